This is an optimization exercise on Yosys and OpenROAD, whose aim is small area, not a production implementation. RTL that was checked went through simulation tests only; none was proved equivalent to the original. Order is by start time. A run may have started before the one above it ended, and the first run may already hold edits. Some runs may be left out. An edit can pass the tests and still lose a function that they never use. Only the layout flow was run in runs 3 and 4; the RTL was not checked for function there. The clock cells of runs 11 to 15 come from the design's own scripts or RTL, not from TritonCTS. No driver is modelled on the clock port, so clock power and skew are understated where the tree is cut down; a real chip needs a root buffer or a tree. Power is estimated from default activity; no workload was simulated.

File: flow/design.v
`timescale 1ns / 1ps
module ball_write(X,Y,Sx,Sy,on);
    input [2:0] X;
    input [2:0] Y;
    input on;
    output reg [7:0] Sx;
    output reg [7:0] Sy;
    always @(X, Y, on)
    begin
    Sx = 8'b00000000;
    Sy = 8'b00000000;
    if (on == 0)
    begin
        Sx = 8'b00000000;
        Sy = 8'b00000000;
    end
    else
    begin
        if (X == 3'b000)
        begin
            Sx = 8'b00000001;
            if (Y == 3'b000)
            begin
                Sy = 8'b11111110;
            end
            else if (Y == 3'b001)
            begin
                Sy = 8'b11111101;
            end
            else if (Y == 3'b010)
            begin
                Sy = 8'b11111011;
            end
            else if (Y == 3'b011)
            begin
                Sy = 8'b11110111;
            end
            else if (Y == 3'b100)
            begin
                Sy = 8'b11101111;
            end
            else if (Y == 3'b101)
            begin
                Sy = 8'b11011111;
            end
            else if (Y == 3'b110)
            begin
                Sy = 8'b10111111;
            end
            else if (Y == 3'b111)
            begin
                Sy = 8'b01111111;
            end
        end
        if (X == 3'b001)
            Sx = 8'b00000010;
            if (Y == 3'b000)
            begin
                Sy = 8'b11111110;
            end
            else if (Y == 3'b001)
            begin
                Sy = 8'b11111101;
            end
            else if (Y == 3'b010)
            begin
                Sy = 8'b11111011;
            end
            else if (Y == 3'b011)
            begin
                Sy = 8'b11110111;
            end
            else if (Y == 3'b100)
            begin
                Sy = 8'b11101111;
            end
            else if (Y == 3'b101)
            begin
                Sy = 8'b11011111;
            end
            else if (Y == 3'b110)
            begin
                Sy = 8'b10111111;
            end
            else if (Y == 3'b111)
            begin
                Sy = 8'b01111111;
            end
        if (X == 3'b010)
        begin
            Sx = 8'b00000100;
            if (Y == 3'b000)
            begin
                Sy = 8'b11111110;
            end
            else if (Y == 3'b001)
            begin
                Sy = 8'b11111101;
            end
            else if (Y == 3'b010)
            begin
                Sy = 8'b11111011;
            end
            else if (Y == 3'b011)
            begin
                Sy = 8'b11110111;
            end
            else if (Y == 3'b100)
            begin
                Sy = 8'b11101111;
            end
            else if (Y == 3'b101)
            begin
                Sy = 8'b11011111;
            end
            else if (Y == 3'b110)
            begin
                Sy = 8'b10111111;
            end
            else if (Y == 3'b111)
            begin
                Sy = 8'b01111111;
            end
        end
        if (X == 3'b011)
        begin
            Sx = 8'b00001000;
            if (Y == 3'b000)
            begin
                Sy = 8'b11111110;
            end
            else if (Y == 3'b001)
            begin
                Sy = 8'b11111101;
            end
            else if (Y == 3'b010)
            begin
                Sy = 8'b11111011;
            end
            else if (Y == 3'b011)
            begin
                Sy = 8'b11110111;
            end
            else if (Y == 3'b100)
            begin
                Sy = 8'b11101111;
            end
            else if (Y == 3'b101)
            begin
                Sy = 8'b11011111;
            end
            else if (Y == 3'b110)
            begin
                Sy = 8'b10111111;
            end
            else if (Y == 3'b111)
            begin
                Sy = 8'b01111111;
            end
        end
        if (X == 3'b100)
        begin
            Sx = 8'b00010000;
            if (Y == 3'b000)
            begin
                Sy = 8'b11111110;
            end
            else if (Y == 3'b001)
            begin
                Sy = 8'b11111101;
            end
            else if (Y == 3'b010)
            begin
                Sy = 8'b11111011;
            end
            else if (Y == 3'b011)
            begin
                Sy = 8'b11110111;
            end
            else if (Y == 3'b100)
            begin
                Sy = 8'b11101111;
            end
            else if (Y == 3'b101)
            begin
                Sy = 8'b11011111;
            end
            else if (Y == 3'b110)
            begin
                Sy = 8'b10111111;
            end
            else if (Y == 3'b111)
            begin
                Sy = 8'b01111111;
            end
        end
        if (X == 3'b101)
        begin
            Sx = 8'b00100000;
            if (Y == 3'b000)
            begin
                Sy = 8'b11111110;
            end
            else if (Y == 3'b001)
            begin
                Sy = 8'b11111101;
            end
            else if (Y == 3'b010)
            begin
                Sy = 8'b11111011;
            end
            else if (Y == 3'b011)
            begin
                Sy = 8'b11110111;
            end
            else if (Y == 3'b100)
            begin
                Sy = 8'b11101111;
            end
            else if (Y == 3'b101)
            begin
                Sy = 8'b11011111;
            end
            else if (Y == 3'b110)
            begin
                Sy = 8'b10111111;
            end
            else if (Y == 3'b111)
            begin
                Sy = 8'b01111111;
            end
        end
        if (X == 3'b110)
        begin
            Sx = 8'b01000000;
            if (Y == 3'b000)
            begin
                Sy = 8'b11111110;
            end
            else if (Y == 3'b001)
            begin
                Sy = 8'b11111101;
            end
            else if (Y == 3'b010)
            begin
                Sy = 8'b11111011;
            end
            else if (Y == 3'b011)
            begin
                Sy = 8'b11110111;
            end
            else if (Y == 3'b100)
            begin
                Sy = 8'b11101111;
            end
            else if (Y == 3'b101)
            begin
                Sy = 8'b11011111;
            end
            else if (Y == 3'b110)
            begin
                Sy = 8'b10111111;
            end
            else if (Y == 3'b111)
            begin
                Sy = 8'b01111111;
            end
        end
        if (X == 3'b111)
        begin
            Sx = 8'b10000000;
            if (Y == 3'b000)
            begin
                Sy = 8'b11111110;
            end
            else if (Y == 3'b001)
            begin
                Sy = 8'b11111101;
            end
            else if (Y == 3'b010)
            begin
                Sy = 8'b11111011;
            end
            else if (Y == 3'b011)
            begin
                Sy = 8'b11110111;
            end
            else if (Y == 3'b100)
            begin
                Sy = 8'b11101111;
            end
            else if (Y == 3'b101)
            begin
                Sy = 8'b11011111;
            end
            else if (Y == 3'b110)
            begin
                Sy = 8'b10111111;
            end
            else if (Y == 3'b111)
            begin
                Sy = 8'b01111111;
            end
        end
    end
end
endmodule
`timescale 1ns / 1ps
module paddle_write1(pos,Sx,Sy,on);
       input [2:0] pos; 
       input on;
       output reg [7:0] Sx;
       output reg [7:0] Sy;
       always @(pos, on)
       begin
            if (on == 0)
            begin
                Sx = 8'b00000000;
                Sy = 8'b00000000;
            end
            else
            begin
                Sx = 8'b00000000;
                Sx[pos] = 1'b1;
                Sx[pos + 1] = 1'b1;
                Sx[pos + 2] = 1'b1;
                Sy = 8'b01111111;
            end
       end
endmodule
module paddle_write2(pos,Sx,Sy,on);
       input [2:0] pos; 
       input on;
       output reg [7:0] Sx;
       output reg [7:0] Sy;
       always @(pos, on)
       begin
            if (on == 0)
            begin
                Sx = 8'b00000000;
                Sy = 8'b00000000;
            end
            else
            begin
                Sx = 8'b00000000;
                Sx[pos] = 1'b1;
                Sx[pos + 1] = 1'b1;
                Sx[pos + 2] = 1'b1;
                Sy = 8'b11111110;
            end
       end
endmodule
`timescale 1ns / 1ps
module ping_pong(Ox,Oy,sysclk,rst,p1b1,p1b2,p2b1,p2b2,divclk,divclk2,divclk3,DA,D1,D2,Dt1,Dt2
);
    input sysclk;
    input rst;
    input p1b1;
    input p1b2;
    input p2b1;
    input p2b2;
    output [7:0] Ox;
    output [7:0] Oy;
    output [6:0] DA;
    output Dt1, Dt2;
    assign Dt1 = 1'b1;
    assign Dt2 = 1'b1;
    wire [6:0] DA1;
    wire [6:0] DA2;
    output reg D1;
    output reg D2;
    assign DA = DA1 | DA2;
    wire [7:0] Sx;
    wire [7:0] Sy;
    wire [7:0] Px1;
    wire [7:0] Py1;
    wire [7:0] Px2;
    wire [7:0] Py2;
    wire [7:0] Px;
    wire [7:0] Py;
    wire [2:0] Wx;
    wire [2:0] Wy;
    output divclk;
    output divclk2;
    output divclk3;
    reg ball_on;
    reg paddle_on1;
    reg paddle_on2;
    ball_write l1(Wx, Wy, Sx, Sy, ball_on);
    reg [2:0] dir;
    reg [2:0] X;
    reg [2:0] Y;
    reg [2:0] P1;
    reg [2:0] P2;
    integer ctr;
    integer disp;
    reg [3:0] sc1;
    reg [3:0] sc2;
    paddle_write1 d1(P1, Px1, Py1, paddle_on1);
    paddle_write2 d2(P2, Px2, Py2, paddle_on2);
    assign Wx = X;
    assign Wy = Y;
    assign Ox = Sx | Px1 | Px2;
    assign Oy = Sy | Py1 | Py2;
    wire rise1, rise2, rise3;
    freq_div  #(.DIVISOR(28'd700))  f1(sysclk, rst, divclk,  rise1);
    freq_div2 #(.DIVISOR(28'd1000)) f2(sysclk, rst, divclk2, rise2);
    freq_div3 #(.DIVISOR(28'd200))  f3(sysclk, rst, divclk3, rise3);
    bcd_display bd1(sc1, D1, DA1);
    bcd_display bd2(sc2, D2, DA2);
    always @(posedge sysclk)
    begin
        if (rst)
        begin
            D1 <= 1'b1;
            D2 <= 1'b1;
            disp <= 0;
        end
        else if (rise3)
        begin
            if (disp % 2 == 0)
            begin
                D1 <= 1'b1;
                D2 <= 1'b0;
            end
            if (disp % 2 == 1)
            begin
                D1 <= 1'b0;
                D2 <= 1'b1;
            end
            disp <= disp + 1;
        end
    end
    reg [2:0] nP1, nP2;
    always @(*)
    begin
        nP1 = P1;
        nP2 = P2;
        if (p1b1 == 1)
        begin
            if (nP1 != 3'b000)
                nP1 = nP1 - 1;
        end
        if (p1b2 == 1)
        begin
            if (nP1 != 3'b101)
                nP1 = nP1 + 1;
        end
        if (p2b1 == 1)
        begin
            if (nP2 != 3'b000)
                nP2 = nP2 - 1;
        end
        if (p2b2 == 1)
        begin
            if (nP2 != 3'b101)
                nP2 = nP2 + 1;
        end
    end
    always @(posedge sysclk)
    begin
        if (rst)
        begin
            P1 <= 3'b000;
            P2 <= 3'b000;
        end
        else if (rise2)
        begin
            P1 <= nP1;
            P2 <= nP2;
        end
    end
    always @(posedge sysclk)
    begin
        if (rst)
        begin
            ball_on <= 1;
            paddle_on1 <= 0;
            paddle_on2 <= 0;
            ctr <= 0;
        end
        else if (rise3)
        begin
            if (ctr % 3 == 0)
            begin
                ball_on <= 1;
                paddle_on1 <= 0;
                paddle_on2 <= 0;
            end
            if (ctr % 3 == 1)
            begin
                ball_on <= 0;
                paddle_on1 <= 1;
                paddle_on2 <= 0;
            end
            if (ctr % 3 == 2)
            begin
                ball_on <= 0;
                paddle_on1 <= 0;
                paddle_on2 <= 1;
            end
            ctr <= ctr + 1;
        end
    end
    reg [2:0] nX, nY, ndir;
    reg [3:0] nsc1, nsc2;
    always @(*)
    begin
        nX = X;
        nY = Y;
        ndir = dir;
        nsc1 = sc1;
        nsc2 = sc2;
        if (nX == 3'b000)
        begin
            if (ndir == 3'b011)
                ndir = 3'b001;
            if (ndir == 3'b100)
                ndir = 3'b000;
            if (ndir == 3'b101)
               ndir = 3'b111;
        end
        if (nX == 3'b111)
        begin
            if (ndir == 3'b000)
                ndir = 3'b100;
            if (ndir == 3'b001)
                ndir = 3'b011;
            if (ndir == 3'b111)
               ndir = 3'b101;
        end
        if (nY == 3'b000 )
        begin
            if (P2 == nX)
            begin
                ndir = 3'b011;
            end
            else if (P2 + 1 == nX)
            begin
                ndir = 3'b010;
            end
            else if (P2 + 2 == nX)
            begin
                ndir = 3'b001;
            end
            else
            begin
                nX = 3'b100;
                nY = 3'b100;
                ndir = 3'b010;
                nsc1 = nsc1 + 1;
            end
        end
        if (nY == 3'b111)
        begin
            if (P1 == nX)
            begin
                ndir = 3'b101;
            end
            else if (P1 + 1 == nX)
            begin
                ndir = 3'b110;
            end
            else if (P1 + 2 == nX)
            begin
                ndir = 3'b111;
            end
            else
            begin
                nX = 3'b100;
                nY = 3'b100;
                ndir = 3'b110;
                nsc2 = nsc2 + 1;
            end
        end
        if (ndir == 3'b000)
        begin
            nX = nX + 1;
        end
        if (ndir == 3'b001)
        begin
            nX = nX + 1;
            nY = nY + 1;
        end
        if (ndir == 3'b010)
        begin
            nY = nY + 1;
        end
        if (ndir == 3'b011)
        begin
            nX = nX - 1;
            nY = nY + 1;
        end
        if (ndir == 3'b100)
        begin
            nX = nX - 1;
        end
        if (ndir == 3'b101)
        begin
            nX = nX - 1;
            nY = nY - 1;
        end
        if (ndir == 3'b110)
         begin
            nY = nY - 1;
        end
        if (ndir == 3'b111)
        begin
            nX = nX + 1;
            nY = nY - 1;
        end
    end
    always @(posedge sysclk)
    begin
        if (rst)
        begin
            dir <= 3'b001;
            X <= 3'b100;
            Y <= 3'b100;
            sc1 <= 4'b0000;
            sc2 <= 4'b0000;
        end
        else if (rise1 && ctr % 3 == 0)
        begin
            dir <= ndir;
            X <= nX;
            Y <= nY;
            sc1 <= nsc1;
            sc2 <= nsc2;
        end
    end
endmodule
module freq_div(clk, rst, out_clk, rise);
    input clk;
    input rst;
    output reg out_clk;
    output rise;
    reg[27:0] counter;
    parameter DIVISOR = 28'd7000000;
    assign rise = !out_clk && (counter < DIVISOR/2);
    always @(posedge clk)
    begin
        if (rst)
        begin
            counter <= 28'd0;
            out_clk <= 1'b0;
        end
        else
        begin
        counter <= counter + 1;
        if (counter >= (DIVISOR-1))
            counter <= 28'd0;
        out_clk <= (counter < DIVISOR/2) ? 1'b1 : 1'b0;
        end
    end
endmodule
module freq_div2(clk, rst, out_clk, rise);
    input clk;
    input rst;
    output reg out_clk;
    output rise;
    reg[27:0] counter;
    parameter DIVISOR = 28'd10000000;
    assign rise = !out_clk && (counter < DIVISOR/2);
    always @(posedge clk)
    begin
        if (rst)
        begin
            counter <= 28'd0;
            out_clk <= 1'b0;
        end
        else
        begin
        counter <= counter + 1;
        if (counter >= (DIVISOR-1))
            counter <= 28'd0;
        out_clk <= (counter < DIVISOR/2) ? 1'b1 : 1'b0;
        end
    end
endmodule
module freq_div3(clk, rst, out_clk, rise);
    input clk;
    input rst;
    output reg out_clk;
    output rise;
    reg[27:0] counter;
    parameter DIVISOR = 28'd2000000;
    assign rise = !out_clk && (counter < DIVISOR/2);
    always @(posedge clk)
    begin
        if (rst)
        begin
            counter <= 28'd0;
            out_clk <= 1'b0;
        end
        else
        begin
        counter <= counter + 1;
        if (counter >= (DIVISOR-1))
            counter <= 28'd0;
        out_clk <= (counter < DIVISOR/2) ? 1'b1 : 1'b0;
        end
    end
endmodule
module bcd_display(
    input [3:0] sc1,
    input D1,
    output reg [6:0] DA1
);
    always @(*)
    begin
        if (D1 == 1'b0)
            DA1 = 7'b0000000;
        else
        begin
            case (sc1)
                4'b0000: DA1 = 7'b1000000;  
                4'b0001: DA1 = 7'b1111001;  
                4'b0010: DA1 = 7'b0100100;  
                4'b0011: DA1 = 7'b0110000;  
                4'b0100: DA1 = 7'b0011001;  
                4'b0101: DA1 = 7'b0010010;  
                4'b0110: DA1 = 7'b0000010;  
                4'b0111: DA1 = 7'b1111000;  
                4'b1000: DA1 = 7'b0000000;  
                4'b1001: DA1 = 7'b0010000;  
                default : DA1 = 7'b0000000;
           endcase
        end
    end
endmodule
File: flow/run.sh
#!/bin/bash
# synth_recipe.tcl (not shown) runs the flow's synth.tcl, then flattens the netlist and writes it again
# the make line also repeats each setting of config.mk as NAME=value (left out here)
make -C /OpenROAD-flow-scripts/flow DESIGN_CONFIG=/design/flow/config.mk WORK_HOME=/design/flow/orfs CLKGATE_MAP_FILE= SYNTH_SCRIPT=/design/flow/synth_recipe.tcl finish
File: flow/config.mk
export PLATFORM = sky130hd
export DESIGN_NAME = ping_pong
export DESIGN_NICKNAME = ping_pong
export VERILOG_FILES = /design/flow/design.v
export SDC_FILE = /design/flow/constraint.sdc
export NUM_CORES = 4
export LEC_CHECK = 0
export CAP_MARGIN = 20
export CORE_MARGIN = 2
export CORE_UTILIZATION = 40
export SLEW_MARGIN = 20
File: flow/constraint.sdc
create_clock -name core_clock -period 14.0 [get_ports {sysclk}]
set_input_delay 2.8000 -clock core_clock [delete_from_list [all_inputs] [get_ports {sysclk}]]
set_output_delay 2.8000 -clock core_clock [all_outputs]
set_load 0.01 [all_outputs]
==> results.yml, run 1 <==
clock_tree:
  clk_latency_ns: 0.43
  path_clk_slew_ns: 0.08
  cts_buffers: 17
  cts_setup_buffers: 0
  hold_buffers: 0
  cts_resized: 0
  htreeDepth: 4
  cts-root-buf: "clkbuf_16"
  clkSinkCount: 193
  cts_buffer_depth: 2
  cts_tree: "built"
status:
  status: "timing/DRC/antenna clean"
final_layout:
  diodes: 0
  area_growth_pct: 10.6
  fin_util: 0.447
  layout-drive-gt1-share: 0.0632
  layout.nets: 1722
  fin_cells: 2104
floorplanning:
  rows: 66
  start_util: 0.404
  io_pins: 36
  die_y_um: 185
  core-area_um2: 32400
  dieArea_um2: 34200
  die_w_um: 185
timing:
  setup_viol: 0
  finalSetupTns_ns: 0
  finalMaxSlewViolations: 0
  max_freq_ghz: 0.0789
  relSlewSlack: 0.329
  min_period_ns: 12.67
  clock_skew_ns: 0.00887
  finalHoldViolations: 0
  fin_crit_sh: 0.905
  tightest_slew_ns: 1.00
  layout_setup_ws_ns: 1.33
placed_design:
  port_buffers: 33
  dpl.cell_count: 2072
  dp_hpwl_mm: 21.6
  pre_cts_ws_ns: 1.28
  globalplace.congestion: 0.846
flow_run:
  cap_violations: 0
synth:
  synth.top_cell.area_share: 0.295
  synthCells: 1616
  ys_seq_area_frac: 0.295
  synth_edf_count: 0
  async_reset_ff_frac: 0
  synth_area_um2: 13100
  ys_warn_count: 8
  postSynthAreaPerCell_um2: 8.10
  yosys.area.top_type: "dfxtp_1"
  synthTopCellsByArea: "dfxtp_1, ha_1, xor2_1"
  synthFlopType: "dfxtp_1"
  synth_cell_types: 99
  ys_ff_latch: 193
worst_setup_path:
  crit_arrival_ns: 12.98
  worst-setup-path-type: "reg2reg"
  crit_required_ns: 14.31
  start_kind: "flop"
  cp_max_fo: 18
  crit_slowest_cell: "and3_1"
  worst_setup_path_end_kind: "flop"
  cpPeakStageDelay_ns: 0.57
routing:
  ant_nets: 0
  drt-pass1-iter-count: 9
  finalWirelength_mm: 29.5
  via_count: 11527
  vias_per_cell: 5.48
  drt_iter0_drc: 898
  drc: 0
  drt-wirelength-per-cell_um: 14.0
global_routing:
  track_usage: 0.175
  grt-ovfl-total: 0
  antenna_found_initial: 0
  grt_pass1_wl_mm: 50.5
  grt_pass1_vias: 10557
  grt_max_degree: 80
hold_path:
  hold_path_class: "reg2reg"
[worst max-delay path: cells and delay by family (launching register included)]
kind / cells / cell delay [ns]
xor gates and xnor gates: 3 / 0.66
and+or+nand+nor: 19 / 4.54
DFF: 1 / 0.48
buffers and inverters: 6 / 0.70
AOI/OAI and AO/OA: 16 / 4.68
muxes: 1 / 0.28
adders and majority gates: 5 / 1.20
[area by class of cell]
| type | instances | area [µm²] |
|---|---|---|
| Clock inverter | 15 | 204 |
| Fill cell | 3231 | 17900 |
| Tap cell | 442 | 553 |
| Multi-Input combinational cell | 1335 | 8810 |
| Sequential cell | 193 | 3860 |
| Inverter | 61 | 229 |
| Timing Repair Buffer | 41 | 388 |
| Clock buffer | 17 | 425 |
[sequential cells by signal, summed over array words and instances (netlist names), named ones only]
| name | cells |
|---|---|
| f1.counter | 28 |
| P1 | 3 |
| paddle_on2 | 1 |
| D1 | 1 |
| f1.out_clk | 1 |
| Y | 3 |
| P2 | 3 |
| D2 | 1 |
| f2.counter | 28 |
| sc2 | 4 |
| f3.counter | 28 |
| f3.out_clk | 1 |
| sc1 | 4 |
| ctr | 32 |
| ball_on | 1 |
| paddle_on1 | 1 |
| f2.out_clk | 1 |
| X | 3 |
| dir | 3 |
| disp | 32 |
[synthesized netlist by cell type (all sizes together) (11+ instances only)]
cell type,count
or2,11
ha,67
a21oi,67
clkbuf,43
mux2i,19
nand2,144
dfxtp,193
buf,40
inv,60
nand4,32
nor4,35
o211ai,14
xor2,92
xnor2,71
o22ai,13
o21ai,71
and3,35
a31oi,20
o31ai,14
nor2b,11
o41ai,14
and4,14
nor2,183
nand2b,16
and2,18
nand3,65
or3,22
nor3,52
a211oi,13
[kinds of logic after synthesis]
logic type | synth area share
AND/OR/NAND/NOR | 0.260
flip-flops | 0.295
other | 0.000574
multiplexers | 0.0226
adder cells (fa/ha/maj) | 0.0641
buffers and inverters | 0.0491
AO/OA/AOI/OAI | 0.198
XOR/XNOR | 0.111
[per-layer routing]
metal  up-vias  routed length, µm  global-route usage
met4         0                466              0.0470
met3        30               1160              0.0254
met5         -                  0                   0
met1      5350              14700               0.246
li1       5891                  -                   -
met2       256              13100               0.281
[metrics by stage]
step / hold slack (ns) / instance area [µm²]
2_1_floorplan: 0.418 / 13300
3_3_place_gp: 0.430 / 13800
3_5_place_dp: 0.436 / 13800
4_1_cts: 0.451 / 14500
5_1_grt: 0.476 / 14500
6_report: 0.454 / 14500
[cells in the final DEF, fill, tap and decap left out, types with 16 or more instances in the layout]
| master | n |
|---|---|
| clkdlybuf4s50_1 | 32 |
| nor2_1 | 183 |
| dfxtp_1 | 193 |
| nand2b_1 | 16 |
| nand2_1 | 143 |
| clkbuf_16 | 17 |
| a21oi_1 | 66 |
| conb_1 | 58 |
| nand4_1 | 31 |
| nand3_1 | 62 |
| xnor2_1 | 69 |
| or3_1 | 22 |
| inv_1 | 58 |
| a31oi_1 | 20 |
| nor4_1 | 27 |
| ha_1 | 67 |
| nor3_1 | 51 |
| and3_1 | 35 |
| and2_1 | 16 |
| xor2_1 | 89 |
| o21ai_0 | 65 |
| mux2i_1 | 19 |
[path summary, 6_finish.rpt]
path | start | end | slack (ns) | cells after the start
worst min register to register | f2.counter[0] | f2.counter[0] | 0.45 | 1
worst min-delay path | f2.counter[0] | f2.counter[0] | 0.45 | 1
worst max-delay path | ctr[0] | flop | 1.33 | 50
worst max register to register | ctr[0] | flop | 1.33 | 50
Power of run 1 is not shown: the default activity estimate is doubtful for this run.
==> inputs of run 2 (changes only) <==
==> flow/design.v (replaced) <==
module ping_pong(Ox,Oy,sysclk,rst,p1b1,p1b2,p2b1,p2b2,divclk,divclk2,divclk3,DA,D1,D2,Dt1,Dt2);
    input sysclk;
    input rst;
    input p1b1;
    input p1b2;
    input p2b1;
    input p2b2;
    output [7:0] Ox;
    output [7:0] Oy;
    output [6:0] DA;
    output D1, D2;
    output Dt1, Dt2;
    output divclk, divclk2, divclk3;
    assign Dt1 = 1'b1;
    assign Dt2 = 1'b1;
    reg [6:0] b;
    reg [3:0] k10;
    reg [2:0] k7;
    wire bz = (b == 7'd0);
    wire bw = (b == 7'd99);
    always @(posedge sysclk) begin
        if (rst) begin
            b <= 7'd0;
            k10 <= 4'd0;
            k7 <= 3'd0;
        end else begin
            b <= bw ? 7'd0 : b + 7'd1;
            if (bw) begin
                k10 <= (k10 == 4'd9) ? 4'd0 : k10 + 4'd1;
                k7 <= (k7 == 3'd6) ? 3'd0 : k7 + 3'd1;
            end
        end
    end
    assign divclk  = (k7 == 3'd0) ? !bz : (k7 == 3'd1 || k7 == 3'd2) ? 1'b1 :
                     (k7 == 3'd3) ? (b <= 7'd50) : 1'b0;
    assign divclk2 = (k10 == 4'd0) ? !bz : (k10 <= 4'd4) ? 1'b1 :
                     (k10 == 4'd5) ? bz : 1'b0;
    assign divclk3 = k10[0] ? bz : !bz;
    wire rise1 = bz && (k7 == 3'd0);
    wire rise2 = bz && (k10 == 4'd0);
    wire rise3 = bz && !k10[0];
    reg u, v, p;
    wire R = u & v;
    wire ball_on = (u == v);
    wire paddle_on1 = !u & v;
    wire paddle_on2 = u & !v;
    always @(posedge sysclk) begin
        if (rst) begin
            u <= 1'b1;
            v <= 1'b1;
            p <= 1'b0;
        end else if (rise3) begin
            u <= !u & v;
            v <= !u & !v;
            p <= !p;
        end
    end
    assign D1 = R | p;
    assign D2 = R | !p;
    reg [2:0] P1, P2;
    function [2:0] pnext;
        input [2:0] P;
        input bdn, bup;
        begin
            pnext = P;
            if (bdn && P != 3'd0) pnext = pnext - 3'd1;
            if (bup && pnext != 3'd5) pnext = pnext + 3'd1;
        end
    endfunction
    always @(posedge sysclk) begin
        if (rst) begin
            P1 <= 3'd0;
            P2 <= 3'd0;
        end else if (rise2) begin
            P1 <= pnext(P1, p1b1, p1b2);
            P2 <= pnext(P2, p2b1, p2b2);
        end
    end
    reg [2:0] X, Y;
    reg dl, dr, dy;
    reg [3:0] sc1, sc2;
    wire [2:0] d2 = X - P2;
    wire [2:0] d1 = X - P1;
    reg [2:0] nX, nY;
    reg ndl, ndr, ndy, inc1, inc2;
    always @(*) begin
        nX = X;
        nY = Y;
        ndl = dl;
        ndr = dr;
        ndy = dy;
        inc1 = 1'b0;
        inc2 = 1'b0;
        if (X == 3'd0 && dl) begin ndl = 1'b0; ndr = 1'b1; end
        if (X == 3'd7 && dr) begin ndl = 1'b1; ndr = 1'b0; end
        if (Y == 3'd0) begin
            ndy = 1'b1;
            if (d2 == 3'd0) begin ndl = 1'b1; ndr = 1'b0; end
            else if (d2 == 3'd1) begin ndl = 1'b0; ndr = 1'b0; end
            else if (d2 == 3'd2) begin ndl = 1'b0; ndr = 1'b1; end
            else begin nX = 3'd4; nY = 3'd4; ndl = 1'b0; ndr = 1'b0; inc1 = 1'b1; end
        end
        if (Y == 3'd7) begin
            ndy = 1'b0;
            if (d1 == 3'd0) begin ndl = 1'b1; ndr = 1'b0; end
            else if (d1 == 3'd1) begin ndl = 1'b0; ndr = 1'b0; end
            else if (d1 == 3'd2) begin ndl = 1'b0; ndr = 1'b1; end
            else begin nX = 3'd4; nY = 3'd4; ndl = 1'b0; ndr = 1'b0; inc2 = 1'b1; end
        end
        if (ndl) nX = nX - 3'd1;
        if (ndr) nX = nX + 3'd1;
        if (ndy) nY = nY + 3'd1; else nY = nY - 3'd1;
    end
    always @(posedge sysclk) begin
        if (rst) begin
            X <= 3'd4;
            Y <= 3'd4;
            dl <= 1'b0;
            dr <= 1'b1;
            dy <= 1'b1;
            sc1 <= 4'd0;
            sc2 <= 4'd0;
        end else if (rise1 && u) begin
            X <= nX;
            Y <= nY;
            dl <= ndl;
            dr <= ndr;
            dy <= ndy;
            if (inc1) sc1 <= sc1 + 4'd1;
            if (inc2) sc2 <= sc2 + 4'd1;
        end
    end
    wire [2:0] Pm = paddle_on1 ? P1 : P2;
    wire [2:0] Xm = ball_on ? X : Pm;
    reg [7:0] ox;
    integer i;
    always @(*) begin
        for (i = 0; i < 8; i = i + 1)
            ox[i] = ball_on ? (Xm == i) : ((i - Xm) >= 0 && (i - Xm) <= 2);
    end
    assign Ox = ox;
    assign Oy = ball_on ? ~(8'd1 << Y) : paddle_on1 ? 8'b01111111 : 8'b11111110;
    wire [3:0] sc = p ? sc1 : sc2;
    reg [6:0] seg;
    always @(*) begin
        case (sc)
            4'd0: seg = 7'b1000000;
            4'd1: seg = 7'b1111001;
            4'd2: seg = 7'b0100100;
            4'd3: seg = 7'b0110000;
            4'd4: seg = 7'b0011001;
            4'd5: seg = 7'b0010010;
            4'd6: seg = 7'b0000010;
            4'd7: seg = 7'b1111000;
            4'd9: seg = 7'b0010000;
            default: seg = 7'b0000000;
        endcase
    end
    assign DA = seg;
endmodule
==> run 2 against run 1 <==
Effect of this change: via count down 77%; worst setup slack better by 6.2 ns; critical path type is now reg2out; highest routed layer unchanged; synthesized cell count fell by 75%; clock skew grew 0.00063 ns; critical path depth down 40; non-clock buffer count is 7 lower; sequential cell count shrank 153.
==> results.yml, run 2 <==
global_routing:
  grt_pass1_vias: 2345
  grt_use_met1: 0.204
  grt.busiest_layer: "met2"
  antenna_found_initial: 0
  grt_pass1_wl_mm: 10.8
  use_met2: 0.263
  grt-ovfl-total: 0
  met3_usage: 0.0244
  grt_max_degree: 32
  track_usage: 0.153
timing:
  layout_setup_ws_ns: 7.56
  fin_crit_sh: 0.460
  clock_skew_ns: 0.00951
  finalSetupTns_ns: 0
  finalHoldViolations: 0
  tightest_slew_ns: 0.622
  min_period_ns: 6.44
  max_freq_ghz: 0.155
  setup_viol: 0
  relSlewSlack: 0.585
  rsz0062_at_grt: "false"
  finalMaxSlewViolations: 0
synth:
  synth.top_cell.area_share: 0.255
  synthCells: 396
  ys_warn_count: 1
  ys_seq_area_frac: 0.255
  synth_edf_count: 0
  synth_cell_types: 54
  synthTopCellsByArea: "dfxtp_1, ha_1, nor2_1"
  synth_area_um2: 3140
  yosys.area.top_type: "dfxtp_1"
  yosysMostFrequentCell: "nor2_1"
  async_reset_ff_frac: 0
  synthFlopType: "dfxtp_1"
  synth_common_cells: "nor2_1, dfxtp_1, nand2_1"
  postSynthAreaPerCell_um2: 7.93
  ys_ff_latch: 40
clock_tree:
  htreeDepth: 2
  cts_buffer_depth: 2
  clkSinkCount: 40
  clk_latency_ns: 0.29
  path_clk_slew_ns: 0.08
  cts_setup_buffers: 0
  cts-root-buf: "clkbuf_8"
  cts_tree: "built"
  hold_buffers: 0
  cts_buffers: 5
  cts_resized: 0
final_layout:
  final_common_cell: "nor2_1"
  area_growth_pct: 15.1
  top_register: "b"
  layout-drive-gt1-share: 0.0545
  multiInputGateArea_um2: 2150
  layout.nets: 464
  final_cell_mix: "nor2_1, dfxtp_1, nand2_1, ha_1, clkdlybuf4s50_1"
  diodes: 0
  fillers: 751
  largest_reg_flops: 7
  seq_area_um2: 801
routing:
  drc: 0
  vias_per_cell: 5.06
  finalWirelength_mm: 6.48
  via_count: 2650
  drt_iter0_drc: 75
  drt-wirelength-per-cell_um: 12.4
  ant_nets: 0
  drt-pass1-iter-count: 4
power_and_ir_drop:
  pwr-share-clk: 0.154
  seq_power_share: 0.313
  internal_power_uw: 280
  p_per_area_nw_per_um2: 131
  p_leak_nw: 1.50
  p_comb_frac: 0.533
  switching_share: 0.406
  vdd_drop_max_mv: 0.0573
  power_switching_uw: 192
floorplanning:
  dieArea_um2: 8580
  core-area_um2: 7650
  die_y_um: 92.6
  die_w_um: 92.6
  io_pins: 36
  rows: 32
  start_util: 0.411
hold_path:
  min_path_cells: 1
  holdPathEnd: "b[0]"
  hold_start: "b[0]"
  hold_path_class: "reg2reg"
placed_design:
  pre_cts_ws_ns: 7.91
  globalplace.congestion: 0.795
  dp_hpwl_mm: 4.92
  port_buffers: 33
worst_setup_path:
  r2r-end: "X[1]"
  setup.worst_path.start: "u"
  start_kind: "flop"
  crit_required_ns: 11.20
  worst_setup_path_end_kind: "primary output"
  rrSetupSlack_ns: 10.68
  r2r_cells: 12
  r2r_start: "X[0]"
  crit_arrival_ns: 3.64
  worst-setup-path-type: "reg2out"
  cp_max_fo: 19
status:
  status: "timing/DRC/antenna clean"
flow_run:
  cap_violations: 0
[run 2: cell count changes after synthesis, sizes merged, moves of 50 or more]
cell and change:
nor2 -131, xnor2 -61, o21ai -50, dfxtp -153, nand3 -54, xor2 -82, nand2 -105
[run 2: how the worst max path moves through the flow]
stage / to / slack (ns) / depth (start not counted)
after floorplan: Ox[0] / 8.65 / 10
after global placement: Ox[0] / 7.97 / 10
after detailed placement: Ox[0] / 7.91 / 10
after CTS: Ox[0] / 7.55 / 10
after global routing: Ox[0] / 7.27 / 10
final: Ox[0] / 7.56 / 10
[run 2: metrics by stage]
step	hold WS, ns	util	power, mW	instance area [µm²]	instances
2_1_floorplan	0.430	-	0.328	3140	397
3_3_place_gp	0.443	0.462	0.397	3540	517
3_5_place_dp	0.462	0.462	0.402	3540	517
4_1_cts	0.473	0.473	0.476	3610	524
5_1_grt	0.503	0.473	0.512	3610	524
6_report	0.467	0.473	0.472	3610	524
[run 2: layout make-up]
type | count | share of cell area
multi-input combinational | 310 | 0.596
sequential | 40 | 0.222
timing repair buffer | 34 | 0.0935
tap | 102 | 0.0353
inverter | 31 | 0.0322
clock buffer | 6 | 0.0201
clock inverter | 1 | 0.00139
[run 2: worst max-delay path: stages (launching register included)]
cell and delay [ns]:
dfxtp_1 0.37, inv_1 0.09, ha_1 0.69, nor2_1 0.09, a21oi_1 0.40, inv_1 0.18, ha_1 0.24, ha_1 0.30
inv_1 0.04, o41ai_1 0.34, clkdlybuf4s50_1 0.59
[run 2: kinds of logic (layout without fill, tap and decap cells)]
group | Yosys count | count (layout) | synth area share
xor gates and xnor gates | 23 | 23 | 0.0781
DFF | 40 | 40 | 0.255
muxes | 18 | 18 | 0.0594
AOI/OAI and AO/OA | 76 | 76 | 0.160
and+or+nand+nor | 155 | 155 | 0.235
buffers and inverters | 47 | 72 | 0.0606
other | 1 | 2 | 0.00119
adders and majority gates | 36 | 36 | 0.151
[run 2: layer usage]
| metal | vias to the layer above | wire length [µm] |
|---|---|---|
| li1 | 1401 | - |
| met1 | 1217 | 3350 |
| met2 | 30 | 2960 |
| met3 | 2 | 153 |
| met4 | 0 | 23 |
| met5 | - | 0 |
[run 2: power by group through the flow]
stage	sequential [mW]	combinational, mW	clock [mW]
after floorplan	0.137	0.191	0
after global placement	0.151	0.247	0
after detailed placement	0.151	0.251	0
after CTS	0.148	0.253	0.0753
after global routing	0.151	0.283	0.0791
final	0.148	0.252	0.0726
==> inputs of run 3 (changes only) <==
--- a/flow/design.v
+++ b/flow/design.v
@@ -1,16 +1,3 @@
-module ping_pong(Ox,Oy,sysclk,rst,p1b1,p1b2,p2b1,p2b2,divclk,divclk2,divclk3,DA,D1,D2,Dt1,Dt2);
-    input sysclk;
-    input rst;
-    input p1b1;
-    input p1b2;
-    input p2b1;
-    input p2b2;
-    output [7:0] Ox;
-    output [7:0] Oy;
-    output [6:0] DA;
-    output D1, D2;
-    output Dt1, Dt2;
-    output divclk, divclk2, divclk3;
-    assign Dt1 = 1'b1;
-    assign Dt2 = 1'b1;
+module timebase(input clk, input rst, output divclk, output divclk2, output divclk3,
+                output rise1, output rise2, output rise3);
     reg [6:0] b;
@@ -20,3 +7,3 @@
     wire bw = (b == 7'd99);
-    always @(posedge sysclk) begin
+    always @(posedge clk) begin
         if (rst) begin
@@ -38,11 +25,14 @@
     assign divclk3 = k10[0] ? bz : !bz;
-    wire rise1 = bz && (k7 == 3'd0);
-    wire rise2 = bz && (k10 == 4'd0);
-    wire rise3 = bz && !k10[0];
+    assign rise1 = bz && (k7 == 3'd0);
+    assign rise2 = bz && (k10 == 4'd0);
+    assign rise3 = bz && !k10[0];
+endmodule
+module phase(input clk, input rst, input rise3, output u, output ball_on, output paddle_on1,
+             output paddle_on2, output p, output D1, output D2);
     reg u, v, p;
     wire R = u & v;
-    wire ball_on = (u == v);
-    wire paddle_on1 = !u & v;
-    wire paddle_on2 = u & !v;
-    always @(posedge sysclk) begin
+    assign ball_on = (u == v);
+    assign paddle_on1 = !u & v;
+    assign paddle_on2 = u & !v;
+    always @(posedge clk) begin
         if (rst) begin
@@ -59,3 +49,5 @@
     assign D2 = R | !p;
-    reg [2:0] P1, P2;
+endmodule
+module paddles(input clk, input rst, input rise2, input p1b1, input p1b2, input p2b1, input p2b2,
+               output reg [2:0] P1, output reg [2:0] P2);
     function [2:0] pnext;
@@ -69,3 +61,3 @@
     endfunction
-    always @(posedge sysclk) begin
+    always @(posedge clk) begin
         if (rst) begin
@@ -78,5 +70,6 @@
     end
-    reg [2:0] X, Y;
+endmodule
+module ballst(input clk, input rst, input en, input [2:0] P1, input [2:0] P2,
+              output reg [2:0] X, output reg [2:0] Y, output reg [3:0] sc1, output reg [3:0] sc2);
     reg dl, dr, dy;
-    reg [3:0] sc1, sc2;
     wire [2:0] d2 = X - P2;
@@ -113,3 +106,3 @@
     end
-    always @(posedge sysclk) begin
+    always @(posedge clk) begin
         if (rst) begin
@@ -122,3 +115,3 @@
             sc2 <= 4'd0;
-        end else if (rise1 && u) begin
+        end else if (en) begin
             X <= nX;
@@ -132,2 +125,5 @@
     end
+endmodule
+module matrix(input ball_on, input paddle_on1, input [2:0] X, input [2:0] Y, input [2:0] P1,
+              input [2:0] P2, output [7:0] Ox, output [7:0] Oy);
     wire [2:0] Pm = paddle_on1 ? P1 : P2;
@@ -138,3 +134,3 @@
         for (i = 0; i < 8; i = i + 1)
-            ox[i] = ball_on ? (Xm == i) : ((i - Xm) >= 0 && (i - Xm) <= 2);
+            ox[i] = ball_on ? (Xm == i) : ((i - Xm) <= 2);
     end
@@ -142,4 +138,5 @@
     assign Oy = ball_on ? ~(8'd1 << Y) : paddle_on1 ? 8'b01111111 : 8'b11111110;
+endmodule
+module segs(input p, input [3:0] sc1, input [3:0] sc2, output reg [6:0] seg);
     wire [3:0] sc = p ? sc1 : sc2;
-    reg [6:0] seg;
     always @(*) begin
@@ -158,3 +155,27 @@
     end
-    assign DA = seg;
 endmodule
+module ping_pong(Ox,Oy,sysclk,rst,p1b1,p1b2,p2b1,p2b2,divclk,divclk2,divclk3,DA,D1,D2,Dt1,Dt2);
+    input sysclk;
+    input rst;
+    input p1b1;
+    input p1b2;
+    input p2b1;
+    input p2b2;
+    output [7:0] Ox;
+    output [7:0] Oy;
+    output [6:0] DA;
+    output D1, D2;
+    output Dt1, Dt2;
+    output divclk, divclk2, divclk3;
+    assign Dt1 = 1'b1;
+    assign Dt2 = 1'b1;
+    wire rise1, rise2, rise3, u, ball_on, paddle_on1, paddle_on2, p;
+    wire [2:0] P1, P2, X, Y;
+    wire [3:0] sc1, sc2;
+    timebase tb(sysclk, rst, divclk, divclk2, divclk3, rise1, rise2, rise3);
+    phase ph(sysclk, rst, rise3, u, ball_on, paddle_on1, paddle_on2, p, D1, D2);
+    paddles pd(sysclk, rst, rise2, p1b1, p1b2, p2b1, p2b2, P1, P2);
+    ballst bl(sysclk, rst, rise1 & u, P1, P2, X, Y, sc1, sc2);
+    matrix mx(ball_on, paddle_on1, X, Y, P1, P2, Ox, Oy);
+    segs sg(p, sc1, sc2, DA);
+endmodule
==> flow/flow/run.sh (new file) <==
#!/bin/bash
# Own layout flow: the standard ORFS flow, with two synthesis changes and one
# placement change:
#  - ABC maps the logic with an area-oriented script (flow/abc_area.script)
#    instead of ORFS's speed script; the clock period is long, so timing is not at risk;
#  - no extraction of half/full adder cells, so ABC can optimise the adder logic
#    together with the rest;
#  - ports are buffered with buf_1 rather than the default buffer choice.
# Everything else (register inference, flattening, renaming, floorplan, PDN,
# placement, CTS, routing) is the standard flow, run through standard.sh.
set -euo pipefail
W=$(pwd)
S=$W/mysynth
mkdir -p $S
# synth.tcl as ORFS has it, with the ABC script replaced right after the preamble
awk -v abc="$W/flow/abc_area.script" '{print} /^source .*synth_preamble.tcl/ {print "set abc_args [list -script " abc " {*}$lib_args {*}$lib_dont_use_args -constr $::env(OBJECTS_DIR)/abc.constr]"}' \
    "$FLOW_HOME/scripts/synth.tcl" > $S/synth.tcl
grep -q "flow/abc_area.script" $S/synth.tcl
# synth_recipe.tcl, sourcing the patched synth.tcl
sed "s#\$::env(SCRIPTS_DIR)/synth.tcl#$S/synth.tcl#" $W/synth_recipe.tcl > $S/synth_recipe.tcl
grep -q "$S/synth.tcl" $S/synth_recipe.tcl
bash $W/standard.sh SYNTH_SCRIPT=$S/synth_recipe.tcl ADDER_MAP_FILE= \
    "BUFFER_PORTS_ARGS=-buffer_cell sky130_fd_sc_hd__buf_1" finish > $W/flow_make.log 2>&1
==> flow/flow/abc_area.script (new file) <==
strash
dc2
dch -f
amap
topo
==> flow/standard.sh (new file) <==
#!/bin/bash
# synth_recipe.tcl (not shown) runs the flow's synth.tcl, then flattens the netlist and writes it again
# the make line also repeats each setting of config.mk as NAME=value (left out here)
make -C /OpenROAD-flow-scripts/flow DESIGN_CONFIG=/design/flow/config.mk WORK_HOME=/design/flow/orfs CLKGATE_MAP_FILE= SYNTH_SCRIPT=/design/flow/synth_recipe.tcl "${@:-finish}"
removed: flow/run.sh
==> run 3 against run 2 <==
Effect of this change: still clean; final area is 27% lower; combinational power fell by 58%; core utilization grew 0.31 points; sequential share of layout area up 8.2 points; clock skew barely moved; maximum frequency rose by 22%; cell count fell by 13%.
==> results.yml, run 3 <==
status:
  status: "timing/DRC/antenna clean"
synth:
  synth_edf_count: 0
  synthTopCellsByArea: "dfxtp_1, nor2_1, clkinv_1"
  ys_warn_count: 6
  async_reset_ff_frac: 0
  postSynthAreaPerCell_um2: 6.75
  synth_common_cells: "nor2_1, clkinv_1, dfxtp_1"
  synthCells: 342
  synth.top_cell.area_share: 0.347
  ys_ff_latch: 40
  yosys.area.top_type: "dfxtp_1"
  ys_seq_area_frac: 0.347
  synth_cell_types: 32
  synth_area_um2: 2310
  yosysMostFrequentCell: "nor2_1"
  synthFlopType: "dfxtp_1"
floorplanning:
  io_pins: 36
  rows: 27
  dieArea_um2: 6390
  die_w_um: 79.9
  core-area_um2: 5540
  die_y_um: 79.9
  start_util: 0.416
clock_tree:
  cts_tree: "built"
  path_clk_slew_ns: 0.08
  hold_buffers: 0
  cts_setup_buffers: 0
  cts_resized: 0
  clkSinkCount: 40
  cts_buffers: 5
  htreeDepth: 2
  cts_buffer_depth: 2
  clk_latency_ns: 0.30
  cts-root-buf: "clkbuf_8"
final_layout:
  final_common_cell: "nor2_1"
  layout.nets: 388
  layout-drive-gt1-share: 0.0261
  final_cell_mix: "nor2_1, clkinv_1, dfxtp_1, buf_1, nand2_1"
  fin_util: 0.476
  post-route-cell-area_um2: 2640
  fillers: 587
  area_growth_pct: 14.2
  top_register: "tb.b"
  diodes: 0
  largest_reg_flops: 7
power_and_ir_drop:
  p_comb_frac: 0.319
  p_per_area_nw_per_um2: 125
  p_total_uw: 331
  internal_power_uw: 209
  switching_share: 0.367
  pwr-share-clk: 0.287
  seq_power_share: 0.394
  p_leak_nw: 0.857
  power_switching_uw: 121
  vdd_drop_max_mv: 0.0608
global_routing:
  grt_max_degree: 18
  grt.busiest_layer: "met2"
  use_met2: 0.301
  grt_pass1_wl_mm: 9.56
  met3_usage: 0.0305
  grt_pass1_vias: 2220
  grt-ovfl-total: 0
  grt_use_met1: 0.245
  track_usage: 0.185
  antenna_found_initial: 0
routing:
  via_count: 2393
  finalWirelength_mm: 5.54
  vias_per_cell: 5.26
  drt_iter0_drc: 136
  ant_nets: 0
  drt-pass1-iter-count: 4
  drt-wirelength-per-cell_um: 12.2
  drc: 0
worst_setup_path:
  r2r_cells: 16
  worst-setup-path-type: "reg2out"
  cp_max_fo: 11
  worst_setup_path_end_kind: "primary output"
  setup.worst_path.start: "ph.v"
  rrSetupSlack_ns: 10.93
  crit_path_end: "Ox[2]"
  crit_required_ns: 11.20
  r2r-end: "bl.X[2]"
  crit_arrival_ns: 2.47
  start_kind: "flop"
  r2r_start: "bl.X[1]"
timing:
  finalMaxSlewViolations: 0
  tightest_slew_ns: 0.913
  finalHoldViolations: 0
  setup_viol: 0
  relSlewSlack: 0.392
  min_period_ns: 5.27
  rsz0062_at_grt: "false"
  clock_skew_ns: 0.0100
  finalSetupTns_ns: 0
  max_freq_ghz: 0.190
  fin_crit_sh: 0.376
hold_path:
  hold_path_class: "reg2reg"
  hold_start: "tb.b[0]"
placed_design:
  place_area_um2: 2520
  globalplace.congestion: 0.883
  dp_hpwl_mm: 4.29
  port_buffers: 33
flow_run:
  cap_violations: 0
==> run 3: power groups by stage <==
stage	clock network, mW	logic [mW]	registers, mW
final	0.0948	0.106	0.130
after global routing	0.103	0.121	0.132
after CTS	0.0978	0.105	0.130
after detailed placement	0	0.105	0.133
after global placement	0	0.105	0.133
after floorplan	0	0.0800	0.131
==> run 3: worst max-delay path, cell delays in order, from the launching register on <==
cell	delay [ns]
dfxtp_1	0.42
nor2_1	0.08
a21oi_1	0.28
clkinv_1	0.32
a21oi_1	0.42
clkinv_1	0.18
nor2_1	0.16
nand2_1	0.07
o21ai_0	0.06
buf_1	0.17
==> run 3: metal layers <==
metal	part of all wire	wire, µm	vias up
li1	-	-	1300
met1	0.51	2820	1056
met2	0.45	2510	29
met3	0.026	144	8
met4	0.013	72	0
met5	0	0	-
==> run 3: final cells by class <==
class	count	area [µm²]	share of cell area
multi-input cells	252	1320	0.500
flip-flops and latches	40	801	0.304
inverters	49	184	0.0698
repair buffers	34	131	0.0499
well taps	72	90.1	0.0342
clock buffers	5	68.8	0.0261
clock inverters	3	42.5	0.0161
==> run 3: metrics by stage <==
step / setup slack [ns] / std cells / hold slack [ns]
after floorplan: 9.35 / 343 / 0.413
after global placement: 8.92 / 447 / 0.429
after detailed placement: 8.85 / 447 / 0.434
after CTS: 8.51 / 455 / 0.453
after global routing: 8.49 / 455 / 0.488
final: 8.73 / 455 / 0.450
==> run 3: worst min-delay path by stage <==
| stage | to | slack [ns] | depth (start not counted) |
|---|---|---|---|
| after floorplan | tb.b[0] | 0.41 | 1 |
| after global placement | tb.b[0] | 0.43 | 1 |
| after detailed placement | tb.b[0] | 0.43 | 1 |
| after CTS | tb.b[0] | 0.45 | 1 |
| after global routing | tb.b[0] | 0.49 | 1 |
| final | tb.b[0] | 0.45 | 1 |
==> run 3: logic make-up (layout without fill, tap and decap cells) <==
group,after synthesis,count (layout),share of synthesized area
AND/OR/NAND/NOR,139,139,0.260
AO/OA/AOI/OAI,111,111,0.305
buffers and inverters,51,91,0.0862
flip-flops,40,40,0.347
other,1,2,0.00163
==> inputs of run 4 (changes only) <==
==> flow/design.v (replaced) <==
module timebase(input clk, input rst, output divclk, output divclk2, output divclk3,
                output rise1, output rise2, output rise3);
    reg [5:0] c;
    reg [1:0] m4;
    reg [2:0] m7;
    reg [2:0] m5;
    wire e = (c[4:0] == 5'b10001);
    wire fb = ~(c[5] ^ c[4]) ^ e;
    always @(posedge clk) begin
        if (rst) begin
            c <= 6'b110001;
            m4 <= 2'd0;
            m7 <= 3'd0;
            m5 <= 3'd0;
        end else begin
            c <= {c[4:0], fb};
            if (e) begin
                m4 <= m4 + 2'd1;
                m7 <= (m7 == 3'd6) ? 3'd0 : m7 + 3'd1;
                if (m4 == 2'd3) m5 <= (m5 == 3'd4) ? 3'd0 : m5 + 3'd1;
            end
        end
    end
    assign divclk3 = (m4 == 2'd1) || (m4 == 2'd2);
    assign rise3 = e && (m4 == 2'd0);
    assign divclk = (m7 == 3'd0) ? m4[0] : (m4[0] == m7[0]);
    assign rise1 = e && (m7 == 3'd0) && !m4[0];
    assign divclk2 = (m5 == 3'd0) ? (m4 != 2'd0) : (m5 == 3'd1) ? 1'b1 :
                     (m5 == 3'd2) ? (m4 != 2'd3) : 1'b0;
    assign rise2 = e && (m5 == 3'd0) && (m4 == 2'd0);
endmodule
module phase(input clk, input rst, input rise3, output u, output ball_on, output paddle_on1,
             output paddle_on2, output p, output D1, output D2);
    reg u, v, p;
    wire R = u & v;
    assign ball_on = (u == v);
    assign paddle_on1 = !u & v;
    assign paddle_on2 = u & !v;
    always @(posedge clk) begin
        if (rst) begin
            u <= 1'b1;
            v <= 1'b1;
            p <= 1'b0;
        end else if (rise3) begin
            u <= !u & v;
            v <= !u & !v;
            p <= !p;
        end
    end
    assign D1 = R | p;
    assign D2 = R | !p;
endmodule
module paddles(input clk, input rst, input rise2, input p1b1, input p1b2, input p2b1, input p2b2,
               output reg [2:0] P1, output reg [2:0] P2);
    function [2:0] pnext;
        input [2:0] q;
        input bdn, bup;
        reg z, f, up, dn;
        begin
            z = !q[2] & !q[0];
            f = q[2] & !q[1];
            up = bup & (bdn ? z : !f);
            dn = bdn & !bup & !z;
            pnext = up ? {q[1], q[0], !q[2]} : dn ? {!q[0], q[2], q[1]} : q;
        end
    endfunction
    always @(posedge clk) begin
        if (rst) begin
            P1 <= 3'd0;
            P2 <= 3'd0;
        end else if (rise2) begin
            P1 <= pnext(P1, p1b1, p1b2);
            P2 <= pnext(P2, p2b1, p2b2);
        end
    end
endmodule
module pbin(input [2:0] q, output [2:0] b);
    assign b = {q[2] & !q[0], q[1] & q[0], q[2] ^ q[1] ^ q[0]};
endmodule
module ballst(input clk, input rst, input en, input [2:0] P1, input [2:0] P2,
              output reg [2:0] X, output reg [2:0] Y, output reg [3:0] sc1, output reg [3:0] sc2);
    reg dl, dr, dy;
    wire yb = (Y == 3'd0);
    wire yt = (Y == 3'd7);
    wire edg = yb | yt;
    wire [2:0] Pj = yt ? P1 : P2;
    wire [2:0] Pm;
    pbin pb(Pj, Pm);
    wire [2:0] d = X - Pm;
    wire h0 = (d == 3'd0), h1 = (d == 3'd1), h2 = (d == 3'd2);
    wire miss = edg & !(h0 | h1 | h2);
    wire ndl = edg ? h0 : ((dl & (X != 3'd0)) | (dr & (X == 3'd7)));
    wire ndr = edg ? h2 : ((dr & (X != 3'd7)) | (dl & (X == 3'd0)));
    wire ndy = yb | (dy & !yt);
    wire [2:0] nX = miss ? 3'd4 : ndr ? X + 3'd1 : ndl ? X - 3'd1 : X;
    wire [2:0] nY = miss ? (yb ? 3'd5 : 3'd3) : ndy ? Y + 3'd1 : Y - 3'd1;
    always @(posedge clk) begin
        if (rst) begin
            X <= 3'd4; Y <= 3'd4; dl <= 1'b0; dr <= 1'b1; dy <= 1'b1;
            sc1 <= 4'd0; sc2 <= 4'd0;
        end else if (en) begin
            X <= nX; Y <= nY; dl <= ndl; dr <= ndr; dy <= ndy;
            if (miss & yb) sc1 <= sc1 + 4'd1;
            if (miss & yt) sc2 <= sc2 + 4'd1;
        end
    end
endmodule
module pmask(input [2:0] q, output [7:0] m);
    assign m = {q[2] & !q[1], q[2] & !q[0], q[2], q[1], q[0], !q[2], !q[2] & !q[1], !q[2] & !q[0]};
endmodule
module matrix(input ball_on, input paddle_on1, input [2:0] X, input [2:0] Y, input [2:0] P1,
              input [2:0] P2, output [7:0] Ox, output [7:0] Oy);
    wire [2:0] Pm = paddle_on1 ? P1 : P2;
    wire [7:0] pm;
    pmask mk(Pm, pm);
    assign Ox = ball_on ? (8'd1 << X) : pm;
    assign Oy = ball_on ? ~(8'd1 << Y) : paddle_on1 ? 8'b01111111 : 8'b11111110;
endmodule
module segs(input p, input [3:0] sc1, input [3:0] sc2, output reg [6:0] seg);
    wire [3:0] sc = p ? sc1 : sc2;
    always @(*) begin
        case (sc)
            4'd0: seg = 7'b1000000;
            4'd1: seg = 7'b1111001;
            4'd2: seg = 7'b0100100;
            4'd3: seg = 7'b0110000;
            4'd4: seg = 7'b0011001;
            4'd5: seg = 7'b0010010;
            4'd6: seg = 7'b0000010;
            4'd7: seg = 7'b1111000;
            4'd9: seg = 7'b0010000;
            default: seg = 7'b0000000;
        endcase
    end
endmodule
module ping_pong(Ox,Oy,sysclk,rst,p1b1,p1b2,p2b1,p2b2,divclk,divclk2,divclk3,DA,D1,D2,Dt1,Dt2);
    input sysclk;
    input rst;
    input p1b1;
    input p1b2;
    input p2b1;
    input p2b2;
    output [7:0] Ox;
    output [7:0] Oy;
    output [6:0] DA;
    output D1, D2;
    output Dt1, Dt2;
    output divclk, divclk2, divclk3;
    assign Dt1 = 1'b1;
    assign Dt2 = 1'b1;
    wire rise1, rise2, rise3, u, ball_on, paddle_on1, paddle_on2, p;
    wire [2:0] P1, P2, X, Y;
    wire [3:0] sc1, sc2;
    timebase tb(sysclk, rst, divclk, divclk2, divclk3, rise1, rise2, rise3);
    phase ph(sysclk, rst, rise3, u, ball_on, paddle_on1, paddle_on2, p, D1, D2);
    paddles pd(sysclk, rst, rise2, p1b1, p1b2, p2b1, p2b2, P1, P2);
    ballst bl(sysclk, rst, rise1 & u, P1, P2, X, Y, sc1, sc2);
    matrix mx(ball_on, paddle_on1, X, Y, P1, P2, Ox, Oy);
    segs sg(p, sc1, sc2, DA);
endmodule
--- a/flow/flow/run.sh
+++ b/flow/flow/run.sh
@@ -22,2 +22,3 @@
 bash $W/standard.sh SYNTH_SCRIPT=$S/synth_recipe.tcl ADDER_MAP_FILE= \
-    "BUFFER_PORTS_ARGS=-buffer_cell sky130_fd_sc_hd__buf_1" finish > $W/flow_make.log 2>&1
+    "BUFFER_PORTS_ARGS=-buffer_cell sky130_fd_sc_hd__buf_1" \
+    "CTS_ARGS=-sink_clustering_enable -repair_clock_nets -dont_use_dummy_load -sink_clustering_size 40 -sink_clustering_max_diameter 300 -buf_list sky130_fd_sc_hd__clkbuf_8 -root_buf sky130_fd_sc_hd__clkbuf_8" finish > $W/flow_make.log 2>&1
==> flow/flow/abc_area.script (replaced) <==
strash
fraig
dc2
balance
rewrite -z
refactor -z
rewrite -z
dch -f
amap
topo
==> run 4 against run 3 <==
Effect of this change: still clean on timing, DRC and antenna; register-to-register slack got worse by 1.4 ns; maximum frequency rose by 5.8%; routed wire length fell by 9.5%; die area shrank 5.8%; critical path depth stayed put; power fell by 17%; highest routed layer is now met3.
==> results.yml, run 4 <==
floorplanning:
  die_y_um: 77.6
  die_w_um: 77.6
  rows: 26
  start_util: 0.419
  io_pins: 36
  core-area_um2: 5170
  dieArea_um2: 6020
routing:
  drt_iter0_drc: 178
  drt-wirelength-per-cell_um: 11.8
  vias_per_cell: 5.21
  drc: 0
  via_count: 2207
  wirelength_met1_mm: 2.56
  finalWirelength_mm: 5.01
  route.met3.wl_um: 216
  ant_nets: 0
  drt-pass1-iter-count: 4
  wl_met2_mm: 2.24
  top_layer: "met3"
clock_tree:
  cts_tree: "built"
  cts-root-buf: "clkbuf_8"
  clkSinkCount: 40
  cts_buffer_depth: 2
  cts_resized: 0
  cts_setup_buffers: 0
  path_clk_slew_ns: 0.07
  cts_buffers: 5
  hold_buffers: 0
  htreeDepth: 2
  clk_latency_ns: 0.28
synth:
  synthTopCellsByArea: "dfxtp_1, nor2_1, clkinv_1"
  synth_cell_types: 32
  yosys.area.top_type: "dfxtp_1"
  async_reset_ff_frac: 0
  postSynthAreaPerCell_um2: 6.88
  synth_area_um2: 2170
  ys_ff_latch: 40
  ys_warn_count: 5
  synth_edf_count: 0
  ys_seq_area_frac: 0.370
  synth.top_cell.area_share: 0.370
  yosysMostFrequentCell: "nor2_1"
  synthFlopType: "dfxtp_1"
  synthCells: 315
  synth_common_cells: "nor2_1, clkinv_1, dfxtp_1"
timing:
  tightest_slew_ns: 0.583
  finalHoldViolations: 0
  min_period_ns: 4.98
  worst_hold_slack_ns: 0.424
  max_freq_ghz: 0.201
  fin_crit_sh: 0.355
  rsz0062_at_grt: "false"
  clock_skew_ns: 0.00620
  finalMaxSlewViolations: 0
  finalSetupTns_ns: 0
  relSlewSlack: 0.607
  setup_viol: 0
final_layout:
  seq_area_um2: 801
  largest_reg_flops: 6
  fillers: 532
  post-route-cell-area_um2: 2450
  layout-drive-gt1-share: 0.0198
  fin_util: 0.474
  layout.nets: 362
  top_register: "tb.c"
  top_regs: "tb.c: 6 flops, bl.sc1: 4 flops, bl.sc2: 4 flops"
  area_growth_pct: 13.1
  multiInputGateArea_um2: 1170
  final_common_cell: "nor2_1"
  final_cell_mix: "nor2_1, clkinv_1, dfxtp_1, buf_1, o21ai_0"
  diodes: 0
worst_setup_path:
  crit_arrival_ns: 2.18
  worst_setup_path_end_kind: "primary output"
  r2r_cells: 19
  rrSetupSlack_ns: 9.56
  start_kind: "flop"
  cp_max_fo: 5
  crit_required_ns: 11.20
  worst-setup-path-type: "reg2out"
global_routing:
  grt-ovfl-total: 0
  track_usage: 0.181
  grt_max_degree: 33
  grt_pass1_wl_mm: 9.00
  grt_pass1_vias: 1960
  antenna_found_initial: 0
placed_design:
  dp_hpwl_mm: 3.85
  place_area_um2: 2380
  port_buffers: 33
  globalplace.congestion: 0.890
power_and_ir_drop:
  vdd_drop_max_mv: 0.0548
  p_per_area_nw_per_um2: 111
  p_leak_nw: 0.862
flow_run:
  cap_violations: 0
hold_path:
  hold_path_class: "reg2reg"
  min_path_cells: 2
status:
  status: "timing/DRC/antenna clean"
## run 4: critical path, cell delays in order, from the launching register on
cell and delay, ns:
dfxtp_1 0.37, clkinv_1 0.11, nor2_1 0.27, clkinv_1 0.22
o22ai_1 0.23, clkinv_1 0.13, nor2_1 0.15, clkinv_1 0.11
o32ai_1 0.13, buf_1 0.18
## run 4: routing by layer
metal,up-vias,global-route usage
li1,1192,-
met1,967,0.253
met2,48,0.275
met3,0,0.0395
met4,0,0.0607
met5,-,0
## run 4: kinds of logic after synthesis
kind of cell,Yosys count,share of synthesized area
and+or+nand+nor,125,0.255
AOI/OAI and AO/OA,98,0.282
buffers and inverters,51,0.0919
DFF,40,0.370
other,1,0.00173
## run 4: path summary, 6_finish.rpt
check,start,end
worst max-delay path,ph.v,Ox[1]
worst min-delay path,tb.c[0],tb.c[1]
worst max register to register,bl.Y[2],bl.sc1[3]
worst min register to register,tb.c[0],tb.c[1]
## run 4: layout make-up
type,count,area share
Sequential cell,40,0.327
Timing Repair Buffer,35,0.0567
Inverter,49,0.0751
Tap cell,70,0.0358
Clock buffer,5,0.0281
Multi-Input combinational cell,225,0.478
## run 4: power breakdown
group / switching [mW] / leakage, nW / internal (mW) / total, mW
Sequential: 0.00772 / 0.326 / 0.120 / 0.128
Clock: 0.0356 / 0.0359 / 0.0321 / 0.0678
Combinational: 0.0511 / 0.499 / 0.0261 / 0.0772
Total: 0.0945 / 0.862 / 0.178 / 0.273
## run 4: stage by stage
step           total power, mW  setup slack [ns]  std cells
6_report                 0.273              9.02        424
5_1_grt                  0.294              8.71        424
4_1_cts                  0.276              9.01        424
3_5_place_dp             0.207              9.33        419
3_3_place_gp             0.207              9.45        419
2_1_floorplan            0.185              9.68        316
==> inputs of run 5 (changes only) <==
--- a/flow/design.v
+++ b/flow/design.v
@@ -31,5 +31,5 @@
 endmodule
-module phase(input clk, input rst, input rise3, output u, output ball_on, output paddle_on1,
-             output paddle_on2, output p, output D1, output D2);
-    reg u, v, p;
+module phase(input clk, input rst, input rise3, output reg u, output ball_on, output paddle_on1,
+             output paddle_on2, output reg p, output D1, output D2);
+    reg v;
     wire R = u & v;
--- a/flow/flow/run.sh
+++ b/flow/flow/run.sh
@@ -22,3 +22,2 @@
 bash $W/standard.sh SYNTH_SCRIPT=$S/synth_recipe.tcl ADDER_MAP_FILE= \
-    "BUFFER_PORTS_ARGS=-buffer_cell sky130_fd_sc_hd__buf_1" \
-    "CTS_ARGS=-sink_clustering_enable -repair_clock_nets -dont_use_dummy_load -sink_clustering_size 40 -sink_clustering_max_diameter 300 -buf_list sky130_fd_sc_hd__clkbuf_8 -root_buf sky130_fd_sc_hd__clkbuf_8" finish > $W/flow_make.log 2>&1
+    "BUFFER_PORTS_ARGS=-buffer_cell sky130_fd_sc_hd__buf_1" finish > $W/flow_make.log 2>&1
==> run 5 against run 4 <==
Effect of this change: power grew 3.8%; cell count grew 0.71%; first-iteration DRC count rose by 19%; hold slack hardly changed; still clean; largest cell class unchanged; sequential cell count did not move; clock power is 15% higher; non-clock buffer count did not move; global-route usage unchanged; register-to-register slack hardly changed; routed wire length rose by 0.34%.
==> results.yml, run 5 <==
timing:
  finalHoldViolations: 0
  max_freq_ghz: 0.201
  finalMaxSlewViolations: 0
  tightest_slew_ns: 0.581
  fin_crit_sh: 0.356
  finalSetupTns_ns: 0
  relSlewSlack: 0.608
  rsz0062_at_grt: "false"
  min_period_ns: 4.98
  clock_skew_ns: 0.00702
  setup_viol: 0
routing:
  route.met3.wl_um: 255
  wirelength_met1_mm: 2.57
  drt-wirelength-per-cell_um: 11.8
  drt_iter0_drc: 211
  drc: 0
  finalWirelength_mm: 5.03
  wl_met2_mm: 2.20
  vias_per_cell: 5.18
  drt-pass1-iter-count: 4
  ant_nets: 0
  via_count: 2213
  top_layer: "met3"
global_routing:
  grt_pass1_wl_mm: 9.01
  grt-ovfl-total: 0
  track_usage: 0.181
  antenna_found_initial: 0
  grt_pass1_vias: 1958
  grt_max_degree: 33
final_layout:
  layout.nets: 362
  post-route-cell-area_um2: 2470
  top_register: "tb.c"
  fin_util: 0.478
  layout-drive-gt1-share: 0.0224
  fillers: 531
  largest_reg_flops: 6
  final_common_cell: "nor2_1"
  fin_cells: 427
  area_growth_pct: 14.1
  top_regs: "tb.c: 6 flops, bl.sc1: 4 flops, bl.sc2: 4 flops"
  final_cell_mix: "nor2_1, clkinv_1, dfxtp_1, buf_1, o21ai_0"
  diodes: 0
synth:
  synthCells: 315
  synth_area_um2: 2170
  async_reset_ff_frac: 0
  synth_cell_types: 32
  synth.top_cell.area_share: 0.370
  synth_common_cells: "nor2_1, clkinv_1, dfxtp_1"
  postSynthAreaPerCell_um2: 6.88
  synth_edf_count: 0
  synthFlopType: "dfxtp_1"
  ys_warn_count: 5
  yosysMostFrequentCell: "nor2_1"
  ys_seq_area_frac: 0.370
  yosys.area.top_type: "dfxtp_1"
  synthTopCellsByArea: "dfxtp_1, nor2_1, clkinv_1"
  ys_ff_latch: 40
worst_setup_path:
  crit_required_ns: 11.20
  cp_max_fo: 5
  crit_arrival_ns: 2.18
  worst-setup-path-type: "reg2out"
  start_kind: "flop"
  worst_setup_path_end_kind: "primary output"
  r2r_cells: 19
placed_design:
  dpl.cell_count: 419
  globalplace.congestion: 0.890
  place_area_um2: 2380
  dp_hpwl_mm: 3.85
  port_buffers: 33
hold_path:
  hold_path_class: "reg2reg"
  min_path_cells: 2
clock_tree:
  cts-root-buf: "clkbuf_8"
  htreeDepth: 2
  cts_setup_buffers: 0
  cts_buffers: 5
  clkSinkCount: 40
  cts_buffer_depth: 2
  hold_buffers: 0
  cts_resized: 0
  cts_tree: "built"
  path_clk_slew_ns: 0.07
  clk_latency_ns: 0.29
power_and_ir_drop:
  vdd_drop_max_mv: 0.0607
  p_per_area_nw_per_um2: 115
  p_leak_nw: 0.871
floorplanning:
  io_pins: 36
  dieArea_um2: 6020
  die_y_um: 77.6
  core-area_um2: 5170
  start_util: 0.419
  die_w_um: 77.6
  rows: 26
status:
  status: "timing/DRC/antenna clean"
flow_run:
  cap_violations: 0
==> run 5: cell counts after synthesis <==
No cell type changed its count.
==> run 5: path summary, 6_finish.rpt <==
check,endpoint,from,slack [ns]
worst max-delay path,Ox[1],ph.v,9.02
worst min-delay path,tb.c[1],tb.c[0],0.42
worst max register to register,bl.sc1[3],bl.Y[2],9.56
worst min register to register,tb.c[1],tb.c[0],0.42
==> run 5: logic make-up after synthesis <==
group,count (synthesis),synth area share
buf+inv,51,0.0919
other cells,1,0.00173
compound gates,98,0.282
flops,40,0.370
simple gates,125,0.255
==> run 5: worst max-delay path, cell delays in order, from the launching register on <==
cell      delay (ns)
dfxtp_1         0.37
clkinv_1        0.11
nor2_1          0.27
clkinv_1        0.22
o22ai_1         0.23
clkinv_1        0.13
nor2_1          0.15
clkinv_1        0.11
o32ai_1         0.13
buf_1           0.18
==> run 5: report_power, final <==
part	total (mW)	internal (mW)	switching, mW
clock	0.0780	0.0402	0.0378
combinational	0.0773	0.0261	0.0513
sequential	0.128	0.120	0.00767
total	0.283	0.186	0.0968
==> run 5: layout make-up <==
type	count	area (µm²)	area share
Tap cell	70	87.6	0.0354
Sequential cell	40	801	0.324
Inverter	49	184	0.0744
Timing Repair Buffer	35	139	0.0562
Clock buffer	8	90.1	0.0365
Multi-Input combinational cell	225	1170	0.473
==> run 5: stage by stage <==
| step | power, mW | hold slack [ns] | setup WS, ns |
|---|---|---|---|
| after floorplan | 0.185 | 0.402 | 9.68 |
| final | 0.283 | 0.424 | 9.02 |
| after detailed placement | 0.207 | 0.418 | 9.33 |
| after global routing | 0.304 | 0.461 | 8.70 |
| after global placement | 0.207 | 0.416 | 9.45 |
| after CTS | 0.286 | 0.429 | 9.00 |
==> run 5: per-layer routing <==
| metal | GRT usage | vias to the layer above |
|---|---|---|
| met5 | 0 | - |
| met4 | 0.0607 | 0 |
| met3 | 0.0395 | 0 |
| met2 | 0.274 | 46 |
| met1 | 0.254 | 971 |
| li1 | - | 1196 |
==> inputs of run 6 (changes only) <==
--- a/flow/design.v
+++ b/flow/design.v
@@ -12,4 +12,4 @@
             m4 <= 2'd0;
-            m7 <= 3'd0;
-            m5 <= 3'd0;
+            m7 <= 3'b111;
+            m5 <= 3'b000;
         end else begin
@@ -18,4 +18,4 @@
                 m4 <= m4 + 2'd1;
-                m7 <= (m7 == 3'd6) ? 3'd0 : m7 + 3'd1;
-                if (m4 == 2'd3) m5 <= (m5 == 3'd4) ? 3'd0 : m5 + 3'd1;
+                m7 <= {m7[1:0], m7[2] ^ m7[1]};
+                if (m4 == 2'd3) m5 <= {m5[1:0], !(m5[2] | m5[1])};
             end
@@ -23,25 +23,30 @@
     end
-    assign divclk3 = (m4 == 2'd1) || (m4 == 2'd2);
+    wire m7z = m7[2] & m7[1] & m7[0];                
+    wire m7h = (m7[0] & !m7[1]) | (m7[1] & m7[2]);   
+    wire m5z = !m5[2] & !m5[0];                       
+    wire m5o = m5[0] & !m5[1];                        
+    wire m5t = m5[1] & m5[0];                         
+    assign divclk3 = m4[1] ^ m4[0];
     assign rise3 = e && (m4 == 2'd0);
-    assign divclk = (m7 == 3'd0) ? m4[0] : (m4[0] == m7[0]);
-    assign rise1 = e && (m7 == 3'd0) && !m4[0];
-    assign divclk2 = (m5 == 3'd0) ? (m4 != 2'd0) : (m5 == 3'd1) ? 1'b1 :
-                     (m5 == 3'd2) ? (m4 != 2'd3) : 1'b0;
-    assign rise2 = e && (m5 == 3'd0) && (m4 == 2'd0);
+    assign divclk = !(m4[0] ^ m7h);
+    assign rise1 = e && m7z && !m4[0];
+    assign divclk2 = m5z ? (m4 != 2'd0) : m5o ? 1'b1 : m5t ? (m4 != 2'd3) : 1'b0;
+    assign rise2 = e && m5z && (m4 == 2'd0);
 endmodule
-module phase(input clk, input rst, input rise3, output reg u, output ball_on, output paddle_on1,
+module phase(input clk, input rst, input rise3, output u, output ball_on, output paddle_on1,
              output paddle_on2, output reg p, output D1, output D2);
-    reg v;
-    wire R = u & v;
-    assign ball_on = (u == v);
-    assign paddle_on1 = !u & v;
-    assign paddle_on2 = u & !v;
+    reg s1, s0;
+    wire R = !s1 & s0;
+    assign u = s0;
+    assign ball_on = !s1;
+    assign paddle_on1 = s1 & !s0;
+    assign paddle_on2 = s1 & s0;
     always @(posedge clk) begin
         if (rst) begin
-            u <= 1'b1;
-            v <= 1'b1;
+            s1 <= 1'b0;
+            s0 <= 1'b1;
             p <= 1'b0;
         end else if (rise3) begin
-            u <= !u & v;
-            v <= !u & !v;
+            s1 <= !s0;
+            s0 <= s1 & !s0;
             p <= !p;
--- a/flow/flow/run.sh
+++ b/flow/flow/run.sh
@@ -22,2 +22,3 @@
 bash $W/standard.sh SYNTH_SCRIPT=$S/synth_recipe.tcl ADDER_MAP_FILE= \
-    "BUFFER_PORTS_ARGS=-buffer_cell sky130_fd_sc_hd__buf_1" finish > $W/flow_make.log 2>&1
+    "BUFFER_PORTS_ARGS=-buffer_cell sky130_fd_sc_hd__buf_1" \
+    "CTS_ARGS=-sink_clustering_enable -repair_clock_nets -dont_use_dummy_load -sink_clustering_size 40 -sink_clustering_max_diameter 300 -buf_list sky130_fd_sc_hd__clkbuf_8 -root_buf sky130_fd_sc_hd__clkbuf_8" finish > $W/flow_make.log 2>&1
==> run 6 against run 5 <==
Effect of this change: power fell by 8.9%; die area decreased by 3.2%; sequential cell count stayed put; critical path depth shrank 2; clock skew up 0.0086 ns; sequential share of layout area increased by 1.4 points; synthesized cell count down 3.8%; final area shrank 4.1%; clock power down 9.6%; sequential power about the same; critical endpoint is now Ox[0]; largest cell class unchanged.
==> results.yml, run 6 <==
floorplanning:
  rows: 26
  core-area_um2: 5070
  die_w_um: 76.3
  die_y_um: 76.3
  dieArea_um2: 5830
  start_util: 0.412
  io_pins: 36
timing:
  max_freq_ghz: 0.190
  worst_hold_slack_ns: 0.438
  rsz0062_at_grt: "false"
  finalHoldViolations: 0
  clock_skew_ns: 0.0156
  finalMaxSlewViolations: 0
  fin_crit_sh: 0.375
  layout_setup_ws_ns: 8.75
  setup_viol: 0
  min_period_ns: 5.25
  finalSetupTns_ns: 0
global_routing:
  grt_pass1_vias: 1948
  grt-ovfl-total: 0
  grt_pass1_wl_mm: 8.81
  track_usage: 0.183
  grt_max_degree: 31
  antenna_found_initial: 0
synth:
  synthCells: 303
  synth.top_cell.area_share: 0.383
  synth_cell_types: 28
  synthTopCellsByArea: "dfxtp_1, nor2_1, clkinv_1"
  postSynthAreaPerCell_um2: 6.91
  ys_seq_area_frac: 0.383
  async_reset_ff_frac: 0
  yosys.area.top_type: "dfxtp_1"
  synth_edf_count: 0
  synth_area_um2: 2090
  yosysMostFrequentCell: "nor2_1"
  synthFlopType: "dfxtp_1"
  synth_common_cells: "nor2_1, clkinv_1, dfxtp_1"
  ys_warn_count: 5
  ys_ff_latch: 40
worst_setup_path:
  crit_required_ns: 11.20
  worst-setup-path-type: "reg2out"
  cpPeakStageDelay_ns: 0.43
  path_cells: "clkinv_1 -> nor2_1 -> clkinv_1 -> o22ai_1 -> clkinv_1 -> o22ai_1 -> buf_1"
  cp_max_fo: 14
  cpMostUsedCell: "clkinv_1"
  crit_slowest_cell: "dfxtp_1"
  start_kind: "flop"
  worst_setup_path_end_kind: "primary output"
  crit_arrival_ns: 2.45
final_layout:
  area_growth_pct: 13.2
  diodes: 0
  layout.nets: 349
  layout-drive-gt1-share: 0.0176
  top_register: "tb.c"
  largest_reg_flops: 6
  final_common_cell: "nor2_1"
  fillers: 538
  final_cell_mix: "nor2_1, clkinv_1, dfxtp_1, buf_1, nand2_1"
  top_regs: "tb.c: 6 flops, bl.sc1: 4 flops, bl.sc2: 4 flops"
flow_run:
  cap_violations: 0
routing:
  via_count: 2134
  drt-wirelength-per-cell_um: 12.2
  finalWirelength_mm: 5.03
  drt_iter0_drc: 100
  drc: 0
  ant_nets: 0
  drt-pass1-iter-count: 4
  vias_per_cell: 5.19
power_and_ir_drop:
  p_comb_frac: 0.234
  p_leak_nw: 0.823
  power_switching_uw: 85.1
  seq_power_share: 0.492
  internal_power_uw: 173
  p_per_area_nw_per_um2: 109
  pwr-share-clk: 0.273
  switching_share: 0.330
  vdd_drop_max_mv: 0.0587
clock_tree:
  htreeDepth: 2
  cts_setup_buffers: 0
  cts_buffer_depth: 2
  clk_latency_ns: 0.30
  clkSinkCount: 40
  path_clk_slew_ns: 0.08
  cts_resized: 0
  cts_buffers: 5
  cts-root-buf: "clkbuf_8"
  hold_buffers: 0
  cts_tree: "built"
status:
  status: "timing/DRC/antenna clean"
placed_design:
  pre_cts_ws_ns: 9.09
  port_buffers: 33
  globalplace.congestion: 0.864
  dp_hpwl_mm: 3.83
hold_path:
  hold_path_class: "reg2reg"
## run 6: worst paths after layout
check | cells after the start | startpoint | slack (ns) | endpoint
max | 7 | ph.s1 | 8.75 | Ox[0]
min | 2 | tb.c[0] | 0.44 | tb.c[1]
max reg2reg | 22 | bl.Y[0] | 9.83 | bl.sc1[3]
min reg2reg | 2 | tb.c[0] | 0.44 | tb.c[1]
## run 6: logic make-up after synthesis
kind of cell	after synthesis	share of synthesized area
DFF	40	0.383
other	1	0.00179
AOI/OAI and AO/OA	89	0.262
and+or+nand+nor	127	0.267
buffers and inverters	46	0.0861
## run 6: cell type report
type / instances / area [µm²] / area share
clock buffers: 5 / 68.8 / 0.0290
well taps: 70 / 87.6 / 0.0370
multi-input cells: 218 / 1120 / 0.471
repair buffers: 34 / 131 / 0.0554
inverters: 44 / 165 / 0.0697
flip-flops and latches: 40 / 801 / 0.338
## run 6: worst max-delay path, delay by kind of cell, from the launching register on
| kind | cells | cell delay (ns) |
|---|---|---|
| buf+inv | 4 | 0.88 |
| compound gates | 2 | 0.46 |
| flops | 1 | 0.43 |
| simple gates | 1 | 0.38 |
## run 6: power by group through the flow
stage | clock, mW | combinational (mW) | sequential [mW]
6_report | 0.0705 | 0.0605 | 0.127
5_1_grt | 0.0760 | 0.0693 | 0.128
4_1_cts | 0.0725 | 0.0608 | 0.127
3_5_place_dp | 0 | 0.0605 | 0.130
3_3_place_gp | 0 | 0.0608 | 0.130
2_1_floorplan | 0 | 0.0447 | 0.128
## run 6: routing by layer
| layer | vias up | track usage | part of all wire |
|---|---|---|---|
| li1 | 1140 | - | - |
| met1 | 944 | 0.238 | 0.49 |
| met2 | 41 | 0.304 | 0.46 |
| met3 | 9 | 0.0308 | 0.031 |
| met4 | 0 | 0.0691 | 0.016 |
| met5 | - | 0 | 0 |
## run 6: stage by stage
step / power [mW] / std cells / cell area [µm²] / utilization
after floorplan: 0.172 / 304 / 2100 / -
after global placement: 0.190 / 406 / 2300 / 0.453
after detailed placement: 0.190 / 406 / 2300 / 0.453
after CTS: 0.260 / 411 / 2370 / 0.467
after global routing: 0.273 / 411 / 2370 / 0.467
final: 0.258 / 411 / 2370 / 0.467
==> inputs of run 7 (changes only) <==
--- a/flow/flow/run.sh
+++ b/flow/flow/run.sh
@@ -23,2 +23,2 @@
     "BUFFER_PORTS_ARGS=-buffer_cell sky130_fd_sc_hd__buf_1" \
-    "CTS_ARGS=-sink_clustering_enable -repair_clock_nets -dont_use_dummy_load -sink_clustering_size 40 -sink_clustering_max_diameter 300 -buf_list sky130_fd_sc_hd__clkbuf_8 -root_buf sky130_fd_sc_hd__clkbuf_8" finish > $W/flow_make.log 2>&1
+    "CTS_ARGS=-sink_clustering_enable -repair_clock_nets -dont_use_dummy_load -sink_clustering_size 40 -sink_clustering_max_diameter 300 -buf_list sky130_fd_sc_hd__clkbuf_4 -root_buf sky130_fd_sc_hd__clkbuf_4" finish > $W/flow_make.log 2>&1
--- a/flow/config.mk
+++ b/flow/config.mk
@@ -9,3 +9,3 @@
 export CORE_MARGIN = 2
-export CORE_UTILIZATION = 40
+export CORE_UTILIZATION = 55
 export SLEW_MARGIN = 20
==> run 7 against run 6 <==
Effect of this change: final area shrank 2.5%; critical path depth unchanged; non-clock buffer count unchanged; hold slack worse by 0.0020 ns; first-iteration DRC count increased by 18%; die area fell by 26%; sequential power hardly changed; register-to-register slack got worse by 0.02 ns; sequential cell count unchanged; sequential share of layout area up 0.86 points; global-route usage grew 5.1 points; power down 7.7%; critical endpoint is now Ox[7]; largest cell class unchanged; highest routed layer unchanged.
==> results.yml, run 7 <==
status:
  status: "timing/DRC/antenna clean"
worst_setup_path:
  critPathTopFamily: "buffers and inverters"
  start_kind: "flop"
  cpPeakStageDelay_ns: 0.44
  path_cells: "clkinv_1 -> nor2_1 -> clkinv_1 -> o22ai_1 -> clkinv_1 -> o22ai_1 -> buf_1"
  cpMostUsedCell: "clkinv_1"
  worst_setup_path_end_kind: "primary output"
  crit_buf_inv: 4
  rrSetupSlack_ns: 9.81
  crit_required_ns: 11.20
  crit_slowest_cell: "dfxtp_1"
  cp_max_fo: 14
  crit_arrival_ns: 2.45
  worst-setup-path-type: "reg2out"
global_routing:
  grt_pass1_vias: 1871
  antenna_found_initial: 0
  grt_pass1_wl_mm: 7.90
  grt_max_degree: 31
  track_usage: 0.235
  grt-ovfl-total: 0
synth:
  synth.top_cell.area_share: 0.383
  synth_cell_types: 28
  postSynthAreaPerCell_um2: 6.91
  synthTopCellsByArea: "dfxtp_1, nor2_1, clkinv_1"
  yosysMostFrequentCell: "nor2_1"
  synthFlopType: "dfxtp_1"
  synth_common_cells: "nor2_1, clkinv_1, dfxtp_1"
  ys_warn_count: 5
  yosys.area.top_type: "dfxtp_1"
  synth_area_um2: 2090
  async_reset_ff_frac: 0
  ys_seq_area_frac: 0.383
  ys_ff_latch: 40
  synth_edf_count: 0
  synthCells: 303
routing:
  vias_per_cell: 5.65
  drt-pass1-iter-count: 4
  via_count: 2196
  drt_iter0_drc: 118
  drc: 0
  finalWirelength_mm: 4.76
  ant_nets: 0
  drt-wirelength-per-cell_um: 12.2
timing:
  max_freq_ghz: 0.190
  finalHoldViolations: 0
  layout_setup_ws_ns: 8.75
  clock_skew_ns: 0.0204
  finalMaxSlewViolations: 0
  min_period_ns: 5.25
  fin_crit_sh: 0.375
  rsz0062_at_grt: "false"
  finalSetupTns_ns: 0
  setup_viol: 0
floorplanning:
  die_y_um: 65.7
  io_pins: 36
  dieArea_um2: 4320
  start_util: 0.572
  die_w_um: 65.7
  rows: 22
  core-area_um2: 3660
clock_tree:
  cts_setup_buffers: 0
  clk_latency_ns: 0.35
  cts_buffer_depth: 2
  clkSinkCount: 40
  cts_tree: "built"
  path_clk_slew_ns: 0.10
  htreeDepth: 2
  cts_buffers: 5
  cts-root-buf: "clkbuf_4"
  cts_resized: 0
  hold_buffers: 0
power_and_ir_drop:
  p_comb_frac: 0.255
  power_switching_uw: 80.7
  internal_power_uw: 158
  vdd_drop_max_mv: 0.0724
  pwr-share-clk: 0.212
  p_leak_nw: 0.811
  p_per_area_nw_per_um2: 103
  seq_power_share: 0.533
  switching_share: 0.339
hold_path:
  hold_path_class: "reg2reg"
placed_design:
  place_area_um2: 2270
  globalplace.congestion: 0.915
  pre_cts_ws_ns: 9.16
  port_buffers: 33
  dp_hpwl_mm: 3.69
final_layout:
  layout.nets: 349
  post-route-cell-area_um2: 2310
  fillers: 363
  top_register: "tb.c"
  top_regs: "tb.c: 6 flops, bl.sc1: 4 flops, bl.sc2: 4 flops"
  largest_reg_flops: 6
  area_growth_pct: 10.4
  seq_area_um2: 801
  diodes: 0
  layout-drive-gt1-share: 0.0176
  final_common_cell: "nor2_1"
  final_cell_mix: "nor2_1, clkinv_1, dfxtp_1, buf_1, nand2_1"
  multiInputGateArea_um2: 1120
flow_run:
  cap_violations: 0
[run 7: tightest hold or removal path, cell delays in order (launching register included)]
cell and delay [ns]:
dfxtp_1 0.32, clkinv_1 0.05, nor2_1 0.04
[run 7: path summary, 6_finish.rpt]
path	depth (start not counted)	start	end
min	2	tb.c[0]	tb.c[1]
max	7	ph.s1	Ox[7]
min reg2reg	2	tb.c[0]	tb.c[1]
max reg2reg	22	bl.Y[0]	bl.sc1[3]
[run 7: final cells by class]
cell class	instances	area share
Clock buffer	5	0.0162
Sequential cell	40	0.347
Inverter	44	0.0715
Tap cell	48	0.0260
Multi-Input combinational cell	218	0.483
Timing Repair Buffer	34	0.0568
[run 7: per-layer routing]
layer | up-vias | wire length (µm) | GRT usage
li1 | 1145 | - | -
met1 | 976 | 2230 | 0.300
met2 | 67 | 2160 | 0.389
met3 | 8 | 307 | 0.0582
met4 | 0 | 68 | 0.0703
met5 | - | 0 | 0
[run 7: power by group through the flow]
stage	sequential (mW)	clock [mW]	combinational, mW
6_report	0.127	0.0505	0.0608
5_1_grt	0.128	0.0571	0.0689
4_1_cts	0.127	0.0520	0.0609
3_5_place_dp	0.129	0	0.0607
3_3_place_gp	0.129	0	0.0598
2_1_floorplan	0.128	0	0.0447
[run 7: per-stage QoR]
step	instances	hold slack [ns]	power [mW]	utilization
after floorplan	304	0.402	0.172	-
after global placement	384	0.428	0.189	0.621
after detailed placement	384	0.416	0.190	0.621
after CTS	389	0.441	0.240	0.631
after global routing	389	0.465	0.254	0.631
final	389	0.436	0.238	0.631
[run 7: kinds of logic after synthesis]
family,share of synthesized area
simple gates,0.267
compound gates,0.262
buf+inv,0.0861
flops,0.383
other cells,0.00179
==> inputs of run 8 (changes only) <==
--- a/flow/design.v
+++ b/flow/design.v
@@ -86,3 +86,3 @@
               output reg [2:0] X, output reg [2:0] Y, output reg [3:0] sc1, output reg [3:0] sc2);
-    reg dl, dr, dy;
+    reg mv, rt, dy;
     wire yb = (Y == 3'd0);
@@ -90,3 +90,3 @@
     wire edg = yb | yt;
-    wire [2:0] Pj = yt ? P1 : P2;
+    wire [2:0] Pj = dy ? P1 : P2;
     wire [2:0] Pm;
@@ -96,13 +96,13 @@
     wire miss = edg & !(h0 | h1 | h2);
-    wire ndl = edg ? h0 : ((dl & (X != 3'd0)) | (dr & (X == 3'd7)));
-    wire ndr = edg ? h2 : ((dr & (X != 3'd7)) | (dl & (X == 3'd0)));
-    wire ndy = yb | (dy & !yt);
-    wire [2:0] nX = miss ? 3'd4 : ndr ? X + 3'd1 : ndl ? X - 3'd1 : X;
-    wire [2:0] nY = miss ? (yb ? 3'd5 : 3'd3) : ndy ? Y + 3'd1 : Y - 3'd1;
+    wire nmv = edg ? (h0 | h2) : mv;
+    wire nrt = edg ? h2 : ((X == 3'd0) | (rt & (X != 3'd7)));
+    wire ndy = dy ^ edg;
+    wire [2:0] nX = miss ? 3'd4 : !nmv ? X : nrt ? X + 3'd1 : X - 3'd1;
+    wire [2:0] nY = miss ? (dy ? 3'd3 : 3'd5) : ndy ? Y + 3'd1 : Y - 3'd1;
     always @(posedge clk) begin
         if (rst) begin
-            X <= 3'd4; Y <= 3'd4; dl <= 1'b0; dr <= 1'b1; dy <= 1'b1;
+            X <= 3'd4; Y <= 3'd4; mv <= 1'b1; rt <= 1'b1; dy <= 1'b1;
             sc1 <= 4'd0; sc2 <= 4'd0;
         end else if (en) begin
-            X <= nX; Y <= nY; dl <= ndl; dr <= ndr; dy <= ndy;
+            X <= nX; Y <= nY; mv <= nmv; rt <= nrt; dy <= ndy;
             if (miss & yb) sc1 <= sc1 + 4'd1;
--- a/flow/flow/run.sh
+++ b/flow/flow/run.sh
@@ -23,2 +23,2 @@
     "BUFFER_PORTS_ARGS=-buffer_cell sky130_fd_sc_hd__buf_1" \
-    "CTS_ARGS=-sink_clustering_enable -repair_clock_nets -dont_use_dummy_load -sink_clustering_size 40 -sink_clustering_max_diameter 300 -buf_list sky130_fd_sc_hd__clkbuf_4 -root_buf sky130_fd_sc_hd__clkbuf_4" finish > $W/flow_make.log 2>&1
+    "CTS_ARGS=-sink_clustering_enable -repair_clock_nets -dont_use_dummy_load -sink_clustering_size 40 -sink_clustering_max_diameter 300 -buf_list sky130_fd_sc_hd__clkbuf_8 -root_buf sky130_fd_sc_hd__clkbuf_8" finish > $W/flow_make.log 2>&1
--- a/flow/config.mk
+++ b/flow/config.mk
@@ -9,3 +9,3 @@
 export CORE_MARGIN = 2
-export CORE_UTILIZATION = 55
+export CORE_UTILIZATION = 40
 export SLEW_MARGIN = 20
==> run 8 against run 7 <==
Effect of this change: still clean on timing, DRC and antenna; synthesized cell count down 4.6%; count of clock-buffer cells in the layout unchanged; cell count is 2.1% higher; final area grew 0.87%; largest cell class unchanged; highest routed layer unchanged.
==> results.yml, run 8 <==
timing:
  max_freq_ghz: 0.193
  finalSetupTns_ns: 0
  layout_setup_ws_ns: 8.82
  setup_viol: 0
  relSlewSlack: 0.625
  fin_crit_sh: 0.370
  rsz0062_at_grt: "false"
  finalHoldViolations: 0
  min_period_ns: 5.18
  tightest_slew_ns: 0.559
  finalMaxSlewViolations: 0
  clock_skew_ns: 0.0170
synth:
  synthFlopType: "dfxtp_1"
  postSynthAreaPerCell_um2: 7.11
  yosys.area.top_type: "dfxtp_1"
  synth_common_cells: "nor2_1, clkinv_1, dfxtp_1"
  synth_cell_types: 32
  ys_warn_count: 5
  synth_edf_count: 0
  ys_seq_area_frac: 0.390
  synth_area_um2: 2050
  async_reset_ff_frac: 0
  synthTopCellsByArea: "dfxtp_1, nor2_1, clkinv_1"
  yosysMostFrequentCell: "nor2_1"
  synth.top_cell.area_share: 0.390
  ys_ff_latch: 40
  synthCells: 289
worst_setup_path:
  crit_buf_inv: 4
  crit_required_ns: 11.20
  critPathTopFamily: "buffers and inverters"
  r2r_cells: 19
  start_kind: "flop"
  setup.worst_path.start: "ph.s1"
  crit_slowest_cell: "dfxtp_1"
  cp_max_fo: 14
  worst_setup_path_end_kind: "primary output"
  cpMostUsedCell: "clkinv_1"
  crit_arrival_ns: 2.38
  r2r-end: "bl.sc2[3]"
  r2r_start: "bl.dy"
  path_cells: "clkinv_1 -> nor2_1 -> clkinv_1 -> o22ai_1 -> clkinv_1 -> o32ai_1 -> buf_1"
  rrSetupSlack_ns: 10.09
  cpPeakStageDelay_ns: 0.44
  worst-setup-path-type: "reg2out"
hold_path:
  min_path_cells: 2
  holdPathEnd: "tb.c[1]"
  hold_path_class: "reg2reg"
  hold_start: "tb.c[0]"
global_routing:
  grt-ovfl-total: 0
  antenna_found_initial: 0
  grt_pass1_wl_mm: 7.78
  grt_max_degree: 35
  grt_pass1_vias: 1745
  track_usage: 0.177
floorplanning:
  dieArea_um2: 5730
  rows: 26
  io_pins: 36
  core-area_um2: 5040
  start_util: 0.407
  die_w_um: 75.7
  die_y_um: 75.7
final_layout:
  final_cell_mix: "nor2_1, clkinv_1, dfxtp_1, buf_1"
  largest_reg_flops: 6
  top_regs: "tb.c: 6 flops, bl.sc1: 4 flops, bl.sc2: 4 flops"
  top_register: "tb.c"
  diodes: 0
  layout-drive-gt1-share: 0.0183
  area_growth_pct: 13.5
  fin_util: 0.462
  final_common_cell: "nor2_1"
  layout.nets: 335
  fin_cells: 397
clock_tree:
  hold_buffers: 0
  htreeDepth: 2
  cts_setup_buffers: 0
  cts_resized: 0
  cts_buffers: 5
  cts-root-buf: "clkbuf_8"
  cts_buffer_depth: 2
  cts_tree: "built"
  path_clk_slew_ns: 0.07
  clk_latency_ns: 0.29
  clkSinkCount: 40
routing:
  ant_nets: 0
  drt_iter0_drc: 99
  drc: 0
  drt-pass1-iter-count: 5
  drt-wirelength-per-cell_um: 11.6
  via_count: 2060
  finalWirelength_mm: 4.61
  vias_per_cell: 5.19
flow_run:
  cap_violations: 0
status:
  status: "timing/DRC/antenna clean"
placed_design:
  dp_hpwl_mm: 3.55
  globalplace.congestion: 0.812
  pre_cts_ws_ns: 9.14
  port_buffers: 33
  dpl.cell_count: 392
power_and_ir_drop:
  p_per_area_nw_per_um2: 110
  p_leak_nw: 0.797
  vdd_drop_max_mv: 0.0549
  p_total_uw: 257
## run 8: cell types whose count changed in the layout (fill, tap and decap cells not counted), sizes merged, moves of 2 or more
cell,before,now
nand2,28,23
nor2,55,52
nor3,16,14
o21ai,25,23
and3,4,2
clkinv,44,41
a21oi,22,19
nand4,4,2
a211oi,4,6
## run 8: where the power goes
group / switching, mW / total [mW] / internal (mW)
registers: 0.00692 / 0.127 / 0.120
logic: 0.0409 / 0.0619 / 0.0210
clock network: 0.0359 / 0.0680 / 0.0321
## run 8: area by class of cell
class / instances / area [µm²]
flip-flops and latches: 40 / 801
fillers: 524 / 2710
inverters: 41 / 154
clock buffers: 5 / 68.8
well taps: 70 / 87.6
repair buffers: 34 / 131
multi-input cells: 207 / 1090
## run 8: worst max-delay path by stage
| stage | depth (start not counted) | endpoint |
|---|---|---|
| finish | 7 | Ox[7] |
| global route | 7 | Ox[7] |
| CTS | 7 | Ox[7] |
| detailed placement | 7 | Ox[7] |
| global placement | 7 | Ox[7] |
| floorplan | 6 | Ox[0] |
## run 8: cells by family (layout without fill, tap and decap cells)
logic type             Yosys count  after routing  synth area share
AO/OA/AOI/OAI                   90             90             0.280
buffers and inverters           43             80            0.0822
flip-flops                      40             40             0.390
other                            1              2           0.00183
AND/OR/NAND/NOR                115            115             0.246
## run 8: metal layers
layer  track usage  up-vias  share of wire
li1              -     1118              -
met1         0.236      888           0.49
met2         0.295       49           0.45
met3        0.0397        5          0.053
met4        0.0409        0         0.0091
met5             0        -              0
## run 8: worst reg2reg max path, cell delays in order, from the launching register on
cell and delay [ns]:
dfxtp_1 0.49, clkinv_1 0.24, o22a_1 0.23, nand2_1 0.11, o21ai_0 0.11, nor2_1 0.11
a21oi_1 0.07, nor2_1 0.19, clkinv_1 0.11, a21oi_1 0.17, nor2_1 0.07, a21oi_1 0.16
a211oi_1 0.09, a21oi_1 0.19, o21ai_0 0.23, nor2_1 0.40, and3_1 0.27, and2_0 0.20
nand2_1 0.09, a221oi_1 0.29
## run 8: per-stage QoR
step / cell area, µm² / hold slack (ns)
6_report: 2330 / 0.431
5_1_grt: 2330 / 0.469
2_1_floorplan: 2060 / 0.402
3_5_place_dp: 2260 / 0.416
4_1_cts: 2330 / 0.434
3_3_place_gp: 2260 / 0.419
==> inputs of run 9 (changes only) <==
--- a/flow/flow/run.sh
+++ b/flow/flow/run.sh
@@ -23,2 +23,2 @@
     "BUFFER_PORTS_ARGS=-buffer_cell sky130_fd_sc_hd__buf_1" \
-    "CTS_ARGS=-sink_clustering_enable -repair_clock_nets -dont_use_dummy_load -sink_clustering_size 40 -sink_clustering_max_diameter 300 -buf_list sky130_fd_sc_hd__clkbuf_8 -root_buf sky130_fd_sc_hd__clkbuf_8" finish > $W/flow_make.log 2>&1
+    "CTS_ARGS=-sink_clustering_enable -repair_clock_nets -dont_use_dummy_load -sink_clustering_size 40 -sink_clustering_max_diameter 300 -buf_list sky130_fd_sc_hd__clkbuf_4 -root_buf sky130_fd_sc_hd__clkbuf_4" finish > $W/flow_make.log 2>&1
--- a/flow/config.mk
+++ b/flow/config.mk
@@ -9,3 +9,3 @@
 export CORE_MARGIN = 2
-export CORE_UTILIZATION = 40
+export CORE_UTILIZATION = 55
 export SLEW_MARGIN = 20
==> run 9 against run 8 <==
Effect of this change: core utilization increased by 16 points; power down 7.3%; sequential cell count unchanged; maximum frequency grew 0.31%; count of clock-buffer cells in the layout stayed put; combinational power decreased by 0.8%; largest cell class unchanged.
==> results.yml, run 9 <==
status:
  status: "timing/DRC/antenna clean"
worst_setup_path:
  r2r_start: "bl.dy"
  worst_setup_path_end_kind: "primary output"
  crit_buf_inv: 4
  path_cells: "clkinv_1 -> nor2_1 -> clkinv_1 -> o22ai_1 -> clkinv_1 -> o32ai_1 -> buf_1"
  crit_path_end: "Ox[7]"
  crit_required_ns: 11.20
  setup.worst_path.start: "ph.s1"
  rrSetupSlack_ns: 9.99
  path_depth: 7
  start_kind: "flop"
  crit_arrival_ns: 2.37
  critPathTopFamily: "buffers and inverters"
  worst-setup-path-type: "reg2out"
  crit_slowest_cell: "dfxtp_1"
  cp_max_fo: 14
  cpPeakStageDelay_ns: 0.44
  r2r-end: "bl.sc2[3]"
  cpMostUsedCell: "clkinv_1"
  r2r_cells: 19
floorplanning:
  dieArea_um2: 4240
  io_pins: 36
  core-area_um2: 3630
  start_util: 0.565
  die_y_um: 65.1
  rows: 22
  die_w_um: 65.1
global_routing:
  grt_pass1_wl_mm: 7.85
  use_met2: 0.379
  grt_max_degree: 35
  grt-ovfl-total: 0
  grt.busiest_layer: "met2"
  met3_usage: 0.0599
  grt_pass1_vias: 1799
  antenna_found_initial: 0
  track_usage: 0.237
  grt_use_met1: 0.312
synth:
  ys_ff_latch: 40
  synth_cell_types: 32
  postSynthAreaPerCell_um2: 7.11
  synth.top_cell.area_share: 0.390
  ys_warn_count: 5
  synth_common_cells: "nor2_1, clkinv_1, dfxtp_1"
  synthFlopType: "dfxtp_1"
  synthTopCellsByArea: "dfxtp_1, nor2_1, clkinv_1"
  ys_seq_area_frac: 0.390
  synthCells: 289
  synth_area_um2: 2050
  synth_edf_count: 0
  async_reset_ff_frac: 0
  yosysMostFrequentCell: "nor2_1"
  yosys.area.top_type: "dfxtp_1"
routing:
  ant_nets: 0
  drt-wirelength-per-cell_um: 12.0
  drt_iter0_drc: 122
  via_count: 2068
  drc: 0
  finalWirelength_mm: 4.49
  vias_per_cell: 5.51
  drt-pass1-iter-count: 4
clock_tree:
  cts_buffers: 5
  path_clk_slew_ns: 0.12
  hold_buffers: 0
  clk_latency_ns: 0.34
  cts_tree: "built"
  cts_resized: 0
  cts_buffer_depth: 2
  cts_setup_buffers: 0
  cts-root-buf: "clkbuf_4"
  htreeDepth: 2
  clkSinkCount: 40
placed_design:
  dp_hpwl_mm: 3.36
  dpl.cell_count: 370
  pre_cts_ws_ns: 9.18
  port_buffers: 33
  globalplace.congestion: 0.833
timing:
  finalSetupTns_ns: 0
  relSlewSlack: 0.619
  tightest_slew_ns: 0.568
  min_period_ns: 5.17
  clock_skew_ns: 0.0283
  layout_setup_ws_ns: 8.83
  finalMaxSlewViolations: 0
  finalHoldViolations: 0
  rsz0062_at_grt: "false"
  worst_hold_slack_ns: 0.445
  fin_crit_sh: 0.369
  setup_viol: 0
  max_freq_ghz: 0.194
final_layout:
  layout.nets: 335
  diodes: 0
  final_cell_mix: "nor2_1, clkinv_1, dfxtp_1, buf_1"
  layout-drive-gt1-share: 0.0183
  fillers: 365
  final_common_cell: "nor2_1"
  area_growth_pct: 10.6
  largest_reg_flops: 6
  top_register: "tb.c"
  fin_cells: 375
  top_regs: "tb.c: 6 flops, bl.sc1: 4 flops, bl.sc2: 4 flops"
power_and_ir_drop:
  p_leak_nw: 0.784
  p_total_uw: 238
  vdd_drop_max_mv: 0.0661
  p_per_area_nw_per_um2: 105
flow_run:
  cap_violations: 0
hold_path:
  hold_path_class: "reg2reg"
  min_path_cells: 2
run 9: cell counts after synthesis:
No cell type changed its count.
run 9: worst reg2reg max path, stage by stage (launching register included):
cell      delay (ns)
dfxtp_1         0.51
clkinv_1        0.24
o22a_1          0.24
nand2_1         0.10
o21ai_0         0.11
nor2_1          0.11
a21oi_1         0.06
nor2_1          0.19
clkinv_1        0.11
a21oi_1         0.17
nor2_1          0.07
a21oi_1         0.15
a211oi_1        0.08
a21oi_1         0.19
o21ai_0         0.22
nor2_1          0.42
and3_1          0.27
and2_0          0.21
nand2_1         0.10
a221oi_1        0.32
run 9: stage by stage:
stage,util,area [µm²]
after CTS,0.625,2270
after detailed placement,0.615,2230
after global placement,0.615,2230
after floorplan,-,2060
after global routing,0.625,2270
final,0.625,2270
run 9: layout make-up:
type,instances,area [µm²],share of cell area
Clock buffer,5,37.5,0.0165
Inverter,41,154,0.0677
Multi-Input combinational cell,207,1090,0.479
Sequential cell,40,801,0.352
Tap cell,48,60.1,0.0264
Timing Repair Buffer,34,131,0.0578
run 9: how the worst min path moves through the flow:
stage                  from      end
finish              tb.c[0]  tb.c[1]
global route        tb.c[0]  tb.c[1]
CTS                 tb.c[0]  tb.c[1]
detailed placement  tb.c[0]  tb.c[1]
global placement    tb.c[0]  tb.c[1]
floorplan           tb.c[0]  tb.c[1]
run 9: where the power goes:
part / internal [mW] / switching (mW)
combinational: 0.0210 / 0.0403
clock: 0.0168 / 0.0331
sequential: 0.120 / 0.00689
total: 0.158 / 0.0803
run 9: routing by layer:
layer,up-vias,routed length (µm)
li1,1102,-
met1,910,2180
met2,50,1990
met3,6,246
met4,0,74
met5,-,0
run 9: logic make-up after synthesis:
logic type      after synthesis  synth area share
buf+inv                      43            0.0822
compound gates               90             0.280
simple gates                115             0.246
flops                        40             0.390
other cells                   1           0.00183
==> inputs of run 10 (changes only) <==
==> flow/flow/abc_area.script (replaced) <==
strash
drf
fraig
drw
resub
dc2
resub -K 8 -z
dc2 -b
dch -f
amap -F 50 -A 50
topo
--- a/flow/config.mk
+++ b/flow/config.mk
@@ -9,3 +9,3 @@
 export CORE_MARGIN = 2
-export CORE_UTILIZATION = 55
+export CORE_UTILIZATION = 60
 export SLEW_MARGIN = 20
==> run 10 against run 9 <==
Effect of this change: maximum frequency about the same; power increased by 3.8%; sequential cell count unchanged; first-iteration DRC count increased by 14%; final area decreased by 1.3%; core utilization rose by 5.8 points; synthesized cell count is 3.8% lower; critical path depth unchanged; hold slack got worse by 0.013 ns.
==> results.yml, run 10 <==
final_layout:
  fin_util: 0.683
  post-route-cell-area_um2: 2240
  fin_cells: 362
  area_growth_pct: 10.6
  final_cell_mix: "clkinv_1, dfxtp_1, o21ai_0, buf_1, nor2_1"
  layout-drive-gt1-share: 0.0190
  top_regs: "tb.c: 6 flops, bl.sc1: 4 flops, bl.sc2: 4 flops"
  largest_reg_flops: 6
  final_common_cell: "clkinv_1"
  seq_area_um2: 801
  multiInputGateArea_um2: 1060
  diodes: 0
  fillers: 292
  top_register: "tb.c"
  layout.nets: 324
worst_setup_path:
  cpPeakStageDelay_ns: 0.47
  crit_required_ns: 11.20
  start_kind: "flop"
  worst_setup_path_end_kind: "primary output"
  path_cells: "clkinv_1 -> nor2_1 -> clkinv_1 -> o22ai_1 -> clkinv_1 -> o32ai_1 -> buf_1"
  cp_max_fo: 13
  cpMostUsedCell: "clkinv_1"
  worst-setup-path-type: "reg2out"
  crit_arrival_ns: 2.36
  crit_slowest_cell: "dfxtp_1"
clock_tree:
  htreeDepth: 2
  cts_buffers: 5
  clkSinkCount: 40
  clk_latency_ns: 0.34
  cts_buffer_depth: 2
  cts_setup_buffers: 0
  cts_resized: 0
  hold_buffers: 0
  cts-root-buf: "clkbuf_4"
  path_clk_slew_ns: 0.11
  cts_tree: "built"
routing:
  ant_nets: 0
  drc: 0
  wirelength_met1_mm: 2.23
  wl_met2_mm: 1.98
  route.met3.wl_um: 257
  top_layer: "met4"
  finalWirelength_mm: 4.51
  vias_per_cell: 5.82
  drt-wirelength-per-cell_um: 12.4
  drt-pass1-iter-count: 5
  via_count: 2107
  drt_iter0_drc: 139
synth:
  synthTopCellsByArea: "dfxtp_1, o21ai_0, clkinv_1"
  yosysMostFrequentCell: "clkinv_1"
  synthCells: 278
  synth_common_cells: "clkinv_1, dfxtp_1, o21ai_0"
  async_reset_ff_frac: 0
  synthFlopType: "dfxtp_1"
  synth.top_cell.area_share: 0.395
  synth_cell_types: 31
  ys_warn_count: 5
  postSynthAreaPerCell_um2: 7.30
  synth_area_um2: 2030
  synth_edf_count: 0
  ys_seq_area_frac: 0.395
  ys_ff_latch: 40
  yosys.area.top_type: "dfxtp_1"
timing:
  tightest_slew_ns: 0.578
  min_period_ns: 5.16
  worst_hold_slack_ns: 0.431
  finalMaxSlewViolations: 0
  finalSetupTns_ns: 0
  clock_skew_ns: 0.0287
  rsz0062_at_grt: "false"
  relSlewSlack: 0.610
  max_freq_ghz: 0.194
  fin_crit_sh: 0.369
  setup_viol: 0
  layout_setup_ws_ns: 8.84
  finalHoldViolations: 0
power_and_ir_drop:
  p_total_uw: 248
  vdd_drop_max_mv: 0.0640
  pwr-share-clk: 0.202
  p_per_area_nw_per_um2: 110
  switching_share: 0.350
  internal_power_uw: 161
  p_comb_frac: 0.280
  seq_power_share: 0.518
  power_switching_uw: 86.7
  p_leak_nw: 0.793
floorplanning:
  dieArea_um2: 3860
  core-area_um2: 3280
  io_pins: 36
  die_y_um: 62.1
  rows: 21
  die_w_um: 62.1
  start_util: 0.618
placed_design:
  pre_cts_ws_ns: 9.21
  dp_hpwl_mm: 3.36
  globalplace.congestion: 0.907
  place_area_um2: 2210
  dpl.cell_count: 357
  port_buffers: 33
hold_path:
  hold_path_class: "reg2reg"
status:
  status: "timing/DRC/antenna clean"
global_routing:
  grt_pass1_vias: 1787
  track_usage: 0.244
  grt_pass1_wl_mm: 7.75
  grt-ovfl-total: 0
  antenna_found_initial: 0
  grt_max_degree: 24
flow_run:
  cap_violations: 0
==> run 10: cell count changes in the layout (fill, tap and decap cells not counted), sizes merged, moves of 3 or more <==
cell,previous run,this run
a21oi,19,16
nor2,52,32
a211oi,6,9
nand4,2,7
o21ai,23,37
o22ai,16,19
nor3,14,8
==> run 10: per-layer routing <==
metal,global-route usage,vias up
met4,0.0778,0
li1,-,1101
met5,0,-
met2,0.397,71
met1,0.321,933
met3,0.0616,2
==> run 10: area by class of cell <==
| type | instances | share of cell area |
|---|---|---|
| tap | 46 | 0.0257 |
| inverter | 41 | 0.0686 |
| timing repair buffer | 34 | 0.0586 |
| multi-input combinational | 196 | 0.474 |
| sequential | 40 | 0.357 |
| clock buffer | 5 | 0.0167 |
==> run 10: power by group through the flow <==
stage	registers, mW	clock network [mW]	logic, mW
floorplan	0.129	0	0.0514
global placement	0.131	0	0.0674
detailed placement	0.131	0	0.0680
CTS	0.128	0.0508	0.0683
global route	0.130	0.0550	0.0780
finish	0.128	0.0500	0.0692
==> run 10: worst max-delay path: cells and delay by family (launching register included) <==
| family | cells | cell delay (ns) |
|---|---|---|
| compound gates | 2 | 0.35 |
| flops | 1 | 0.47 |
| simple gates | 1 | 0.37 |
| buf+inv | 4 | 0.87 |
==> run 10: kinds of logic after synthesis <==
kind of cell,count (synthesis),synth area share
and+or+nand+nor,86,0.187
buffers and inverters,43,0.0833
other,1,0.00185
AOI/OAI and AO/OA,108,0.333
DFF,40,0.395
==> run 10: path summary, 6_finish.rpt <==
path	startpoint	to	slack, ns	cells past startpoint
setup / recovery	ph.s1	Ox[7]	8.84	7
hold / removal	tb.c[0]	tb.c[1]	0.43	2
setup reg to reg	bl.dy	bl.sc1[3]	10.05	20
hold reg to reg	tb.c[0]	tb.c[1]	0.43	2
==> inputs of run 11 (changes only) <==
--- a/flow/design.v
+++ b/flow/design.v
@@ -47,3 +47,3 @@
             s0 <= 1'b1;
-            p <= 1'b0;
+            p <= 1'b1;
         end else if (rise3) begin
@@ -51,6 +51,6 @@
             s0 <= s1 & !s0;
-            p <= !p;
+            p <= !p | R;
         end
     end
-    assign D1 = R | p;
+    assign D1 = p;
     assign D2 = R | !p;
==> flow/flow/run.sh (replaced) <==
#!/bin/bash
# Own layout flow: the standard ORFS flow (standard.sh, on a copy of the
# ORFS scripts) with these changes:
#  - synthesis: ABC maps the logic with an area-oriented script
#    (flow/abc_area.script) instead of ORFS's speed script, and no half/full
#    adder cells are extracted, so ABC optimises adder logic with the rest.
#    Register inference, flattening and renaming are the standard synthesis's.
#  - placement: ports are buffered with buf_1.
#  - CTS: flow/manual_cts.tcl replaces clock_tree_synthesis: the clock port
#    drives one root clkbuf_4, which drives 6 leaf clkbuf_4s, each at the centre
#    of an equal-size cluster of registers. Every register gets its clock
#    through the same two buffer levels. The rest of the CTS step (placement
#    legalisation, timing repair) and everything after it is unchanged.
# The make output goes to flow_make.log and each ORFS step's log to orfs/logs/.
set -euo pipefail
W=$(pwd)
SD=$W/scripts
rm -rf $SD
cp -r "$FLOW_HOME/scripts" $SD
# synth.tcl with the ABC script replaced right after the preamble
awk -v abc="$W/flow/abc_area.script" '{print} /^source .*synth_preamble.tcl/ {print "set abc_args [list -script " abc " {*}$lib_args {*}$lib_dont_use_args -constr $::env(OBJECTS_DIR)/abc.constr]"}' \
    "$FLOW_HOME/scripts/synth.tcl" > $SD/synth.tcl
grep -q "flow/abc_area.script" $SD/synth.tcl
# cts.tcl with the hand-built clock tree in place of clock_tree_synthesis
awk -v m="$W/flow/manual_cts.tcl" '/^log_cmd clock_tree_synthesis/ {print "source " m; print "manual_cts sysclk sky130_fd_sc_hd__clkbuf_4 sky130_fd_sc_hd__clkbuf_4 6"; print "set_propagated_clock [all_clocks]"; next} {print}' \
    "$FLOW_HOME/scripts/cts.tcl" > $SD/cts.tcl
grep -q "^manual_cts " $SD/cts.tcl
bash $W/standard.sh SCRIPTS_DIR=$SD ADDER_MAP_FILE= \
    "BUFFER_PORTS_ARGS=-buffer_cell sky130_fd_sc_hd__buf_1" finish > $W/flow_make.log 2>&1
==> flow/flow/abc_area.script (replaced) <==
strash
drf
fraig
dch -f
fraig
drw
resub
dc2
resub -K 8 -z
dc2 -b
dch -f
amap -F 50 -A 50
topo
==> flow/flow/manual_cts.tcl (new file) <==
# Clock tree built by hand in place of clock_tree_synthesis: the clock port
# drives one root buffer, which drives $nleaf leaf buffers, each placed at the
# centre of a cluster of registers (k-means on register positions) and
# driving that cluster's clock pins. Every register sees the same two buffer
# levels.
proc manual_cts { port root_cell leaf_cell nleaf } {
  set db [ord::get_db]
  set block [ord::get_db_block]
  set clknet [$block findNet $port]
  set pts {}
  set sinks {}
  foreach it [$clknet getITerms] {
    set box [[$it getInst] getBBox]
    lappend sinks $it
    lappend pts [list [expr {([$box xMin] + [$box xMax]) / 2.0}] [expr {([$box yMin] + [$box yMax]) / 2.0}]]
  }
  set n [llength $pts]
  # k-means, seeded with points spread along the sorted x+y order
  set order [lsort -real -indices [lmap p $pts {expr {[lindex $p 0] + [lindex $p 1]}}]]
  set cent {}
  for {set k 0} {$k < $nleaf} {incr k} {
    lappend cent [lindex $pts [lindex $order [expr {int(($k + 0.5) * $n / $nleaf)}]]]
  }
  for {set iter 0} {$iter < 50} {incr iter} {
    # assignment with a capacity of ceil(n/nleaf) registers per leaf:
    # registers in order of their best-to-second-best distance gap
    set cap [expr {($n + $nleaf - 1) / $nleaf}]
    set cnt {}
    for {set k 0} {$k < $nleaf} {incr k} { lappend cnt 0 }
    set keyed {}
    set i 0
    foreach p $pts {
      set ds {}
      for {set k 0} {$k < $nleaf} {incr k} {
        set c [lindex $cent $k]
        lappend ds [expr {abs([lindex $p 0] - [lindex $c 0]) + abs([lindex $p 1] - [lindex $c 1])}]
      }
      set sd [lsort -real $ds]
      lappend keyed [list $i [expr {[lindex $sd 1] - [lindex $sd 0]}] $ds]
      incr i
    }
    set asg [lrepeat $n 0]
    foreach item [lsort -real -decreasing -index 1 $keyed] {
      lassign $item i gap ds
      set best -1; set bd 1e30
      for {set k 0} {$k < $nleaf} {incr k} {
        if {[lindex $cnt $k] < $cap && [lindex $ds $k] < $bd} { set bd [lindex $ds $k]; set best $k }
      }
      lset asg $i $best
      lset cnt $best [expr {[lindex $cnt $best] + 1}]
    }
    set newc {}
    for {set k 0} {$k < $nleaf} {incr k} {
      set sx 0; set sy 0; set m 0
      foreach p $pts a $asg {
        if {$a == $k} { set sx [expr {$sx + [lindex $p 0]}]; set sy [expr {$sy + [lindex $p 1]}]; incr m }
      }
      if {$m > 0} { lappend newc [list [expr {$sx / $m}] [expr {$sy / $m}]] } else { lappend newc [lindex $cent $k] }
    }
    set cent $newc
  }
  set rmaster [$db findMaster $root_cell]
  set lmaster [$db findMaster $leaf_cell]
  set root [odb::dbInst_create $block $rmaster clkbuf_0_$port]
  set rnet [odb::dbNet_create $block clknet_0_$port]
  $rnet setSigType CLOCK
  foreach it $sinks { $it disconnect }
  [$root findITerm A] connect $clknet
  [$root findITerm X] connect $rnet
  set rx 0; set ry 0
  for {set k 0} {$k < $nleaf} {incr k} {
    set leaf [odb::dbInst_create $block $lmaster clkbuf_1_${k}_$port]
    set lnet [odb::dbNet_create $block clknet_1_${k}_$port]
    $lnet setSigType CLOCK
    [$leaf findITerm A] connect $rnet
    [$leaf findITerm X] connect $lnet
    set c [lindex $cent $k]
    $leaf setLocation [expr {int([lindex $c 0])}] [expr {int([lindex $c 1])}]
    $leaf setPlacementStatus PLACED
    set rx [expr {$rx + [lindex $c 0]}]; set ry [expr {$ry + [lindex $c 1]}]
    set m 0
    foreach it $sinks a $asg { if {$a == $k} { $it connect $lnet; incr m } }
    puts "manual_cts: leaf $k at [lindex $c 0] [lindex $c 1] drives $m clock pins"
  }
  $root setLocation [expr {int($rx / $nleaf)}] [expr {int($ry / $nleaf)}]
  $root setPlacementStatus PLACED
}
==> run 11 against run 10 <==
Effect of this change: critical path depth did not move; sequential share of layout area down 0.26 points; routed wire length up 2.6%; sequential power about the same; core utilization increased by 0.50 points; synthesized area about the same; synthesized cell count increased by 0.72%; combinational power up 1%; die area hardly changed; sequential cell count did not move; largest cell class unchanged.
==> results.yml, run 11 <==
final_layout:
  final_common_cell: "clkinv_1"
  fillers: 304
  top_regs: "tb.c: 6 flops, bl.sc1: 4 flops, bl.sc2: 4 flops"
  fin_util: 0.688
  layout-drive-gt1-share: 0.0250
  layout.nets: 328
  diodes: 0
  fin_cells: 366
  post-route-cell-area_um2: 2260
  largest_reg_flops: 6
  final_cell_mix: "clkinv_1, dfxtp_1, nor2_1, o21ai_0, buf_1"
  top_register: "tb.c"
  area_growth_pct: 11.3
global_routing:
  track_usage: 0.243
  met3_usage: 0.0308
  grt_pass1_wl_mm: 8.12
  antenna_found_initial: 0
  grt_pass1_vias: 1869
  grt_use_met1: 0.330
  grt_max_degree: 25
  grt-ovfl-total: 0
  grt.busiest_layer: "met2"
  use_met2: 0.428
clock_tree:
  path_clk_slew_ns: 0.07
  cts_resized: 0
  cts_setup_buffers: 0
  hold_buffers: 0
  clk_latency_ns: 0.37
synth:
  synth.top_cell.area_share: 0.395
  yosys.area.top_type: "dfxtp_1"
  postSynthAreaPerCell_um2: 7.25
  synth_area_um2: 2030
  yosysMostFrequentCell: "clkinv_1"
  synthFlopType: "dfxtp_1"
  ys_seq_area_frac: 0.395
  synth_common_cells: "clkinv_1, dfxtp_1, nor2_1"
  synth_cell_types: 29
  synthTopCellsByArea: "dfxtp_1, o21ai_0, clkinv_1"
  ys_warn_count: 5
  synth_edf_count: 0
  synthCells: 280
  async_reset_ff_frac: 0
  ys_ff_latch: 40
worst_setup_path:
  rrSetupSlack_ns: 10.22
  cp_max_fo: 14
  start_kind: "flop"
  worst_setup_path_end_kind: "primary output"
  worst-setup-path-type: "reg2out"
  crit_required_ns: 11.20
  crit_arrival_ns: 2.42
timing:
  rsz0062_at_grt: "false"
  finalHoldViolations: 0
  relSlewSlack: 0.607
  layout_setup_ws_ns: 8.78
  finalSetupTns_ns: 0
  tightest_slew_ns: 0.583
  min_period_ns: 5.22
  clock_skew_ns: 0.0228
  setup_viol: 0
  max_freq_ghz: 0.192
  finalMaxSlewViolations: 0
  worst_hold_slack_ns: 0.430
  fin_crit_sh: 0.373
floorplanning:
  rows: 21
  start_util: 0.618
  core-area_um2: 3280
  die_y_um: 62.2
  io_pins: 36
  dieArea_um2: 3860
  die_w_um: 62.2
routing:
  finalWirelength_mm: 4.62
  drt_iter0_drc: 116
  via_count: 2110
  ant_nets: 0
  drt-wirelength-per-cell_um: 12.6
  drc: 0
  drt-pass1-iter-count: 4
  vias_per_cell: 5.77
hold_path:
  hold_path_class: "reg2reg"
placed_design:
  globalplace.congestion: 0.870
  dp_hpwl_mm: 3.40
  pre_cts_ws_ns: 9.18
  port_buffers: 33
  place_area_um2: 2210
  dpl.cell_count: 359
flow_run:
  cap_violations: 0
power_and_ir_drop:
  p_total_uw: 257
  p_per_area_nw_per_um2: 114
  vdd_drop_max_mv: 0.0677
  p_leak_nw: 0.818
status:
  status: "timing/DRC/antenna clean"
[run 11: worst paths after layout]
| kind | end | cells after the start | from |
|---|---|---|---|
| setup / recovery | Ox[7] | 7 | ph.s1 |
| hold / removal | tb.c[1] | 2 | tb.c[0] |
| setup reg to reg | bl.sc1[3] | 20 | bl.dy |
| hold reg to reg | tb.c[1] | 2 | tb.c[0] |
[run 11: final cells by class]
type	count	area, µm²	share of cell area
plain buffers	7	52.6	0.0233
well taps	46	57.6	0.0255
multi-input cells	198	1060	0.471
repair buffers	34	131	0.0581
flip-flops and latches	40	801	0.354
inverters	41	154	0.0681
[run 11: critical path: stages, from the launching register on]
cell	delay (ns)
dfxtp_1	0.41
clkinv_1	0.34
nor2_1	0.38
clkinv_1	0.21
o22ai_1	0.22
clkinv_1	0.11
o21ai_0	0.21
buf_1	0.17
[run 11: cell families after synthesis]
logic type	synth area share
buffers and inverters	0.0832
flip-flops	0.395
other	0.00185
AO/OA/AOI/OAI	0.329
AND/OR/NAND/NOR	0.192
[run 11: report_power, final]
group	leakage, nW	internal (mW)	switching, mW	total (mW)
registers	0.327	0.121	0.00741	0.128
logic	0.460	0.0238	0.0462	0.0699
clock network	0.0322	0.0232	0.0359	0.0591
total	0.818	0.168	0.0895	0.257
[run 11: routing by layer]
layer,part of all wire,vias to the layer above,wire [µm]
met1,0.48,933,2220
met4,0.011,0,50
li1,-,1111,-
met5,0,-,0
met2,0.44,60,2050
met3,0.064,6,298
==> inputs of run 12 (changes only) <==
--- a/flow/flow/run.sh
+++ b/flow/flow/run.sh
@@ -9,6 +9,8 @@
 #  - CTS: flow/manual_cts.tcl replaces clock_tree_synthesis: the clock port
-#    drives one root clkbuf_4, which drives 6 leaf clkbuf_4s, each at the centre
-#    of an equal-size cluster of registers. Every register gets its clock
-#    through the same two buffer levels. The rest of the CTS step (placement
-#    legalisation, timing repair) and everything after it is unchanged.
+#    drives one root clkbuf_2, which drives N leaf clkbuf_4s, each at the centre
+#    of an equal-size cluster of registers; N is the smallest from 4 to 8 whose
+#    estimated register clock-pin slew is at most 100 ps. Every register gets
+#    its clock through the same two buffer levels. The rest of the CTS step
+#    (placement legalisation, timing repair) and everything after it is
+#    unchanged.
 # The make output goes to flow_make.log and each ORFS step's log to orfs/logs/.
@@ -24,3 +26,3 @@
 # cts.tcl with the hand-built clock tree in place of clock_tree_synthesis
-awk -v m="$W/flow/manual_cts.tcl" '/^log_cmd clock_tree_synthesis/ {print "source " m; print "manual_cts sysclk sky130_fd_sc_hd__clkbuf_4 sky130_fd_sc_hd__clkbuf_4 6"; print "set_propagated_clock [all_clocks]"; next} {print}' \
+awk -v m="$W/flow/manual_cts.tcl" '/^log_cmd clock_tree_synthesis/ {print "source " m; print "manual_cts sysclk sky130_fd_sc_hd__clkbuf_2 sky130_fd_sc_hd__clkbuf_4 4 8 0.100"; print "set_propagated_clock [all_clocks]"; next} {print}' \
     "$FLOW_HOME/scripts/cts.tcl" > $SD/cts.tcl
--- a/flow/flow/manual_cts.tcl
+++ b/flow/flow/manual_cts.tcl
@@ -5,3 +5,3 @@
 # levels.
-proc manual_cts { port root_cell leaf_cell nleaf } {
+proc manual_cts_build { port root_cell leaf_cell nleaf } {
   set db [ord::get_db]
@@ -87 +87,38 @@
 }
+
+# Undo manual_cts_build: the clock port drives the register clock pins again.
+proc manual_cts_undo { port nleaf } {
+  set block [ord::get_db_block]
+  set clknet [$block findNet $port]
+  for {set k 0} {$k < $nleaf} {incr k} {
+    set lnet [$block findNet clknet_1_${k}_$port]
+    foreach it [$lnet getITerms] {
+      if {[[$it getInst] getName] eq "clkbuf_1_${k}_$port"} { continue }
+      $it disconnect
+      $it connect $clknet
+    }
+    odb::dbInst_destroy [$block findInst clkbuf_1_${k}_$port]
+    odb::dbNet_destroy $lnet
+  }
+  odb::dbInst_destroy [$block findInst clkbuf_0_$port]
+  odb::dbNet_destroy [$block findNet clknet_0_$port]
+}
+
+# The smallest number of leaves, from nmin to nmax, whose estimated register
+# clock-pin slew after placement is at most max_slew (in the library's time
+# unit); nmax if none is.
+proc manual_cts { port root_cell leaf_cell nmin nmax max_slew } {
+  set_propagated_clock [all_clocks]
+  for {set n $nmin} {$n <= $nmax} {incr n} {
+    manual_cts_build $port $root_cell $leaf_cell $n
+    estimate_parasitics -placement
+    set worst 0
+    foreach pin [get_pins */CLK] {
+      set s [get_property $pin slew_max]
+      if {$s > $worst} { set worst $s }
+    }
+    puts "manual_cts: $n leaves, estimated worst clock-pin slew $worst"
+    if {$worst <= $max_slew || $n == $nmax} { return }
+    manual_cts_undo $port $n
+  }
+}
==> run 12 against run 11 <==
Effect of this change: sequential cell count stayed put; final area is 0.44% lower; maximum frequency is 0.99% lower; core utilization is 0.30 points lower; global-route usage hardly changed; worst setup slack worse by 0.052 ns; first-iteration DRC count is 17% higher; critical path depth stayed put; largest power group unchanged.
==> results.yml, run 12 <==
flow_run:
  cap_violations: 0
routing:
  drc: 0
  drt-wirelength-per-cell_um: 12.7
  vias_per_cell: 5.76
  finalWirelength_mm: 4.62
  via_count: 2101
  drt-pass1-iter-count: 4
  drt_iter0_drc: 136
  ant_nets: 0
hold_path:
  hold_path_class: "reg2reg"
timing:
  finalHoldViolations: 0
  min_period_ns: 5.27
  rsz0062_at_grt: "false"
  relSlewSlack: 0.607
  worst_hold_slack_ns: 0.431
  max_freq_ghz: 0.190
  setup_viol: 0
  finalSetupTns_ns: 0
  clock_skew_ns: 0.0165
  finalMaxSlewViolations: 0
  tightest_slew_ns: 0.584
  fin_crit_sh: 0.376
clock_tree:
  clk_latency_ns: 0.39
  cts_setup_buffers: 0
  hold_buffers: 0
  cts_resized: 0
  path_clk_slew_ns: 0.10
synth:
  synthAdderAreaFrac: 0
  synthSimpleGateAreaFrac: 0.192
  synthMuxAreaShare: 0
  postSynthAreaPerCell_um2: 7.25
  synth_area_um2: 2030
  ys_seq_area_frac: 0.395
  async_reset_ff_frac: 0
  ys_ff_latch: 40
  synthXorXnorAreaFrac: 0
  synthCells: 280
  synth-compound-area-share: 0.329
  synth.top_cell.area_share: 0.395
  synth_top_family_by_area: "compound AO/OA/AOI/OAI gates"
  synth_edf_count: 0
  ys_warn_count: 5
  synthTopCellsByArea: "dfxtp_1, o21ai_0, clkinv_1"
  yosys.area.top_type: "dfxtp_1"
  synth_common_cells: "clkinv_1, dfxtp_1, nor2_1"
  yosysMostFrequentCell: "clkinv_1"
  synthFlopType: "dfxtp_1"
  synth_cell_types: 29
power_and_ir_drop:
  p_total_uw: 252
  p_per_area_nw_per_um2: 112
  vdd_drop_max_mv: 0.0707
  p_leak_nw: 0.813
final_layout:
  layout-drive-gt1-share: 0.0219
  largest_reg_flops: 6
  area_growth_pct: 10.9
  layout.nets: 327
  final_common_cell: "clkinv_1"
  top_regs: "tb.c: 6 flops, bl.sc1: 4 flops, bl.sc2: 4 flops"
  seq_area_um2: 801
  fillers: 300
  diodes: 0
  final_cell_mix: "clkinv_1, dfxtp_1, nor2_1, o21ai_0, buf_1"
  multiInputGateArea_um2: 1060
  top_register: "tb.c"
floorplanning:
  dieArea_um2: 3860
  rows: 21
  core-area_um2: 3280
  start_util: 0.618
  io_pins: 36
  die_w_um: 62.2
  die_y_um: 62.2
placed_design:
  globalplace.congestion: 0.870
  dp_hpwl_mm: 3.40
  port_buffers: 33
worst_setup_path:
  worst_setup_path_end_kind: "primary output"
  cp_max_fo: 14
  worst-setup-path-type: "reg2out"
  start_kind: "flop"
  crit_required_ns: 11.20
  crit_arrival_ns: 2.47
status:
  status: "timing/DRC/antenna clean"
global_routing:
  track_usage: 0.244
  antenna_found_initial: 0
  grt_pass1_wl_mm: 8.14
  grt-ovfl-total: 0
  grt_pass1_vias: 1858
  grt_max_degree: 25
run 12: cell counts after synthesis:
Identical to the previous run, type by type.
run 12: layout make-up:
cell class,instances,share of cell area
multi-input combinational,198,0.473
sequential,40,0.356
inverter,41,0.0684
timing repair buffer,34,0.0584
tap,46,0.0256
buffer,6,0.0189
run 12: worst max-delay path: stages, from the launching register on:
cell and delay, ns:
dfxtp_1 0.42, clkinv_1 0.34, nor2_1 0.38, clkinv_1 0.21
o22ai_1 0.22, clkinv_1 0.11, o21ai_0 0.23, buf_1 0.18
run 12: per-stage QoR:
step           setup slack [ns]  area, µm²  std cells   util
2_1_floorplan              9.48       2030        281      -
3_3_place_gp               9.25       2210        359  0.672
3_5_place_dp               9.18       2210        359  0.672
4_1_cts                    8.74       2250        365  0.685
5_1_grt                    8.45       2250        365  0.685
6_report                   8.73       2250        365  0.685
run 12: report_power, final:
| part | internal (mW) | switching, mW | leakage [nW] | total, mW |
|---|---|---|---|---|
| clock | 0.0184 | 0.0360 | 0.0272 | 0.0545 |
| combinational | 0.0238 | 0.0460 | 0.460 | 0.0698 |
| sequential | 0.121 | 0.00739 | 0.327 | 0.128 |
run 12: cell families after synthesis:
kind of cell / count (synthesis)
AND/OR/NAND/NOR: 89
buffers and inverters: 43
other: 1
flip-flops: 40
AO/OA/AOI/OAI: 107
run 12: path summary, 6_finish.rpt:
check | start | end | slack (ns) | cells after the start
hold / removal | tb.c[0] | tb.c[1] | 0.43 | 2
hold reg to reg | tb.c[0] | tb.c[1] | 0.43 | 2
setup reg to reg | bl.dy | bl.sc1[3] | 10.23 | 20
setup / recovery | ph.s1 | Ox[7] | 8.73 | 7
run 12: metal layers:
| metal | track usage | vias to the layer above | share of wire |
|---|---|---|---|
| li1 | - | 1109 | - |
| met3 | 0.0199 | 6 | 0.062 |
| met1 | 0.341 | 915 | 0.49 |
| met2 | 0.423 | 71 | 0.43 |
| met5 | 0 | - | 0 |
| met4 | 0.0361 | 0 | 0.014 |
==> inputs of run 13 (changes only) <==
--- a/flow/config.mk
+++ b/flow/config.mk
@@ -10,2 +10,3 @@
 export CORE_UTILIZATION = 60
+export GPL_TIMING_DRIVEN = 0
 export SLEW_MARGIN = 20
==> run 13 against run 12 <==
Effect of this change: routed wire length is 3.5% lower; clock power is 3% lower; synthesized area stayed put; global-route usage is 1.5 points lower; synthesized cell count stayed put; first-iteration DRC count is 15% lower; combinational power is 0.9% lower; die area stayed put; critical path depth stayed put; worst setup slack worse by 0.079 ns; hold slack better by 0.00062 ns; core utilization is 0.27 points higher; largest cell class unchanged; highest routed layer unchanged.
==> results.yml, run 13 <==
status:
  status: "timing/DRC/antenna clean"
clock_tree:
  clk_latency_ns: 0.36
  path_clk_slew_ns: 0.09
  cts_resized: 0
  hold_buffers: 0
  cts_setup_buffers: 0
routing:
  ant_nets: 0
  drt_iter0_drc: 115
  via_count: 2088
  drt-pass1-iter-count: 4
  drc: 0
  finalWirelength_mm: 4.46
  drt-wirelength-per-cell_um: 12.2
  vias_per_cell: 5.70
synth:
  synth_common_cells: "clkinv_1, dfxtp_1, nor2_1"
  synth_edf_count: 0
  synthCells: 280
  synthFlopType: "dfxtp_1"
  ys_seq_area_frac: 0.395
  yosys.area.top_type: "dfxtp_1"
  synth_cell_types: 29
  synthMuxAreaShare: 0
  ys_warn_count: 5
  synthXorXnorAreaFrac: 0
  synth.top_cell.area_share: 0.395
  synth_area_um2: 2030
  synthSimpleGateAreaFrac: 0.192
  postSynthAreaPerCell_um2: 7.25
  synthTopCellsByArea: "dfxtp_1, o21ai_0, clkinv_1"
  synth_top_family_by_area: "compound AO/OA/AOI/OAI gates"
  synth-compound-area-share: 0.329
  ys_ff_latch: 40
  synthAdderAreaFrac: 0
  async_reset_ff_frac: 0
  yosysMostFrequentCell: "clkinv_1"
worst_setup_path:
  path_cells: "clkinv_1 -> nor2_1 -> clkinv_1 -> o22ai_1 -> nand2_1 -> o22ai_1 -> buf_1"
  crit_slowest_cell: "nor2_1"
  crit_arrival_ns: 2.55
  start_kind: "flop"
  worst-setup-path-type: "reg2out"
  rrSetupSlack_ns: 10.24
  worst_setup_path_end_kind: "primary output"
  crit_required_ns: 11.20
  cp_max_fo: 14
  cpPeakStageDelay_ns: 0.44
timing:
  clock_skew_ns: 0.00425
  finalSetupTns_ns: 0
  rsz0062_at_grt: "false"
  fin_crit_sh: 0.382
  min_period_ns: 5.35
  max_freq_ghz: 0.187
  finalMaxSlewViolations: 0
  finalHoldViolations: 0
  tightest_slew_ns: 0.578
  setup_viol: 0
  relSlewSlack: 0.611
final_layout:
  diodes: 0
  largest_reg_flops: 6
  layout-drive-gt1-share: 0.0281
  area_growth_pct: 11.3
  top_register: "tb.c"
  layout.nets: 328
  final_cell_mix: "clkinv_1, dfxtp_1, nor2_1, o21ai_0, buf_1"
  final_common_cell: "clkinv_1"
  top_regs: "tb.c: 6 flops, bl.sc1: 4 flops, bl.sc2: 4 flops"
global_routing:
  antenna_found_initial: 0
  track_usage: 0.229
  grt-ovfl-total: 0
  grt_max_degree: 25
  grt_pass1_wl_mm: 7.69
  grt_pass1_vias: 1784
placed_design:
  dp_hpwl_mm: 3.29
  port_buffers: 33
  globalplace.congestion: 0.844
floorplanning:
  rows: 21
  die_y_um: 62.2
  die_w_um: 62.2
  io_pins: 36
  core-area_um2: 3280
  start_util: 0.618
  dieArea_um2: 3860
power_and_ir_drop:
  p_leak_nw: 0.820
  vdd_drop_max_mv: 0.0760
  p_total_uw: 250
  p_per_area_nw_per_um2: 111
flow_run:
  cap_violations: 0
hold_path:
  hold_path_class: "reg2reg"
run 13: critical path: cells and delay by family, from the launching register on:
kind | cells | cell delay (ns)
flops | 1 | 0.42
simple gates | 2 | 0.55
buf+inv | 3 | 0.79
compound gates | 2 | 0.43
run 13: path summary, 6_finish.rpt:
kind,end,startpoint,cells after the start
max,Ox[0],ph.s1,7
min,tb.c[1],tb.c[0],2
max reg2reg,bl.sc2[3],bl.dy,20
min reg2reg,tb.c[1],tb.c[0],2
run 13: logic make-up (layout without fill, tap and decap cells):
| family | count (synthesis) | after routing |
|---|---|---|
| and+or+nand+nor | 89 | 89 |
| buffers and inverters | 43 | 82 |
| DFF | 40 | 40 |
| other | 1 | 2 |
| AOI/OAI and AO/OA | 107 | 107 |
run 13: layout make-up:
| cell class | count | area, µm² |
|---|---|---|
| inverters | 41 | 154 |
| fillers | 314 | 1030 |
| repair buffers | 33 | 125 |
| plain buffers | 8 | 57.6 |
| flip-flops and latches | 40 | 801 |
| multi-input cells | 198 | 1060 |
| well taps | 46 | 57.6 |
run 13: layer usage:
layer / GRT usage / wire length (µm)
met1: 0.323 / 2200
met2: 0.394 / 1940
met3: 0.0217 / 274
met4: 0.0250 / 40
met5: 0 / 0
run 13: stage by stage:
stage           util  instances  instance area [µm²]  hold WS [ns]  setup slack (ns)
5_1_grt        0.688        366                 2260         0.426              8.44
3_3_place_gp   0.674        360                 2210         0.428              9.07
4_1_cts        0.687        366                 2260         0.431              8.62
2_1_floorplan      -        281                 2030         0.402              9.48
6_report       0.688        366                 2260         0.432              8.65
3_5_place_dp   0.674        360                 2210         0.420              9.03
run 13: report_power, final:
part / total, mW / switching, mW / leakage (nW) / internal [mW]
registers: 0.128 / 0.00751 / 0.327 / 0.121
clock network: 0.0526 / 0.0342 / 0.0272 / 0.0185
logic: 0.0692 / 0.0453 / 0.466 / 0.0239
==> inputs of run 14 (changes only) <==
--- a/flow/flow/run.sh
+++ b/flow/flow/run.sh
@@ -29,3 +29,3 @@
 grep -q "^manual_cts " $SD/cts.tcl
-bash $W/standard.sh SCRIPTS_DIR=$SD ADDER_MAP_FILE= \
+bash $W/standard.sh SCRIPTS_DIR=$SD ADDER_MAP_FILE= SYNTH_INSBUF=0 \
     "BUFFER_PORTS_ARGS=-buffer_cell sky130_fd_sc_hd__buf_1" finish > $W/flow_make.log 2>&1
==> flow/flow/abc_area.script (replaced) <==
strash
&get -n
&deepsyn -T 15
&put
drf
fraig
dch -f
fraig
drw
resub
dc2
resub -K 8 -z
dc2 -b
dch -f
amap -F 50 -A 50
topo
==> run 14 against run 13 <==
Effect of this change: clock power up 1%; cell count grew 4.1%; final area up 1.6%; critical path depth is 2 higher; synthesized area increased by 1.8%; clock skew is 0.012 ns higher; core utilization up 0.51 points; routed wire length grew 3.8%; synthesized cell count is 5.4% higher; critical path type unchanged; power up 8.9%.
==> results.yml, run 14 <==
status:
  status: "timing/DRC/antenna clean"
final_layout:
  largest_reg_flops: 6
  top_regs: "tb.c: 6 flops, bl.sc1: 4 flops, bl.sc2: 4 flops"
  top_register: "tb.c"
  diodes: 0
  fin_util: 0.693
  layout-drive-gt1-share: 0.0179
  fillers: 317
  final_common_cell: "nor2_1"
  layout.nets: 343
  final_cell_mix: "nor2_1, clkinv_1, dfxtp_1, buf_1, o21ai_0"
  seq_area_um2: 801
  area_growth_pct: 11.0
  multiInputGateArea_um2: 1090
flow_run:
  cap_violations: 0
synth:
  postSynthAreaPerCell_um2: 7.00
  synthSimpleGateAreaFrac: 0.225
  synth.top_cell.area_share: 0.388
  synthXorXnorAreaFrac: 0
  ys_warn_count: 5
  synth_edf_count: 0
  synthTopCellsByArea: "dfxtp_1, nor2_1, clkinv_1"
  synth-compound-area-share: 0.298
  synth_common_cells: "nor2_1, clkinv_1, dfxtp_1"
  ys_seq_area_frac: 0.388
  yosysMostFrequentCell: "nor2_1"
  ys_ff_latch: 40
  synth_cell_types: 28
  synthMuxAreaShare: 0
  synth_top_family_by_area: "compound AO/OA/AOI/OAI gates"
  synth_area_um2: 2070
  yosys.area.top_type: "dfxtp_1"
  synthCells: 295
  synthFlopType: "dfxtp_1"
  synthAdderAreaFrac: 0
  async_reset_ff_frac: 0
worst_setup_path:
  start_kind: "flop"
  cp_max_fo: 7
  worst-setup-path-type: "reg2out"
  worst_setup_path_end_kind: "primary output"
  cpPeakStageDelay_ns: 0.47
  path_cells: "clkinv_1 -> o22ai_1 -> nor2_1 -> o21ai_0 -> o21ai_0 -> o21ai_0 -> clkinv_1 -> nor2_1 -> buf_1"
  crit_slowest_cell: "dfxtp_1"
  crit_arrival_ns: 2.39
  crit_required_ns: 11.20
  critPathTopFamily: "compound AO/OA/AOI/OAI gates"
  crit_buf_inv: 3
  cpMostUsedCell: "o21ai_0"
power_and_ir_drop:
  vdd_drop_max_mv: 0.109
  pwr-share-clk: 0.196
  internal_power_uw: 170
  p_comb_frac: 0.315
  p_leak_nw: 0.786
  switching_share: 0.374
  power_switching_uw: 102
  seq_power_share: 0.490
  p_per_area_nw_per_um2: 119
routing:
  drt-pass1-iter-count: 4
  drt-wirelength-per-cell_um: 12.1
  vias_per_cell: 5.66
  drc: 0
  finalWirelength_mm: 4.63
  drt_iter0_drc: 135
  ant_nets: 0
  via_count: 2157
floorplanning:
  dieArea_um2: 3930
  start_util: 0.624
  die_w_um: 62.7
  rows: 21
  core-area_um2: 3310
  io_pins: 36
  die_y_um: 62.7
global_routing:
  grt_pass1_vias: 1875
  grt-ovfl-total: 0
  track_usage: 0.242
  grt_max_degree: 22
  grt_pass1_wl_mm: 8.18
  antenna_found_initial: 0
timing:
  finalHoldViolations: 0
  setup_viol: 0
  tightest_slew_ns: 0.971
  max_freq_ghz: 0.193
  clock_skew_ns: 0.0166
  rsz0062_at_grt: "false"
  min_period_ns: 5.19
  finalSetupTns_ns: 0
  fin_crit_sh: 0.371
  relSlewSlack: 0.352
  finalMaxSlewViolations: 0
clock_tree:
  clk_latency_ns: 0.37
  cts_resized: 0
  hold_buffers: 0
  cts_setup_buffers: 0
  path_clk_slew_ns: 0.10
placed_design:
  globalplace.congestion: 0.855
  port_buffers: 33
  dp_hpwl_mm: 3.47
hold_path:
  hold_path_class: "reg2reg"
## run 14: final cells by class
cell class / instances / share of cell area
flip-flops and latches: 40 / 0.349
plain buffers: 6 / 0.0185
inverters: 48 / 0.0786
multi-input cells: 208 / 0.475
well taps: 46 / 0.0251
repair buffers: 33 / 0.0540
## run 14: metrics by stage
stage          cells  instance area, µm²  total power [mW]  hold slack, ns  worst slack (ns)
3_5_place_dp     375                2250             0.221           0.419              9.23
2_1_floorplan    296                2070             0.195           0.400              9.34
6_report         381                2290             0.272           0.432              8.81
3_3_place_gp     375                2250             0.219           0.420              9.30
5_1_grt          381                2290             0.292           0.459              8.44
4_1_cts          381                2290             0.273           0.436              8.80
## run 14: power groups by stage
stage	registers, mW	clock network [mW]	logic, mW
after floorplan	0.133	0	0.0620
after CTS	0.133	0.0548	0.0855
after global routing	0.135	0.0604	0.0970
final	0.133	0.0532	0.0857
after global placement	0.135	0	0.0837
after detailed placement	0.136	0	0.0852
## run 14: per-layer routing
layer  GRT usage  wire length (µm)  share of wire  up-vias
met4      0.0222                24         0.0052        0
met3      0.0216               175          0.038        2
met2       0.417              2060           0.44       51
li1            -                 -              -     1132
met5           0                 0              0        -
met1       0.342              2370           0.51      972
## run 14: final timing paths
check	from	endpoint	slack [ns]	cells after the start
min	tb.c[1]	tb.c[2]	0.43	2
min reg2reg	tb.c[1]	tb.c[2]	0.43	2
max reg2reg	bl.dy	bl.X[2]	10.96	17
max	ph.p	DA[1]	8.81	9
## run 14: tightest hold or removal path, stage by stage, from the launching register on
cell and delay (ns):
dfxtp_1 0.31, clkinv_1 0.05, nor2_1 0.04
## run 14: kinds of logic (layout without fill, tap and decap cells)
family	after synthesis	in the layout
AND/OR/NAND/NOR	108	108
buffers and inverters	48	87
flip-flops	40	40
AO/OA/AOI/OAI	98	98
other	1	2
==> inputs of run 15 (changes only) <==
--- a/flow/design.v
+++ b/flow/design.v
@@ -35,4 +35,4 @@
 endmodule
-module phase(input clk, input rst, input rise3, output u, output ball_on, output paddle_on1,
-             output paddle_on2, output reg p, output D1, output D2);
+module phase(input clk, input rst, input rise3, output u, output ball_on,
+             output reg p, output D1, output D2);
     reg s1, s0;
@@ -41,4 +41,2 @@
     assign ball_on = !s1;
-    assign paddle_on1 = s1 & !s0;
-    assign paddle_on2 = s1 & s0;
     always @(posedge clk) begin
@@ -115,5 +113,5 @@
 endmodule
-module matrix(input ball_on, input paddle_on1, input [2:0] X, input [2:0] Y, input [2:0] P1,
+module matrix(input ball_on, input sel1, input [2:0] X, input [2:0] Y, input [2:0] P1,
               input [2:0] P2, output [7:0] Ox, output [7:0] Oy);
-    wire [2:0] Pm = paddle_on1 ? P1 : P2;
+    wire [2:0] Pm = sel1 ? P1 : P2;
     wire [7:0] pm;
@@ -121,3 +119,3 @@
     assign Ox = ball_on ? (8'd1 << X) : pm;
-    assign Oy = ball_on ? ~(8'd1 << Y) : paddle_on1 ? 8'b01111111 : 8'b11111110;
+    assign Oy = ball_on ? ~(8'd1 << Y) : sel1 ? 8'b01111111 : 8'b11111110;
 endmodule
@@ -155,3 +153,3 @@
     assign Dt2 = 1'b1;
-    wire rise1, rise2, rise3, u, ball_on, paddle_on1, paddle_on2, p;
+    wire rise1, rise2, rise3, u, ball_on, p;
     wire [2:0] P1, P2, X, Y;
@@ -159,6 +157,6 @@
     timebase tb(sysclk, rst, divclk, divclk2, divclk3, rise1, rise2, rise3);
-    phase ph(sysclk, rst, rise3, u, ball_on, paddle_on1, paddle_on2, p, D1, D2);
+    phase ph(sysclk, rst, rise3, u, ball_on, p, D1, D2);
     paddles pd(sysclk, rst, rise2, p1b1, p1b2, p2b1, p2b2, P1, P2);
     ballst bl(sysclk, rst, rise1 & u, P1, P2, X, Y, sc1, sc2);
-    matrix mx(ball_on, paddle_on1, X, Y, P1, P2, Ox, Oy);
+    matrix mx(ball_on, !u, X, Y, P1, P2, Ox, Oy);
     segs sg(p, sc1, sc2, DA);
--- a/flow/flow/run.sh
+++ b/flow/flow/run.sh
@@ -7,2 +7,4 @@
 #    Register inference, flattening and renaming are the standard synthesis's.
+#    SYNTH_INSBUF=0: no buf_4 on the two constant outputs (the floorplan gives
+#    each its own tie cell anyway).
 #  - placement: ports are buffered with buf_1.
==> flow/flow/abc_area.script (replaced) <==
strash
drf
fraig
dch -f
fraig
drw
resub
dc2
resub -K 8 -z
dc2 -b
dch -f
amap -F 50 -A 50
topo
==> run 15 against run 14 <==
Effect of this change: clock skew fell by 0.0067 ns; power fell by 7.7%; routed wire length fell by 2.6%; combinational power fell by 19%; synthesized area fell by 2.9%; sequential power fell by 3%; critical endpoint is now DA[4].
==> results.yml, run 15 <==
placed_design:
  dp_hpwl_mm: 3.37
  pre_cts_ws_ns: 9.15
  dpl.cell_count: 352
  globalplace.congestion: 0.872
  port_buffers: 33
floorplanning:
  die_w_um: 61.8
  core-area_um2: 3130
  die_y_um: 61.8
  dieArea_um2: 3820
  start_util: 0.641
  io_pins: 36
  rows: 20
global_routing:
  use_met2: 0.409
  met3_usage: 0.0290
  grt.busiest_layer: "met2"
  grt_max_degree: 25
  grt_use_met1: 0.349
  track_usage: 0.245
  grt-ovfl-total: 0
  grt_pass1_wl_mm: 7.47
  antenna_found_initial: 0
  grt_pass1_vias: 1785
synth:
  synth_area_um2: 2010
  ys_warn_count: 5
  synthFlopType: "dfxtp_1"
  async_reset_ff_frac: 0
  synth.top_cell.area_share: 0.399
  postSynthAreaPerCell_um2: 7.32
  synth_edf_count: 0
  synth_cell_types: 29
  ys_ff_latch: 40
  ys_seq_area_frac: 0.399
  synth_common_cells: "clkinv_1, dfxtp_1, o21ai_0"
  synthTopCellsByArea: "dfxtp_1, o21ai_0, clkinv_1"
  yosys.area.top_type: "dfxtp_1"
  synthCells: 274
timing:
  tightest_slew_ns: 1.11
  relSlewSlack: 0.258
  rsz0062_at_grt: "false"
  finalMaxSlewViolations: 0
  min_period_ns: 5.15
  clock_skew_ns: 0.00996
  layout_setup_ws_ns: 8.85
  finalHoldViolations: 0
  setup_viol: 0
  max_freq_ghz: 0.194
  fin_crit_sh: 0.368
  finalSetupTns_ns: 0
final_layout:
  top_regs: "tb.c: 6 flops, bl.sc1: 4 flops, bl.sc2: 4 flops"
  fin_util: 0.713
  layout-drive-gt1-share: 0.0191
  top_register: "tb.c"
  area_growth_pct: 11.2
  final_cell_mix: "clkinv_1, dfxtp_1, o21ai_0, buf_1, nor2_1"
  fin_cells: 358
  layout.nets: 322
  diodes: 0
  largest_reg_flops: 6
clock_tree:
  clk_latency_ns: 0.37
  hold_buffers: 0
  cts_setup_buffers: 0
  path_clk_slew_ns: 0.08
  cts_resized: 0
hold_path:
  hold_path_class: "reg2reg"
  hold_start: "tb.c[0]"
  min_path_cells: 2
  holdPathEnd: "tb.c[1]"
routing:
  drc: 0
  drt_iter0_drc: 145
  via_count: 2083
  vias_per_cell: 5.82
  drt-pass1-iter-count: 5
  drt-wirelength-per-cell_um: 12.6
  ant_nets: 0
  finalWirelength_mm: 4.51
power_and_ir_drop:
  power_switching_uw: 88.3
  p_leak_nw: 0.790
  switching_share: 0.352
  p_per_area_nw_per_um2: 113
  p_comb_frac: 0.277
  vdd_drop_max_mv: 0.0777
  pwr-share-clk: 0.210
  seq_power_share: 0.513
  internal_power_uw: 163
worst_setup_path:
  cp_max_fo: 7
  worst_setup_path_end_kind: "primary output"
  crit_required_ns: 11.20
  r2r-end: "bl.sc1[3]"
  worst-setup-path-type: "reg2out"
  r2r_cells: 20
  rrSetupSlack_ns: 10.20
  r2r_start: "bl.dy"
  crit_arrival_ns: 2.35
  start_kind: "flop"
flow_run:
  cap_violations: 0
status:
  status: "timing/DRC/antenna clean"
[run 15: worst max-delay path, cell delays in order, from the launching register on]
cell and delay (ns):
dfxtp_1 0.46, clkinv_1 0.20, o22ai_1 0.25, clkinv_1 0.16, nor2b_1 0.20, or2_0 0.16
o21ai_0 0.15, nand2_1 0.13, o21a_1 0.12, buf_1 0.14
[run 15: final cells by class]
| cell class | instances | area [µm²] |
|---|---|---|
| Buffer | 6 | 42.5 |
| Fill cell | 279 | 897 |
| Multi-Input combinational cell | 195 | 1060 |
| Inverter | 40 | 150 |
| Timing Repair Buffer | 33 | 124 |
| Tap cell | 44 | 55.1 |
| Sequential cell | 40 | 801 |
[run 15: power groups by stage]
| stage | Sequential, mW | Clock (mW) | Combinational (mW) |
|---|---|---|---|
| CTS | 0.129 | 0.0530 | 0.0689 |
| detailed placement | 0.131 | 0 | 0.0686 |
| global placement | 0.131 | 0 | 0.0670 |
| global route | 0.130 | 0.0581 | 0.0797 |
| finish | 0.129 | 0.0528 | 0.0696 |
| floorplan | 0.129 | 0 | 0.0517 |
[run 15: cell families (layout without fill, tap and decap cells)]
| logic type | Yosys count | after routing | share of synthesized area |
|---|---|---|---|
| AOI/OAI and AO/OA | 109 | 109 | 0.337 |
| buffers and inverters | 40 | 79 | 0.0749 |
| DFF | 40 | 40 | 0.399 |
| other | 1 | 2 | 0.00187 |
| and+or+nand+nor | 84 | 84 | 0.187 |
[run 15: per-stage QoR]
stage | hold WS [ns] | cell area, µm² | total power [mW]
floorplan | 0.402 | 2010 | 0.181
global placement | 0.423 | 2190 | 0.198
detailed placement | 0.419 | 2190 | 0.200
CTS | 0.436 | 2230 | 0.251
global route | 0.450 | 2230 | 0.268
finish | 0.436 | 2230 | 0.251
[run 15: worst max path at each step]
stage / startpoint / to / slack, ns / depth (start not counted)
2_1_floorplan: ph.p / DA[0] / 9.48 / 7
3_3_place_gp: rst / tb.m5[2] / 9.14 / 3
3_5_place_dp: rst / tb.m5[2] / 9.15 / 3
4_1_cts: ph.p / DA[4] / 8.84 / 9
5_1_grt: ph.p / DA[0] / 8.56 / 8
6_report: ph.p / DA[4] / 8.85 / 9
[run 15: metal layers]
layer,share of wire,wire length (µm)
met1,0.49,2230
met2,0.43,1960
met3,0.063,286
met4,0.0084,38
met5,0,0

## afterwards: timing with drivers on the ports
Ports are ideal in the flow. The routed layouts listed here were re-timed in OpenROAD. Step 1 (the two cells are an assumption about what drives the block):
set clk [get_ports {sysclk}]
set_driving_cell -lib_cell sky130_fd_sc_hd__clkbuf_16 $clk
set_driving_cell -lib_cell sky130_fd_sc_hd__buf_2 [delete_from_list [all_inputs] $clk]
Step 2 adds t to the input delays and takes it off the output delays; t is the mean of the earliest and latest rising clock arrival at the registers after step 1. Input paths then give back, and output paths get back, about the clock's delay inside the block. Slacks: ideal ports / drivers / drivers and shift; pairs: ideal ports / drivers.
run | t, ns | slack for setup (ns) | worst data-port slew with drivers (ns)
run 1 | 0.474 | 1.332 / 1.332 / 1.332 | 0.03
run 2 | 0.307 | 7.562 / 7.536 / 7.843 | 0.03
run 3 | 0.321 | 8.733 / 8.706 / 9.027 | 0.03
run 4 | 0.306 | 9.024 / 8.999 / 9.305 | 0.04
run 5 | 0.308 | 9.018 / 8.992 / 9.300 | 0.03
run 6 | 0.315 | 8.747 / 8.721 / 9.036 | 0.03
run 7 | 0.361 | 8.745 / 8.723 / 9.084 | 0.03
run 8 | 0.307 | 8.817 / 8.793 / 9.100 | 0.03
run 9 | 0.359 | 8.833 / 8.805 / 9.164 | 0.03
run 10 | 0.352 | 8.837 / 8.812 / 9.163 | 0.03
run 11 | 0.378 | 8.783 / 8.759 / 9.137 | 0.03
run 12 | 0.400 | 8.731 / 8.708 / 9.108 | 0.03
run 13 | 0.379 | 8.652 / 8.628 / 9.007 | 0.03
run 14 | 0.381 | 8.811 / 8.788 / 9.169 | 0.03
run 15 | 0.387 | 8.853 / 8.833 / 9.076 | 0.03
After both steps setup and hold are still met in every run listed.
